Context: an optimization exercise on an open-source flow, tuned for a short achievable clock period and few clock cycles. The choices shown serve that exercise and are no tape-out recipe.
The RTL was checked by simulation tests, not by an equivalence proof against the original design.
The runs stand in the order in which they began. Some may have run side by side, so a run need not build on the results above it, and the first need not be the original design.
Some runs may be left out. An edit can pass the tests and still lose a function that they never use.
No activity file was given, so power comes from the tool's default toggle rates.

==> design.v <==
`default_nettype none
`timescale 1ns / 1ps
module store_mask_t(input wire [1:0] addr,
                    input wire [2:0] width,
                    output reg [3:0] mask
                    );
  always @* begin
  case (addr)
  0: case (width)
    1:       mask = 4'b0001;
    2:       mask = 4'b0011;
    default: mask = 4'b1111;
    endcase
  1: case (width)
    1:       mask = 4'b0010;
    default: mask = 4'b0000;  
    endcase
  2: case (width)
    1:       mask = 4'b0100;
    2:       mask = 4'b1100;
    default: mask = 4'b0000;  
    endcase
  3: case (width)
    1:       mask = 4'b1000;
    default: mask = 4'b0000;  
    endcase
  endcase
  end
endmodule
module out_shifter_t(input wire [1:0] addr,
                     input wire [2:0] width,
                     input wire [31:0] in_data,
                     output reg [31:0] out_data
                     );
  always @* begin
  case (addr)
  0: case (width)
    1:       out_data = {8'd0, 8'd0, 8'd0, in_data[ 7: 0]};
    2:       out_data = {8'd0, 8'd0, in_data[15: 0]      };
    default: out_data = in_data;
    endcase
  1: case (width)
    1:       out_data = {8'd0, 8'd0, in_data[ 7: 0], 8'd0};
    default: out_data = 32'd0;  
    endcase
  2: case (width)
    1:       out_data = {8'd0, in_data[ 7: 0], 8'd0, 8'd0};
    2:       out_data = {in_data[15: 0],       8'd0, 8'd0};
    default: out_data = 32'd0;  
    endcase
  3: case (width)
    1:       out_data = {in_data[ 7: 0], 8'd0, 8'd0, 8'd0};
    default: out_data = 32'd0;  
    endcase
  endcase
  end
endmodule
module in_shifter_t(input wire [1:0] addr,
                    input wire [2:0] width,
                    input wire [31:0] in_data,
                    output reg [31:0] out_data
                    );
  always @* begin
  case (addr)
  0: case (width)
    1:       out_data = {24'd0, in_data[ 7: 0]};
    2:       out_data = {16'd0, in_data[15: 0]};
    default: out_data = in_data;
    endcase
  1: case (width)
    1:       out_data = {24'd0, in_data[15: 8]};
    default: out_data = 32'd0;  
    endcase
  2: case (width)
    1:       out_data = {24'd0, in_data[23:16]};
    2:       out_data = {16'd0, in_data[31:16]};
    default: out_data = 32'd0;  
    endcase
  3: case (width)
    1:       out_data = {24'd0, in_data[31:24]};
    default: out_data = 32'd0;  
    endcase
  endcase
  end
endmodule
module rv32i_cpu_t(
    input wire clk,                    
    input wire reset,                  
    input wire hold,                   
    input wire [31:0] in_data,         
    output wire [3:0] out_write_mask,  
    output wire [31:0] out_mem_addr,   
    output wire [31:0] out_data        
    );
  localparam REG_ZERO = 0;
  localparam REG_SP   = 2;
  parameter RESET_VECTOR  = 32'h00010074;
  parameter STACK_POINTER = 32'hffffffff;
  reg [31:0] pc;     
  reg [31:0] inst;   
  reg [31:0] X[32];  
  wire [4:0]  group  = inst[ 6: 2];
  wire [4:0]  rd     = inst[11: 7];
  wire [2:0]  funct3 = inst[14:12];
  wire [4:0]  rs1    = inst[19:15];
  wire [4:0]  rs2    = inst[24:20];
  wire [6:0]  funct7 = inst[31:25];
  wire [31:0] immi   = { {21{inst[31]}}, inst[30:20] };
  wire [31:0] immb   = { {20{inst[31]}}, inst[7], inst[30:25], inst[11:8], 1'b0 };
  wire [31:0] immu   = { inst[31:12], 12'b0 };
  wire [31:0] immj   = { {13{inst[31]}}, inst[19:12], inst[30:21], 1'b0 };
  wire [31:0] imms   = { {21{inst[31]}}, inst[30:25], inst[11:7] };
  localparam STAGE_IFETCH = 0;   
  localparam STAGE_EXEC   = 1;   
  localparam STAGE_PSTORE = 2;   
  localparam STAGE_PLOAD  = 3;   
  reg [1:0] phi;
  reg mem_write;
  reg mem_read;
  reg [2:0] mem_width;  
  wire [31:0] mem_in;
  in_shifter_t  in_shift (out_mem_addr[1:0], mem_width, in_data, mem_in);
  out_shifter_t out_shift(out_mem_addr[1:0], mem_width, X[rs2], out_data);
  wire [3:0] mask;
  store_mask_t mask_gen(out_mem_addr[1:0], mem_width, mask);
  assign out_write_mask = mem_write ? mask : 4'b0;
  wire bit30 = inst[30];
  wire [2:0] access_width =  (funct3 == 0 || funct3 == 4) ? 1 :   
                            ((funct3 == 1 || funct3 == 5) ? 2 :   
                                                            4);   
  wire [31:0] ld_addr  = X[rs1] + immi;
  wire [31:0] st_addr  = X[rs1] + imms;
  assign out_mem_addr  = (phi == STAGE_IFETCH) ? pc :          
                         (group == 5'b00000) ? ld_addr :       
                                               st_addr;        
  wire will_read  = (group == 5'b00000);                       
  wire will_store = (group == 5'b01000);                       
  wire [31:0] pc_step   = pc + 4;
  wire [31:0] pc_branch = pc + immb;
  reg [31:0] next_pc;
  always @* begin
    casez({funct3, group})
    8'b000_11000: next_pc = (X[rs1] == X[rs2])                   ? pc_branch : pc_step;  
    8'b001_11000: next_pc = (X[rs1] != X[rs2])                   ? pc_branch : pc_step;  
    8'b100_11000: next_pc = ($signed(X[rs1]) <  $signed(X[rs2])) ? pc_branch : pc_step;  
    8'b101_11000: next_pc = ($signed(X[rs1]) >= $signed(X[rs2])) ? pc_branch : pc_step;  
    8'b110_11000: next_pc = (X[rs1] <  X[rs2])                   ? pc_branch : pc_step;  
    8'b111_11000: next_pc = (X[rs1] >= X[rs2])                   ? pc_branch : pc_step;  
    8'b???_11001: next_pc = (immi + X[rs1]) & 32'hfffffffe;                              
    8'b???_11011: next_pc = pc + immj;                                                   
    default:      next_pc = pc_step;
    endcase
  end
  wire [31:0] rhs = (group == 'b01100) ? X[rs2] : immi;
  reg [31:0] res_alu;
  always @* begin
    casez({bit30, funct3, group})
    9'b?_???_01101: res_alu = immu;                                        
    9'b?_???_00101: res_alu = immu + pc;                                   
    9'b?_???_110?1: res_alu = pc_step;                                     
    9'b0_000_01100: res_alu = X[rs1] +    rhs;                             
    9'b?_000_00100: res_alu = X[rs1] +    rhs;                             
    9'b1_000_01100: res_alu = X[rs1] -    rhs;                             
    9'b?_001_0?100: res_alu = X[rs1] <<  (rhs & 31);                       
    9'b?_010_0?100: res_alu = { 31'b0, $signed(X[rs1]) < $signed(rhs)};    
    9'b?_011_0?100: res_alu = { 31'b0,         X[rs1]  <         rhs };    
    9'b?_100_0?100: res_alu = X[rs1] ^    rhs;                             
    9'b0_101_0?100: res_alu = X[rs1] >>  (rhs & 31);                       
    9'b1_101_0?100: res_alu = $signed(X[rs1]) >>> (rhs & 31);              
    9'b?_110_0?100: res_alu = X[rs1] |    rhs;                             
    9'b?_111_0?100: res_alu = X[rs1] &    rhs;                             
    9'b?_000_00000: res_alu = { {24{mem_in[ 7]}}, mem_in[ 7:0] };          
    9'b?_001_00000: res_alu = { {16{mem_in[15]}}, mem_in[15:0] };          
    9'b?_010_00000: res_alu = mem_in;                                      
    9'b?_100_00000: res_alu = { 24'b0, mem_in[ 7:0] };                     
    9'b?_101_00000: res_alu = { 16'b0, mem_in[15:0] };                     
    default:        res_alu = 32'b0;
    endcase
  end
  wire rdnz = (rd != REG_ZERO);
  reg write_rd;
  always @* begin
    casez({group})
    5'b00000: write_rd = rdnz;  
    5'b00100: write_rd = rdnz;  
    5'b00101: write_rd = rdnz;  
    5'b01100: write_rd = rdnz;  
    5'b01101: write_rd = rdnz;  
    5'b11001: write_rd = rdnz;  
    5'b11011: write_rd = rdnz;  
    default:  write_rd = 0;
    endcase
  end
  always @(posedge clk) begin
    if (reset) begin
      pc          <= RESET_VECTOR;       
      X[REG_ZERO] <= 32'd0;              
      X[REG_SP]   <= STACK_POINTER;      
      phi         <= STAGE_IFETCH;       
      mem_write   <= 0;                  
      mem_read    <= 1;                  
      mem_width   <= 4;                  
    end else begin
      if (!hold) begin
        case(phi)
        STAGE_IFETCH: begin  
          mem_read  <= 0;
          mem_write <= 0;
          mem_width <= access_width;
          inst <= mem_in;
          phi <= STAGE_EXEC;
        end
        STAGE_EXEC: begin  
          if (will_read) begin
            mem_read  <= 1;
            mem_write <= 0;
            mem_width <= access_width;
            phi <= STAGE_PLOAD;
          end else if (will_store) begin
            mem_read  <= 0;
            mem_write <= 1;
            mem_width <= access_width;
            phi <= STAGE_PSTORE;
          end else begin
            mem_read  <= 1;
            mem_write <= 0;
            mem_width <= 4;
            X[rd] <= write_rd ? res_alu : X[rd];
            pc <= next_pc;
            phi <= STAGE_IFETCH;
          end
        end
        STAGE_PSTORE: begin   
          mem_read  <= 1;
          mem_write <= 0;
          mem_width <= 4;
          pc <= next_pc;
          phi <= STAGE_IFETCH;
        end
        STAGE_PLOAD: begin   
          mem_read  <= 1;
          mem_write <= 0;
          mem_width <= 4;
          X[rd] <= write_rd ? res_alu : X[rd];
          pc <= next_pc;
          phi <= STAGE_IFETCH;
        end
        endcase
      end
    end
  end
endmodule
==> run.sh <==
#!/bin/bash
# synth_recipe.tcl (not shown) runs the flow's synth.tcl, then flattens the netlist and writes it again
# the make line also repeats each setting of config.mk as NAME=value (left out here)
make -C /OpenROAD-flow-scripts/flow DESIGN_CONFIG=/design/flow/config.mk WORK_HOME=/design/flow/orfs CLKGATE_MAP_FILE= SYNTH_SCRIPT=/design/flow/synth_recipe.tcl finish
==> config.mk <==
export PLATFORM = sky130hd
export DESIGN_NAME = rv32i_cpu_t
export DESIGN_NICKNAME = rv32i_cpu_t
export VERILOG_FILES = /design/flow/design.v
export SDC_FILE = /design/flow/constraint.sdc
export NUM_CORES = 4
export LEC_CHECK = 0
export CAP_MARGIN = 20
export CORE_MARGIN = 2
export CORE_UTILIZATION = 40
export SLEW_MARGIN = 20
==> constraint.sdc <==
create_clock -name core_clock -period 12.0 [get_ports {clk}]
set_input_delay 2.4000 -clock core_clock [delete_from_list [all_inputs] [get_ports {clk}]]
set_output_delay 2.4000 -clock core_clock [all_outputs]
set_load 0.01 [all_outputs]
==> flow_metrics.tcl, run 1 <==
set metrics [dict create \
    async_flop_share_pct 0 \
    die_h_um 448 \
    die_area_sq_um 200000 \
    routed_wl_um 369000 \
    cts_root_buf "clkbuf_16" \
    swShare_pct 35.9 \
    cts.hold.buffers_added 0 \
    clkSinkCount 1106 \
    viasPerCell 7.12 \
    status "no timing/DRC/antenna violations" \
    drt-initial-drc-count 9890 \
    hold_viol 0 \
    drive_gt1_share_pct 20.2 \
    fp.dieW_um 448 \
    grtUsageMet2_pct 55.4 \
    p_leak_nw 30.6 \
    coreArea_sq_um 195000 \
    cp-end-kind "output pin" \
    antenna_found_initial 22 \
    maxCapViolCount 0 \
    hold_path_class "reg -> reg" \
    clkPwrFrac_pct 32.6 \
    setup_viol 0 \
    fp-row-count 162 \
    grtUsageMet3_pct 8.60 \
    syn_avg_cell_area_sq_um 12.2 \
    post_cts_buffers 0 \
    cts_tree "yes" \
    p_per_area_nw_per_um2 139 \
    path_max_fanout 29 \
    cts_max_path_buffers 3 \
    overflow 0 \
    whs_ns 0.529 \
    first_pass_iters 6 \
    ys_dominant_reg_cell "edfxtp_1" \
    p_int_w 0.00778 \
    setup-tns-final_ns 0 \
    worstSkewPairLatency_ns 0.82 \
    ant_nets 0 \
    ios 103 \
    ir_drop_v 0.000139 \
    htreeDepth 3 \
    dp_hpwl_um 253000 \
    synth-edff-count 1022 \
    area_growth_pct 10.8 \
    cp.required_ns 9.60 \
    critPathKind "reg -> out" \
    relSlewSlack_pct 21.9 \
    syn_nets 6733 \
    synth-seq-cells 1106 \
    layout_min_cycle_time_ns 10.40 \
    layout.nets 6681 \
    grt_busiest_layer "met2" \
    clk_pin_slew_ns 0.06 \
    grt_max_degree 123 \
    fmaxAchievable_mhz 96.2 \
    avgRoutedWirePerCell_um 40.4 \
    min_period_over_period_pct 86.6 \
    p_sw_w 0.00435 \
    initial_core_util_pct 40.3 \
    grt_usage_pct 36.1 \
    vias 65100 \
    power_frac_seq_pct 35.5 \
    grt_use_met1_pct 44.2 \
    finalMaxSlewViolations 0 \
    ys_types 108 \
    worstPathArrival_ns 8.00 \
    yosysSeqAreaShare_pct 41.1 \
    drc 0 \
    netlist_area_sq_um 78700 \
    grt_pass1_wl_um 504000 \
    ctsResizeCount 0 \
    rsz0062_at_grt "no" \
    fin_skew_ns 0.0477 \
    combPwrFrac_pct 31.9 \
    synth_warnings 4 \
    numCtsBuffers 121 \
    io_buffers 102 \
    worst_pin_slew_ns 1.15 \
    netlist_instances 6448 \
    grt_pass1_vias 62900 \
    start_kind "flop" \
    globalplace.congestion 1.05 \
]
## layout by cell type, fill, tap and decap left out, types with 56 or more instances in the layout
cell type and count:
edfxtp_1 1022, mux4_2 678, mux2i_1 546, a21oi_1 413, nand2_1 368, nor2_1 327, o21ai_0 269, ha_1 243
buf_4 229, a22oi_1 222, inv_1 160, nand3_1 138, clkbuf_16 121, xnor2_1 114, o22ai_1 110, clkdlybuf4s50_1 101
nor3_1 76, a21o_1 74, dfxtp_1 70, xor2_1 66, o211ai_1 61, a221oi_1 56
## power groups by stage
stage / combinational (W) / sequential [W] / clock (W)
floorplan: 0.00229 / 0.00431 / 0
global placement: 0.00373 / 0.00438 / 0
detailed placement: 0.00371 / 0.00438 / 0
CTS: 0.00373 / 0.00430 / 0.00397
global route: 0.00396 / 0.00431 / 0.00411
finish: 0.00387 / 0.00431 / 0.00395
## final timing paths
| path | depth (start not counted) | end | from | slack (ns) |
|---|---|---|---|---|
| max | 17 | out_mem_addr[31] | flop | 1.60 |
| min | 2 | mem_write$_SDFFE_PP0N_ | mem_write$_SDFFE_PP0N_ | 0.53 |
| max reg2reg | 20 | X[3][30]$_DFFE_PP_ | flop | 2.71 |
| min reg2reg | 2 | mem_write$_SDFFE_PP0N_ | mem_write$_SDFFE_PP0N_ | 0.53 |
## final cells by class
cell class / instances / area (sq um)
Fill cell: 17600 / 108000
Tap cell: 2624 / 3280
Clock buffer: 145 / 3200
Antenna cell: 6 / 15.0
Clock inverter: 85 / 950
Timing Repair Buffer: 346 / 3020
Inverter: 169 / 637
Sequential cell: 1106 / 32400
Multi-Input combinational cell: 4652 / 43700
## metal layers
metal | vias to the layer above | routed length [um] | part of all wire [%]
li1 | 25900 | - | -
met3 | 1312 | 42200 | 11
met5 | - | 103 | 0.028
met4 | 16 | 33000 | 8.9
met2 | 5082 | 164000 | 44
met1 | 32700 | 130000 | 35
## critical path, cell delays in order, from the launching register on
cell	delay, ns
dfxtp_4	0.65
nor2b_4	0.90
buf_4	0.72
a22oi_1	0.22
nand3_1	0.15
and4_1	0.55
inv_1	0.45
ha_1	0.73
nand2_1	0.35
o21ai_0	0.43
a21oi_1	0.15
o21ai_0	0.28
a221oi_1	0.12
o21ai_0	0.27
a21oi_1	0.08
xor2_1	0.17
a21oi_1	0.29
clkdlybuf4s50_1	0.60
## Yosys cell counts, drive strengths merged (28+ instances only)
| cell | count | area share (%) |
|---|---|---|
| mux2i | 562 | 7.1 |
| inv | 167 | 0.80 |
| a211o | 29 | 0.32 |
| nand2b | 32 | 0.25 |
| o211ai | 62 | 0.60 |
| nor3 | 83 | 0.53 |
| nand3 | 138 | 0.88 |
| o31ai | 38 | 0.38 |
| clkbuf | 299 | 1.5 |
| xor2 | 66 | 0.73 |
| nand4 | 43 | 0.34 |
| mux4 | 678 | 19 |
| mux2 | 30 | 0.43 |
| buf | 221 | 1.7 |
| o21a | 32 | 0.31 |
| o221ai | 31 | 0.34 |
| edfxtp | 1022 | 39 |
| and3 | 41 | 0.33 |
| nor2b | 28 | 0.22 |
| a31oi | 39 | 0.33 |
| nand2 | 368 | 1.8 |
| a21oi | 416 | 2.7 |
| nor2 | 362 | 1.7 |
| xnor2 | 114 | 1.3 |
| ha | 243 | 3.9 |
| nor4 | 43 | 0.35 |
| o21ai | 275 | 1.8 |
| a211oi | 54 | 0.51 |
| dfxtp | 84 | 2.1 |
| o21bai | 41 | 0.39 |
| a22oi | 224 | 2.1 |
| a221oi | 58 | 0.65 |
| o22ai | 111 | 0.88 |
| and2 | 41 | 0.33 |
| a21o | 74 | 0.71 |
## sequential cells by signal (all words and copies together) (netlist names), named ones only
register and count:
X 1024, pc 31, inst 30, mem_width 3
phi 2, mem_write 1
## cell families after synthesis
| kind of cell | share of synthesized area (%) |
|---|---|
| adders and majority gates | 4.04 |
| AOI/OAI and AO/OA | 14.1 |
| and+or+nand+nor | 7.72 |
| muxes | 27.0 |
| DFF | 41.1 |
| xor gates and xnor gates | 2.00 |
| buffers and inverters | 4.02 |
## through the flow
stage	power (W)	worst slack, ns	cell area (sq um)	util, %	std cells
final	0.0121	1.60	87200	44.7	9133
after global routing	0.0124	1.63	87200	44.7	9128
after CTS	0.0120	1.92	87200	44.6	9125
after detailed placement	0.00809	2.75	83000	42.5	8895
after global placement	0.00811	2.58	83000	42.5	8892
after floorplan	0.00660	4.28	78700	-	6448
Testbench counts, summed over its fixed seeds: cycles 393,462.
==> run 2, diff against run 1 <==
==> design.v (replaced) <==
`default_nettype none
`timescale 1ns / 1ps
module rv32i_cpu_t(
    input wire clk,                    
    input wire reset,                  
    input wire hold,                   
    input wire [31:0] in_data,         
    output wire [3:0] out_write_mask,  
    output wire [31:0] out_mem_addr,   
    output wire [31:0] out_data        
    );
  localparam RESET_VECTOR  = 32'h00010074;
  localparam STACK_POINTER = 32'hffffffff;
  reg [31:0] fpc;       
  reg [31:0] aq;        
  reg        d_valid;
  reg [31:0] d_inst;
  reg [31:0] d_pc;
  reg [31:0] d_pc4;
  reg        e_valid;
  reg [31:0] e_a;       
  reg [31:0] e_r2;      
  reg [31:0] e_imm;     
  reg [31:0] e_pre;     
  reg [31:0] e_alt;     
  reg [4:0]  e_rd;
  reg        e_wen;
  reg        e_load;    
  reg        e_store;
  reg        e_br;
  reg        e_jalr;
  reg        e_pred;
  reg [2:0]  e_f3;
  reg        e_selimm, e_selpre, e_seladd, e_sub, e_slt, e_sltu,
             e_xor, e_or, e_and, e_sll, e_sr, e_sra;
  reg        e_fm1, e_fw1, e_ld1, e_fm2, e_fw2, e_ld2;
  reg        m_valid;
  reg        m_port;    
  reg        m_load;
  reg        m_wen;
  reg [4:0]  m_rd;
  reg [2:0]  m_f3;
  reg [31:0] m_res;
  reg [31:0] m_sd;
  reg [3:0]  m_mask;
  reg        w_wen;
  reg [4:0]  w_rd;
  reg [31:0] w_data;
  assign out_mem_addr   = aq;
  assign out_write_mask = m_mask;
  assign out_data       = m_sd;
  wire [1023:0] xv;
  assign xv[31:0] = 32'd0;
  genvar gi;
  generate
    for (gi = 1; gi < 32; gi = gi + 1) begin : g_rf
      reg [31:0] r;
      always @(posedge clk) begin
        if (reset && gi == 2)
          r <= STACK_POINTER;
        else if (w_wen && w_rd == gi)
          r <= w_data;
      end
      assign xv[gi*32 +: 32] = r;
    end
  endgenerate
  wire [4:0] d_op  = d_inst[6:2];
  wire [4:0] d_rd  = d_inst[11:7];
  wire [2:0] d_f3  = d_inst[14:12];
  wire [4:0] d_rs1 = d_inst[19:15];
  wire [4:0] d_rs2 = d_inst[24:20];
  wire d_is_load  = d_op == 5'b00000;
  wire d_is_opimm = d_op == 5'b00100;
  wire d_is_auipc = d_op == 5'b00101;
  wire d_is_store = d_op == 5'b01000;
  wire d_is_op    = d_op == 5'b01100;
  wire d_is_lui   = d_op == 5'b01101;
  wire d_is_br    = d_op == 5'b11000;
  wire d_is_jalr  = d_op == 5'b11001;
  wire d_is_jal   = d_op == 5'b11011;
  wire d_rdnz = d_rd != 5'd0;
  wire d_wen  = d_rdnz & (d_is_load | d_is_opimm | d_is_auipc | d_is_op |
                          d_is_lui | d_is_jalr | d_is_jal);
  wire d_use1 = d_is_load | d_is_opimm | d_is_store | d_is_op | d_is_br | d_is_jalr;
  wire d_use2 = d_is_store | d_is_op | d_is_br;
  wire [31:0] d_immi = {{21{d_inst[31]}}, d_inst[30:20]};
  wire [31:0] d_imms = {{21{d_inst[31]}}, d_inst[30:25], d_inst[11:7]};
  wire [31:0] d_immb = {{20{d_inst[31]}}, d_inst[7], d_inst[30:25], d_inst[11:8], 1'b0};
  wire [31:0] d_immu = {d_inst[31:12], 12'b0};
  wire [31:0] d_immj = {{12{d_inst[31]}}, d_inst[19:12], d_inst[20], d_inst[30:21], 1'b0};
  wire [31:0] d_toff = d_is_jal ? d_immj : d_is_br ? d_immb : d_immu;
  wire [31:0] d_tgt  = d_pc + d_toff;
  wire d_pred = d_is_br & d_inst[31] & (d_f3[2:1] != 2'b01);
  wire [31:0] rf1 = (w_wen && w_rd == d_rs1) ? w_data : xv[d_rs1*32 +: 32];
  wire [31:0] rf2 = (w_wen && w_rd == d_rs2) ? w_data : xv[d_rs2*32 +: 32];
  wire [31:0] opa = e_fm1 ? m_res : e_fw1 ? w_data : e_a;
  wire [31:0] r2v = e_fm2 ? m_res : e_fw2 ? w_data : e_r2;
  wire [31:0] opb = e_selimm ? e_imm : r2v;
  wire [31:0] sum = opa + (e_sub ? ~opb : opb) + {31'd0, e_sub};
  wire        eq  = opa == opb;
  wire        ltu = opa < opb;
  wire        lts = $signed(opa) < $signed(opb);
  wire [31:0] sll = opa << opb[4:0];
  wire [31:0] sr  = $signed({e_sra & opa[31], opa}) >>> opb[4:0];
  wire [31:0] res = ({32{e_selpre}} & e_pre) |
                    ({32{e_seladd}} & sum) |
                    ({32{e_slt}}    & {31'd0, lts}) |
                    ({32{e_sltu}}   & {31'd0, ltu}) |
                    ({32{e_xor}}    & (opa ^ opb)) |
                    ({32{e_or}}     & (opa | opb)) |
                    ({32{e_and}}    & (opa & opb)) |
                    ({32{e_sll}}    & sll) |
                    ({32{e_sr}}     & sr);
  reg taken;
  always @* begin
    case (e_f3)
      3'd0:    taken = eq;
      3'd1:    taken = !eq;
      3'd4:    taken = lts;
      3'd5:    taken = !lts;
      3'd6:    taken = ltu;
      3'd7:    taken = !ltu;
      default: taken = 1'b0;
    endcase
  end
  reg [3:0] smask;
  always @* begin
    case (e_f3[1:0])
      2'd0:    smask = 4'b0001 << sum[1:0];
      2'd1:    smask = sum[0] ? 4'b0000 : sum[1] ? 4'b1100 : 4'b0011;
      default: smask = (sum[1:0] == 2'd0) ? 4'b1111 : 4'b0000;
    endcase
  end
  wire [31:0] sdata = (e_f3[1:0] == 2'd0) ? {4{r2v[7:0]}} :
                      (e_f3[1:0] == 2'd1) ? {2{r2v[15:0]}} : r2v;
  wire e_stall    = e_valid & (e_ld1 | e_ld2);
  wire e_adv      = e_valid & ~e_stall;
  wire e_redirect = e_adv & (e_jalr | (e_br & (taken ^ e_pred)));
  wire [31:0] e_target = e_jalr ? {sum[31:1], 1'b0} : e_alt;
  wire e_port     = e_adv & (e_load | (e_store & (smask != 4'd0)));
  wire [1:0] ma = m_res[1:0];
  wire m_byte = m_f3[1:0] == 2'd0;
  wire m_half = m_f3[1:0] == 2'd1;
  wire m_sgn  = ~m_f3[2];
  wire s_w  = (m_f3 == 3'd2) & (ma == 2'd0);
  wire s_h0 = m_half & (ma == 2'd0);
  wire s_h2 = m_half & (ma == 2'd2);
  wire s_b0 = m_byte & (ma == 2'd0);
  wire s_b1 = m_byte & (ma == 2'd1);
  wire s_b2 = m_byte & (ma == 2'd2);
  wire s_b3 = m_byte & (ma == 2'd3);
  wire [7:0] ld_lo = ({8{s_w | s_h0 | s_b0}} & in_data[7:0]) |
                     ({8{s_h2 | s_b2}}       & in_data[23:16]) |
                     ({8{s_b1}}              & in_data[15:8]) |
                     ({8{s_b3}}              & in_data[31:24]);
  wire sign8  = m_sgn & ((s_b0 & in_data[7]) | (s_b1 & in_data[15]) |
                         (s_b2 & in_data[23]) | (s_b3 & in_data[31]));
  wire sign16 = m_sgn & ((s_h0 & in_data[15]) | (s_h2 & in_data[31]));
  wire [7:0] ld_mid = ({8{s_w | s_h0}} & in_data[15:8]) |
                      ({8{s_h2}}       & in_data[31:24]) |
                      {8{sign8}};
  wire [15:0] ld_hi = ({16{s_w}} & in_data[31:16]) | {16{sign8 | sign16}};
  wire [31:0] ld_val = {ld_hi, ld_mid, ld_lo};
  wire d_fire     = d_valid & ~e_stall;
  wire d_redirect = d_fire & ~e_redirect & (d_is_jal | d_pred);
  wire f_fire     = ~m_port & (~d_valid | d_fire);
  wire [31:0] fpc4 = fpc + 32'd4;
  wire [31:0] fpc_next = e_redirect ? e_target :
                         d_redirect ? d_tgt :
                         f_fire     ? fpc4 : fpc;
  always @(posedge clk) begin
    if (reset) begin
      fpc     <= RESET_VECTOR;
      aq      <= RESET_VECTOR;
      d_valid <= 1'b0;
      e_valid <= 1'b0;
      m_valid <= 1'b0;
      m_port  <= 1'b0;
      m_mask  <= 4'd0;
      w_wen   <= 1'b0;
    end else if (!hold) begin
      fpc <= fpc_next;
      aq  <= e_port ? sum : fpc_next;
      if (f_fire) begin
        d_inst <= in_data;
        d_pc   <= fpc;
        d_pc4  <= fpc4;
      end
      d_valid <= f_fire ? ~(e_redirect | d_redirect) :
                 d_fire ? 1'b0 : d_valid & ~e_redirect;
      if (d_fire) begin
        e_a      <= rf1;
        e_r2     <= rf2;
        e_imm    <= d_is_store ? d_imms : d_immi;
        e_pre    <= d_is_lui ? d_immu : d_is_auipc ? d_tgt : d_pc4;
        e_alt    <= d_pred ? d_pc4 : d_tgt;
        e_rd     <= d_rd;
        e_wen    <= d_wen;
        e_load   <= d_is_load & d_rdnz;
        e_store  <= d_is_store;
        e_br     <= d_is_br;
        e_jalr   <= d_is_jalr;
        e_pred   <= d_pred;
        e_f3     <= d_f3;
        e_selimm <= d_is_opimm | d_is_load | d_is_store | d_is_jalr;
        e_selpre <= d_is_lui | d_is_auipc | d_is_jal | d_is_jalr;
        e_seladd <= ((d_is_op | d_is_opimm) & (d_f3 == 3'd0)) | d_is_load | d_is_store;
        e_sub    <= d_is_op & (d_f3 == 3'd0) & d_inst[30];
        e_slt    <= (d_is_op | d_is_opimm) & (d_f3 == 3'd2);
        e_sltu   <= (d_is_op | d_is_opimm) & (d_f3 == 3'd3);
        e_xor    <= (d_is_op | d_is_opimm) & (d_f3 == 3'd4);
        e_or     <= (d_is_op | d_is_opimm) & (d_f3 == 3'd6);
        e_and    <= (d_is_op | d_is_opimm) & (d_f3 == 3'd7);
        e_sll    <= (d_is_op | d_is_opimm) & (d_f3 == 3'd1);
        e_sr     <= (d_is_op | d_is_opimm) & (d_f3 == 3'd5);
        e_sra    <= d_inst[30];
        e_fm1    <= e_valid & e_wen & ~e_load & (e_rd == d_rs1);
        e_ld1    <= e_valid & e_wen &  e_load & (e_rd == d_rs1) & d_use1;
        e_fw1    <= m_valid & m_wen & (m_rd == d_rs1);
        e_fm2    <= e_valid & e_wen & ~e_load & (e_rd == d_rs2);
        e_ld2    <= e_valid & e_wen &  e_load & (e_rd == d_rs2) & d_use2;
        e_fw2    <= m_valid & m_wen & (m_rd == d_rs2);
      end else if (e_stall) begin
        e_a   <= opa;
        e_r2  <= r2v;
        e_fm1 <= 1'b0;
        e_fm2 <= 1'b0;
        e_fw1 <= e_ld1;
        e_fw2 <= e_ld2;
        e_ld1 <= 1'b0;
        e_ld2 <= 1'b0;
      end
      e_valid <= d_fire ? ~e_redirect : e_stall;
      m_valid <= e_adv;
      m_port  <= e_port;
      m_mask  <= (e_adv & e_store) ? smask : 4'd0;
      if (e_adv) begin
        m_load <= e_load;
        m_wen  <= e_wen;
        m_rd   <= e_rd;
        m_f3   <= e_f3;
        m_res  <= res;
        m_sd   <= sdata;
      end
      w_wen <= m_valid & m_wen;
      if (m_valid) begin
        w_rd   <= m_rd;
        w_data <= m_load ? ld_val : m_res;
      end
    end
  end
endmodule
==> run 2 against run 1 <==
Against the previous run:
- synthesized area is 2.7% lower
- critical endpoint is now fpc[31]$_SDFFE_PP0N_
- still clean on timing, DRC and antenna
- first-iteration DRC count is 27% lower
- total power down 5.4%
- final cell count fell by 10%
- non-clock buffer count decreased by 67
- wire length fell by 24%
- sequential share of layout area increased by 12 points
- register-to-register slack better by 2.6 ns
- critical path type is now reg -> reg
==> flow_metrics.tcl, run 2 <==
set metrics [dict create \
    fin_skew_ns 0.0590 \
    grt_pass1_wl_um 394000 \
    layout_common_cells "edfxtp_1 (1,334), mux4_2 (576), nand2_1 (506)" \
    synth_most_common_cell "edfxtp_1" \
    cts_tree "yes" \
    netlist_area_sq_um 76600 \
    grt_use_met1_pct 39.2 \
    ys_dominant_reg_cell "edfxtp_1" \
    synth_top_area_cell "edfxtp_1" \
    fp.dieW_um 442 \
    dp_hpwl_um 180000 \
    synth_top_area_share_pct 52.3 \
    path_max_fanout 32 \
    async_flop_share_pct 0 \
    drive_gt1_share_pct 19.4 \
    routed_wl_um 282000 \
    crit_chain "buf_4, mux2i_1, nor2_1, a21oi_1, nor2_1, a21oi_1, ha_1, a21oi_1, o21ai_0, nand2b_1, and3_1, a2111oi_4, xnor2_1, a221o_1, nand3_2, a211oi_1, a211oi_1, nor3_1" \
    path_common_cell "a21oi_1" \
    synth-seq-cells 1439 \
    critPathSlowestCell "nand3_2" \
    setup_ws_ns 5.34 \
    grt_usage_pct 28.6 \
    critPathBufInv 1 \
    dpl_worst_slack_ns 5.49 \
    first_pass_iters 9 \
    instances_no_fill 8220 \
    cts_max_path_buffers 3 \
    start_kind "flop" \
    ys_types 89 \
    ant_nets 0 \
    die_area_sq_um 195000 \
    p_leak_nw 29.1 \
    setup_viol 0 \
    hold_path_class "reg -> reg" \
    drc 0 \
    vias 52700 \
    clkSinkCount 1439 \
    io_buffers 102 \
    coreArea_sq_um 190000 \
    syn_avg_cell_area_sq_um 13.8 \
    grt_busiest_layer "met2" \
    initial_core_util_pct 40.3 \
    fmaxAchievable_mhz 150 \
    netlist_instances 5554 \
    ios 103 \
    worst_pin_slew_ns 1.24 \
    r2r_start "e_fw2$_DFFE_PP_" \
    regMostFlops "g_rf.r" \
    htreeDepth 4 \
    numCtsBuffers 156 \
    grtUsageMet2_pct 44.2 \
    overflow 0 \
    relSlewSlack_pct 16.2 \
    design_area_sq_um 86200 \
    placedCellCount 7909 \
    avgRoutedWirePerCell_um 34.3 \
    max_stage_delay_ns 0.82 \
    post-route-util_pct 45.3 \
    min_from "m_mask[0]$_SDFFE_PP0N_" \
    syn_nets 5748 \
    clk_pin_slew_ns 0.06 \
    globalplace.congestion 1.05 \
    cp.required_ns 12.74 \
    worstPathArrival_ns 7.41 \
    finalMaxSlewViolations 0 \
    p_per_area_nw_per_um2 133 \
    min_period_over_period_pct 55.5 \
    cts.hold.buffers_added 0 \
    grtUsageMet3_pct 4.81 \
    largest_reg_flops 992 \
    post_cts_buffers 0 \
    final_common_cell "edfxtp_1" \
    viasPerCell 6.41 \
    ir_drop_v 0.000143 \
    critPathTopFamily "compound AO/OA/AOI/OAI gates" \
    critPathKind "reg -> reg" \
    grt_pass1_vias 50500 \
    worstSkewPairLatency_ns 0.85 \
    rsz0062_at_grt "no" \
    layout_min_cycle_time_ns 6.66 \
    setup-tns-final_ns 0 \
    maxCapViolCount 0 \
    antenna_found_initial 12 \
    ys_top_cells_by_count "edfxtp_1 (1,334), mux4_2 (576), nand2_1 (506)" \
    layout.nets 5771 \
    drt-initial-drc-count 7248 \
    startpoint "e_fw2$_DFFE_PP_" \
    die_h_um 442 \
    yosysSeqAreaShare_pct 55.0 \
    postPlaceCellArea_sq_um 80800 \
    area_growth_pct 12.5 \
    grt_max_degree 125 \
    ctsResizeCount 0 \
    synth_warnings 1 \
    synthTopCellsByArea "edfxtp_1 (52%), mux4_2 (17%), mux2i_1 (3.4%)" \
    synth-edff-count 1334 \
    cp-end-kind "flop" \
    cts_root_buf "clkbuf_16" \
    status "no timing/DRC/antenna violations" \
    hold_viol 0 \
    fp-row-count 160 \
]
run 2: layer usage:
| layer | vias up | share of wire, % |
|---|---|---|
| li1 | 21900 | - |
| met1 | 27200 | 39 |
| met2 | 3055 | 46 |
| met3 | 538 | 9.4 |
| met4 | 2 | 5.7 |
| met5 | - | 0.0067 |
run 2: through the flow:
| step | power [W] | hold WS (ns) |
|---|---|---|
| after global routing | 0.0118 | 0.474 |
| after floorplan | 0.00632 | 0.403 |
| after global placement | 0.00675 | 0.438 |
| after detailed placement | 0.00674 | 0.442 |
| final | 0.0115 | 0.451 |
| after CTS | 0.0115 | 0.455 |
run 2: final timing paths:
kind / to / slack (ns) / cells past startpoint
max: fpc[31]$_SDFFE_PP0N_ / 5.34 / 18
min: m_mask[0]$_SDFFE_PP0N_ / 0.45 / 2
max reg2reg: fpc[31]$_SDFFE_PP0N_ / 5.34 / 18
min reg2reg: m_mask[0]$_SDFFE_PP0N_ / 0.45 / 2
run 2: cell type report:
cell class | instances | area [sq um]
diodes | 2 | 5.00
clock buffers | 205 | 4160
clock inverters | 83 | 850
fillers | 16800 | 104000
inverters | 116 | 435
multi-input cells | 3585 | 32800
flip-flops and latches | 1439 | 42200
well taps | 2511 | 3140
repair buffers | 279 | 2640
run 2: power by group:
part	switching, W	internal [W]	total (W)	leakage (nW)
Sequential	0.0000485	0.00548	0.00553	12.9
Clock	0.00212	0.00269	0.00481	2.43
Combinational	0.000719	0.000420	0.00114	13.8
run 2: kinds of logic after synthesis:
group | after synthesis | share of synthesized area, %
mux | 891 | 21.2
xor+xnor | 177 | 2.02
compound gates | 1188 | 9.88
simple gates | 1170 | 6.62
fa+ha+maj | 159 | 2.62
buf+inv | 530 | 2.66
flops | 1439 | 55.0
run 2: worst register-to-register path: cells and delay by family, from the launching register on:
kind	cells	cell delay, ns
XOR/XNOR	1	0.17
buffers and inverters	1	0.51
adder cells (fa/ha/maj)	1	0.39
multiplexers	1	0.31
flip-flops	1	0.33
AND/OR/NAND/NOR	6	1.73
AO/OA/AOI/OAI	8	3.14
Testbench counts for the RTL of run 2, summed over its fixed seeds: cycles 255,392.
==> run 3, diff against run 2 <==
==> design.v (replaced) <==
`default_nettype none
`timescale 1ns / 1ps
module rv32i_cpu_t(
    input wire clk,                    
    input wire reset,                  
    input wire hold,                   
    input wire [31:0] in_data,         
    output wire [3:0] out_write_mask,  
    output wire [31:0] out_mem_addr,   
    output wire [31:0] out_data        
    );
  localparam RESET_VECTOR  = 32'h00010074;
  localparam STACK_POINTER = 32'hffffffff;
  reg [31:0] fpc;       
  reg [31:0] aq;        
  reg        d_valid;
  reg [31:0] d_inst;
  reg [31:0] d_pc;
  reg [31:0] d_pc4;
  reg        e_valid;
  reg [31:0] e_a;       
  reg [31:0] e_b;       
  reg [31:0] e_r2;      
  reg [31:0] e_pre;     
  reg [31:0] e_alt;     
  reg [4:0]  e_rd;
  reg        e_wen;
  reg        e_load;    
  reg        e_store;
  reg        e_br;      
  reg        e_jalr;
  reg        e_inv;     
  reg [2:0]  e_f3;
  reg        e_ceq, e_clt, e_cltu;
  reg        e_sub, e_selpre, e_seladd, e_slt, e_sltu,
             e_xor, e_or, e_and, e_sll, e_sr, e_sra;
  reg        m_valid;
  reg        m_port;    
  reg        m_load;
  reg        m_wen;
  reg [4:0]  m_rd;
  reg [2:0]  m_f3;
  reg [31:0] m_res;
  reg [31:0] m_sd;
  reg [3:0]  m_mask;
  reg        w_wen;
  reg [4:0]  w_rd;
  reg [31:0] w_data;
  assign out_mem_addr   = aq;
  assign out_write_mask = m_mask;
  assign out_data       = m_sd;
  wire [1023:0] xv;
  assign xv[31:0] = 32'd0;
  genvar gi;
  generate
    for (gi = 1; gi < 32; gi = gi + 1) begin : g_rf
      reg [31:0] r;
      always @(posedge clk) begin
        if (reset && gi == 2)
          r <= STACK_POINTER;
        else if (w_wen && w_rd == gi)
          r <= w_data;
      end
      assign xv[gi*32 +: 32] = r;
    end
  endgenerate
  wire [32:0] sum33 = {1'b0, e_a} + {1'b0, e_sub ? ~e_b : e_b} + {32'd0, e_sub};
  wire [31:0] sum   = sum33[31:0];
  wire        eq    = e_a == e_b;
  wire        ltu   = ~sum33[32];
  wire        lts   = (e_a[31] ^ e_b[31]) ? e_a[31] : ltu;
  wire [31:0] sll = e_a << e_b[4:0];
  wire [31:0] sr  = $signed({e_sra & e_a[31], e_a}) >>> e_b[4:0];
  wire [31:0] res = ({32{e_selpre}} & e_pre) |
                    ({32{e_seladd}} & sum) |
                    ({32{e_slt}}    & {31'd0, lts}) |
                    ({32{e_sltu}}   & {31'd0, ltu}) |
                    ({32{e_xor}}    & (e_a ^ e_b)) |
                    ({32{e_or}}     & (e_a | e_b)) |
                    ({32{e_and}}    & (e_a & e_b)) |
                    ({32{e_sll}}    & sll) |
                    ({32{e_sr}}     & sr);
  wire cond = (e_ceq & eq) | (e_clt & lts) | (e_cltu & ltu);
  reg [3:0] smask;
  always @* begin
    case (e_f3[1:0])
      2'd0:    smask = 4'b0001 << sum[1:0];
      2'd1:    smask = sum[0] ? 4'b0000 : sum[1] ? 4'b1100 : 4'b0011;
      default: smask = (sum[1:0] == 2'd0) ? 4'b1111 : 4'b0000;
    endcase
  end
  wire [31:0] sdata = (e_f3[1:0] == 2'd0) ? {4{e_r2[7:0]}} :
                      (e_f3[1:0] == 2'd1) ? {2{e_r2[15:0]}} : e_r2;
  wire e_redirect = e_valid & (e_jalr | (e_br & (cond ^ e_inv)));
  wire [31:0] e_target = e_jalr ? {sum[31:1], 1'b0} : e_alt;
  wire e_port     = e_valid & (e_load | (e_store & (smask != 4'd0)));
  wire [1:0] ma = m_res[1:0];
  wire m_byte = m_f3[1:0] == 2'd0;
  wire m_half = m_f3[1:0] == 2'd1;
  wire m_sgn  = ~m_f3[2];
  wire s_w  = (m_f3 == 3'd2) & (ma == 2'd0);
  wire s_h0 = m_half & (ma == 2'd0);
  wire s_h2 = m_half & (ma == 2'd2);
  wire s_b0 = m_byte & (ma == 2'd0);
  wire s_b1 = m_byte & (ma == 2'd1);
  wire s_b2 = m_byte & (ma == 2'd2);
  wire s_b3 = m_byte & (ma == 2'd3);
  wire [7:0] ld_lo = ({8{s_w | s_h0 | s_b0}} & in_data[7:0]) |
                     ({8{s_h2 | s_b2}}       & in_data[23:16]) |
                     ({8{s_b1}}              & in_data[15:8]) |
                     ({8{s_b3}}              & in_data[31:24]);
  wire sign8  = m_sgn & ((s_b0 & in_data[7]) | (s_b1 & in_data[15]) |
                         (s_b2 & in_data[23]) | (s_b3 & in_data[31]));
  wire sign16 = m_sgn & ((s_h0 & in_data[15]) | (s_h2 & in_data[31]));
  wire [7:0] ld_mid = ({8{s_w | s_h0}} & in_data[15:8]) |
                      ({8{s_h2}}       & in_data[31:24]) |
                      {8{sign8}};
  wire [15:0] ld_hi = ({16{s_w}} & in_data[31:16]) | {16{sign8 | sign16}};
  wire [31:0] ld_val = {ld_hi, ld_mid, ld_lo};
  wire [4:0] d_op  = d_inst[6:2];
  wire [4:0] d_rd  = d_inst[11:7];
  wire [2:0] d_f3  = d_inst[14:12];
  wire [4:0] d_rs1 = d_inst[19:15];
  wire [4:0] d_rs2 = d_inst[24:20];
  wire d_is_load  = d_op == 5'b00000;
  wire d_is_opimm = d_op == 5'b00100;
  wire d_is_auipc = d_op == 5'b00101;
  wire d_is_store = d_op == 5'b01000;
  wire d_is_op    = d_op == 5'b01100;
  wire d_is_lui   = d_op == 5'b01101;
  wire d_is_br    = d_op == 5'b11000;
  wire d_is_jalr  = d_op == 5'b11001;
  wire d_is_jal   = d_op == 5'b11011;
  wire d_alu      = d_is_op | d_is_opimm;
  wire d_rdnz = d_rd != 5'd0;
  wire d_wen  = d_rdnz & (d_is_load | d_is_opimm | d_is_auipc | d_is_op |
                          d_is_lui | d_is_jalr | d_is_jal);
  wire d_use1 = d_is_load | d_is_opimm | d_is_store | d_is_op | d_is_br | d_is_jalr;
  wire d_use2 = d_is_store | d_is_op | d_is_br;
  wire d_selimm = d_is_opimm | d_is_load | d_is_store | d_is_jalr;
  wire d_brv  = d_is_br & (d_f3[2:1] != 2'b01);    
  wire [31:0] d_immi = {{21{d_inst[31]}}, d_inst[30:20]};
  wire [31:0] d_imms = {{21{d_inst[31]}}, d_inst[30:25], d_inst[11:7]};
  wire [31:0] d_immb = {{20{d_inst[31]}}, d_inst[7], d_inst[30:25], d_inst[11:8], 1'b0};
  wire [31:0] d_immu = {d_inst[31:12], 12'b0};
  wire [31:0] d_immj = {{12{d_inst[31]}}, d_inst[19:12], d_inst[20], d_inst[30:21], 1'b0};
  wire [31:0] d_imm  = d_is_store ? d_imms : d_immi;
  wire [31:0] d_toff = d_is_jal ? d_immj : d_is_br ? d_immb : d_immu;
  wire [31:0] d_tgt  = d_pc + d_toff;
  wire d_pred = d_brv & d_inst[31];
  wire d_e1 = e_valid & e_wen & (e_rd == d_rs1);
  wire d_m1 = m_valid & m_wen & (m_rd == d_rs1);
  wire d_w1 = w_wen & (w_rd == d_rs1);
  wire d_e2 = e_valid & e_wen & (e_rd == d_rs2);
  wire d_m2 = m_valid & m_wen & (m_rd == d_rs2);
  wire d_w2 = w_wen & (w_rd == d_rs2);
  wire d_haz = (d_use1 & (d_e1 ? e_load : (d_m1 & m_load))) |
               (d_use2 & (d_e2 ? e_load : (d_m2 & m_load)));
  wire [31:0] o1 = d_m1 ? m_res : d_w1 ? w_data : xv[d_rs1*32 +: 32];
  wire [31:0] o2 = d_m2 ? m_res : d_w2 ? w_data : xv[d_rs2*32 +: 32];
  wire [31:0] a_next  = d_e1 ? res : o1;
  wire [31:0] r2_next = d_e2 ? res : o2;
  wire [31:0] b_next  = d_selimm ? d_imm : r2_next;
  wire d_fire     = d_valid & ~d_haz;
  wire d_redirect = d_fire & ~e_redirect & (d_is_jal | d_pred);
  wire f_fire     = ~m_port & (~d_valid | d_fire);
  wire [31:0] fpc4 = fpc + 32'd4;
  wire [31:0] fpc_next = e_redirect ? e_target :
                         d_redirect ? d_tgt :
                         f_fire     ? fpc4 : fpc;
  always @(posedge clk) begin
    if (reset) begin
      fpc     <= RESET_VECTOR;
      aq      <= RESET_VECTOR;
      d_valid <= 1'b0;
      e_valid <= 1'b0;
      m_valid <= 1'b0;
      m_port  <= 1'b0;
      m_mask  <= 4'd0;
      w_wen   <= 1'b0;
    end else if (!hold) begin
      fpc <= fpc_next;
      aq  <= e_port ? sum : fpc_next;
      if (f_fire) begin
        d_inst <= in_data;
        d_pc   <= fpc;
        d_pc4  <= fpc4;
      end
      d_valid <= f_fire ? ~(e_redirect | d_redirect) :
                 d_fire ? 1'b0 : d_valid & ~e_redirect;
      e_valid  <= d_fire & ~e_redirect;
      e_a      <= a_next;
      e_b      <= b_next;
      e_r2     <= r2_next;
      e_pre    <= d_is_lui ? d_immu : d_is_auipc ? d_tgt : d_pc4;
      e_alt    <= d_pred ? d_pc4 : d_tgt;
      e_rd     <= d_rd;
      e_wen    <= d_wen;
      e_load   <= d_is_load & d_rdnz;
      e_store  <= d_is_store;
      e_br     <= d_brv;
      e_jalr   <= d_is_jalr;
      e_inv    <= d_f3[0] ^ d_pred;
      e_f3     <= d_f3;
      e_ceq    <= d_f3[2:1] == 2'b00;
      e_clt    <= d_f3[2:1] == 2'b10;
      e_cltu   <= d_f3[2:1] == 2'b11;
      e_sub    <= (d_is_op & (d_f3 == 3'd0) & d_inst[30]) |
                  (d_alu & (d_f3[2:1] == 2'b01)) | d_is_br;
      e_selpre <= d_is_lui | d_is_auipc | d_is_jal | d_is_jalr;
      e_seladd <= (d_alu & (d_f3 == 3'd0)) | d_is_load | d_is_store;
      e_slt    <= d_alu & (d_f3 == 3'd2);
      e_sltu   <= d_alu & (d_f3 == 3'd3);
      e_xor    <= d_alu & (d_f3 == 3'd4);
      e_or     <= d_alu & (d_f3 == 3'd6);
      e_and    <= d_alu & (d_f3 == 3'd7);
      e_sll    <= d_alu & (d_f3 == 3'd1);
      e_sr     <= d_alu & (d_f3 == 3'd5);
      e_sra    <= d_inst[30];
      m_valid <= e_valid;
      m_port  <= e_port;
      m_mask  <= (e_valid & e_store) ? smask : 4'd0;
      m_load  <= e_load;
      m_wen   <= e_wen;
      m_rd    <= e_rd;
      m_f3    <= e_f3;
      m_res   <= res;
      m_sd    <= sdata;
      w_wen  <= m_valid & m_wen;
      w_rd   <= m_rd;
      w_data <= m_load ? ld_val : m_res;
    end
  end
endmodule
==> flow/run.sh (new file) <==
#!/bin/bash
set -euo pipefail
bash standard.sh SETUP_SLACK_MARGIN=8 finish > layout.log 2>&1
==> standard.sh (new file) <==
#!/bin/bash
# synth_recipe.tcl (not shown) runs the flow's synth.tcl, then flattens the netlist and writes it again
# the make line also repeats each setting of config.mk as NAME=value (left out here)
make -C /OpenROAD-flow-scripts/flow DESIGN_CONFIG=/design/flow/config.mk WORK_HOME=/design/flow/orfs CLKGATE_MAP_FILE= SYNTH_SCRIPT=/design/flow/synth_recipe.tcl "${@:-finish}"
--- a/config.mk
+++ b/config.mk
@@ -7,2 +7,3 @@
 export LEC_CHECK = 0
+export ABC_CLOCK_PERIOD_IN_PS = 4000
 export CAP_MARGIN = 20
removed: run.sh
==> run 3 against run 2 <==
Against the previous run:
- still clean
- worst setup slack gained 2.6 ns
- die area is essentially flat
- final area grew 3.6%
- fmax grew 63%
- via count shrank 1.4%
- total power grew 7.4%
- global-route usage shrank 1.1 points
- worst hold slack lost 0.029 ns
- final cell count shrank 1.6%
- highest routed layer unchanged
==> flow_metrics.tcl, run 3 <==
set metrics [dict create \
    status "no timing/DRC/antenna violations" \
    clkPwrFrac_pct 40.5 \
    synth_top_area_share_pct 52.9 \
    synth-seq-cells 1456 \
    instances_no_fill 8091 \
    syn_avg_cell_area_sq_um 14.4 \
    ir_drop_v 0.000164 \
    critPathSlowestCell "edfxtp_1" \
    n_fill_cell 16400 \
    min_from "e_f3[2]$_DFFE_PP_" \
    rr_endpoint "aq[26]$_SDFFE_PP0N_" \
    grt_max_degree 76 \
    die_area_sq_um 195000 \
    p_per_area_nw_per_um2 138 \
    io_buffers 102 \
    largest_reg_flops 992 \
    final_common_cell "edfxtp_1" \
    synth-edff-count 1351 \
    syn_nets 5500 \
    max_stage_delay_ns 0.43 \
    crit_chain "buf_12, and3b_2, and3_4, a22o_2, ha_1, a211o_1, a21oi_4, a2111o_1, nand2_2, o211a_1, o211a_1, mux2_2, a221oi_4, a21oi_1, a21o_1" \
    synth_most_common_cell "edfxtp_1" \
    numCtsBuffers 159 \
    synth_warnings 1 \
    p_total_w 0.0123 \
    drt-initial-drc-count 6797 \
    cts.hold.buffers_added 0 \
    path_max_fanout 7 \
    whs_path_depth 0 \
    initial_core_util_pct 40.3 \
    globalplace.congestion 0.997 \
    ant_nets 0 \
    layout_min_cycle_time_ns 4.09 \
    routed_wl_um 276000 \
    cts_max_path_buffers 3 \
    design_area_sq_um 89300 \
    grt_pass1_vias 50700 \
    r2r_start "d_inst[5]$_DFFE_PP_" \
    r2r_slack_ns 7.91 \
    clk_pin_slew_ns 0.06 \
    layout.nets 5610 \
    cp.required_ns 12.74 \
    htreeDepth 4 \
    setup_viol 0 \
    ios 103 \
    hold_path_class "reg -> reg" \
    viasPerCell 6.42 \
    whs_ns 0.422 \
    relSlewSlack_pct 22.5 \
    synth_top_area_cell "edfxtp_1" \
    synthTopCellsByArea "edfxtp_1 (53%), mux4_2 (19%), mux2i_1 (2.8%)" \
    finalMaxSlewViolations 0 \
    netlist_area_sq_um 76700 \
    grt_usage_pct 27.6 \
    netlist_instances 5336 \
    fp-row-count 160 \
    worstSkewPairLatency_ns 0.84 \
    cts_root_buf "clkbuf_16" \
    maxCapViolCount 0 \
    p_leak_nw 29.8 \
    p_sw_w 0.00326 \
    vias 52000 \
    swShare_pct 26.4 \
    regMostFlops "g_rf.r" \
    p_int_w 0.00907 \
    avgRoutedWirePerCell_um 34.1 \
    clkSinkCount 1456 \
    layout_common_cells "edfxtp_1 (1,351), mux4_2 (636), nand2_1 (387)" \
    r2r_cells 15 \
    worst_pin_slew_ns 1.16 \
    start_kind "flop" \
    yosysSeqAreaShare_pct 55.7 \
    ys_top_cells_by_count "edfxtp_1 (1,351), mux4_2 (636), nand2_1 (393)" \
    coreArea_sq_um 190000 \
    overflow 0 \
    postPlaceCellArea_sq_um 80600 \
    power_frac_seq_pct 46.8 \
    critPathKind "reg -> reg" \
    fmaxAchievable_mhz 245 \
    fp.dieW_um 442 \
    combPwrFrac_pct 12.7 \
    cts_tree "yes" \
    ys_types 98 \
    whs_endpoint "m_f3[2]$_DFFE_PP_" \
    area_growth_pct 16.5 \
    dp_hpwl_um 170000 \
    worstPathArrival_ns 4.83 \
    min_period_over_period_pct 34.1 \
    first_pass_iters 6 \
    placedCellCount 7680 \
    hold_viol 0 \
    path_common_cell "o211a_1" \
    ys_dominant_reg_cell "edfxtp_1" \
    rsz0062_at_grt "yes" \
    async_flop_share_pct 0 \
    grt_pass1_wl_um 385000 \
    die_h_um 442 \
    fin_skew_ns 0.0413 \
    drc 0 \
    antenna_found_initial 9 \
    drive_gt1_share_pct 26.4 \
    cp-end-kind "flop" \
    setup-tns-final_ns 0 \
]
run 3: changes by cell type in the layout (fill, tap and decap cells not counted), sizes merged, moves of 44 or more:
cell,delta
a22o,-52
buf,+60
clkdlybuf4s50,-68
dlygate4sd2,+66
mux2i,-44
mux4,+60
nand2,-112
o21ai,-65
run 3: critical path: cells and delay by family, from the launching register on:
kind	cells	cell delay, ns
muxes	1	0.32
adders and majority gates	1	0.31
and+or+nand+nor	3	0.55
DFF	1	0.43
buffers and inverters	1	0.15
AOI/OAI and AO/OA	9	2.23
run 3: worst max-delay path by stage:
stage | depth (start not counted) | from | slack, ns | endpoint
6_report | 15 | d_inst[5]$_DFFE_PP_ | 7.91 | aq[26]$_SDFFE_PP0N_
5_1_grt | 18 | d_inst[5]$_DFFE_PP_ | 7.79 | aq[26]$_SDFFE_PP0N_
4_1_cts | 14 | e_sub$_DFFE_PP_ | 7.93 | e_b[26]$_DFFE_PP_
3_5_place_dp | 5 | reset | 6.04 | m_sd[6]$_DFFE_PP_
3_3_place_gp | 5 | reset | 6.09 | m_sd[5]$_DFFE_PP_
2_1_floorplan | 5 | reset | 6.40 | d_inst[10]$_DFFE_PP_
run 3: metrics by stage:
stage | util, % | worst slack [ns]
after CTS | 46.1 | 7.93
final | 46.9 | 7.91
after detailed placement | 42.4 | 6.04
after floorplan | - | 6.40
after global routing | 46.9 | 7.79
after global placement | 42.4 | 6.09
run 3: cell type report:
class	count	area [sq um]	area share (%)
flip-flops and latches	1456	42700	47.8
multi-input cells	3337	33700	37.8
clock buffers	190	4150	4.64
repair buffers	357	3910	4.38
well taps	2511	3140	3.52
clock inverters	102	1150	1.28
inverters	134	519	0.582
repair inverters	1	8.76	0.00981
diodes	3	7.51	0.00841
run 3: cells by family (layout without fill, tap and decap cells):
| kind of cell | count (synthesis) | after routing | share of synthesized area (%) |
|---|---|---|---|
| DFF | 1456 | 1456 | 55.7 |
| AOI/OAI and AO/OA | 1116 | 1117 | 9.33 |
| and+or+nand+nor | 1028 | 1029 | 5.99 |
| muxes | 891 | 891 | 22.1 |
| buffers and inverters | 545 | 784 | 2.84 |
| xor gates and xnor gates | 171 | 171 | 1.95 |
| adders and majority gates | 129 | 129 | 2.13 |
| other | 0 | 3 | 0 |
run 3: timing repair:
| item | in CTS | in global routing |
|---|---|---|
| gates cloned | 17 | 4 |
| gates resized for setup | 310 | 185 |
| pin swaps | 30 | 72 |
| endpoints found under the setup margin | 635 | 149 |
| buffers inserted | 36 | 42 |
run 3: routing by layer:
metal | up-vias | global-route usage [%] | wire (um)
li1 | 21500 | - | -
met1 | 26900 | 35.2 | 102000
met2 | 2839 | 44.6 | 131000
met3 | 652 | 4.92 | 24300
met4 | 2 | 15.5 | 17800
met5 | - | 0 | 13
run 3: power by group through the flow:
stage / Combinational (W) / Sequential (W) / Clock [W]
finish: 0.00156 / 0.00577 / 0.00499
global route: 0.00163 / 0.00577 / 0.00525
CTS: 0.00144 / 0.00578 / 0.00504
detailed placement: 0.00133 / 0.00589 / 0
global placement: 0.00132 / 0.00588 / 0
floorplan: 0.000827 / 0.00582 / 0
Testbench counts for the RTL of run 3, summed over its fixed seeds: cycles 255,909.
==> run 4, diff against run 3 <==
==> run.sh (new file) <==
#!/bin/bash
# synth_recipe.tcl (not shown) runs the flow's synth.tcl, then flattens the netlist and writes it again
# the make line also repeats each setting of config.mk as NAME=value (left out here)
make -C /OpenROAD-flow-scripts/flow DESIGN_CONFIG=/design/flow/config.mk WORK_HOME=/design/flow/orfs CLKGATE_MAP_FILE= SYNTH_SCRIPT=/design/flow/synth_recipe.tcl finish
removed: flow/run.sh
removed: standard.sh
==> run 4 against run 3 <==
Against the previous run:
- still clean on timing, DRC and antenna
- clock power up 3%
- first-iteration DRC count stayed put
- via count shrank 2.1%
- worst hold slack improved by 0.023 ns
- fmax is 27% lower
- largest power group unchanged
==> flow_metrics.tcl, run 4 <==
set metrics [dict create \
    status "no timing/DRC/antenna violations" \
    hold_viol 0 \
    synth_top_area_share_pct 52.9 \
    final_common_cell "edfxtp_1" \
    crit_chain "buf_4, buf_12, buf_4, mux4_2, mux4_2, mux2i_1, o211ai_1, o211ai_1, o21ai_0" \
    grt_max_degree 162 \
    fin_skew_ns 0.0362 \
    synth_most_common_cell "edfxtp_1" \
    n_fill_cell 16600 \
    cts_max_path_buffers 3 \
    finalMaxSlewViolations 0 \
    htreeDepth 4 \
    layout_common_cells "edfxtp_1 (1,351), mux4_2 (636), nand2_1 (391)" \
    fp.dieW_um 442 \
    cts_root_buf "clkbuf_16" \
    vias 50900 \
    drt-initial-drc-count 6797 \
    p_sw_w 0.00313 \
    placedCellCount 7688 \
    fp-row-count 160 \
    worstPathArrival_ns 6.13 \
    ios 103 \
    p_total_w 0.0123 \
    setup_ws_ns 6.39 \
    ys_types 98 \
    ys_top_cells_by_count "edfxtp_1 (1,351), mux4_2 (636), nand2_1 (393)" \
    synth-seq-cells 1456 \
    synth_top_area_cell "edfxtp_1" \
    r2r_cells 9 \
    grt_pass1_wl_um 377000 \
    avgRoutedWirePerCell_um 33.2 \
    synth_warnings 1 \
    cp-end-kind "flop" \
    dpl_worst_slack_ns 6.38 \
    hold_path_class "reg -> reg" \
    ant_nets 0 \
    area_growth_pct 12.7 \
    layout.nets 5521 \
    clkSinkCount 1456 \
    netlist_area_sq_um 76700 \
    min_period_over_period_pct 46.7 \
    netlist_instances 5336 \
    setup_viol 0 \
    syn_nets 5500 \
    die_h_um 442 \
    async_flop_share_pct 0 \
    ir_drop_v 0.000161 \
    multiInputGateArea_sq_um 32100 \
    rsz0062_at_grt "no" \
    start_kind "flop" \
    largest_reg_flops 992 \
    overflow 0 \
    io_buffers 102 \
    worstSkewPairLatency_ns 0.84 \
    viasPerCell 6.36 \
    first_pass_iters 6 \
    clkPwrFrac_pct 41.8 \
    max_stage_delay_ns 1.03 \
    whs_path_depth 0 \
    worst_pin_slew_ns 1.25 \
    ys_dominant_reg_cell "edfxtp_1" \
    critPathKind "reg -> reg" \
    swShare_pct 25.5 \
    drc 0 \
    p_leak_nw 28.6 \
    combPwrFrac_pct 11.2 \
    grt_pass1_vias 50300 \
    regMostFlops "g_rf.r" \
    path_max_fanout 94 \
    initial_core_util_pct 40.3 \
    power_frac_seq_pct 47.0 \
    ctsResizeCount 0 \
    regArea_sq_um 42700 \
    coreArea_sq_um 190000 \
    relSlewSlack_pct 15.5 \
    antenna-diode-count 0 \
    antenna_found_initial 4 \
    critPathSlowestCell "edfxtp_1" \
    globalplace.congestion 0.984 \
    yosysSeqAreaShare_pct 55.7 \
    drive_gt1_share_pct 21.4 \
    p_int_w 0.00913 \
    r2r_slack_ns 6.39 \
    synth-edff-count 1351 \
    cp.required_ns 12.53 \
    dp_hpwl_um 166000 \
    synthTopCellsByArea "edfxtp_1 (53%), mux4_2 (19%), mux2i_1 (2.8%)" \
    syn_avg_cell_area_sq_um 14.4 \
    whs_ns 0.445 \
    fmaxAchievable_mhz 178 \
    p_per_area_nw_per_um2 142 \
    die_area_sq_um 195000 \
    numCtsBuffers 159 \
    setup-tns-final_ns 0 \
    layout_min_cycle_time_ns 5.61 \
    instances_no_fill 8001 \
    cts_tree "yes" \
    routed_wl_um 265000 \
    grt_usage_pct 26.9 \
    clk_pin_slew_ns 0.06 \
    post_cts_buffers 0 \
    maxCapViolCount 0 \
    cts.hold.buffers_added 0 \
]
[run 4: cell families after synthesis]
group / Yosys count / share of synthesized area [%]
simple gates: 1028 / 5.99
fa+ha+maj: 129 / 2.13
buf+inv: 545 / 2.84
mux: 891 / 22.1
xor+xnor: 171 / 1.95
flops: 1456 / 55.7
compound gates: 1116 / 9.33
[run 4: cell type report]
type,instances,area share [%]
Clock buffer,194,4.84
Clock inverter,100,1.43
Inverter,134,0.591
Multi-Input combinational cell,3335,37.2
Sequential cell,1456,49.4
Tap cell,2511,3.64
Timing Repair Buffer,271,2.93
[run 4: worst max-delay path, delay by kind of cell (launching register included)]
family | cells | cell delay, ns
buffers and inverters | 3 | 2.19
multiplexers | 3 | 1.44
flip-flops | 1 | 1.03
AO/OA/AOI/OAI | 3 | 0.40
[run 4: worst paths after layout]
kind / startpoint / endpoint
worst max-delay path: d_inst[15]$_DFFE_PP_ / e_a[17]$_DFFE_PP_
worst min-delay path: e_f3[2]$_DFFE_PP_ / m_f3[2]$_DFFE_PP_
worst max register to register: d_inst[15]$_DFFE_PP_ / e_a[17]$_DFFE_PP_
worst min register to register: e_f3[2]$_DFFE_PP_ / m_f3[2]$_DFFE_PP_
[run 4: stage by stage]
stage               utilization [%]  cell area (sq um)
global route                   45.4              86400
CTS                            45.3              86100
finish                         45.4              86400
floorplan                         -              76700
global placement               42.4              80600
detailed placement             42.4              80700
[run 4: routing by layer]
metal	global-route usage (%)	up-vias	part of all wire (%)
met5	0	-	0
met4	13.7	0	5.8
met3	4.37	534	8.5
met2	43.3	2652	47
met1	35.3	26300	38
li1	-	21400	-
[run 4: power groups by stage]
stage	clock network [W]	registers, W	logic, W
after floorplan	0	0.00583	0.000825
after global placement	0	0.00588	0.00132
after detailed placement	0	0.00588	0.00132
after CTS	0.00518	0.00578	0.00133
after global routing	0.00539	0.00576	0.00145
final	0.00512	0.00576	0.00138
==> run 5, diff against run 4 <==
--- a/design.v
+++ b/design.v
@@ -19,2 +19,5 @@
   reg [31:0] d_pc4;
+  reg        d_bp;      
+  reg [7:0]  d_bpsel;   
+  reg [31:0] d_bptgt;   
   reg        e_valid;
@@ -32,2 +35,8 @@
   reg        e_inv;     
+  reg [31:0] e_pc;
+  reg [31:0] e_btgt;    
+  reg        e_jal;
+  reg        e_bp;
+  reg [7:0]  e_bpsel;
+  reg [31:0] e_v0, e_v1;  
   reg [2:0]  e_f3;
@@ -45,2 +54,11 @@
   reg [3:0]  m_mask;
+  reg [29:0] m_pc;
+  reg        m_ctl;     
+  reg        m_taken;
+  reg [29:0] m_tgt;
+  reg        m_bp;
+  reg [7:0]  m_bpsel;
+  reg        u_alloc, u_fix, u_clear;
+  reg [7:0]  u_sel;
+  reg [29:0] u_tag, u_tgt;
   reg        w_wen;
@@ -66,6 +84,44 @@
   endgenerate
-  wire [32:0] sum33 = {1'b0, e_a} + {1'b0, e_sub ? ~e_b : e_b} + {32'd0, e_sub};
-  wire [31:0] sum   = sum33[31:0];
+  reg [7:0]  bt_v;
+  reg [29:0] bt_tag [0:7];
+  reg [29:0] bt_tgt [0:7];
+  reg [2:0]  bt_rr;
+  wire [7:0] bt_hit;
+  reg  [29:0] bt_htgt;
+  integer bi;
+  genvar gb;
+  generate
+    for (gb = 0; gb < 8; gb = gb + 1) begin : g_bt
+      assign bt_hit[gb] = bt_v[gb] & (bt_tag[gb] == fpc[31:2]);
+    end
+  endgenerate
+  always @* begin
+    bt_htgt = 30'd0;
+    for (bi = 0; bi < 8; bi = bi + 1)
+      bt_htgt = bt_htgt | ({30{bt_hit[bi]}} & bt_tgt[bi]);
+  end
+  wire bt_any = |bt_hit;
+  wire [7:0] bt_rrsel = 8'd1 << bt_rr;
+  always @(posedge clk) begin
+    if (reset) begin
+      bt_v  <= 8'd0;
+      bt_rr <= 3'd0;
+    end else begin
+      for (bi = 0; bi < 8; bi = bi + 1) begin
+        if ((u_alloc && bt_rrsel[bi]) || (u_fix && u_sel[bi])) begin
+          bt_v[bi]   <= 1'b1;
+          bt_tag[bi] <= u_tag;
+          bt_tgt[bi] <= u_tgt;
+        end else if (u_clear && u_sel[bi]) begin
+          bt_v[bi]   <= 1'b0;
+        end
+      end
+      if (u_alloc) bt_rr <= bt_rr + 3'd1;
+    end
+  end
+  wire [31:0] sum   = e_a + e_b;
+  wire [32:0] dif33 = {1'b0, e_a} + {1'b0, ~e_b} + 33'd1;
+  wire [31:0] dif   = dif33[31:0];
   wire        eq    = e_a == e_b;
-  wire        ltu   = ~sum33[32];
+  wire        ltu   = ~dif33[32];
   wire        lts   = (e_a[31] ^ e_b[31]) ? e_a[31] : ltu;
@@ -75,2 +131,3 @@
                     ({32{e_seladd}} & sum) |
+                    ({32{e_sub}}    & dif) |
                     ({32{e_slt}}    & {31'd0, lts}) |
@@ -93,5 +150,7 @@
                       (e_f3[1:0] == 2'd1) ? {2{e_r2[15:0]}} : e_r2;
-  wire e_redirect = e_valid & (e_jalr | (e_br & (cond ^ e_inv)));
+  wire e_jok      = e_bp & ((e_a == e_v0) | (e_a == e_v1));
+  wire e_redirect = e_valid & ((e_jalr & ~e_jok) | (e_br & (cond ^ e_inv)));
+  wire e_taken    = e_jal | e_jalr | (e_br & (cond ^ e_f3[0]));
   wire [31:0] e_target = e_jalr ? {sum[31:1], 1'b0} : e_alt;
-  wire e_port     = e_valid & (e_load | (e_store & (smask != 4'd0)));
+  wire e_port     = e_valid & (e_load | e_store);
   wire [1:0] ma = m_res[1:0];
@@ -147,5 +206,10 @@
   wire [31:0] d_imm  = d_is_store ? d_imms : d_immi;
-  wire [31:0] d_toff = d_is_jal ? d_immj : d_is_br ? d_immb : d_immu;
-  wire [31:0] d_tgt  = d_pc + d_toff;
-  wire d_pred = d_brv & d_inst[31];
+  wire [31:0] d_tj   = d_pc + d_immj;
+  wire [31:0] d_tb   = d_pc + d_immb;
+  wire [31:0] d_tu   = d_pc + d_immu;
+  wire [31:0] d_tgt  = ({32{d_is_jal}} & d_tj) | ({32{~d_is_jal}} & d_tb);
+  wire d_spred = d_brv & d_inst[31] & ~d_bp;
+  wire d_pred  = d_spred | d_bp;
+  wire [31:0] d_v0 = d_bptgt - d_immi;
+  wire [31:0] d_v1 = {d_bptgt[31:1], 1'b1} - d_immi;
   wire d_e1 = e_valid & e_wen & (e_rd == d_rs1);
@@ -164,3 +228,3 @@
   wire d_fire     = d_valid & ~d_haz;
-  wire d_redirect = d_fire & ~e_redirect & (d_is_jal | d_pred);
+  wire d_redirect = d_fire & ~e_redirect & ~d_bp & (d_is_jal | d_spred);
   wire f_fire     = ~m_port & (~d_valid | d_fire);
@@ -169,3 +233,3 @@
                          d_redirect ? d_tgt :
-                         f_fire     ? fpc4 : fpc;
+                         f_fire     ? (bt_any ? {bt_htgt, 2'b00} : fpc4) : fpc;
   always @(posedge clk) begin
@@ -180,5 +244,26 @@
       w_wen   <= 1'b0;
-    end else if (!hold) begin
-      fpc <= fpc_next;
-      aq  <= e_port ? sum : fpc_next;
+      u_alloc <= 1'b0;
+      u_fix   <= 1'b0;
+      u_clear <= 1'b0;
+    end else if (hold) begin
+      u_alloc <= 1'b0;
+      u_fix   <= 1'b0;
+      u_clear <= 1'b0;
+    end else begin
+      fpc     <= fpc_next;
+      aq      <= e_port ? sum : fpc_next;
+      d_valid <= f_fire ? ~(e_redirect | d_redirect) :
+                 d_fire ? 1'b0 : d_valid & ~e_redirect;
+      e_valid <= d_fire & ~e_redirect;
+      m_valid <= e_valid;
+      m_port  <= e_port;
+      m_mask  <= (e_valid & e_store) ? smask : 4'd0;
+      w_wen   <= m_valid & m_wen;
+      u_alloc <= m_valid & m_ctl & m_taken & ~m_bp;
+      u_fix   <= m_valid & m_ctl & m_taken & m_bp;
+      u_clear <= m_valid & m_ctl & ~m_taken & m_bp;
+    end
+  end
+  always @(posedge clk) begin
+    if (!hold) begin
       if (f_fire) begin
@@ -187,6 +272,6 @@
         d_pc4  <= fpc4;
+        d_bp    <= bt_any;
+        d_bpsel <= bt_hit;
+        d_bptgt <= {bt_htgt, 2'b00};
       end
-      d_valid <= f_fire ? ~(e_redirect | d_redirect) :
-                 d_fire ? 1'b0 : d_valid & ~e_redirect;
-      e_valid  <= d_fire & ~e_redirect;
       e_a      <= a_next;
@@ -194,3 +279,4 @@
       e_r2     <= r2_next;
-      e_pre    <= d_is_lui ? d_immu : d_is_auipc ? d_tgt : d_pc4;
+      e_pre    <= ({32{d_is_lui}} & d_immu) | ({32{d_is_auipc}} & d_tu) |
+                  ({32{~d_is_lui & ~d_is_auipc}} & d_pc4);
       e_alt    <= d_pred ? d_pc4 : d_tgt;
@@ -203,2 +289,9 @@
       e_inv    <= d_f3[0] ^ d_pred;
+      e_pc     <= d_pc;
+      e_btgt   <= d_tgt;
+      e_jal    <= d_is_jal;
+      e_bp     <= d_bp;
+      e_bpsel  <= d_bpsel;
+      e_v0     <= d_v0;
+      e_v1     <= d_v1;
       e_f3     <= d_f3;
@@ -207,6 +300,5 @@
       e_cltu   <= d_f3[2:1] == 2'b11;
-      e_sub    <= (d_is_op & (d_f3 == 3'd0) & d_inst[30]) |
-                  (d_alu & (d_f3[2:1] == 2'b01)) | d_is_br;
+      e_sub    <= d_is_op & (d_f3 == 3'd0) & d_inst[30];
       e_selpre <= d_is_lui | d_is_auipc | d_is_jal | d_is_jalr;
-      e_seladd <= (d_alu & (d_f3 == 3'd0)) | d_is_load | d_is_store;
+      e_seladd <= (d_alu & (d_f3 == 3'd0) & ~(d_is_op & d_inst[30])) | d_is_load | d_is_store;
       e_slt    <= d_alu & (d_f3 == 3'd2);
@@ -219,5 +311,2 @@
       e_sra    <= d_inst[30];
-      m_valid <= e_valid;
-      m_port  <= e_port;
-      m_mask  <= (e_valid & e_store) ? smask : 4'd0;
       m_load  <= e_load;
@@ -228,3 +317,11 @@
       m_sd    <= sdata;
-      w_wen  <= m_valid & m_wen;
+      m_pc    <= e_pc[31:2];
+      m_ctl   <= e_valid & (e_br | e_jal | e_jalr);
+      m_taken <= e_taken;
+      m_tgt   <= e_jalr ? sum[31:2] : e_btgt[31:2];
+      m_bp    <= e_bp;
+      m_bpsel <= e_bpsel;
+      u_sel   <= m_bpsel;
+      u_tag   <= m_pc;
+      u_tgt   <= m_tgt;
       w_rd   <= m_rd;
==> flow/run.sh (new file) <==
#!/bin/bash
set -euo pipefail
bash standard.sh SETUP_SLACK_MARGIN=9 "BUFFER_PORTS_ARGS=-buffer_cell sky130_fd_sc_hd__buf_4" finish > layout.log 2>&1
==> standard.sh (new file) <==
#!/bin/bash
# synth_recipe.tcl (not shown) runs the flow's synth.tcl, then flattens the netlist and writes it again
# the make line also repeats each setting of config.mk as NAME=value (left out here)
make -C /OpenROAD-flow-scripts/flow DESIGN_CONFIG=/design/flow/config.mk WORK_HOME=/design/flow/orfs CLKGATE_MAP_FILE= SYNTH_SCRIPT=/design/flow/synth_recipe.tcl "${@:-finish}"
removed: run.sh
==> run 5 against run 4 <==
Against the previous run:
- still clean on timing, DRC and antenna
- clock power up 46%
- fmax up 35%
- total power up 70%
- first-iteration DRC count up 79%
- combinational power rose to 3.0 times the previous value
- worst hold slack worse by 0.063 ns
- utilization up 5.5 points
- clock-buffer cell count up 117
- synthesized area up 45%
- worst setup slack better by 1.5 ns
- synthesized cell count up 47%
- non-clock buffer count up 756
- largest cell class unchanged
- highest routed layer is now met5
==> flow_metrics.tcl, run 5 <==
set metrics [dict create \
    critPathBufInv 4 \
    drt-initial-drc-count 12200 \
    grt_pass1_vias 76600 \
    max_stage_delay_ns 0.58 \
    layout.nets 8778 \
    crit_chain "inv_2, ha_4, or4_4, nor3_4, o211a_4, o311ai_4, buf_6, a21boi_4, nor3_4, buf_6, buf_6, o31a_1, a221o_1, a21oi_2, mux2i_1, mux2_2" \
    cp-end-kind "flop" \
    fin_skew_ns 0.0908 \
    avgRoutedWirePerCell_um 35.9 \
    clk_pin_slew_ns 0.07 \
    netlist_area_sq_um 111000 \
    setup_viol 0 \
    layout_min_cycle_time_ns 4.15 \
    n_fill_cell 22700 \
    first_pass_iters 9 \
    path_common_cell "buf_6" \
    relSlewSlack_pct 10.2 \
    cts.hold.buffers_added 0 \
    numCtsBuffers 241 \
    critPathSlowestCell "or4_4" \
    drc 0 \
    dp_hpwl_um 258000 \
    layout_common_cells "edfxtp_1 (2,143), mux4_2 (622), nand2_1 (539)" \
    coreArea_sq_um 277000 \
    status "no timing/DRC/antenna violations" \
    critPathKind "reg -> reg" \
    fmaxAchievable_mhz 241 \
    yosysSeqAreaShare_pct 59.9 \
    viasPerCell 6.44 \
    ant_nets 0 \
    syn_nets 8067 \
    whs_ns 0.382 \
    vias 80300 \
    worstPathArrival_ns 4.82 \
    maxCapViolCount 0 \
    overflow 0 \
    area_growth_pct 26.4 \
    clkSinkCount 2262 \
    async_flop_share_pct 0 \
    syn_avg_cell_area_sq_um 14.2 \
    ios 103 \
    synth-edff-count 2143 \
    synthTopCellsByArea "edfxtp_1 (58%), mux4_2 (13%), xnor2_1 (2.5%)" \
    netlist_instances 7837 \
    dpl_worst_slack_ns 6.23 \
    critPathTopFamily "compound AO/OA/AOI/OAI gates" \
    worst_pin_slew_ns 1.34 \
    path_max_fanout 5 \
    fp.dieW_um 532 \
    hold_viol 0 \
    cts_tree "yes" \
    grt_usage_pct 30.5 \
    start_kind "flop" \
    fp-row-count 193 \
    finalMaxSlewViolations 0 \
    worstSkewPairLatency_ns 0.95 \
    globalplace.congestion 0.988 \
    synth-seq-cells 2262 \
    htreeDepth 4 \
    drive_gt1_share_pct 34.1 \
    ys_dominant_reg_cell "edfxtp_1" \
    p_leak_nw 48.5 \
    die_h_um 532 \
    ir_drop_v 0.000148 \
    cts_max_path_buffers 4 \
    ys_top_cells_by_count "edfxtp_1 (2,143), mux4_2 (622), nand2_1 (574)" \
    cp.required_ns 12.66 \
    die_area_sq_um 283000 \
    routed_wl_um 447000 \
    regMostFlops "g_rf.r" \
    placedCellCount 11300 \
    ys_types 94 \
    p_per_area_nw_per_um2 148 \
    antenna_found_initial 22 \
    min_period_over_period_pct 34.6 \
    synth_top_area_share_pct 57.7 \
    setup-tns-final_ns 0 \
    instances_no_fill 12500 \
    final_common_cell "edfxtp_1" \
    initial_core_util_pct 40.3 \
    synth_top_area_cell "edfxtp_1" \
    grt_pass1_wl_um 610000 \
    hold_path_class "reg -> reg" \
    cts_root_buf "clkbuf_16" \
    largest_reg_flops 992 \
    io_buffers 102 \
    setup_ws_ns 7.85 \
    grt_max_degree 133 \
    rsz0062_at_grt "yes" \
    synth_warnings 3 \
    synth_most_common_cell "edfxtp_1" \
]
-- run 5: cell types whose count changed after synthesis, sizes merged, moves of 62 or more --
cell,previous run,this run
xor2,91,186
nor2,338,454
ha,127,189
clkbuf,281,394
xnor2,80,323
a21oi,347,480
nand3,43,107
nand2,393,574
inv,131,212
edfxtp,1351,2143
o21ai,252,358
-- run 5: path summary, 6_finish.rpt --
kind / from / to / slack [ns] / cells after the start
setup / recovery: e_b[11]$_DFFE_PN_ / e_b[20]$_DFFE_PN_ / 7.85 / 16
setup reg to reg: e_b[11]$_DFFE_PN_ / e_b[20]$_DFFE_PN_ / 7.85 / 16
hold / removal: e_pc[20]$_DFFE_PN_ / m_pc[18]$_DFFE_PN_ / 0.38 / 0
hold reg to reg: e_pc[20]$_DFFE_PN_ / m_pc[18]$_DFFE_PN_ / 0.38 / 0
-- run 5: cell type report --
class,count,area [sq um],area share [%]
repair inverters,4,71.3,0.0506
flip-flops and latches,2262,66900,47.5
inverters,216,960,0.681
repair buffers,1027,12800,9.08
diodes,12,30.0,0.0213
multi-input cells,4796,47700,33.9
clock inverters,131,1270,0.899
clock buffers,311,6530,4.63
well taps,3705,4640,3.29
-- run 5: where the power goes --
part	switching [W]	internal, W
clock network	0.00323	0.00426
logic	0.00238	0.00172
registers	0.000282	0.00898
total	0.00589	0.0150
-- run 5: per-layer routing --
| metal | track usage [%] | wire length (um) | vias to the layer above | share of wire (%) |
|---|---|---|---|---|
| met3 | 6.86 | 52300 | 1229 | 12 |
| met1 | 40.0 | 163000 | 41100 | 36 |
| met4 | 18.5 | 33300 | 8 | 7.4 |
| met5 | 0 | 59 | - | 0.013 |
| li1 | - | - | 32300 | - |
| met2 | 46.2 | 199000 | 5699 | 44 |
-- run 5: repair_timing --
item                                    4_1_cts  5_1_grt
pin swaps                                   209      237
gates resized for setup                    1328      525
gates cloned                                105        6
endpoints found under the setup margin     1720      821
setup buffers                               417      190
-- run 5: per-stage QoR --
step / power, W / util (%) / instance area (sq um)
CTS: 0.0204 / 49.4 / 137000
global placement: 0.0121 / 42.1 / 117000
finish: 0.0209 / 50.9 / 141000
floorplan: 0.0109 / - / 112000
detailed placement: 0.0121 / 42.2 / 117000
global route: 0.0213 / 50.9 / 141000
-- run 5: cell families (layout without fill, tap and decap cells) --
group                      count (synthesis)  in the layout  synth area share [%]
buffers and inverters                    784           1689                  2.75
and+or+nand+nor                         1546           1548                  6.33
DFF                                     2262           2262                  59.9
xor gates and xnor gates                 509            509                  4.00
adders and majority gates                195            195                  2.23
muxes                                    939            939                  15.5
other                                      0             12                     0
AOI/OAI and AO/OA                       1602           1605                  9.33
Testbench counts for the RTL of run 5, summed over its fixed seeds: cycles 235,509.
==> run 6, diff against run 5 <==
--- a/design.v
+++ b/design.v
@@ -22,2 +22,3 @@
   reg [31:0] d_bptgt;   
+  reg        d_fill;    
   reg        e_valid;
@@ -28,2 +29,3 @@
   reg [31:0] e_alt;     
+  reg [31:0] e_alt4;    
   reg [4:0]  e_rd;
@@ -121,2 +123,36 @@
   end
+  reg [24:0] ic_tag [0:7];
+  reg [3:0]  ic_v   [0:7];
+  reg [31:0] ic_d   [0:31];
+  wire [2:0] ic_li  = fpc[6:4];
+  wire [1:0] ic_wi  = fpc[3:2];
+  wire [7:0] ic_teq;
+  wire [7:0] ic_vw;
+  genvar gc;
+  generate
+    for (gc = 0; gc < 8; gc = gc + 1) begin : g_ict
+      assign ic_teq[gc] = ic_tag[gc] == fpc[31:7];
+      assign ic_vw[gc]  = ic_v[gc][ic_wi];
+    end
+  endgenerate
+  wire       ic_hit = ic_teq[ic_li] & ic_vw[ic_li];
+  wire [31:0] ic_q  = ic_d[fpc[6:2]];
+  wire [2:0] fl_li  = d_pc[6:4];
+  wire [1:0] fl_wi  = d_pc[3:2];
+  wire       fl_same = ic_tag[fl_li] == d_pc[31:7];
+  integer ci;
+  always @(posedge clk) begin
+    if (reset) begin
+      for (ci = 0; ci < 8; ci = ci + 1) ic_v[ci] <= 4'd0;
+    end else if (d_fill) begin
+      ic_v[fl_li]   <= (fl_same ? ic_v[fl_li] : 4'd0) | (4'd1 << fl_wi);
+      ic_tag[fl_li] <= d_pc[31:7];
+      ic_d[d_pc[6:2]] <= d_inst;
+    end
+  end
+  wire [2:0] al_li  = e_alt[6:4];
+  wire [1:0] al_wi  = e_alt[3:2];
+  wire       al_hit = ic_v[al_li][al_wi] & (ic_tag[al_li] == e_alt[31:7]);
+  wire [31:0] al_q  = ic_d[e_alt[6:2]];
+  wire       e_altok = e_br & al_hit;
   wire [31:0] sum   = e_a + e_b;
@@ -229,5 +265,6 @@
   wire d_redirect = d_fire & ~e_redirect & ~d_bp & (d_is_jal | d_spred);
-  wire f_fire     = ~m_port & (~d_valid | d_fire);
+  wire f_fire     = (ic_hit | ~m_port) & (~d_valid | d_fire);
   wire [31:0] fpc4 = fpc + 32'd4;
-  wire [31:0] fpc_next = e_redirect ? e_target :
+  wire e_fast = e_redirect & e_altok;
+  wire [31:0] fpc_next = e_redirect ? (e_altok ? e_alt4 : e_target) :
                          d_redirect ? d_tgt :
@@ -243,3 +280,5 @@
       m_mask  <= 4'd0;
+      m_sd    <= 32'd0;    
       w_wen   <= 1'b0;
+      d_fill  <= 1'b0;
       u_alloc <= 1'b0;
@@ -254,4 +293,4 @@
       aq      <= e_port ? sum : fpc_next;
-      d_valid <= f_fire ? ~(e_redirect | d_redirect) :
-                 d_fire ? 1'b0 : d_valid & ~e_redirect;
+      d_valid <= e_fast | (f_fire ? ~(e_redirect | d_redirect) :
+                           d_fire ? 1'b0 : d_valid & ~e_redirect);
       e_valid <= d_fire & ~e_redirect;
@@ -260,3 +299,5 @@
       m_mask  <= (e_valid & e_store) ? smask : 4'd0;
+      m_sd    <= sdata;
       w_wen   <= m_valid & m_wen;
+      d_fill  <= f_fire & ~ic_hit;
       u_alloc <= m_valid & m_ctl & m_taken & ~m_bp;
@@ -268,4 +309,9 @@
     if (!hold) begin
-      if (f_fire) begin
-        d_inst <= in_data;
+      if (e_fast) begin
+        d_inst  <= al_q;
+        d_pc    <= e_alt;
+        d_pc4   <= e_alt4;
+        d_bp    <= 1'b0;
+      end else if (f_fire) begin
+        d_inst <= ic_hit ? ic_q : in_data;
         d_pc   <= fpc;
@@ -282,2 +328,3 @@
       e_alt    <= d_pred ? d_pc4 : d_tgt;
+      e_alt4   <= d_pred ? d_pc4 + 32'd4 : d_pc4 + d_immb;
       e_rd     <= d_rd;
@@ -316,3 +363,2 @@
       m_res   <= res;
-      m_sd    <= sdata;
       m_pc    <= e_pc[31:2];
==> run 6 against run 5 <==
Against the previous run:
- sequential power rose by 56%
- first-iteration DRC count rose by 49%
- die area rose by 56%
- final area rose by 61%
- clock skew barely moved
- register-to-register slack got worse by 0.27 ns
- via count rose by 56%
- flip-flop and latch count rose by 1240
- synthesized cell count rose by 47%
- clock-buffer cell count rose by 171
- highest routed layer unchanged
==> flow_metrics.tcl, run 6 <==
set metrics [dict create \
    status "no timing/DRC/antenna violations" \
    multiInputGateArea_sq_um 77700 \
    die_area_sq_um 443000 \
    synth-edff-count 3337 \
    worstSkewPairLatency_ns 1.03 \
    coreArea_sq_um 435000 \
    largest_reg_flops 992 \
    synth_warnings 3 \
    initial_core_util_pct 40.2 \
    start_kind "flop" \
    drc 0 \
    r2r_slack_ns 7.58 \
    globalplace.congestion 0.969 \
    viasPerCell 6.59 \
    cts_root_buf "clkbuf_16" \
    cts_max_path_buffers 4 \
    cp-end-kind "flop" \
    ys_types 87 \
    drt-initial-drc-count 18100 \
    layout_common_cells "edfxtp_1 (3,337), mux4_2 (1,353), buf_4 (772)" \
    worstPathArrival_ns 5.10 \
    layout.nets 13100 \
    cp.required_ns 12.68 \
    p_total_w 0.0346 \
    synth_top_area_share_pct 57.3 \
    fp.dieW_um 665 \
    maxCapViolCount 0 \
    critPathKind "reg -> reg" \
    p_per_area_nw_per_um2 153 \
    regMostFlops "g_rf.r" \
    area_growth_pct 29.7 \
    fin_skew_ns 0.0906 \
    relSlewSlack_pct 20.1 \
    antenna_found_initial 55 \
    htreeDepth 5 \
    fmaxAchievable_mhz 226 \
    die_h_um 665 \
    rsz0062_at_grt "yes" \
    clk_pin_slew_ns 0.06 \
    clkSinkCount 3502 \
    avgRoutedWirePerCell_um 40.0 \
    ant_nets 0 \
    rr_endpoint "d_inst[3]$_DFFE_PP_" \
    grt_pass1_wl_um 1010000 \
    ir_drop_v 0.000135 \
    hold_path_class "reg -> reg" \
    layout_min_cycle_time_ns 4.42 \
    setup-tns-final_ns 0 \
    overflow 0 \
    async_flop_share_pct 0 \
    instances_no_fill 19000 \
    synthTopCellsByArea "edfxtp_1 (57%), mux4_2 (17%), xnor2_1 (2.6%)" \
    startpoint "e_a[0]$_DFFE_PN_" \
    ys_dominant_reg_cell "edfxtp_1" \
    first_pass_iters 8 \
    grt_usage_pct 32.8 \
    setup_viol 0 \
    n_fill_cell 34600 \
    p_leak_nw 76.8 \
    grt_max_degree 84 \
    dp_hpwl_um 422000 \
    final_common_cell "edfxtp_1" \
    path_max_fanout 7 \
    whs_path_depth 0 \
    io_buffers 102 \
    drive_gt1_share_pct 41.2 \
    netlist_area_sq_um 175000 \
    r2r_start "e_a[0]$_DFFE_PN_" \
    cts_tree "yes" \
    vias 125000 \
    worst_pin_slew_ns 1.20 \
    fp-row-count 242 \
    ys_top_cells_by_count "edfxtp_1 (3,337), mux4_2 (1,353), nand2_1 (797)" \
    synth-seq-cells 3502 \
    min_period_over_period_pct 36.8 \
    netlist_instances 11500 \
    routed_wl_um 758000 \
    syn_avg_cell_area_sq_um 15.2 \
    finalMaxSlewViolations 0 \
    whs_endpoint "u_tag[14]$_DFFE_PN_" \
    synth_top_area_cell "edfxtp_1" \
    regArea_sq_um 104000 \
    min_from "m_pc[14]$_DFFE_PN_" \
    cts.hold.buffers_added 0 \
    ios 103 \
    yosysSeqAreaShare_pct 59.2 \
    syn_nets 11700 \
    placedCellCount 16800 \
    hold_viol 0 \
    numCtsBuffers 387 \
    grt_pass1_vias 120000 \
    r2r_cells 19 \
    synth_most_common_cell "edfxtp_1" \
]
-- run 6: what timing repair did --
action | in CTS | in global routing
pin swaps | 531 | 433
gates cloned | 187 | 54
setup buffers | 780 | 343
endpoints found under the setup margin | 3041 | 2095
resized for setup | 2525 | 949
-- run 6: worst max path at each step --
stage	endpoint	slack, ns	cells after the start
3_3_place_gp	flop	5.61	14
5_1_grt	d_inst[30]$_DFFE_PP_	7.55	19
3_5_place_dp	flop	5.60	14
4_1_cts	e_b[20]$_DFFE_PN_	7.74	17
2_1_floorplan	flop	6.95	14
6_report	d_inst[3]$_DFFE_PP_	7.58	19
-- run 6: logic make-up after synthesis --
kind of cell               Yosys count  share of synthesized area, %
DFF                               3502                          59.2
and+or+nand+nor                   2164                          5.68
AOI/OAI and AO/OA                 1884                          6.88
muxes                             1818                          20.2
buffers and inverters             1089                          2.46
xor gates and xnor gates           800                          4.01
adders and majority gates          227                          1.65
-- run 6: stage by stage --
step	worst slack (ns)	area (sq um)	util (%)	hold slack, ns
6_report	7.58	227000	52.2	0.417
2_1_floorplan	6.95	175000	-	0.400
3_3_place_gp	5.61	183000	42.1	0.401
3_5_place_dp	5.60	183000	42.1	0.405
4_1_cts	7.74	218000	50.2	0.415
5_1_grt	7.55	227000	52.1	0.421
-- run 6: layout make-up --
cell class / count / share of cell area (%)
diodes: 27 / 0.0298
repair buffers: 1808 / 10.8
inverters: 243 / 0.469
flip-flops and latches: 3502 / 45.7
multi-input cells: 6922 / 34.2
clock inverters: 230 / 1.02
repair inverters: 5 / 0.0187
well taps: 5734 / 3.16
clock buffers: 482 / 4.52
-- run 6: power breakdown --
| part | total, W | internal, W | leakage [nW] | switching (W) |
|---|---|---|---|---|
| sequential | 0.0144 | 0.0139 | 32.0 | 0.000498 |
| clock | 0.0121 | 0.00688 | 6.14 | 0.00518 |
| combinational | 0.00819 | 0.00358 | 38.7 | 0.00461 |
| total | 0.0346 | 0.0243 | 76.8 | 0.0103 |
-- run 6: worst max-delay path, cell delays in order, from the launching register on --
cell      delay, ns
edfxtp_1       0.43
inv_2          0.11
ha_4           0.14
inv_2          0.04
fa_2           0.36
nor3b_4        0.17
o31a_1         0.28
buf_4          0.15
o41a_1         0.38
o211ai_1       0.27
a41oi_2        0.23
mux2i_2        0.30
a31o_4         0.16
buf_12         0.15
nand2_8        0.10
a21oi_4        0.20
buf_12         0.14
buf_12         0.15
buf_12         0.12
buf_16         0.15
-- run 6: per-layer routing --
layer | track usage (%) | wire length, um | vias up
li1 | - | - | 48800
met1 | 42.3 | 270000 | 65000
met2 | 49.7 | 335000 | 8907
met3 | 8.13 | 91000 | 2201
met4 | 20.8 | 61800 | 34
met5 | 0 | 231 | -
Testbench counts for the RTL of run 6, summed over its fixed seeds: cycles 206,256.
==> run 7, diff against run 6 <==
--- a/design.v
+++ b/design.v
@@ -154,3 +154,11 @@
   wire [1:0] al_wi  = e_alt[3:2];
-  wire       al_hit = ic_v[al_li][al_wi] & (ic_tag[al_li] == e_alt[31:7]);
+  wire [7:0] al_teq;
+  wire [7:0] al_vw;
+  generate
+    for (gc = 0; gc < 8; gc = gc + 1) begin : g_alt
+      assign al_teq[gc] = ic_tag[gc] == e_alt[31:7];
+      assign al_vw[gc]  = ic_v[gc][al_wi];
+    end
+  endgenerate
+  wire       al_hit = al_teq[al_li] & al_vw[al_li];
   wire [31:0] al_q  = ic_d[e_alt[6:2]];
@@ -158,6 +166,6 @@
   wire [31:0] sum   = e_a + e_b;
-  wire [32:0] dif33 = {1'b0, e_a} + {1'b0, ~e_b} + 33'd1;
+  wire [32:0] dif33 = {1'b0, e_a} - {1'b0, e_b};
   wire [31:0] dif   = dif33[31:0];
   wire        eq    = e_a == e_b;
-  wire        ltu   = ~dif33[32];
+  wire        ltu   = dif33[32];
   wire        lts   = (e_a[31] ^ e_b[31]) ? e_a[31] : ltu;
@@ -260,5 +268,27 @@
   wire [31:0] o2 = d_m2 ? m_res : d_w2 ? w_data : xv[d_rs2*32 +: 32];
-  wire [31:0] a_next  = d_e1 ? res : o1;
-  wire [31:0] r2_next = d_e2 ? res : o2;
-  wire [31:0] b_next  = d_selimm ? d_imm : r2_next;
+  wire [31:0] v_pre = e_pre;
+  wire [31:0] v_slt = {31'd0, lts};
+  wire [31:0] v_sltu = {31'd0, ltu};
+  wire [31:0] v_xor = e_a ^ e_b;
+  wire [31:0] v_or  = e_a | e_b;
+  wire [31:0] v_and = e_a & e_b;
+  wire fb = d_e2 & ~d_selimm;
+  wire [31:0] a_next  = ({32{d_e1 & e_selpre}} & v_pre) | ({32{d_e1 & e_seladd}} & sum) |
+                        ({32{d_e1 & e_sub}} & dif) | ({32{d_e1 & e_slt}} & v_slt) |
+                        ({32{d_e1 & e_sltu}} & v_sltu) | ({32{d_e1 & e_xor}} & v_xor) |
+                        ({32{d_e1 & e_or}} & v_or) | ({32{d_e1 & e_and}} & v_and) |
+                        ({32{d_e1 & e_sll}} & sll) | ({32{d_e1 & e_sr}} & sr) |
+                        ({32{~d_e1}} & o1);
+  wire [31:0] r2_next = ({32{d_e2 & e_selpre}} & v_pre) | ({32{d_e2 & e_seladd}} & sum) |
+                        ({32{d_e2 & e_sub}} & dif) | ({32{d_e2 & e_slt}} & v_slt) |
+                        ({32{d_e2 & e_sltu}} & v_sltu) | ({32{d_e2 & e_xor}} & v_xor) |
+                        ({32{d_e2 & e_or}} & v_or) | ({32{d_e2 & e_and}} & v_and) |
+                        ({32{d_e2 & e_sll}} & sll) | ({32{d_e2 & e_sr}} & sr) |
+                        ({32{~d_e2}} & o2);
+  wire [31:0] b_next  = ({32{fb & e_selpre}} & v_pre) | ({32{fb & e_seladd}} & sum) |
+                        ({32{fb & e_sub}} & dif) | ({32{fb & e_slt}} & v_slt) |
+                        ({32{fb & e_sltu}} & v_sltu) | ({32{fb & e_xor}} & v_xor) |
+                        ({32{fb & e_or}} & v_or) | ({32{fb & e_and}} & v_and) |
+                        ({32{fb & e_sll}} & sll) | ({32{fb & e_sr}} & sr) |
+                        ({32{~fb}} & (d_selimm ? d_imm : o2));
   wire d_fire     = d_valid & ~d_haz;
==> flow/run.sh (replaced) <==
#!/bin/bash
set -euo pipefail
bash standard.sh SETUP_SLACK_MARGIN=8.5 "BUFFER_PORTS_ARGS=-buffer_cell sky130_fd_sc_hd__buf_4" finish > layout.log 2>&1
==> run 7 against run 6 <==
Against the previous run:
- critical path type unchanged
- synthesized cell count is 0.61% higher
- utilization shrank 2.9 points
- final area is 5.1% lower
- clock-buffer cell count increased by 2
- fmax grew 3.9%
- total power decreased by 4.4%
- synthesized area rose by 0.11%
- largest cell class unchanged
- first-iteration DRC count is 3.0% lower
- register-to-register slack better by 0.17 ns
==> flow_metrics.tcl, run 7 <==
set metrics [dict create \
    first_pass_iters 9 \
    antenna_found_initial 51 \
    cts_root_buf "clkbuf_16" \
    ys_top_cells_by_count "edfxtp_1 (3,337), mux4_2 (1,308), nand2_1 (729)" \
    yosysSeqAreaShare_pct 59.1 \
    async_flop_share_pct 0 \
    syn_nets 11800 \
    synthTopCellsByArea "edfxtp_1 (57%), mux4_2 (17%), xnor2_1 (2.7%)" \
    ant_nets 0 \
    synth_top_area_share_pct 57.2 \
    relSlewSlack_pct 14.5 \
    postPlaceCellArea_sq_um 183000 \
    fp-row-count 243 \
    io_buffers 102 \
    synth_most_common_cell "edfxtp_1" \
    design_area_sq_um 215000 \
    rr_endpoint "d_inst[31]$_DFFE_PP_" \
    die_area_sq_um 443000 \
    drive_gt1_share_pct 33.8 \
    dp_hpwl_um 407000 \
    routed_wl_um 711000 \
    netlist_instances 11600 \
    crit_chain "buf_4, xor2_1, nor4_4, nand4_1, a221o_1, nand2_1, a32o_1, buf_6, o31ai_4, buf_12, buf_6, a21oi_4, buf_6, buf_12, buf_12, buf_16" \
    setup_viol 0 \
    r2r_slack_ns 7.75 \
    globalplace.congestion 0.997 \
    netlist_area_sq_um 175000 \
    grt_usage_pct 31.1 \
    multiInputGateArea_sq_um 73600 \
    vias 121000 \
    regMostFlops "g_rf.r" \
    grt_max_degree 162 \
    whs_ns 0.382 \
    maxCapViolCount 0 \
    instances_no_fill 18500 \
    grt_pass1_wl_um 963000 \
    layout.nets 12700 \
    die_h_um 666 \
    startpoint "e_alt[18]$_DFFE_PN_" \
    clkSinkCount 3502 \
    viasPerCell 6.55 \
    coreArea_sq_um 437000 \
    r2r_cells 16 \
    r2r_start "e_alt[18]$_DFFE_PN_" \
    numCtsBuffers 378 \
    clk_pin_slew_ns 0.07 \
    setup-tns-final_ns 0 \
    syn_avg_cell_area_sq_um 15.2 \
    fin_skew_ns 0.0948 \
    rsz0062_at_grt "yes" \
    path_max_fanout 9 \
    fmaxAchievable_mhz 235 \
    synth_warnings 3 \
    synth_top_area_cell "edfxtp_1" \
    cp.required_ns 12.66 \
    htreeDepth 5 \
    n_fill_cell 36000 \
    synth-edff-count 3337 \
    avgRoutedWirePerCell_um 38.3 \
    drc 0 \
    hold_viol 0 \
    ys_types 99 \
    layout_min_cycle_time_ns 4.25 \
    cts_tree "yes" \
    cp-end-kind "flop" \
    start_kind "flop" \
    max_stage_delay_ns 0.48 \
    crit_path_end "d_inst[31]$_DFFE_PP_" \
    finalMaxSlewViolations 0 \
    area_growth_pct 23.0 \
    drt-initial-drc-count 17600 \
    worst_pin_slew_ns 1.28 \
    p_leak_nw 72.7 \
    synth-seq-cells 3502 \
    grt_pass1_vias 118000 \
    worstPathArrival_ns 4.91 \
    cts_max_path_buffers 4 \
    largest_reg_flops 992 \
    status "no timing/DRC/antenna violations" \
    initial_core_util_pct 40.1 \
    final_common_cell "edfxtp_1" \
    hold_path_class "reg -> reg" \
    min_period_over_period_pct 35.4 \
    critPathSlowestCell "nor4_4" \
    overflow 0 \
    min_from "e_pc[19]$_DFFE_PN_" \
    placedCellCount 17000 \
    critPathKind "reg -> reg" \
    p_per_area_nw_per_um2 154 \
    layout_common_cells "edfxtp_1 (3,337), mux4_2 (1,308), buf_4 (682)" \
    worstSkewPairLatency_ns 1.04 \
    ir_drop_v 0.000143 \
    ys_dominant_reg_cell "edfxtp_1" \
    ios 103 \
    fp.dieW_um 666 \
    regArea_sq_um 104000 \
]
## run 7: critical path, delay by kind of cell (launching register included)
kind	cells	cell delay [ns]
buffers and inverters	8	1.33
XOR/XNOR	1	0.29
AND/OR/NAND/NOR	3	0.96
AO/OA/AOI/OAI	4	0.88
flip-flops	1	0.43
## run 7: power by group
group | internal, W | switching (W)
Clock | 0.00669 | 0.00508
Sequential | 0.0139 | 0.000483
Combinational | 0.00294 | 0.00404
Total | 0.0235 | 0.00960
## run 7: worst min path at each step
stage	end	slack, ns	cells past startpoint
2_1_floorplan	e_bpsel[0]$_DFFE_PN_	0.40	0
5_1_grt	m_pc[23]$_DFFE_PN_	0.41	0
3_5_place_dp	m_pc[15]$_DFFE_PN_	0.40	0
6_report	m_pc[17]$_DFFE_PN_	0.38	0
3_3_place_gp	u_tag[10]$_DFFE_PN_	0.40	0
4_1_cts	u_sel[7]$_DFFE_PN_	0.41	0
## run 7: cell families (layout without fill, tap and decap cells)
group	Yosys count	count (layout)	synth area share, %
xor+xnor	993	993	4.97
compound gates	1885	1885	6.91
flops	3502	3502	59.1
buf+inv	1083	2279	2.59
mux	1706	1706	19.1
other cells	0	30	0
fa+ha+maj	227	227	1.65
simple gates	2158	2159	5.65
## run 7: routing by layer
metal  GRT usage [%]  part of all wire (%)
met1            39.5                    36
met2            47.3                    44
met3            9.15                    12
met4            18.8                   7.7
met5          0.0109                 0.057
## run 7: area by class of cell
type | count | share of cell area, %
flip-flops and latches | 3502 | 48.2
multi-input cells | 6970 | 34.2
repair buffers | 1340 | 8.09
clock buffers | 484 | 4.73
well taps | 5757 | 3.34
clock inverters | 213 | 0.957
inverters | 239 | 0.465
diodes | 30 | 0.0349
repair inverters | 3 | 0.0151
## run 7: through the flow
step	total power, W	worst slack [ns]	util, %
6_report	0.0331	7.75	49.3
5_1_grt	0.0338	7.82	49.3
4_1_cts	0.0324	7.92	48.1
3_5_place_dp	0.0198	6.15	42.0
3_3_place_gp	0.0198	6.10	42.0
2_1_floorplan	0.0176	7.10	-
## run 7: repair_timing
action	in CTS	in global routing
hold buffers	0	0
buffers inserted	501	197
gates resized for setup	1580	671
pin swaps	287	262
cloned	125	20
setup endpoints to repair	2145	860
Testbench counts for the RTL of run 7, summed over its fixed seeds: cycles 206,256.
==> run 8, diff against run 7 <==
--- a/design.v
+++ b/design.v
@@ -311,2 +311,7 @@
       m_sd    <= 32'd0;    
+      e_a     <= 32'd0;
+      e_b     <= 32'd0;
+      e_r2    <= 32'd0;
+      d_inst  <= 32'd0;
+      d_pc    <= 32'd0;
       w_wen   <= 1'b0;
@@ -330,2 +335,12 @@
       m_sd    <= sdata;
+      e_a     <= a_next;
+      e_b     <= b_next;
+      e_r2    <= r2_next;
+      if (e_fast) begin
+        d_inst  <= al_q;
+        d_pc    <= e_alt;
+      end else if (f_fire) begin
+        d_inst <= ic_hit ? ic_q : in_data;
+        d_pc   <= fpc;
+      end
       w_wen   <= m_valid & m_wen;
@@ -340,4 +355,2 @@
       if (e_fast) begin
-        d_inst  <= al_q;
-        d_pc    <= e_alt;
         d_pc4   <= e_alt4;
@@ -345,4 +358,2 @@
       end else if (f_fire) begin
-        d_inst <= ic_hit ? ic_q : in_data;
-        d_pc   <= fpc;
         d_pc4  <= fpc4;
@@ -352,5 +363,2 @@
       end
-      e_a      <= a_next;
-      e_b      <= b_next;
-      e_r2     <= r2_next;
       e_pre    <= ({32{d_is_lui}} & d_immu) | ({32{d_is_auipc}} & d_tu) |
==> run 8 against run 7 <==
Against the previous run:
- critical path type unchanged
- via count increased by 4.3%
- still clean on timing, DRC and antenna
- register-to-register slack better by 0.15 ns
- clock power about the same
==> flow_metrics.tcl, run 8 <==
set metrics [dict create \
    status "no timing/DRC/antenna violations" \
    r2r_start "e_alt[16]$_DFFE_PN_" \
    min_period_over_period_pct 34.2 \
    min_from "e_bpsel[2]$_DFFE_PN_" \
    ys_top_cells_by_count "edfxtp_1 (3,179), mux4_2 (1,313), nor2_1 (756)" \
    grt_pass1_wl_um 984000 \
    cp-end-kind "flop" \
    grt_usage_pct 31.5 \
    grt_pass1_vias 122000 \
    coreArea_sq_um 438000 \
    hold_viol 0 \
    hold_path_class "reg -> reg" \
    layout_min_cycle_time_ns 4.10 \
    numCtsBuffers 375 \
    largest_reg_flops 992 \
    worstPathArrival_ns 4.92 \
    path_max_fanout 10 \
    cts_tree "yes" \
    first_pass_iters 11 \
    clkSinkCount 3502 \
    synth_compound_area_share_pct 7.51 \
    synth-adder-area-share_pct 1.65 \
    p_sw_w 0.00913 \
    worstSkewPairLatency_ns 1.04 \
    multiInputGateArea_sq_um 77200 \
    clk_pin_slew_ns 0.07 \
    setup_viol 0 \
    regArea_sq_um 102000 \
    vias 127000 \
    rsz0062_at_grt "yes" \
    synth_top_area_cell "edfxtp_1" \
    syn_avg_cell_area_sq_um 14.7 \
    avgRoutedWirePerCell_um 38.3 \
    ys_dominant_reg_cell "edfxtp_1" \
    ys_types 97 \
    drt-initial-drc-count 20200 \
    swShare_pct 28.5 \
    post-route-util_pct 50.1 \
    io_buffers 102 \
    die_area_sq_um 445000 \
    die_h_um 667 \
    area_growth_pct 24.7 \
    worst_pin_slew_ns 1.22 \
    ant_nets 0 \
    p_total_w 0.0321 \
    setup-tns-final_ns 0 \
    p_int_w 0.0230 \
    layout_common_cells "edfxtp_1 (3,179), mux4_2 (1,313), buf_4 (830)" \
    htreeDepth 5 \
    layout.nets 13200 \
    critPathKind "reg -> reg" \
    synth_most_common_cell "edfxtp_1" \
    dp_hpwl_um 418000 \
    power_frac_seq_pct 44.2 \
    synth_xor_area_share_pct 4.93 \
    synth_top_family_by_area "multiplexers" \
    start_kind "flop" \
    final_common_cell "edfxtp_1" \
    whs_path_depth 0 \
    initial_core_util_pct 40.1 \
    synth-seq-cells 3502 \
    synthTopCellsByArea "edfxtp_1 (54%), mux4_2 (17%), dfxtp_1 (3.7%)" \
    cts.hold.buffers_added 0 \
    ios 103 \
    synthMuxAreaShare_pct 19.2 \
    synth_top_area_share_pct 54.3 \
    drc 0 \
    cts_max_path_buffers 4 \
    clkPwrFrac_pct 36.8 \
    rr_endpoint "d_inst[24]$_SDFFE_PP0P_" \
    cts_root_buf "clkbuf_16" \
    fmaxAchievable_mhz 244 \
    synth-edff-count 3179 \
    globalplace.congestion 0.987 \
    viasPerCell 6.64 \
    cp.required_ns 12.81 \
    netlist_area_sq_um 176000 \
    fp.dieW_um 667 \
    maxCapViolCount 0 \
    yosysSeqAreaShare_pct 58.0 \
    r2r_slack_ns 7.90 \
    n_fill_cell 36000 \
    synth_warnings 3 \
    regMostFlops "g_rf.r" \
    fp-row-count 243 \
    yosys.area_share.simple_pct 6.14 \
    overflow 0 \
    syn_nets 12200 \
    fin_skew_ns 0.0965 \
    grt_max_degree 126 \
    p_per_area_nw_per_um2 146 \
    netlist_instances 12000 \
    relSlewSlack_pct 18.0 \
    ir_drop_v 0.000143 \
    antenna_found_initial 50 \
    drive_gt1_share_pct 35.7 \
    async_flop_share_pct 0 \
    combPwrFrac_pct 19.0 \
    whs_ns 0.414 \
    finalMaxSlewViolations 0 \
    routed_wl_um 731000 \
    whs_endpoint "m_bpsel[2]$_DFFE_PN_" \
    p_leak_nw 73.0 \
    r2r_cells 16 \
]
-- run 8: cell count changes after synthesis, moves of 75 or more --
cell      before   now
nand4_1      144   244
clkbuf_1     509   602
edfxtp_1    3337  3179
xnor2_1      545   620
nor2_1       649   756
dfxtp_1      165   323
a21oi_1      529   625
xor2_1       448   370
-- run 8: logic make-up (layout without fill, tap and decap cells) --
| logic type | Yosys count | count (layout) |
|---|---|---|
| buffers and inverters | 1147 | 2452 |
| AO/OA/AOI/OAI | 2059 | 2059 |
| multiplexers | 1718 | 1718 |
| XOR/XNOR | 990 | 990 |
| flip-flops | 3502 | 3502 |
| adder cells (fa/ha/maj) | 227 | 227 |
| AND/OR/NAND/NOR | 2327 | 2340 |
| other | 0 | 37 |
-- run 8: critical path, stage by stage, from the launching register on --
cell	delay (ns)
edfxtp_1	0.37
buf_4	0.25
xor2_1	0.28
nor4_4	0.47
nand4_1	0.36
a221oi_2	0.37
a311o_2	0.27
nand3_4	0.11
buf_12	0.19
nor2_4	0.20
buf_12	0.20
buf_16	0.17
buf_16	0.19
buf_12	0.13
a211oi_2	0.03
o21ai_1	0.17
a21oi_1	0.08
-- run 8: how the worst max path moves through the flow --
stage,from,to,slack [ns],cells past startpoint
detailed placement,hold,fpc[23]$_SDFFE_PP0N_,5.86,7
global placement,fpc[12]$_SDFFE_PP0N_,d_pc[24]$_SDFFE_PP0P_,5.82,14
floorplan,hold,e_alt4[0]$_DFFE_PN_,7.48,5
global route,e_b[9]$_SDFFE_PP0N_,e_a[22]$_SDFFE_PP0N_,7.92,14
finish,e_alt[16]$_DFFE_PN_,d_inst[24]$_SDFFE_PP0P_,7.90,16
CTS,aq[1]$_SDFFE_PP0N_,out_mem_addr[1],7.99,1
-- run 8: repair_timing --
item,4_1_cts,5_1_grt
setup buffers,511,350
gates resized for setup,1718,837
setup endpoints to repair,2065,1486
pin swaps,335,412
cloned,117,37
-- run 8: routing by layer --
metal,GRT usage [%],wire [um],vias to the layer above,share of wire [%]
met1,40.7,260000,65000,36
met3,8.24,90100,2338,12
met5,0.543,467,-,0.064
met2,47.1,321000,9783,44
met4,20.3,59500,22,8.1
li1,-,-,49600,-
-- run 8: power by group through the flow --
stage          clock (W)  combinational [W]  sequential [W]
2_1_floorplan          0            0.00286          0.0142
3_3_place_gp           0            0.00440          0.0145
3_5_place_dp           0            0.00440          0.0145
4_1_cts           0.0119            0.00539          0.0142
5_1_grt           0.0124            0.00624          0.0142
6_report          0.0118            0.00609          0.0142
-- run 8: layout make-up --
type,count,share of cell area (%)
clock inverter,205,0.956
inverter,240,0.482
antenna,37,0.0422
multi-input combinational,7334,35.2
tap,5757,3.29
timing repair buffer,1504,8.57
sequential,3502,46.7
clock buffer,494,4.66
timing repair inverter,9,0.0634
-- run 8: through the flow --
stage / setup WS, ns / instance area [sq um] / cells
after floorplan: 7.48 / 176000 / 12000
after global placement: 5.82 / 184000 / 17300
after detailed placement: 5.86 / 184000 / 17300
after CTS: 7.99 / 212000 / 18600
after global routing: 7.92 / 219000 / 19100
final: 7.90 / 219000 / 19100
Testbench counts for the RTL of run 8, summed over its fixed seeds: cycles 206,256.
==> run 9, diff against run 8 <==
--- a/design.v
+++ b/design.v
@@ -264,6 +264,6 @@
   wire d_w2 = w_wen & (w_rd == d_rs2);
-  wire d_haz = (d_use1 & (d_e1 ? e_load : (d_m1 & m_load))) |
-               (d_use2 & (d_e2 ? e_load : (d_m2 & m_load)));
-  wire [31:0] o1 = d_m1 ? m_res : d_w1 ? w_data : xv[d_rs1*32 +: 32];
-  wire [31:0] o2 = d_m2 ? m_res : d_w2 ? w_data : xv[d_rs2*32 +: 32];
+  wire d_haz = (d_use1 & d_e1 & e_load) | (d_use2 & d_e2 & e_load);
+  wire [31:0] m_val = m_load ? ld_val : m_res;
+  wire [31:0] o1 = d_m1 ? m_val : d_w1 ? w_data : xv[d_rs1*32 +: 32];
+  wire [31:0] o2 = d_m2 ? m_val : d_w2 ? w_data : xv[d_rs2*32 +: 32];
   wire [31:0] v_pre = e_pre;
==> run 9 against run 8 <==
Against the previous run:
- still clean on timing, DRC and antenna
- clock-buffer cell count up 22
- critical path depth up 1
- first-iteration DRC count down 3.5%
- worst hold slack worse by 0.021 ns
- final cell count down 0.28%
- sequential share of layout area up 0.22 points
- non-clock buffer count down 116
- combinational power down 8.9%
- via count down 0.74%
- critical endpoint is now fpc[5]$_SDFFE_PP1N_
- largest power group unchanged
==> flow_metrics.tcl, run 9 <==
set metrics [dict create \
    fin_skew_ns 0.0903 \
    routed_wl_um 726000 \
    antenna_found_initial 47 \
    coreArea_sq_um 437000 \
    worst_pin_slew_ns 1.38 \
    first_pass_iters 9 \
    ys_dominant_reg_cell "edfxtp_1" \
    initial_core_util_pct 40.1 \
    final_common_cell "edfxtp_1" \
    regMostFlops "g_rf.r" \
    yosysSeqAreaShare_pct 58.2 \
    fmaxAchievable_mhz 243 \
    htreeDepth 5 \
    netlist_instances 12000 \
    drc 0 \
    worstSkewPairLatency_ns 1.03 \
    r2r_cells 17 \
    p_leak_nw 73.5 \
    layout_common_cells "edfxtp_1 (3,179), mux4_2 (1,295), nand2_1 (736)" \
    dp_hpwl_um 420000 \
    syn_avg_cell_area_sq_um 14.6 \
    layout.nets 13200 \
    synth_top_area_cell "edfxtp_1" \
    rsz0062_at_grt "yes" \
    p_per_area_nw_per_um2 146 \
    largest_reg_flops 992 \
    clk_pin_slew_ns 0.07 \
    globalplace.congestion 0.994 \
    maxCapViolCount 0 \
    layout_min_cycle_time_ns 4.11 \
    synth-seq-cells 3502 \
    grt_pass1_wl_um 981000 \
    synth-edff-count 3179 \
    cp.required_ns 12.87 \
    die_h_um 666 \
    synthTopCellsByArea "edfxtp_1 (54%), mux4_2 (17%), dfxtp_1 (3.7%)" \
    grt_usage_pct 31.5 \
    hold_viol 0 \
    whs_ns 0.394 \
    cp-end-kind "flop" \
    post-route-util_pct 49.9 \
    min_period_over_period_pct 34.3 \
    viasPerCell 6.61 \
    cts_tree "yes" \
    synth_most_common_cell "edfxtp_1" \
    async_flop_share_pct 0 \
    vias 126000 \
    syn_nets 12300 \
    grt_max_degree 136 \
    cts.hold.buffers_added 0 \
    io_buffers 102 \
    synth_warnings 3 \
    area_growth_pct 24.6 \
    hold_path_class "reg -> reg" \
    whs_path_depth 0 \
    fp.dieW_um 666 \
    setup-tns-final_ns 0 \
    clkSinkCount 3502 \
    avgRoutedWirePerCell_um 38.2 \
    fp-row-count 243 \
    drt-initial-drc-count 19500 \
    cts_root_buf "clkbuf_16" \
    finalMaxSlewViolations 0 \
    grt_pass1_vias 121000 \
    ant_nets 0 \
    postPlaceCellArea_sq_um 183000 \
    status "no timing/DRC/antenna violations" \
    synth_top_area_share_pct 54.5 \
    drive_gt1_share_pct 35.5 \
    critPathKind "reg -> reg" \
    design_area_sq_um 218000 \
    numCtsBuffers 382 \
    relSlewSlack_pct 7.52 \
    netlist_area_sq_um 175000 \
    cts_max_path_buffers 4 \
    ios 103 \
    worstPathArrival_ns 4.98 \
    ys_types 89 \
    start_kind "flop" \
    ir_drop_v 0.000134 \
    ys_top_cells_by_count "edfxtp_1 (3,179), mux4_2 (1,295), nor2_1 (815)" \
    die_area_sq_um 443000 \
    path_max_fanout 7 \
    setup_viol 0 \
    overflow 0 \
    r2r_slack_ns 7.89 \
]
-- run 9: cell count changes after synthesis, moves of 42 or more --
cell / change
a21oi_1: +42
nand3_1: +50
nand4_1: -79
mux2i_1: -52
mux2_2: +46
nor2_1: +59
nand2_1: +57
-- run 9: cell type report --
cell class              instances  area [sq um]
diodes                         39          97.6
clock buffers                 516         10500
clock inverters               197          2360
fillers                     35900        219000
inverters                     235          1060
multi-input cells            7384         76600
flip-flops and latches       3502        102000
well taps                    5757          7200
repair buffers               1388         18000
repair inverters               10          88.8
-- run 9: worst max-delay path, cell delays in order (launching register included) --
cell	delay, ns
dfxtp_2	0.34
buf_12	0.15
buf_6	0.13
xnor2_1	0.12
nand4_1	0.14
nor4_2	0.06
buf_4	0.17
and3_4	0.17
buf_12	0.12
or4_4	0.48
or4b_4	0.57
buf_12	0.17
buf_12	0.13
buf_4	0.13
nor3_1	0.32
o21ai_4	0.24
a31oi_4	0.29
a2bb2oi_4	0.20
-- run 9: per-layer routing --
metal  vias to the layer above  track usage [%]  part of all wire (%)
met5                         -            0.206                 0.044
li1                      49300                -                     -
met4                        28             19.9                   7.9
met3                      2316             8.01                    12
met2                      9421             47.6                    44
met1                     64700             40.6                    36
-- run 9: per-stage QoR --
stage / std cells / power, W / setup WS, ns
5_1_grt: 19000 / 0.0325 / 7.92
4_1_cts: 18700 / 0.0314 / 7.98
3_5_place_dp: 17300 / 0.0186 / 5.93
6_report: 19000 / 0.0318 / 7.89
3_3_place_gp: 17300 / 0.0185 / 6.06
2_1_floorplan: 12000 / 0.0169 / 7.77
-- run 9: logic make-up after synthesis --
group / after synthesis / share of synthesized area [%]
buf+inv: 1142 / 2.60
compound gates: 2119 / 7.66
mux: 1694 / 19.0
simple gates: 2345 / 5.98
xor+xnor: 987 / 4.93
flops: 3502 / 58.2
fa+ha+maj: 227 / 1.65
-- run 9: path summary, 6_finish.rpt --
| kind | startpoint | end |
|---|---|---|
| worst min register to register | e_pc[4]$_DFFE_PN_ | m_pc[2]$_DFFE_PN_ |
| worst max-delay path | fpc[8]$_SDFFE_PP0N_ | fpc[5]$_SDFFE_PP1N_ |
| worst max register to register | fpc[8]$_SDFFE_PP0N_ | fpc[5]$_SDFFE_PP1N_ |
| worst min-delay path | e_pc[4]$_DFFE_PN_ | m_pc[2]$_DFFE_PN_ |
-- run 9: report_power, final --
| group | switching [W] | internal, W |
|---|---|---|
| combinational | 0.00325 | 0.00230 |
| sequential | 0.000440 | 0.0137 |
| clock | 0.00524 | 0.00692 |
-- run 9: what timing repair did --
item,4_1_cts,5_1_grt
hold endpoints to repair,0,0
resized for setup,1845,855
buffers inserted,566,209
pin swaps,370,397
endpoints found under the setup margin,2408,1277
gates cloned,111,40
Testbench counts for the RTL of run 9, summed over its fixed seeds: cycles 205,507.
==> run 10, diff against run 9 <==
--- a/design.v
+++ b/design.v
@@ -29,3 +29,2 @@
   reg [31:0] e_alt;     
-  reg [31:0] e_alt4;    
   reg [4:0]  e_rd;
@@ -152,15 +151,2 @@
   end
-  wire [2:0] al_li  = e_alt[6:4];
-  wire [1:0] al_wi  = e_alt[3:2];
-  wire [7:0] al_teq;
-  wire [7:0] al_vw;
-  generate
-    for (gc = 0; gc < 8; gc = gc + 1) begin : g_alt
-      assign al_teq[gc] = ic_tag[gc] == e_alt[31:7];
-      assign al_vw[gc]  = ic_v[gc][al_wi];
-    end
-  endgenerate
-  wire       al_hit = al_teq[al_li] & al_vw[al_li];
-  wire [31:0] al_q  = ic_d[e_alt[6:2]];
-  wire       e_altok = e_br & al_hit;
   wire [31:0] sum   = e_a + e_b;
@@ -297,4 +283,3 @@
   wire [31:0] fpc4 = fpc + 32'd4;
-  wire e_fast = e_redirect & e_altok;
-  wire [31:0] fpc_next = e_redirect ? (e_altok ? e_alt4 : e_target) :
+  wire [31:0] fpc_next = e_redirect ? e_target :
                          d_redirect ? d_tgt :
@@ -328,4 +313,4 @@
       aq      <= e_port ? sum : fpc_next;
-      d_valid <= e_fast | (f_fire ? ~(e_redirect | d_redirect) :
-                           d_fire ? 1'b0 : d_valid & ~e_redirect);
+      d_valid <= f_fire ? ~(e_redirect | d_redirect) :
+                 d_fire ? 1'b0 : d_valid & ~e_redirect;
       e_valid <= d_fire & ~e_redirect;
@@ -338,6 +323,3 @@
       e_r2    <= r2_next;
-      if (e_fast) begin
-        d_inst  <= al_q;
-        d_pc    <= e_alt;
-      end else if (f_fire) begin
+      if (f_fire) begin
         d_inst <= ic_hit ? ic_q : in_data;
@@ -354,6 +336,3 @@
     if (!hold) begin
-      if (e_fast) begin
-        d_pc4   <= e_alt4;
-        d_bp    <= 1'b0;
-      end else if (f_fire) begin
+      if (f_fire) begin
         d_pc4  <= fpc4;
@@ -366,3 +345,2 @@
       e_alt    <= d_pred ? d_pc4 : d_tgt;
-      e_alt4   <= d_pred ? d_pc4 + 32'd4 : d_pc4 + d_immb;
       e_rd     <= d_rd;
==> run 10 against run 9 <==
Against the previous run:
- clock-buffer cell count shrank 47
- synthesized area down 8.4%
- worst setup slack improved by 0.12 ns
- still clean
- non-clock buffer count fell by 316
- combinational power fell by 19%
- fmax up 3.0%
- first-iteration DRC count decreased by 21%
- highest routed layer unchanged
- synthesized cell count down 13%
- utilization fell by 0.80 points
- final area down 10%
- flip-flop and latch count down 37
==> flow_metrics.tcl, run 10 <==
set metrics [dict create \
    post-route-util_pct 49.1 \
    cts_root_buf "clkbuf_16" \
    syn_avg_cell_area_sq_um 15.3 \
    worst_pin_slew_ns 1.24 \
    relSlewSlack_pct 17.3 \
    rr_endpoint "aq[29]$_SDFFE_PP0N_" \
    worstSkewPairLatency_ns 1.00 \
    regMostFlops "g_rf.r" \
    viasPerCell 6.36 \
    synth-seq-cells 3465 \
    cp-end-kind "output pin" \
    fp-row-count 232 \
    clkPwrFrac_pct 38.1 \
    cts_tree "yes" \
    vias 107000 \
    path_max_fanout 2 \
    routed_wl_um 595000 \
    crit_path_end "out_data[3]" \
    setup-tns-final_ns 0 \
    io_buffers 102 \
    ios 103 \
    clk_pin_slew_ns 0.06 \
    layout.nets 11400 \
    ys_types 96 \
    coreArea_sq_um 399000 \
    power_frac_seq_pct 46.8 \
    first_pass_iters 8 \
    p_leak_nw 64.9 \
    ir_drop_v 0.000120 \
    r2r_cells 17 \
    finalMaxSlewViolations 0 \
    drt-initial-drc-count 15500 \
    globalplace.congestion 0.977 \
    maxCapViolCount 0 \
    synth-edff-count 3147 \
    synth_top_area_share_pct 58.9 \
    cp.required_ns 9.60 \
    netlist_instances 10500 \
    swShare_pct 26.8 \
    synthTopCellsByArea "edfxtp_1 (59%), mux4_2 (14%), dfxtp_1 (4.0%)" \
    grt_pass1_vias 103000 \
    htreeDepth 5 \
    critPathBufInv 1 \
    clkSinkCount 3465 \
    worstPathArrival_ns 1.59 \
    p_int_w 0.0217 \
    fin_skew_ns 0.0832 \
    final_common_cell "edfxtp_1" \
    dp_hpwl_um 346000 \
    startpoint "m_sd[3]$_SDFFE_PP0N_" \
    antenna_found_initial 27 \
    critPathSlowestCell "dfxtp_4" \
    synth_most_common_cell "edfxtp_1" \
    layout_common_cells "edfxtp_1 (3,147), mux4_2 (987), nand2_1 (626)" \
    initial_core_util_pct 40.2 \
    fmaxAchievable_mhz 250 \
    r2r_start "e_a[22]$_SDFFE_PP0N_" \
    drive_gt1_share_pct 33.2 \
    p_sw_w 0.00794 \
    grt_max_degree 137 \
    critPathTopFamily "flip-flops" \
    die_h_um 637 \
    whs_ns 0.405 \
    setup_viol 0 \
    largest_reg_flops 992 \
    path_depth 1 \
    fp.dieW_um 637 \
    overflow 0 \
    start_kind "flop" \
    ant_nets 0 \
    rsz0062_at_grt "yes" \
    avgRoutedWirePerCell_um 35.5 \
    drc 0 \
    async_flop_share_pct 0 \
    max_stage_delay_ns 0.46 \
    cts_max_path_buffers 4 \
    die_area_sq_um 406000 \
    synth_top_area_cell "edfxtp_1" \
    synth_warnings 3 \
    ys_top_cells_by_count "edfxtp_1 (3,147), mux4_2 (987), nand2_1 (657)" \
    area_growth_pct 22.3 \
    hold_viol 0 \
    grt_usage_pct 28.1 \
    combPwrFrac_pct 15.2 \
    yosysSeqAreaShare_pct 62.9 \
    syn_nets 10700 \
    hold_path_class "reg -> reg" \
    numCtsBuffers 368 \
    netlist_area_sq_um 160000 \
    p_total_w 0.0297 \
    status "no timing/DRC/antenna violations" \
    min_period_over_period_pct 33.3 \
    p_per_area_nw_per_um2 151 \
    grt_pass1_wl_um 813000 \
    crit_chain "buf_6" \
    layout_min_cycle_time_ns 3.99 \
    ys_dominant_reg_cell "edfxtp_1" \
    critPathKind "reg -> out" \
    r2r_slack_ns 8.13 \
]
==> run 10: repair_timing <==
| action | CTS | global route |
|---|---|---|
| buffers inserted | 367 | 211 |
| hold buffers | 0 | 0 |
| gates resized for setup | 1429 | 658 |
| pin swaps | 272 | 299 |
| gates cloned | 82 | 24 |
| endpoints found under the setup margin | 2100 | 1268 |
==> run 10: worst min-delay path by stage <==
| stage | start | to | slack, ns | depth (start not counted) |
|---|---|---|---|---|
| 2_1_floorplan | d_bpsel[0]$_DFFE_PP_ | e_bpsel[0]$_DFFE_PN_ | 0.40 | 0 |
| 3_3_place_gp | e_bpsel[1]$_DFFE_PN_ | m_bpsel[1]$_DFFE_PN_ | 0.40 | 0 |
| 3_5_place_dp | d_bpsel[0]$_DFFE_PP_ | e_bpsel[0]$_DFFE_PN_ | 0.40 | 0 |
| 4_1_cts | m_tgt[11]$_DFFE_PN_ | u_tgt[11]$_DFFE_PN_ | 0.40 | 0 |
| 5_1_grt | m_bpsel[4]$_DFFE_PN_ | u_sel[4]$_DFFE_PN_ | 0.42 | 0 |
| 6_report | m_tgt[11]$_DFFE_PN_ | u_tgt[11]$_DFFE_PN_ | 0.40 | 0 |
==> run 10: final cells by class <==
cell class / instances / area (sq um)
antenna: 8 / 20.0
multi-input combinational: 6016 / 62000
clock buffer: 469 / 9770
clock inverter: 208 / 2000
sequential: 3465 / 101000
inverter: 235 / 1060
timing repair inverter: 13 / 118
timing repair buffer: 1072 / 13300
fill: 33000 / 203000
tap: 5265 / 6590
==> run 10: metrics by stage <==
stage / worst slack [ns] / cell area [sq um] / instances
2_1_floorplan: 7.76 / 161000 / 10500
3_3_place_gp: 6.02 / 168000 / 15400
3_5_place_dp: 5.89 / 168000 / 15400
4_1_cts: 7.95 / 191000 / 16500
5_1_grt: 8.00 / 196000 / 16700
6_report: 8.01 / 196000 / 16800
==> run 10: metal layers <==
metal  vias up  global-route usage [%]  part of all wire, %
met1     55200                    38.0                   38
met2      7041                    43.3                   45
met5         -                       0                0.013
met3      1430                    5.53                   11
met4        12                    14.6                  6.4
li1      42900                       -                    -
==> run 10: logic make-up after synthesis <==
logic type	synth area share, %
buffers and inverters	2.49
XOR/XNOR	4.03
adder cells (fa/ha/maj)	1.55
AND/OR/NAND/NOR	5.28
AO/OA/AOI/OAI	7.49
flip-flops	62.9
multiplexers	16.3
==> run 10: power groups by stage <==
| stage | Sequential (W) | Clock [W] | Combinational, W |
|---|---|---|---|
| 3_5_place_dp | 0.0142 | 0 | 0.00324 |
| 6_report | 0.0139 | 0.0113 | 0.00450 |
| 2_1_floorplan | 0.0140 | 0 | 0.00210 |
| 5_1_grt | 0.0139 | 0.0119 | 0.00466 |
| 3_3_place_gp | 0.0142 | 0 | 0.00323 |
| 4_1_cts | 0.0139 | 0.0114 | 0.00394 |
Testbench counts for the RTL of run 10, summed over its fixed seeds: cycles 207,906.
==> run 11, diff against run 10 <==
==> flow/run.sh (replaced) <==
#!/bin/bash
set -euo pipefail
bash standard.sh SETUP_SLACK_MARGIN=9 "BUFFER_PORTS_ARGS=-buffer_cell sky130_fd_sc_hd__buf_4" finish > layout.log 2>&1
==> run 11 against run 10 <==
Against the previous run:
- combinational power is 16% higher
- clock-buffer cell count stayed put
- sequential share of layout area is 3.6 points lower
- flip-flop and latch count stayed put
- sequential power hardly changed
- synthesized area stayed put
- worst setup slack worse by 0.052 ns
- non-clock buffer count is 646 higher
- die area stayed put
- wire length is 9.8% higher
- clock skew is 0.0019 ns higher
==> flow_metrics.tcl, run 11 <==
set metrics [dict create \
    coreArea_sq_um 399000 \
    syn_avg_cell_area_sq_um 15.3 \
    vias 113000 \
    cts_tree "yes" \
    drc 0 \
    area_growth_pct 31.5 \
    ir_drop_v 0.000120 \
    netlist_instances 10500 \
    yosysSeqAreaShare_pct 62.9 \
    design_area_sq_um 211000 \
    ys_dominant_reg_cell "edfxtp_1" \
    ant_nets 0 \
    clkSinkCount 3465 \
    setup-tns-final_ns 0 \
    min_period_over_period_pct 33.7 \
    ys_top_cells_by_count "edfxtp_1 (3,147), mux4_2 (987), nand2_1 (657)" \
    first_pass_iters 7 \
    hold_viol 0 \
    clkPwrFrac_pct 37.3 \
    die_h_um 637 \
    r2r_cells 22 \
    n_fill_cell 31100 \
    r2r_slack_ns 7.95 \
    antenna_found_initial 22 \
    globalplace.congestion 0.977 \
    synth_top_area_cell "edfxtp_1" \
    ys_types 96 \
    layout_common_cells "edfxtp_1 (3,147), mux4_2 (987), buf_4 (708)" \
    synth_most_common_cell "edfxtp_1" \
    r2r_start "fpc[14]$_SDFFE_PP0N_" \
    grt_pass1_wl_um 861000 \
    setup_viol 0 \
    overflow 0 \
    fp.dieW_um 637 \
    hold_path_class "reg -> reg" \
    die_area_sq_um 406000 \
    synth_top_area_share_pct 58.9 \
    fp-row-count 232 \
    routed_wl_um 653000 \
    fmaxAchievable_mhz 247 \
    maxCapViolCount 0 \
    synthTopCellsByArea "edfxtp_1 (59%), mux4_2 (14%), dfxtp_1 (4.0%)" \
    async_flop_share_pct 0 \
    numCtsBuffers 368 \
    path_max_fanout 22 \
    htreeDepth 5 \
    p_per_area_nw_per_um2 144 \
    grt_usage_pct 30.0 \
    layout.nets 12100 \
    ios 103 \
    relSlewSlack_pct 14.0 \
    drive_gt1_share_pct 40.9 \
    drt-initial-drc-count 17100 \
    p_int_w 0.0221 \
    finalMaxSlewViolations 0 \
    initial_core_util_pct 40.2 \
    p_sw_w 0.00833 \
    p_leak_nw 71.1 \
    layout_min_cycle_time_ns 4.05 \
    worstSkewPairLatency_ns 1.00 \
    clk_pin_slew_ns 0.07 \
    regMostFlops "g_rf.r" \
    postPlaceCellArea_sq_um 168000 \
    min_from "e_pc[20]$_DFFE_PN_" \
    syn_nets 10700 \
    status "no timing/DRC/antenna violations" \
    swShare_pct 27.3 \
    worstPathArrival_ns 4.90 \
    combPwrFrac_pct 17.1 \
    cp.required_ns 12.86 \
    netlist_area_sq_um 160000 \
    rr_endpoint "d_inst[22]$_SDFFE_PP0P_" \
    synth-seq-cells 3465 \
    avgRoutedWirePerCell_um 37.5 \
    fin_skew_ns 0.0851 \
    synth-edff-count 3147 \
    cp-end-kind "flop" \
    cts_root_buf "clkbuf_16" \
    whs_path_depth 0 \
    grt_pass1_vias 108000 \
    synth_warnings 3 \
    worst_pin_slew_ns 1.28 \
    rsz0062_at_grt "yes" \
    start_kind "flop" \
    cts_max_path_buffers 4 \
    io_buffers 102 \
    viasPerCell 6.50 \
    critPathKind "reg -> reg" \
    cts.hold.buffers_added 0 \
    largest_reg_flops 992 \
    power_frac_seq_pct 45.6 \
    grt_max_degree 137 \
    dp_hpwl_um 346000 \
    final_common_cell "edfxtp_1" \
    whs_endpoint "m_pc[18]$_DFFE_PN_" \
]
## run 11: changes by cell type in the layout (fill, tap and decap cells not counted), moves of 60 or more
| cell | change |
|---|---|
| a21oi_1 | -105 |
| a21oi_2 | +76 |
| buf_12 | +144 |
| buf_16 | +104 |
| buf_4 | +131 |
| buf_6 | +183 |
| nand2_1 | -77 |
| o21ai_0 | -60 |
## run 11: worst max path at each step
stage,endpoint,slack [ns],start
after global placement,fpc[28]$_SDFFE_PP0N_,6.02,e_b[2]$_SDFFE_PP0N_
after global routing,d_inst[11]$_SDFFE_PP0P_,7.99,fpc[29]$_SDFFE_PP0N_
after floorplan,e_b[28]$_SDFFE_PP0N_,7.76,in_data[31]
final,d_inst[22]$_SDFFE_PP0P_,7.95,fpc[14]$_SDFFE_PP0N_
after detailed placement,fpc[28]$_SDFFE_PP0N_,5.89,e_b[2]$_SDFFE_PP0N_
after CTS,out_data[3],7.95,m_sd[3]$_SDFFE_PP0N_
## run 11: repair_timing
item	in CTS	in global routing
setup endpoints to repair	2762	1821
gates resized for setup	2621	875
buffers inserted	732	333
pin swaps	563	500
cloned	192	82
## run 11: stage by stage
stage	setup slack (ns)	util [%]	instances	power [W]	hold WS, ns
after floorplan	7.76	-	10500	0.0161	0.400
after global placement	6.02	42.0	15400	0.0174	0.400
after detailed placement	5.89	42.0	15400	0.0175	0.405
after CTS	7.95	50.6	17000	0.0298	0.398
after global routing	7.99	52.8	17400	0.0311	0.422
final	7.95	52.8	17400	0.0304	0.406
## run 11: cell families after synthesis
group | after synthesis | share of synthesized area [%]
xor+xnor | 739 | 4.03
simple gates | 1890 | 5.28
buf+inv | 988 | 2.49
flops | 3465 | 62.9
compound gates | 1820 | 7.49
mux | 1364 | 16.3
fa+ha+maj | 195 | 1.55
## run 11: final cells by class
| cell class | instances | area [sq um] | area share [%] |
|---|---|---|---|
| clock buffers | 469 | 9770 | 4.63 |
| clock inverters | 208 | 2000 | 0.948 |
| well taps | 5265 | 6590 | 3.12 |
| repair inverters | 22 | 268 | 0.127 |
| flip-flops and latches | 3465 | 101000 | 48.1 |
| inverters | 235 | 1120 | 0.532 |
| repair buffers | 1718 | 24100 | 11.4 |
| multi-input cells | 6016 | 65800 | 31.2 |
| diodes | 10 | 25.0 | 0.0119 |
## run 11: worst max-delay path, stage by stage, from the launching register on
cell      delay (ns)
dfxtp_1         0.34
buf_8           0.33
xor2_1          0.17
nor4_2          0.25
nand4_1         0.18
o41ai_2         0.42
a211oi_2        0.16
o22ai_4         0.24
buf_6           0.15
buf_6           0.08
buf_6           0.09
o21a_4          0.16
buf_6           0.10
buf_6           0.08
buf_12          0.10
nand2_8         0.06
buf_12          0.16
buf_6           0.12
buf_12          0.12
buf_16          0.13
a211oi_2        0.19
a21oi_1         0.06
nor2_1          0.16
## run 11: power by group through the flow
| stage | logic (W) | clock network [W] | registers (W) |
|---|---|---|---|
| 3_5_place_dp | 0.00324 | 0 | 0.0142 |
| 5_1_grt | 0.00534 | 0.0119 | 0.0139 |
| 6_report | 0.00521 | 0.0114 | 0.0139 |
| 2_1_floorplan | 0.00210 | 0 | 0.0140 |
| 3_3_place_gp | 0.00323 | 0 | 0.0142 |
| 4_1_cts | 0.00455 | 0.0114 | 0.0139 |
## run 11: layer usage
| metal | global-route usage (%) | share of wire [%] | vias up |
|---|---|---|---|
| met4 | 18.2 | 7.9 | 8 |
| met3 | 7.37 | 12 | 2088 |
| met2 | 45.5 | 44 | 8545 |
| met1 | 39.1 | 35 | 58300 |
| li1 | - | - | 44200 |
| met5 | 0 | 0.020 | - |
==> run 12, diff against run 11 <==
==> flow/run.sh (replaced) <==
#!/bin/bash
set -euo pipefail
bash standard.sh SETUP_SLACK_MARGIN=8.5 "BUFFER_PORTS_ARGS=-buffer_cell sky130_fd_sc_hd__buf_4" finish > layout.log 2>&1
--- a/config.mk
+++ b/config.mk
@@ -10,3 +10,3 @@
 export CORE_MARGIN = 2
-export CORE_UTILIZATION = 40
+export CORE_UTILIZATION = 55
 export SLEW_MARGIN = 20
==> run 12 against run 11 <==
Against the previous run:
- utilization grew 15 points
- combinational power down 5.0%
- critical path depth decreased by 5
- worst setup slack got worse by 0.23 ns
- sequential share of layout area rose by 3.6 points
- die area decreased by 27%
- flip-flop and latch count unchanged
- highest routed layer unchanged
==> flow_metrics.tcl, run 12 <==
set metrics [dict create \
    status "no timing/DRC/antenna violations" \
    synth_top_area_cell "edfxtp_1" \
    drc 0 \
    cts_root_buf "clkbuf_16" \
    combPwrFrac_pct 16.4 \
    netlist_instances 10500 \
    avgRoutedWirePerCell_um 40.7 \
    min_period_over_period_pct 35.7 \
    netlist_area_sq_um 160000 \
    p_int_w 0.0219 \
    clk_pin_slew_ns 0.06 \
    final_common_cell "edfxtp_1" \
    first_pass_iters 14 \
    clkPwrFrac_pct 37.7 \
    drive_gt1_share_pct 33.5 \
    rsz0062_at_grt "yes" \
    antenna_found_initial 35 \
    syn_nets 10700 \
    layout_common_cells "edfxtp_1 (3,147), mux4_2 (987), nand2_1 (616)" \
    path_common_cell "buf_6" \
    layout.nets 11500 \
    viasPerCell 7.09 \
    relSlewSlack_pct 12.8 \
    critPathBufInv 7 \
    p_leak_nw 65.5 \
    grt_usage_pct 41.7 \
    dpl_worst_slack_ns 5.90 \
    grt_pass1_wl_um 848000 \
    die_area_sq_um 296000 \
    synth_most_common_cell "edfxtp_1" \
    numCtsBuffers 358 \
    cts_max_path_buffers 4 \
    routed_wl_um 630000 \
    synthTopCellsByArea "edfxtp_1 (59%), mux4_2 (14%), dfxtp_1 (4.0%)" \
    p_sw_w 0.00821 \
    setup_viol 0 \
    overflow 0 \
    htreeDepth 5 \
    cp.required_ns 12.80 \
    area_growth_pct 22.2 \
    clkSinkCount 3465 \
    globalplace.congestion 1.02 \
    start_kind "flop" \
    worst_pin_slew_ns 1.30 \
    cts_tree "yes" \
    ys_types 96 \
    die_h_um 544 \
    layout_min_cycle_time_ns 4.28 \
    ios 103 \
    setup-tns-final_ns 0 \
    swShare_pct 27.2 \
    worstSkewPairLatency_ns 0.98 \
    synth-seq-cells 3465 \
    p_per_area_nw_per_um2 154 \
    whs_ns 0.382 \
    hold_viol 0 \
    ys_dominant_reg_cell "edfxtp_1" \
    cp-end-kind "flop" \
    ant_nets 0 \
    drt-initial-drc-count 16700 \
    dp_hpwl_um 365000 \
    async_flop_share_pct 0 \
    regMostFlops "g_rf.r" \
    grt_pass1_vias 105000 \
    grt_max_degree 150 \
    setup_ws_ns 7.72 \
    ys_top_cells_by_count "edfxtp_1 (3,147), mux4_2 (987), nand2_1 (657)" \
    synth_warnings 3 \
    maxCapViolCount 0 \
    yosysSeqAreaShare_pct 62.9 \
    finalMaxSlewViolations 0 \
    fin_skew_ns 0.0842 \
    fp.dieW_um 544 \
    vias 110000 \
    cts.hold.buffers_added 0 \
    coreArea_sq_um 291000 \
    syn_avg_cell_area_sq_um 15.3 \
    synth-edff-count 3147 \
    hold_path_class "reg -> reg" \
    largest_reg_flops 992 \
    power_frac_seq_pct 45.9 \
    initial_core_util_pct 55.2 \
    io_buffers 102 \
    path_max_fanout 13 \
    placedCellCount 14100 \
    ir_drop_v 0.000151 \
    worstPathArrival_ns 5.07 \
    fp-row-count 198 \
    crit_chain "buf_6, inv_1, ha_2, inv_2, nand3_1, or4_4, o31a_1, o31ai_4, mux2i_2, buf_4, nor2_4, buf_6, buf_12, buf_6, o211ai_1, o211ai_1, a221oi_2" \
    fmaxAchievable_mhz 234 \
    max_stage_delay_ns 0.56 \
    critPathSlowestCell "or4_4" \
    critPathTopFamily "buffers and inverters" \
    synth_top_area_share_pct 58.9 \
    instances_no_fill 15500 \
    critPathKind "reg -> reg" \
    post-route-util_pct 67.5 \
]
[run 12: cell types whose count changed in the layout (fill, tap and decap cells not counted), moves of 44 or more]
cell	change
ha_1	+44
clkbuf_16	-51
a21oi_1	+93
buf_4	-115
o21ai_0	+74
buf_12	-134
buf_16	-91
nand2_1	+67
buf_6	-150
a21oi_2	-60
[run 12: stage by stage]
stage / total power, W / cell area (sq um)
3_3_place_gp: 0.0176 / 167000
2_1_floorplan: 0.0161 / 161000
6_report: 0.0301 / 196000
3_5_place_dp: 0.0177 / 167000
4_1_cts: 0.0296 / 191000
5_1_grt: 0.0307 / 196000
[run 12: power groups by stage]
stage | Combinational, W | Clock [W] | Sequential, W
2_1_floorplan | 0.00210 | 0 | 0.0140
3_3_place_gp | 0.00349 | 0 | 0.0141
3_5_place_dp | 0.00352 | 0 | 0.0141
4_1_cts | 0.00442 | 0.0114 | 0.0138
5_1_grt | 0.00503 | 0.0118 | 0.0138
6_report | 0.00495 | 0.0114 | 0.0138
[run 12: logic make-up (layout without fill, tap and decap cells)]
family / count (synthesis) / after routing / share of synthesized area, %
flops: 3465 / 3465 / 62.9
simple gates: 1890 / 1896 / 5.28
compound gates: 1820 / 1820 / 7.49
mux: 1364 / 1364 / 16.3
buf+inv: 988 / 2071 / 2.49
xor+xnor: 739 / 739 / 4.03
fa+ha+maj: 195 / 195 / 1.55
other cells: 0 / 16 / 0
[run 12: path summary, 6_finish.rpt]
kind / start / endpoint / slack (ns) / cells past startpoint
worst min-delay path: m_tgt[19]$_DFFE_PN_ / u_tgt[19]$_DFFE_PN_ / 0.38 / 0
worst max register to register: e_a[26]$_SDFFE_PP0N_ / aq[26]$_SDFFE_PP0N_ / 7.72 / 17
worst min register to register: m_tgt[19]$_DFFE_PN_ / u_tgt[19]$_DFFE_PN_ / 0.38 / 0
worst max-delay path: e_a[26]$_SDFFE_PP0N_ / aq[26]$_SDFFE_PP0N_ / 7.72 / 17
[run 12: final cells by class]
| cell class | count | area (sq um) |
|---|---|---|
| timing repair inverter | 14 | 140 |
| fill | 19800 | 94600 |
| antenna | 16 | 40.0 |
| inverter | 235 | 1050 |
| multi-input combinational | 6014 | 61900 |
| sequential | 3465 | 101000 |
| tap | 3900 | 4880 |
| timing repair buffer | 1164 | 14900 |
| clock buffer | 473 | 9730 |
| clock inverter | 185 | 2120 |
[run 12: what timing repair did]
action,4_1_cts,5_1_grt
pin swaps,275,253
gates cloned,93,28
endpoints found under the setup margin,2081,1689
setup buffers,399,186
resized for setup,1594,532
[run 12: worst register-to-register path: stages, from the launching register on]
cell      delay, ns
dfxtp_1        0.33
buf_6          0.25
inv_1          0.17
ha_2           0.43
inv_2          0.15
nand3_1        0.20
or4_4          0.56
o31a_1         0.35
o31ai_4        0.11
mux2i_2        0.35
buf_4          0.18
nor2_4         0.05
buf_6          0.15
buf_12         0.14
buf_6          0.12
o211ai_1       0.10
o211ai_1       0.17
a221oi_2       0.32
[run 12: routing by layer]
layer,part of all wire [%],track usage [%],vias up
met2,45,62.6,8235
met4,8.8,29.1,20
met1,35,53.9,56300
met3,12,9.95,2016
met5,0.031,0.162,-
li1,-,-,43000
==> run 13, diff against run 12 <==
==> flow/run.sh (replaced) <==
#!/bin/bash
set -euo pipefail
bash standard.sh SETUP_SLACK_MARGIN=8.25 "BUFFER_PORTS_ARGS=-buffer_cell sky130_fd_sc_hd__buf_4" finish > layout.log 2>&1
--- a/config.mk
+++ b/config.mk
@@ -10,3 +10,3 @@
 export CORE_MARGIN = 2
-export CORE_UTILIZATION = 55
+export CORE_UTILIZATION = 40
 export SLEW_MARGIN = 20
==> run 13 against run 12 <==
Against the previous run:
- clock skew grew 0.013 ns
- synthesized cell count stayed put
- via count is 4.5% lower
- fmax increased by 7.2%
- combinational power shrank 18%
- die area increased by 37%
- flip-flop and latch count did not move
- critical path type is now reg -> out
- largest cell class unchanged
==> flow_metrics.tcl, run 13 <==
set metrics [dict create \
    setup-tns-final_ns 0 \
    finalMaxSlewViolations 0 \
    fp.dieW_um 637 \
    whs_path_depth 0 \
    multiInputGateArea_sq_um 59800 \
    cts.hold.buffers_added 0 \
    critPathKind "reg -> out" \
    largest_reg_flops 992 \
    r2r_cells 18 \
    dpl_worst_slack_ns 5.89 \
    fp-row-count 232 \
    worst_pin_slew_ns 1.25 \
    routed_wl_um 579000 \
    critPathBufInv 1 \
    start_kind "flop" \
    startpoint "m_sd[3]$_SDFFE_PP0N_" \
    setup_viol 0 \
    drive_gt1_share_pct 29.1 \
    initial_core_util_pct 40.2 \
    first_pass_iters 9 \
    dp_hpwl_um 346000 \
    min_period_over_period_pct 33.3 \
    grt_pass1_wl_um 792000 \
    synth-seq-cells 3465 \
    design_area_sq_um 190000 \
    worstPathArrival_ns 1.59 \
    ys_types 96 \
    die_h_um 637 \
    cts_root_buf "clkbuf_16" \
    p_leak_nw 62.7 \
    critPathTopFamily "flip-flops" \
    clk_pin_slew_ns 0.06 \
    path_max_fanout 2 \
    rsz0062_at_grt "yes" \
    coreArea_sq_um 399000 \
    synth_warnings 3 \
    instances_no_fill 16500 \
    critPathSlowestCell "dfxtp_4" \
    fin_skew_ns 0.0968 \
    rr_endpoint "e_a[30]$_SDFFE_PP0N_" \
    drc 0 \
    area_growth_pct 18.7 \
    avgRoutedWirePerCell_um 35.1 \
    setup_ws_ns 8.01 \
    status "no timing/DRC/antenna violations" \
    synth_top_area_share_pct 58.9 \
    io_buffers 102 \
    max_stage_delay_ns 0.46 \
    ant_nets 0 \
    regArea_sq_um 101000 \
    cp.required_ns 9.60 \
    ys_dominant_reg_cell "edfxtp_1" \
    numCtsBuffers 368 \
    crit_chain "buf_6" \
    placedCellCount 15400 \
    netlist_area_sq_um 160000 \
    syn_nets 10700 \
    n_fill_cell 33600 \
    worstSkewPairLatency_ns 1.00 \
    maxCapViolCount 0 \
    ios 103 \
    netlist_instances 10500 \
    relSlewSlack_pct 15.8 \
    viasPerCell 6.34 \
    hold_viol 0 \
    regMostFlops "g_rf.r" \
    layout_min_cycle_time_ns 3.99 \
    synth_most_common_cell "edfxtp_1" \
    cts_tree "yes" \
    r2r_slack_ns 8.09 \
    grt_max_degree 137 \
    async_flop_share_pct 0 \
    grt_usage_pct 27.3 \
    vias 105000 \
    p_per_area_nw_per_um2 154 \
    layout.nets 11200 \
    hold_path_class "reg -> reg" \
    synthTopCellsByArea "edfxtp_1 (59%), mux4_2 (14%), dfxtp_1 (4.0%)" \
    die_area_sq_um 406000 \
    syn_avg_cell_area_sq_um 15.3 \
    synth-edff-count 3147 \
    clkSinkCount 3465 \
    overflow 0 \
    htreeDepth 5 \
    drt-initial-drc-count 15300 \
    post-route-util_pct 47.7 \
    layout_common_cells "edfxtp_1 (3,147), mux4_2 (987), nand2_1 (638)" \
    globalplace.congestion 0.977 \
    postPlaceCellArea_sq_um 168000 \
    ys_top_cells_by_count "edfxtp_1 (3,147), mux4_2 (987), nand2_1 (657)" \
    antenna_found_initial 25 \
    path_depth 1 \
    final_common_cell "edfxtp_1" \
    yosysSeqAreaShare_pct 62.9 \
    cts_max_path_buffers 4 \
    r2r_start "e_b[2]$_SDFFE_PP0N_" \
    grt_pass1_vias 101000 \
    synth_top_area_cell "edfxtp_1" \
    crit_path_end "out_data[3]" \
    ir_drop_v 0.000120 \
    cp-end-kind "output pin" \
    fmaxAchievable_mhz 251 \
]
run 13: changes by cell type in the layout (fill, tap and decap cells not counted), moves of 52 or more:
cell,before,now
a211oi_1,68,120
o21ai_0,246,324
a21oi_1,371,460
buf_12,153,93
buf_4,593,487
a21oi_2,106,40
buf_6,214,128
run 13: area by class of cell:
| cell class | instances | share of cell area (%) |
|---|---|---|
| Sequential cell | 3465 | 53.2 |
| Timing Repair Buffer | 831 | 5.18 |
| Clock buffer | 469 | 5.13 |
| Timing Repair inverter | 7 | 0.0342 |
| Inverter | 235 | 0.543 |
| Antenna cell | 8 | 0.0105 |
| Multi-Input combinational cell | 6015 | 31.4 |
| Clock inverter | 208 | 1.05 |
| Tap cell | 5265 | 3.46 |
run 13: per-stage QoR:
| stage | hold WS (ns) | total power [W] |
|---|---|---|
| 2_1_floorplan | 0.400 | 0.0161 |
| 3_3_place_gp | 0.400 | 0.0174 |
| 3_5_place_dp | 0.405 | 0.0175 |
| 4_1_cts | 0.398 | 0.0289 |
| 5_1_grt | 0.421 | 0.0300 |
| 6_report | 0.410 | 0.0292 |
run 13: worst min path at each step:
stage | from | endpoint
finish | m_tgt[11]$_DFFE_PN_ | u_tgt[11]$_DFFE_PN_
global route | m_pc[0]$_DFFE_PN_ | u_tag[0]$_DFFE_PN_
CTS | m_tgt[11]$_DFFE_PN_ | u_tgt[11]$_DFFE_PN_
detailed placement | d_bpsel[0]$_DFFE_PP_ | e_bpsel[0]$_DFFE_PN_
global placement | e_bpsel[1]$_DFFE_PN_ | m_bpsel[1]$_DFFE_PN_
floorplan | d_bpsel[0]$_DFFE_PP_ | e_bpsel[0]$_DFFE_PN_
run 13: logic make-up (layout without fill, tap and decap cells):
family	Yosys count	in the layout	synth area share [%]
XOR/XNOR	739	739	4.03
flip-flops	3465	3465	62.9
buffers and inverters	988	1750	2.49
multiplexers	1364	1364	16.3
other	0	8	0
AO/OA/AOI/OAI	1820	1820	7.49
AND/OR/NAND/NOR	1890	1897	5.28
adder cells (fa/ha/maj)	195	195	1.55
run 13: what timing repair did:
action | CTS | global route
setup endpoints to repair | 1797 | 1095
pin swaps | 62 | 172
setup buffers | 132 | 232
gates cloned | 47 | 25
resized for setup | 863 | 477
run 13: where the power goes:
group | internal [W] | switching (W)
Combinational | 0.00161 | 0.00247
Sequential | 0.0135 | 0.000352
Clock | 0.00635 | 0.00493
run 13: per-layer routing:
layer	GRT usage (%)	routed length [um]
met5	0	56
met4	13.3	33500
met3	4.76	60600
met2	42.3	263000
met1	37.5	221000
==> run 14, diff against run 13 <==
==> flow/run.sh (replaced) <==
#!/bin/bash
set -euo pipefail
bash standard.sh SETUP_SLACK_MARGIN=8.5 "BUFFER_PORTS_ARGS=-buffer_cell sky130_fd_sc_hd__buf_4" finish > layout.log 2>&1
--- a/config.mk
+++ b/config.mk
@@ -11,2 +11,4 @@
 export CORE_UTILIZATION = 40
+export CTS_CLUSTER_DIAMETER = 60
+export CTS_CLUSTER_SIZE = 30
 export SLEW_MARGIN = 20
==> run 14 against run 13 <==
Against the previous run:
- clock skew shrank 0.025 ns
- sequential share of layout area shrank 1.3 points
- sequential power is essentially flat
- total power shrank 2.8%
- critical path type unchanged
- largest cell class unchanged
- highest routed layer unchanged
==> flow_metrics.tcl, run 14 <==
set metrics [dict create \
    status "no timing/DRC/antenna violations" \
    synth_most_common_cell "edfxtp_1" \
    fin_skew_ns 0.0719 \
    grt_usage_pct 28.1 \
    finalMaxSlewViolations 0 \
    p_leak_nw 64.3 \
    synth_top_area_share_pct 58.9 \
    globalplace.congestion 0.977 \
    r2r_slack_ns 8.15 \
    synthTopCellsByArea "edfxtp_1 (59%), mux4_2 (14%), dfxtp_1 (4.0%)" \
    netlist_instances 10500 \
    clk_pin_slew_ns 0.08 \
    grt_pass1_vias 102000 \
    cp-end-kind "output pin" \
    routed_wl_um 599000 \
    hold_path_class "reg -> reg" \
    largest_reg_flops 992 \
    worstSkewPairLatency_ns 0.97 \
    antenna_found_initial 21 \
    fp.dieW_um 637 \
    syn_nets 10700 \
    cts_max_path_buffers 4 \
    die_h_um 637 \
    initial_core_util_pct 40.2 \
    layout_min_cycle_time_ns 3.94 \
    cts_root_buf "clkbuf_16" \
    fmaxAchievable_mhz 254 \
    dp_hpwl_um 346000 \
    crit_chain "buf_6" \
    ios 103 \
    die_area_sq_um 406000 \
    rsz0062_at_grt "yes" \
    grt_max_degree 137 \
    critPathBufInv 1 \
    numCtsBuffers 276 \
    async_flop_share_pct 0 \
    setup_viol 0 \
    path_max_fanout 2 \
    r2r_start "e_b[2]$_SDFFE_PP0N_" \
    maxCapViolCount 0 \
    synth-seq-cells 3465 \
    regMostFlops "g_rf.r" \
    whs_endpoint "u_tag[24]$_DFFE_PN_" \
    htreeDepth 5 \
    drc 0 \
    synth_warnings 3 \
    relSlewSlack_pct 16.9 \
    synth-edff-count 3147 \
    critPathSlowestCell "dfxtp_4" \
    ys_top_cells_by_count "edfxtp_1 (3,147), mux4_2 (987), nand2_1 (657)" \
    ant_nets 0 \
    coreArea_sq_um 399000 \
    max_stage_delay_ns 0.47 \
    grt_pass1_wl_um 809000 \
    layout_common_cells "edfxtp_1 (3,147), mux4_2 (987), nand2_1 (628)" \
    drive_gt1_share_pct 33.9 \
    min_period_over_period_pct 32.9 \
    clkSinkCount 3465 \
    area_growth_pct 21.6 \
    rr_endpoint "e_a[30]$_SDFFE_PP0N_" \
    first_pass_iters 7 \
    netlist_area_sq_um 160000 \
    fp-row-count 232 \
    cts.hold.buffers_added 0 \
    p_total_w 0.0284 \
    hold_viol 0 \
    cts_tree "yes" \
    overflow 0 \
    ys_dominant_reg_cell "edfxtp_1" \
    whs_path_depth 0 \
    worst_pin_slew_ns 1.23 \
    synth_top_area_cell "edfxtp_1" \
    n_fill_cell 33000 \
    p_per_area_nw_per_um2 146 \
    ir_drop_v 0.000108 \
    vias 107000 \
    r2r_cells 19 \
    io_buffers 102 \
    setup-tns-final_ns 0 \
    critPathTopFamily "flip-flops" \
    start_kind "flop" \
    viasPerCell 6.40 \
    min_from "m_pc[24]$_DFFE_PN_" \
    ys_types 96 \
    worstPathArrival_ns 1.54 \
    avgRoutedWirePerCell_um 36.0 \
    final_common_cell "edfxtp_1" \
    syn_avg_cell_area_sq_um 15.3 \
    drt-initial-drc-count 15400 \
    cp.required_ns 9.60 \
    yosysSeqAreaShare_pct 62.9 \
    critPathKind "reg -> out" \
    layout.nets 11400 \
]
-- run 14: cell counts after synthesis --
Identical to the previous run, type by type.
-- run 14: power breakdown --
part	internal (W)	switching (W)	total, W
Sequential	0.0135	0.000347	0.0139
Combinational	0.00185	0.00267	0.00452
Clock	0.00501	0.00504	0.0100
Total	0.0204	0.00806	0.0284
-- run 14: routing by layer --
layer / global-route usage, % / wire length (um)
met2: 43.1 / 269000
met3: 5.38 / 66200
met1: 38.0 / 224000
met5: 0 / 57
met4: 14.6 / 39100
-- run 14: cells by family (layout without fill, tap and decap cells) --
kind of cell               after synthesis  after routing  share of synthesized area (%)
buffers and inverters                  988           1883                           2.49
other                                    0              8                              0
AOI/OAI and AO/OA                     1820           1820                           7.49
xor gates and xnor gates               739            739                           4.03
adders and majority gates              195            195                           1.55
and+or+nand+nor                       1890           1898                           5.28
DFF                                   3465           3465                           62.9
muxes                                 1364           1364                           16.3
-- run 14: timing repair --
item	CTS	global route
cloned	89	39
setup endpoints to repair	2107	1397
gates resized for setup	1448	659
pin swaps	276	323
buffers inserted	362	251
-- run 14: layout make-up --
type | count | area [sq um] | area share [%]
clock inverter | 200 | 2590 | 1.32
sequential | 3465 | 101000 | 51.9
timing repair inverter | 15 | 138 | 0.0705
inverter | 235 | 1070 | 0.549
timing repair buffer | 1127 | 13900 | 7.13
clock buffer | 306 | 7280 | 3.73
multi-input combinational | 6016 | 62200 | 31.9
tap | 5265 | 6590 | 3.37
antenna | 8 | 20.0 | 0.0103
-- run 14: how the worst max path moves through the flow --
| stage | end | cells past startpoint | start | slack [ns] |
|---|---|---|---|---|
| 6_report | out_mem_addr[3] | 1 | aq[3]$_SDFFE_PP0N_ | 8.06 |
| 5_1_grt | out_mem_addr[6] | 1 | aq[6]$_SDFFE_PP1N_ | 8.04 |
| 4_1_cts | out_mem_addr[6] | 1 | aq[6]$_SDFFE_PP1N_ | 7.99 |
| 3_5_place_dp | fpc[28]$_SDFFE_PP0N_ | 15 | e_b[2]$_SDFFE_PP0N_ | 5.89 |
| 3_3_place_gp | fpc[28]$_SDFFE_PP0N_ | 15 | e_b[2]$_SDFFE_PP0N_ | 6.02 |
| 2_1_floorplan | e_b[28]$_SDFFE_PP0N_ | 10 | in_data[31] | 7.76 |
-- run 14: through the flow --
| stage | worst slack [ns] | hold slack, ns | std cells | utilization (%) | area [sq um] |
|---|---|---|---|---|---|
| 2_1_floorplan | 7.76 | 0.400 | 10500 | - | 161000 |
| 3_3_place_gp | 6.02 | 0.400 | 15400 | 42.0 | 168000 |
| 3_5_place_dp | 5.89 | 0.405 | 15400 | 42.0 | 168000 |
| 4_1_cts | 7.99 | 0.408 | 16300 | 47.4 | 189000 |
| 5_1_grt | 8.04 | 0.417 | 16600 | 48.9 | 195000 |
| 6_report | 8.06 | 0.415 | 16600 | 48.9 | 195000 |
==> run 15, diff against run 14 <==
--- a/config.mk
+++ b/config.mk
@@ -11,4 +11,4 @@
 export CORE_UTILIZATION = 40
-export CTS_CLUSTER_DIAMETER = 60
-export CTS_CLUSTER_SIZE = 30
+export CTS_CLUSTER_DIAMETER = 40
+export CTS_CLUSTER_SIZE = 20
 export SLEW_MARGIN = 20
==> run 15 against run 14 <==
Against the previous run:
- largest cell class unchanged
- final area up 2.5%
- fmax down 1.2%
- synthesized cell count unchanged
- total power up 13%
- final cell count up 1.8%
- largest power group unchanged
- combinational power about the same
- utilization up 1.2 points
- global-route usage up 0.17 points
- critical path type unchanged
- still clean on timing, DRC and antenna
- critical endpoint is now out_data[3]
==> flow_metrics.tcl, run 15 <==
set metrics [dict create \
    min_period_over_period_pct 33.3 \
    rsz0062_at_grt "yes" \
    regMostFlops "g_rf.r" \
    placedCellCount 15400 \
    critPathSlowestCell "dfxtp_4" \
    path_max_fanout 2 \
    first_pass_iters 9 \
    whs_ns 0.408 \
    antenna_found_initial 28 \
    initial_core_util_pct 40.2 \
    setup_viol 0 \
    cp.required_ns 9.60 \
    rr_endpoint "aq[0]$_SDFFE_PP0N_" \
    p_per_area_nw_per_um2 161 \
    layout_common_cells "edfxtp_1 (3,147), mux4_2 (987), nand2_1 (630)" \
    maxCapViolCount 0 \
    syn_avg_cell_area_sq_um 15.3 \
    instances_no_fill 16900 \
    io_buffers 102 \
    p_leak_nw 66.8 \
    globalplace.congestion 0.977 \
    ys_types 96 \
    htreeDepth 5 \
    grt_usage_pct 28.2 \
    viasPerCell 6.34 \
    critPathBufInv 1 \
    cts_tree "yes" \
    netlist_instances 10500 \
    hold_viol 0 \
    netlist_area_sq_um 160000 \
    status "no timing/DRC/antenna violations" \
    r2r_start "e_a[21]$_SDFFE_PP0N_" \
    drt-initial-drc-count 15700 \
    grt_pass1_wl_um 816000 \
    numCtsBuffers 442 \
    async_flop_share_pct 0 \
    critPathTopFamily "flip-flops" \
    fmaxAchievable_mhz 251 \
    cts_root_buf "clkbuf_16" \
    setup-tns-final_ns 0 \
    clk_pin_slew_ns 0.07 \
    final_common_cell "edfxtp_1" \
    synth-edff-count 3147 \
    fin_skew_ns 0.0954 \
    crit_chain "buf_6" \
    synthTopCellsByArea "edfxtp_1 (59%), mux4_2 (14%), dfxtp_1 (4.0%)" \
    largest_reg_flops 992 \
    synth_most_common_cell "edfxtp_1" \
    clkSinkCount 3465 \
    fp.dieW_um 637 \
    grt_max_degree 137 \
    grt_pass1_vias 104000 \
    critPathKind "reg -> out" \
    p_total_w 0.0322 \
    ir_drop_v 0.000129 \
    cts_max_path_buffers 4 \
    synth_warnings 3 \
    ys_dominant_reg_cell "edfxtp_1" \
    avgRoutedWirePerCell_um 35.4 \
    r2r_slack_ns 8.09 \
    vias 107000 \
    whs_path_depth 0 \
    worstPathArrival_ns 1.59 \
    ys_top_cells_by_count "edfxtp_1 (3,147), mux4_2 (987), nand2_1 (657)" \
    layout.nets 11500 \
    start_kind "flop" \
    synth_top_area_share_pct 58.9 \
    layout_min_cycle_time_ns 3.99 \
    synth_top_area_cell "edfxtp_1" \
    coreArea_sq_um 399000 \
    syn_nets 10700 \
    finalMaxSlewViolations 0 \
    relSlewSlack_pct 19.4 \
    worstSkewPairLatency_ns 1.00 \
    area_growth_pct 24.7 \
    die_area_sq_um 406000 \
    drc 0 \
    cp-end-kind "output pin" \
    dp_hpwl_um 346000 \
    routed_wl_um 599000 \
    worst_pin_slew_ns 1.21 \
    fp-row-count 232 \
    r2r_cells 18 \
    yosysSeqAreaShare_pct 62.9 \
    overflow 0 \
    ant_nets 0 \
    whs_endpoint "u_tgt[11]$_DFFE_PN_" \
    drive_gt1_share_pct 34.6 \
    hold_path_class "reg -> reg" \
    synth-seq-cells 3465 \
    cts.hold.buffers_added 0 \
    max_stage_delay_ns 0.46 \
    die_h_um 637 \
    min_from "m_tgt[11]$_DFFE_PN_" \
    ios 103 \
]
==> run 15: cell families after synthesis <==
logic type,Yosys count,share of synthesized area (%)
adders and majority gates,195,1.55
xor gates and xnor gates,739,4.03
and+or+nand+nor,1890,5.28
AOI/OAI and AO/OA,1820,7.49
buffers and inverters,988,2.49
muxes,1364,16.3
DFF,3465,62.9
==> run 15: layer usage <==
metal | vias to the layer above | routed length (um) | track usage (%)
li1 | 43200 | - | -
met1 | 55500 | 223000 | 37.9
met2 | 7251 | 268000 | 43.1
met3 | 1545 | 67400 | 5.79
met4 | 8 | 40000 | 15.6
met5 | - | 56 | 0
==> run 15: how the worst max path moves through the flow <==
stage                               startpoint              endpoint  slack [ns]  cells past startpoint
final                     m_sd[3]$_SDFFE_PP0N_           out_data[3]        8.01                      1
after global routing      m_sd[3]$_SDFFE_PP0N_           out_data[3]        8.01                      1
after CTS                 m_sd[3]$_SDFFE_PP0N_           out_data[3]        7.94                      1
after detailed placement   e_b[2]$_SDFFE_PP0N_  fpc[28]$_SDFFE_PP0N_        5.89                     15
after global placement     e_b[2]$_SDFFE_PP0N_  fpc[28]$_SDFFE_PP0N_        6.02                     15
after floorplan                    in_data[31]  e_b[28]$_SDFFE_PP0N_        7.76                     10
==> run 15: power by group <==
group / internal [W] / total, W / switching (W)
Combinational: 0.00184 / 0.00450 / 0.00266
Sequential: 0.0135 / 0.0139 / 0.000347
Clock: 0.00815 / 0.0138 / 0.00566
Total: 0.0235 / 0.0322 / 0.00866
==> run 15: final cells by class <==
type                       instances  area, sq um
antenna                           21         52.6
clock buffer                     489        11400
clock inverter                   345         4090
fill                           32600       199000
inverter                         235         1070
multi-input combinational       6016        61800
sequential                      3465       101000
tap                             5265         6590
timing repair buffer            1094        13500
timing repair inverter            13          106
==> run 15: through the flow <==
stage,setup slack (ns),area [sq um],util [%]
3_5_place_dp,5.89,168000,42.0
3_3_place_gp,6.02,168000,42.0
5_1_grt,8.01,200000,50.1
6_report,8.01,200000,50.1
2_1_floorplan,7.76,161000,-
4_1_cts,7.94,195000,48.7
==> run 15: timing repair <==
action	CTS	global route
pin swaps	219	333
endpoints found under the setup margin	2044	1472
resized for setup	1378	601
setup buffers	383	209
gates cloned	83	31

## re-timing with driven ports
How much do the figures lean on ideal ports? The routed layouts below were timed once more, with nothing changed but the port constraints.
Step 1 (the two cells are an assumption about what drives the block):
set clk [get_ports {clk}]
set_driving_cell -lib_cell sky130_fd_sc_hd__clkbuf_16 $clk
set_driving_cell -lib_cell sky130_fd_sc_hd__buf_2 [delete_from_list [all_inputs] $clk]
Step 2 adds t to the input delays and takes it off the output delays; t is the mean of the earliest and latest rising clock arrival at the registers after step 1. Input paths then give back, and output paths get back, about the clock's delay inside the block.
Slacks: ideal / step 1 / step 2; pairs: ideal / step 1.
run | t (ns) | slack for setup (ns) | worst setup path after step 2 | slew at the worst register clock pin (ns) | pins driven straight from the clock port
run 1 | 0.883 | 1.604 / 1.520 / 2.402 | register to output | 0.09 / 0.09 | 1
run 2 | 0.906 | 5.339 / 5.339 / 5.339 | register to register | 0.08 / 0.08 | 1
run 3 | 0.915 | 7.912 / 7.912 / 7.106 | input to register | 0.07 / 0.07 | 1
run 4 | 0.905 | 6.394 / 6.394 / 6.332 | input to register | 0.07 / 0.07 | 1
run 5 | 0.999 | 7.848 / 7.848 / 7.754 | input to register | 0.08 / 0.08 | 1
run 6 | 1.094 | 7.582 / 7.582 / 6.991 | input to register | 0.08 / 0.08 | 1
run 7 | 1.113 | 7.748 / 7.748 / 7.301 | input to register | 0.07 / 0.07 | 1
run 8 | 1.107 | 7.896 / 7.854 / 7.242 | input to register | 0.08 / 0.08 | 1
run 9 | 1.112 | 7.887 / 7.881 / 6.961 | input to register | 0.07 / 0.07 | 1
run 10 | 1.069 | 8.006 / 7.887 / 7.317 | input to register | 0.07 / 0.07 | 1
run 11 | 1.059 | 7.954 / 7.899 / 7.330 | input to register | 0.08 / 0.08 | 1
run 12 | 1.036 | 7.722 / 7.722 / 6.964 | input to register | 0.07 / 0.07 | 1
run 13 | 1.059 | 8.009 / 7.899 / 7.258 | input to register | 0.07 / 0.07 | 1
run 14 | 1.039 | 8.055 / 7.948 / 7.331 | input to register | 0.10 / 0.10 | 1
run 15 | 1.069 | 8.009 / 7.901 / 7.240 | input to register | 0.07 / 0.07 | 1
After both steps every run listed still meets setup and hold. The setup slack of run 9, which loses most, moves by -0.006 ns with the drivers and by -0.926 ns with both steps.
